From an optimization exercise on the open Yosys and OpenROAD flow, aimed at small area and a short achievable clock period; shortcuts taken in it are not production practice.
At most, simulation tests tie the RTL to the original design; equivalence was not proved.
Runs are listed by start time; runs that overlapped did not see each other's results, and the first one shown may already differ from the original design.
Not every run is shown, and edits may drop behaviour that the tests do not exercise.
For runs 2 to 4, only the layout was checked, not whether the RTL still works.
Power figures rest on the tool's default switching activity, not on a simulated workload.

File: flow/design.v
module apb_if (
    input clk,
    input rst_n,
    input psel,
    input pwrite,
    input penable,
    input [11:0] paddr,
    input [31:0] pwdata,
    input [3:0] pstrb,
    input error,
    input [31:0] rdata,
    output reg pready,
    output reg pslverr,
    output reg [31:0] prdata,
    output reg_ren,
    output reg_wen,
    output [11:0] addr,
    output [31:0] wdata,
    output [3:0] byte_en
);
    reg wait_cnt;
    reg [1:0] state;
    reg [1:0] next_state;
    parameter IDLE = 0;
    parameter SETUP = 1;
    parameter WAIT = 2;
    parameter ACCESS = 3;
    assign addr = paddr;
    assign wdata = pwdata;
    assign byte_en = pstrb;
    assign reg_wen = (state == ACCESS && pwrite);
    assign reg_ren = (state == ACCESS && !pwrite);
    always @(*) begin
        next_state = state;
        case (state)
            IDLE:
                begin
                    if (psel && !penable)
                        next_state = SETUP;
                    else
                        next_state = IDLE;
                end
            SETUP:
                if (psel && penable)
                    next_state = WAIT;
            WAIT:
                if (wait_cnt == 1)
                    next_state = ACCESS;
            ACCESS:
                begin
                    if (psel && !penable)
                        next_state = SETUP;
                    else
                        next_state = IDLE;
                end
        endcase
    end
    always @(posedge clk or negedge rst_n) begin
        if (!rst_n)
            state <= IDLE;
        else
            state <= next_state;
    end
    always @(posedge clk or negedge rst_n) begin
        if (!rst_n)
            begin
                wait_cnt <= 0;
                prdata <= 0;
                pready <= 0;
                pslverr <= 0;
            end
        else
            begin
                pslverr <= (state == ACCESS) && error;
                case (state)
                    IDLE:
                        begin
                            wait_cnt <= 0;
                            pready <= 0;
                        end
                    WAIT:
                        begin
                            wait_cnt <= 1;
                            pready <= 0;
                        end
                    ACCESS:
                        begin
                            prdata <= rdata;
                            pready <= 1;
                            wait_cnt <= 0;
                        end
                    default:
                        pready <= 0;
                endcase
            end
    end
endmodule
module register_file (
    input clk,
    input rst_n,
    input r_en,
    input w_en,
    input [11:0] addr,
    input [31:0] wdata,
    input [3:0] byte_en,
    input [63:0] counter,
    input int_st,
    input halt_ack,
    output error,
    output reg [31:0] rdata,
    output timer_en,
    output div_en,
    output [3:0] div_val,
    output halt_req,
    output int_en,
    output int_clr,
    output compare,
    output reg tdr0_wr_select,
    output reg tdr1_wr_select,
    output [31:0] tdr0_value,
    output [31:0] tdr1_value
);
    localparam A_TCR   = 12'h000;
    localparam A_TDR0  = 12'h004;
    localparam A_TDR1  = 12'h008;
    localparam A_TCMP0 = 12'h00C;
    localparam A_TCMP1 = 12'h010;
    localparam A_TIER  = 12'h014;
    localparam A_TISR  = 12'h018;
    localparam A_THCSR = 12'h01C;
    reg [31:0] TCR;
    reg [31:0] TCMP0;
    reg [31:0] TCMP1;
    reg [31:0] TIER;
    reg [31:0] TISR;
    reg [31:0] THCSR;
    reg [31:0] TDR0;
    reg [31:0] TDR1;
    wire [31:0] TCR_wm = 32'h00000F03;
    wire [31:0] TIER_wm = 32'h00000001;
    wire [31:0] THCSR_wm = 32'h00000001;
    wire div_val_er;
    wire timer_en_div_val_er;
    wire timer_en_div_en_er;
    function [31:0] apply_byte_en;
        input [31:0] old_data;
        input [31:0] new_data;
        input [3:0] byte_en;
        begin
            apply_byte_en = old_data;
            if (byte_en[0])
                apply_byte_en[7:0] = new_data[7:0];
            if (byte_en[1])
                apply_byte_en[15:8] = new_data[15:8];
            if (byte_en[2])
                apply_byte_en[23:16] = new_data[23:16];
            if (byte_en[3])
                apply_byte_en[31:24] = new_data[31:24];
        end
    endfunction
    assign timer_en = TCR[0];
    assign div_en = TCR[1];
    assign div_val = TCR[11:8];
    assign int_en = TIER[0];
    assign halt_req = THCSR[0];
    assign compare = (TCMP0 == counter[31:0]) && (TCMP1 == counter[63:32]);
    assign int_clr = (w_en && addr == A_TISR && byte_en[0] && wdata[0] == 1);
    assign div_val_er = w_en && addr == A_TCR && (wdata[11:8] > 4'd8);
    assign timer_en_div_val_er = w_en && addr == A_TCR && TCR[0] && byte_en[1] && (TCR[11:8] !== wdata[15:8]);
    assign timer_en_div_en_er = w_en && addr == A_TCR && TCR[0] && byte_en[0] && (TCR[1] !== wdata[1]);
    assign error = div_val_er || timer_en_div_val_er || timer_en_div_en_er;
    assign tdr0_value = TDR0;
    assign tdr1_value = TDR1;
    always @(posedge clk or negedge rst_n) begin
        if (!rst_n)
            begin
                TCR <= 32'h0000_0100; 
                TCMP0 <= 32'hFFFF_FFFF; 
                TCMP1 <= 32'hFFFF_FFFF;
                TIER <= 0;
                TISR <= 0;
                THCSR <= 0;
                TDR0 <= 0;
                TDR1 <= 0;
                tdr0_wr_select <= 0;
                tdr1_wr_select <= 0;
            end 
        else
            begin
                tdr0_wr_select <= w_en && addr == A_TDR0;
                tdr1_wr_select <= w_en && addr == A_TDR1;
                if (w_en && addr == A_TISR && byte_en[0] && wdata[0])
                    begin
                        TISR[0] <= 0;
                    end
                else if (int_st)
                    begin
                        TISR[0] <= 1;
                    end
                if (halt_ack)
                    THCSR[1] <= 1;
                else
                    THCSR[1] <= 0;
                if (w_en)
                    begin
                        case (addr)
                            A_TCR:
                                begin
                                    if (byte_en[0])
                                        TCR[0] <= wdata[0];
                                    if (!error)
                                        begin
                                            if (byte_en[0])
                                                TCR[1] <= wdata[1];
                                            if (byte_en[1])
                                                TCR[11:8] <= wdata[11:8];
                                        end
                                end
                            A_TDR0:
                                TDR0 <= apply_byte_en(TDR0, wdata, byte_en);
                            A_TDR1:
                                TDR1 <= apply_byte_en(TDR1, wdata, byte_en);
                            A_TCMP0:
                                TCMP0 <= apply_byte_en(TCMP0, wdata, byte_en);
                            A_TCMP1:
                                TCMP1 <= apply_byte_en(TCMP1, wdata, byte_en);
                            A_TIER:
                                TIER <= (apply_byte_en(TIER, wdata, byte_en) & TIER_wm) | (TIER & ~TIER_wm);
                            A_THCSR:
                                THCSR <= (apply_byte_en(THCSR, wdata, byte_en) & THCSR_wm) | (THCSR & ~THCSR_wm);
                            default: ;
                        endcase
                    end
            end
    end
    always @(*) begin
        if (r_en)
            begin
                case (addr)
                    A_TCR:
                        rdata = {20'h0, TCR[11:8], 6'h0, TCR[1:0]};
                    A_TDR0:
                        rdata = counter[31:0];   
                    A_TDR1:
                        rdata = counter[63:32];  
                    A_TCMP0:
                        rdata = TCMP0;
                    A_TCMP1:
                        rdata = TCMP1;
                    A_TIER:
                        rdata = {31'h0, TIER[0]};
                    A_TISR:
                        rdata = {31'h0, TISR[0]};
                    A_THCSR:
                        rdata = {30'h0, THCSR[1:0]};
                    default:
                        rdata = 32'h0;
                endcase
            end
        else
            rdata = 32'h0;
    end
endmodule
module counter (
    input clk,
    input rst_n,
    input timer_en,
    input div_en,
    input [3:0] div_val,
    input halt,
    input tdr0_wr_select,
    input tdr1_wr_select,
    input [31:0] tdr0_init,
    input [31:0] tdr1_init,
    output reg [63:0] counter
);
    reg [7:0] div_cnt;
    reg [31:0] tdr0_reg;
    reg [31:0] tdr1_reg;
    wire cnt_en;
    wire [8:0] div_sel;
    always @(posedge clk or negedge rst_n) begin
        if (!rst_n)
            begin
                tdr0_reg <= 32'h0;
                tdr1_reg <= 32'h0;
            end
        else
            begin
                if (tdr0_wr_select)
                    tdr0_reg <= tdr0_init;
                if (tdr1_wr_select)
                    tdr1_reg <= tdr1_init;
            end
    end
    assign div_sel = div_en ? 1 << div_val : 4'h0;
    always @(posedge clk or negedge rst_n) begin
        if (!rst_n)
            div_cnt <= 0;
        else
            begin
                if (timer_en && !halt)
                    begin
                        if (div_cnt == (div_en ? div_sel - 1 : 0))
                            div_cnt <= 0;
                        else
                            div_cnt <= div_cnt + 1;
                    end
                else
                    div_cnt <= 0;
            end
    end
    assign cnt_en = (timer_en && !halt && div_cnt == (div_en ? div_sel - 1 : 0));
    always @(posedge clk or negedge rst_n) begin
        if (!rst_n)
            begin
                counter <= 0;
            end
        else
            begin
                if (!timer_en)
                    begin
                        counter <= {tdr1_reg, tdr0_reg};
                    end
                else if (cnt_en && !halt)
                    begin
                        counter <= counter + 1;
                    end
            end
    end
endmodule
module interrupt_ctrl (
    input clk,
    input rst_n,
    input int_en,
    input compare,
    input int_clr,
    output tim_int,
    output reg int_st
);
    always @(posedge clk or negedge rst_n) begin
        if (!rst_n)
            begin
                int_st <= 0;
            end
        else
            begin
                if (int_clr)
                    begin
                        int_st <= 0;
                    end
                else if (compare)
                    begin
                        int_st <= 1;
                    end
            end
    end
    assign tim_int = int_en && int_st;
endmodule
module halt_ctrl (
    input clk,
    input rst_n,
    input halt_req,
    input dbg_mode,
    output reg halt_ack,
    output halt_en
);
    always @(posedge clk or negedge rst_n) begin
        if (!rst_n)
            halt_ack <= 1'b0;
        else
            halt_ack <= halt_req && dbg_mode;
    end
    assign halt_en = halt_req && dbg_mode;
endmodule
module timer_top (
    input sys_clk,
    input sys_rst_n,
    input tim_psel,
    input tim_pwrite,
    input tim_penable,
    input [11:0] tim_paddr,
    input [31:0] tim_pwdata,
    input [3:0] tim_pstrb,
    input dbg_mode,
    output tim_int,
    output tim_pready,
    output tim_pslverr,
    output [31:0] tim_prdata
);
    wire [11:0] addr;
    wire [31:0] wdata;
    wire [31:0] rdata;
    wire [3:0] byte_en;
    wire reg_ren;
    wire reg_wen;
    wire error_response;
    wire timer_en;
    wire div_en;
    wire halt_req;
    wire int_en;
    wire int_clr;
    wire compare;
    wire int_st;
    wire halt_ack;
    wire [3:0] div_val;
    wire halt_en;
    wire [63:0] counter_out;
    wire tdr0_wr_select;
    wire tdr1_wr_select;
    wire [31:0] tdr0_value;
    wire [31:0] tdr1_value;
    apb_if APB (
        .clk(sys_clk),
        .rst_n(sys_rst_n),
        .psel(tim_psel),
        .pwrite(tim_pwrite),
        .penable(tim_penable),
        .paddr(tim_paddr),
        .pwdata(tim_pwdata),
        .pstrb(tim_pstrb),
        .error(error_response),
        .rdata(rdata),
        .pready(tim_pready),
        .pslverr(tim_pslverr),
        .prdata(tim_prdata),
        .reg_ren(reg_ren),
        .reg_wen(reg_wen),
        .addr(addr),
        .wdata(wdata),
        .byte_en(byte_en)
    );
    register_file REG (
        .clk(sys_clk),
        .rst_n(sys_rst_n),
        .r_en(reg_ren),
        .w_en(reg_wen),
        .addr(addr),
        .wdata(wdata),
        .byte_en(byte_en),
        .counter(counter_out),
        .int_st(int_st),
        .halt_ack(halt_ack),
        .error(error_response),
        .rdata(rdata),
        .timer_en(timer_en),
        .div_en(div_en),
        .div_val(div_val),
        .halt_req(halt_req),
        .int_en(int_en),
        .int_clr(int_clr),
        .compare(compare),
        .tdr0_wr_select(tdr0_wr_select),
        .tdr1_wr_select(tdr1_wr_select),
        .tdr0_value(tdr0_value),
        .tdr1_value(tdr1_value)
    );
    counter CNT (
        .clk(sys_clk),
        .rst_n(sys_rst_n),
        .timer_en(timer_en),
        .div_en(div_en),
        .div_val(div_val),
        .halt(halt_en),
        .tdr0_wr_select(tdr0_wr_select),
        .tdr1_wr_select(tdr1_wr_select),
        .tdr0_init(tdr0_value),
        .tdr1_init(tdr1_value),
        .counter(counter_out)
    );
    interrupt_ctrl INTR (
        .clk(sys_clk),
        .rst_n(sys_rst_n),
        .int_en(int_en),
        .compare(compare),
        .int_clr(int_clr),
        .tim_int(tim_int),
        .int_st(int_st)
    );
    halt_ctrl HALT (
        .clk(sys_clk),
        .rst_n(sys_rst_n),
        .halt_req(halt_req),
        .dbg_mode(dbg_mode),
        .halt_ack(halt_ack),
        .halt_en(halt_en)
    );
endmodule
File: flow/config.mk
export PLATFORM = sky130hd
export DESIGN_NAME = timer_top
export DESIGN_NICKNAME = timer_top
export VERILOG_FILES = /design/flow/design.v
export SDC_FILE = /design/flow/constraint.sdc
export NUM_CORES = 4
export LEC_CHECK = 0
export CAP_MARGIN = 20
export CORE_MARGIN = 2
export CORE_UTILIZATION = 40
export SLEW_MARGIN = 20
File: flow/constraint.sdc
create_clock -name core_clock -period 4.0 [get_ports {sys_clk}]
set_input_delay 0.8000 -clock core_clock [delete_from_list [all_inputs] [get_ports {sys_clk}]]
set_output_delay 0.8000 -clock core_clock [all_outputs]
set_load 0.01 [all_outputs]
File: flow/run.sh
#!/bin/bash
# synth_recipe.tcl (not shown) runs the flow's synth.tcl, then flattens the netlist and writes it again
# the make line also repeats each setting of config.mk as NAME=value (left out here)
make -C /OpenROAD-flow-scripts/flow DESIGN_CONFIG=/design/flow/config.mk WORK_HOME=/design/flow/orfs CLKGATE_MAP_FILE= SYNTH_SCRIPT=/design/flow/synth_recipe.tcl finish
==> metrics.cfg, run 1 <==
[cts]
h-tree-depth = 2
insertion_delay_ns = 0.53
clock-sinks = 315
postCtsResizedCells = 0
cts_buffers = 36
cts_setup_buffers = 0
clockBufferDepth = 3
cts_tree = yes
cts_root_buf = clkbuf_16
cts.clk_slew.worst_paths_ns = 0.07
cts_hold_buf = 0

[grt]
grt_max_degree = 121
gr-total-overflow = 0
antenna_found_initial = 0
grt_pass1_wl_um = 72700
grt_pass1_vias = 11844
track_usage_pct = 23.0

[routing]
drc_errors = 0
drtAntennaViolNets = 0
routed_wl_um = 47300
drt_iter0_drc = 1217
vias_per_cell = 5.88
first_pass_iters = 6
wl_per_cell_um = 22.9
via_count = 12157

[sta]
tns_ns = 0
finalSetupViolCount = 0
clock_skew_ns = 0.0156
slew_headroom_pct = 36.5
post-route-period-util_pct = 92.2
worstMarginPinSlew_ns = 0.952
final_hold_viol_count = 0
rsz0062_at_grt = false
finalCriticalPeriod_ns = 3.69
clock.fmax_mhz = 271
slew_violations = 0

[floorplan]
start_util_pct = 40.3
fp.dieW_um = 203
chipHeight_um = 203
rows = 73
fp.dieArea_mm2 = 0.0414
num_io_pins = 89
fp.coreArea_mm2 = 0.0395

[power_and_ir_drop]
pwr_density_cell_mw_per_mm2 = 368
leakage_nw = 8.36
ir_drop_v = 0.000201

[yosys]
synthTopCellsByCount = 250 x dfrtp_1, 200 x mux2_2, 85 x nor2_1
yosysSeqAreaShare_pct = 50.1
synth_seq_cells = 315
synth_cell_types = 77
yosysWarnings = 5
yosysTopAreaCellShare_pct = 39.3
yosysMostFrequentCell = dfrtp_1
syn_area_mm2 = 0.0159
synth_edf_count = 0
synth_area_leaders = dfrtp_1 39%, mux2_2 14%, dfstp_2 11%
synth_nets = 1484
syn_area_per_cell_um2 = 11.2
synthArstFlopShare_pct = 100
ys.flop_type = dfrtp_1
yosys.area.top_type = dfrtp_1
synthCells = 1423

[place]
dp_cells = 2004
finalWeightedCongestion = 0.878
dp_hpwl_um = 33000
dpl_cell_area_mm2 = 0.0175
portBuffers = 88

[worst_setup_path]
critical_path_arrival_ns = 4.08
critPathKind = reg -> reg
start_kind = flop
regToRegEndpoint = CNT.counter[58]
cp_cell_sequence = nand4_1, ha_1, and2_4, o211ai_4, o2111ai_1, a211oi_2, o311a_1, nor2_1, or3_1
worst-path-max-fanout = 12
slowest_stage = dfstp_2
cpPeakStageDelay_ns = 0.69
endpoint_kind = flop
r2r_slack_ns = 0.31
worstPathRequired_ns = 4.39
timing.rr.start = REG.TCR[8]
r2r_cells = 9

[finish]
final_layout_size_suffix_gt1_share_pct = 26.2
syn_to_final_growth_pct = 17.5
final_nets = 1578
finalInstanceArea_mm2 = 0.0187
seqCellArea_mm2 = 0.00797
n_fill_cell = 3690
largest_register_ffs = 64
finalNonFillerCells = 2068
multiInputGateArea_mm2 = 0.00734
post-route-util_pct = 47.4
n_antenna_cell = 0
max_flop_register = CNT.counter

[worst_hold_path]
hold_class = in -> async

[flow_run]
maxCapViolCount = 0

[outcome]
status = finished clean

==> worst max path at each step <==
stage | from | end | slack (ns) | depth (start not counted)
finish | REG.TCR[8] | CNT.counter[58] | 0.31 | 9
global route | REG.TCR[8] | CNT.counter[50] | 0.09 | 10
CTS | REG.TCR[8] | CNT.counter[58] | 0.35 | 9
detailed placement | REG.TCR[8] | CNT.counter[58] | 0.38 | 9
global placement | tim_paddr[8] | REG.TCR[10] | 0.44 | 7
floorplan | REG.TCR[1] | CNT.counter[63] | 0.58 | 13
==> power breakdown <==
part           total, mW  internal [mW]  switching [mW]
clock network       3.26           1.96            1.30
logic              0.381          0.121           0.260
registers           3.23           3.21          0.0167
==> cells by family after synthesis <==
| group | count (synthesis) | synth area share, % |
|---|---|---|
| AOI/OAI and AO/OA | 250 | 12.1 |
| xor gates and xnor gates | 84 | 4.63 |
| adders and majority gates | 7 | 0.551 |
| buffers and inverters | 148 | 3.79 |
| DFF | 315 | 50.1 |
| muxes | 218 | 15.3 |
| and+or+nand+nor | 401 | 13.5 |
==> worst max-delay path, delay by kind of cell (launching register included) <==
kind	cells	cell delay, ns
AO/OA/AOI/OAI	4	1.70
AND/OR/NAND/NOR	4	0.82
flip-flops	1	0.69
adder cells (fa/ha/maj)	1	0.33
==> cells in the final DEF (no fill, tap or decap), types with 28 or more instances in the layout <==
cell type | Yosys | routed
xor2_1 | 72 | 72
a222oi_1 | 30 | 30
clkbuf_16 | 0 | 37
o22ai_1 | 32 | 32
dfstp_2 | 65 | 65
dfrtp_1 | 250 | 248
nor2_1 | 85 | 83
buf_4 | 1 | 58
nand3_1 | 55 | 55
o21ai_0 | 29 | 29
clkdlybuf4s50_1 | 0 | 87
inv_1 | 57 | 56
nand2_1 | 74 | 74
mux2_2 | 200 | 200
a21boi_0 | 28 | 28
==> cell type report <==
cell class | instances | share of cell area, %
flip-flops and latches | 315 | 42.6
clock buffers | 53 | 5.65
clock inverters | 11 | 0.569
inverters | 57 | 1.15
multi-input cells | 960 | 39.3
repair buffers | 147 | 7.18
well taps | 525 | 3.52
==> routing by layer <==
layer / track usage (%) / part of all wire, % / vias up
met4: 6.62 / 2.3 / 0
met3: 3.04 / 5.5 / 71
met1: 33.3 / 46 / 6248
li1: - / - / 5449
met5: 0 / 0 / -
met2: 36.2 / 46 / 389
==> metrics by stage <==
step	worst slack, ns	power, mW	hold WS (ns)
2_1_floorplan	0.581	3.42	0.448
3_3_place_gp	0.438	3.66	0.461
3_5_place_dp	0.378	3.67	0.465
4_1_cts	0.353	6.94	0.425
5_1_grt	0.0912	7.11	0.455
6_report	0.313	6.87	0.388
==> inputs of run 2 (changes only) <==
==> flow/design.v (replaced) <==
module timer_top (
    input sys_clk,
    input sys_rst_n,
    input tim_psel,
    input tim_pwrite,
    input tim_penable,
    input [11:0] tim_paddr,
    input [31:0] tim_pwdata,
    input [3:0] tim_pstrb,
    input dbg_mode,
    output tim_int,
    output tim_pready,
    output tim_pslverr,
    output [31:0] tim_prdata
);
    reg [1:0] ph;
    reg       acc;
    reg       pready_q;
    reg [7:0] sel;           
    wire ph3 = (ph == 2'd3);
    always @(posedge sys_clk or negedge sys_rst_n) begin
        if (!sys_rst_n) begin
            ph       <= 2'd0;
            acc      <= 1'b0;
            pready_q <= 1'b0;
            sel      <= 8'd0;
        end else begin
            if (ph == 2'd0)
                ph <= (tim_psel && !tim_penable) ? 2'd1 : 2'd0;
            else
                ph <= ph + 2'd1;
            acc      <= ph3;
            pready_q <= acc;
            sel      <= (ph3 && tim_paddr[11:5] == 7'd0 && tim_paddr[1:0] == 2'd0)
                        ? (8'd1 << tim_paddr[4:2]) : 8'd0;
        end
    end
    wire s_tcr   = sel[0];
    wire s_tdr0  = sel[1];
    wire s_tdr1  = sel[2];
    wire s_tcmp0 = sel[3];
    wire s_tcmp1 = sel[4];
    wire s_tier  = sel[5];
    wire s_tisr  = sel[6];
    wire s_thcsr = sel[7];
    wire wr = tim_pwrite;
    reg       timer_en;
    reg       div_en;
    reg [3:0] div_val;
    wire err = (tim_pwdata[11:8] > 4'd8)
             || (timer_en && tim_pstrb[1] && (tim_pwdata[15:8] != {4'd0, div_val}))
             || (timer_en && tim_pstrb[0] && (tim_pwdata[1] != div_en));
    wire tcr_we = s_tcr && wr;
    reg pslverr_q;
    always @(posedge sys_clk or negedge sys_rst_n) begin
        if (!sys_rst_n) begin
            timer_en  <= 1'b0;
            div_en    <= 1'b0;
            div_val   <= 4'd1;
            pslverr_q <= 1'b0;
        end else begin
            pslverr_q <= tcr_we && err;
            if (tcr_we && tim_pstrb[0])
                timer_en <= tim_pwdata[0];
            if (tcr_we && !err && tim_pstrb[0])
                div_en <= tim_pwdata[1];
            if (tcr_we && !err && tim_pstrb[1])
                div_val <= tim_pwdata[11:8];
        end
    end
    reg [31:0] tdr0, tdr1, tcmp0, tcmp1;
    integer b;
    always @(posedge sys_clk or negedge sys_rst_n) begin
        if (!sys_rst_n) begin
            tdr0  <= 32'h0;
            tdr1  <= 32'h0;
            tcmp0 <= 32'hFFFF_FFFF;
            tcmp1 <= 32'hFFFF_FFFF;
        end else begin
            for (b = 0; b < 4; b = b + 1) begin
                if (s_tdr0 && wr && tim_pstrb[b])  tdr0[8*b +: 8]  <= tim_pwdata[8*b +: 8];
                if (s_tdr1 && wr && tim_pstrb[b])  tdr1[8*b +: 8]  <= tim_pwdata[8*b +: 8];
                if (s_tcmp0 && wr && tim_pstrb[b]) tcmp0[8*b +: 8] <= tim_pwdata[8*b +: 8];
                if (s_tcmp1 && wr && tim_pstrb[b]) tcmp1[8*b +: 8] <= tim_pwdata[8*b +: 8];
            end
        end
    end
    reg        ld_hold;
    reg [7:0]  div_cnt;
    reg [63:0] counter;
    wire halt = halt_req && dbg_mode;
    wire [7:0] div_mask = (8'd1 << div_val) - 8'd1;
    wire div_hit = !div_en || (&(div_cnt | ~div_mask));
    wire cnt_inc = !halt && div_hit;
    always @(posedge sys_clk or negedge sys_rst_n) begin
        if (!sys_rst_n) begin
            ld_hold <= 1'b0;
            div_cnt <= 8'd0;
            counter <= 64'd0;
        end else begin
            ld_hold <= wr && (s_tdr0 || s_tdr1);
            if (!timer_en || halt || div_hit)
                div_cnt <= 8'd0;
            else
                div_cnt <= div_cnt + 8'd1;
            if (!timer_en) begin
                if (!ld_hold)
                    counter <= {tdr1, tdr0};
            end else if (cnt_inc) begin
                counter <= counter + 64'd1;
            end
        end
    end
    reg int_en, pending, status, tim_int_q;
    wire compare = (counter == {tcmp1, tcmp0});
    wire int_clr = s_tisr && wr && tim_pstrb[0] && tim_pwdata[0];
    wire int_en_n  = (s_tier && wr && tim_pstrb[0]) ? tim_pwdata[0] : int_en;
    wire pending_n = !int_clr && (pending || compare);
    always @(posedge sys_clk or negedge sys_rst_n) begin
        if (!sys_rst_n) begin
            int_en    <= 1'b0;
            pending   <= 1'b0;
            status    <= 1'b0;
            tim_int_q <= 1'b0;
        end else begin
            int_en    <= int_en_n;
            pending   <= pending_n;
            status    <= !int_clr && (status || pending);
            tim_int_q <= int_en_n && pending_n;
        end
    end
    reg halt_req;
    reg dbg_d1, dbg_d2;      
    always @(posedge sys_clk or negedge sys_rst_n) begin
        if (!sys_rst_n)
            halt_req <= 1'b0;
        else if (s_thcsr && wr && tim_pstrb[0])
            halt_req <= tim_pwdata[0];
    end
    always @(posedge sys_clk) begin
        dbg_d1 <= dbg_mode;
        dbg_d2 <= dbg_d1;
    end
    reg [31:0] prdata_q;
    wire [31:0] rdata =
          ({32{s_tcr}}   & {20'h0, div_val, 6'h0, div_en, timer_en})
        | ({32{s_tdr0}}  & counter[31:0])
        | ({32{s_tdr1}}  & counter[63:32])
        | ({32{s_tcmp0}} & tcmp0)
        | ({32{s_tcmp1}} & tcmp1)
        | ({32{s_tier}}  & {31'h0, int_en})
        | ({32{s_tisr}}  & {31'h0, status})
        | ({32{s_thcsr}} & {30'h0, halt_req && dbg_d2, halt_req});
    always @(posedge sys_clk or negedge sys_rst_n) begin
        if (!sys_rst_n)
            prdata_q <= 32'h0;
        else
            prdata_q <= rdata;
    end
    assign tim_int     = tim_int_q;
    assign tim_pready  = pready_q;
    assign tim_pslverr = pslverr_q;
    assign tim_prdata  = prdata_q;
endmodule
==> metrics.cfg, run 2 <==
[outcome]
status = finished clean

[yosys]
yosys.area_share.simple_pct = 12.2
syn_area_per_cell_um2 = 10.9
synth_cell_types = 67
ys.flop_type = dfrtp_1
synth_nets = 1254
synthTopCellsByCount = 192 x dfrtp_1, 138 x mux2_2, 98 x nand2_1
syn_area_mm2 = 0.0130
synth_compound_area_share_pct = 16.4
synth-adder-area-share_pct = 0.481
synthArstFlopShare_pct = 99.2
yosys.area.top_type = dfrtp_1
synth_top_family_by_area = compound AO/OA/AOI/OAI gates
synth_xor_area_share_pct = 5.05
yosysMostFrequentCell = dfrtp_1
synth.area.mux_share_pct = 12.1
synth_edf_count = 0
yosysTopAreaCellShare_pct = 37.0
synthCells = 1195
synth_area_leaders = dfrtp_1 37%, dfstp_2 13%, mux2_2 12%
synth_seq_cells = 259
yosysWarnings = 1
yosysSeqAreaShare_pct = 50.4

[floorplan]
rows = 66
start_util_pct = 40.3
chipHeight_um = 184
num_io_pins = 89
fp.coreArea_mm2 = 0.0323
fp.dieW_um = 184
fp.dieArea_mm2 = 0.0340

[finish]
final_layout_size_suffix_gt1_share_pct = 22.9
post-route-util_pct = 47.8
finalNonFillerCells = 1729
largest_register_ffs = 64
syn_to_final_growth_pct = 18.7
final_nets = 1322
final_common_cell = dfrtp_1
n_fill_cell = 2967
finalInstanceArea_mm2 = 0.0154
final_cell_mix = 191 x dfrtp_1, 138 x mux2_2, 98 x nand2_1
max_flop_register = counter

[grt]
gr-total-overflow = 0
antenna_found_initial = 2
track_usage_pct = 24.1
grt_pass1_wl_um = 62400
grt_pass1_vias = 10077
grt_max_degree = 105

[worst_setup_path]
worst-path-max-fanout = 40
endpoint_kind = flop
critPathKind = reg -> reg
start_kind = flop
worstPathRequired_ns = 4.44
critical_path_arrival_ns = 3.40

[routing]
met3_length_um = 3180
via_count = 10416
first_pass_iters = 8
route.met2.wl_um = 18100
vias_per_cell = 6.02
drt_iter0_drc = 1131
wl_per_cell_um = 23.6
routed_wl_um = 40900
topRoutingLayerUsed = met5
wl_met1_um = 17700
drc_errors = 0
drtAntennaViolNets = 0

[cts]
cts_tree = yes
h-tree-depth = 1
clockBufferDepth = 3
cts.clk_slew.worst_paths_ns = 0.06
cts_buffers = 29
postCtsResizedCells = 0
cts_root_buf = clkbuf_16
cts_hold_buf = 0
cts_setup_buffers = 0
clock-sinks = 259
insertion_delay_ns = 0.56

[sta]
worstMarginPinSlew_ns = 1.08
finalWorstSetupSlack_ns = 1.04
final_hold_viol_count = 0
tns_ns = 0
slew_violations = 0
finalCriticalPeriod_ns = 2.96
clock.fmax_mhz = 338
finalSetupViolCount = 0
clock_skew_ns = 0.0147
post-route-period-util_pct = 74.0
hold-worst-slack_ns = 0.295
rsz0062_at_grt = false
slew_headroom_pct = 27.8

[place]
place_ws_ns = 0.707
dpl_cell_area_mm2 = 0.0144
dp_hpwl_um = 28200
portBuffers = 88
dp_cells = 1674
finalWeightedCongestion = 0.904

[power_and_ir_drop]
pwr_density_cell_mw_per_mm2 = 379
leakage_nw = 7.06
finalPower_mw = 5.84
ir_drop_v = 0.000345

[worst_hold_path]
hold_class = in -> async

[flow_run]
maxCapViolCount = 0

run 2: changes by cell type after synthesis, sizes merged, moves of 26 or more:
cell    change
a21boi     -26
a22oi      +90
dfrtp      -58
inv        -30
mux2       -62
nor2       -33
run 2: power breakdown:
group | leakage, nW | switching (mW) | internal [mW] | total (mW)
sequential | 3.35 | 0.0153 | 2.65 | 2.66
clock | 0.521 | 1.12 | 1.86 | 2.97
combinational | 3.19 | 0.118 | 0.0845 | 0.202
run 2: path summary, 6_finish.rpt:
kind | cells after the start | slack [ns] | to | start
setup reg to reg | 10 | 1.04 | counter[63] | div_val[1]
max in group asynchronous | 2 | 2.67 | tcmp0[16] | sys_rst_n
setup / recovery | 10 | 1.04 | counter[63] | div_val[1]
hold / removal | 1 | 0.30 | prdata_q[16] | sys_rst_n
min in group core_clock | 0 | 0.35 | dbg_d2 | dbg_d1
hold reg to reg | 0 | 0.35 | dbg_d2 | dbg_d1
run 2: per-layer routing:
metal	vias up	GRT usage, %
li1	4614	-
met1	5226	34.3
met2	473	36.2
met3	101	4.11
met4	2	10.3
met5	-	0
run 2: cell type report:
cell class / instances / area (µm²) / share of cell area [%]
Sequential cell: 259 / 6560 / 42.5
Timing Repair Buffer: 117 / 1130 / 7.32
Tap cell: 442 / 553 / 3.58
Clock buffer: 39 / 803 / 5.21
Multi-Input combinational cell: 828 / 6020 / 39.0
Inverter: 28 / 105 / 0.681
Clock inverter: 15 / 260 / 1.69
Antenna cell: 1 / 2.50 / 0.0162
run 2: cells by family after synthesis:
kind of cell    after synthesis
simple gates                313
buf+inv                     108
compound gates              295
mux                         140
flops                       259
xor+xnor                     75
fa+ha+maj                     5
run 2: critical path: stages (launching register included):
cell and delay [ns]:
dfrtp_1 0.47, nor2_1 0.24, nand3_1 0.11, ha_1 0.23, nor2b_1 0.14, o31ai_1 0.23, nand3_1 0.16, nand4_1 0.18
buf_4 0.49, a2111oi_0 0.19, or3_1 0.39
==> inputs of run 3 (changes only) <==
--- a/flow/config.mk
+++ b/flow/config.mk
@@ -6,6 +6,8 @@
 export NUM_CORES = 4
 export LEC_CHECK = 0
+export ABC_CLOCK_PERIOD_IN_PS = 1700
 export CAP_MARGIN = 20
 export CORE_MARGIN = 2
-export CORE_UTILIZATION = 40
+export CORE_UTILIZATION = 60
+export SETUP_SLACK_MARGIN = 2.3
 export SLEW_MARGIN = 20
==> metrics.cfg, run 3 <==
[outcome]
status = finished clean

[worst_setup_path]
crit_family = simple AND/OR/NAND/NOR gates
startpoint = div_val[2]
endpoint_kind = flop
r2r_cells = 12
cp_cell_sequence = nor2_4, nand3_2, ha_4, nor2b_4, o31ai_1, nand3_1, buf_4, and4_4, nor2_4, buf_12, buf_12, a2bb2oi_2
r2r_slack_ns = 1.55
timing.rr.start = div_val[2]
critical_path_arrival_ns = 2.93
path_depth = 12
start_kind = flop
worstPathRequired_ns = 4.48
regToRegEndpoint = counter[44]
cpPeakStageDelay_ns = 0.44
cp_num_buf_inv = 3
slowest_stage = dfrtp_2
crit_path_end = counter[44]
worst-path-max-fanout = 8
critPathKind = reg -> reg

[yosys]
synth_nets = 1254
syn_area_mm2 = 0.0130
yosys.area.top_type = dfrtp_1
synth_cell_types = 67
synth_seq_cells = 259
yosysWarnings = 1
synthArstFlopShare_pct = 99.2
synth_area_leaders = dfrtp_1 37%, dfstp_2 13%, mux2_2 12%
yosysTopAreaCellShare_pct = 37.0
synthTopCellsByCount = 192 x dfrtp_1, 138 x mux2_2, 98 x nand2_1
synth_edf_count = 0
synthCells = 1195
syn_area_per_cell_um2 = 10.9
yosysSeqAreaShare_pct = 50.4
ys.flop_type = dfrtp_1
yosysMostFrequentCell = dfrtp_1

[power_and_ir_drop]
pwr_density_cell_mw_per_mm2 = 335
p_int_mw = 4.42
ir_drop_v = 0.000356
p_sw_share_pct = 22.3
leakage_nw = 7.82
p_clk_share_pct = 49.3
switching_power_mw = 1.26
combPwrFrac_pct = 3.8
p_seq_share_pct = 46.9

[routing]
drc_errors = 0
vias_per_cell = 7.13
first_pass_iters = 7
wl_per_cell_um = 27.4
via_count = 11462
routed_wl_um = 44000
drtAntennaViolNets = 0
drt_iter0_drc = 1780

[finish]
final_common_cell = dfrtp_1
final_cell_mix = 164 x dfrtp_1, 101 x mux2_2, 87 x nand2_1
post-route-util_pct = 80.1
final_nets = 1368
max_flop_register = counter
syn_to_final_growth_pct = 30.4
final_layout_size_suffix_gt1_share_pct = 40.9
largest_register_ffs = 64

[floorplan]
fp.coreArea_mm2 = 0.0212
fp.dieW_um = 151
rows = 53
num_io_pins = 89
fp.dieArea_mm2 = 0.0229
chipHeight_um = 151
start_util_pct = 61.4

[sta]
tns_ns = 0
slew_headroom_pct = 47.5
post-route-period-util_pct = 61.3
final_hold_viol_count = 0
worstMarginPinSlew_ns = 0.787
rsz0062_at_grt = true
finalSetupViolCount = 0
clock.fmax_mhz = 408
hold-worst-slack_ns = 0.244
clock_skew_ns = 0.0135
slew_violations = 0
finalCriticalPeriod_ns = 2.45

[cts]
insertion_delay_ns = 0.56
cts.clk_slew.worst_paths_ns = 0.06
cts_hold_buf = 0
cts_buffers = 29
h-tree-depth = 1
clockBufferDepth = 3
cts_tree = yes
cts_root_buf = clkbuf_16
clock-sinks = 259

[grt]
antenna_found_initial = 2
gr-total-overflow = 0
track_usage_pct = 37.3
grt_pass1_vias = 10871
grt_max_degree = 94
grt_pass1_wl_um = 64800

[place]
dp_hpwl_um = 27000
portBuffers = 88
finalWeightedCongestion = 0.973

[flow_run]
maxCapViolCount = 0

[worst_hold_path]
hold_class = in -> async

[run 3: per-layer routing]
metal | routed length, µm | track usage, %
met5 | 49 | 0
met4 | 3090 | 18.4
met3 | 4830 | 8.80
met2 | 19000 | 54.5
met1 | 17100 | 52.5
[run 3: per-stage QoR]
step                instance area [µm²]  std cells  total power [mW]  worst slack [ns]
floorplan                         13500       1195              2.77              1.82
global placement                  14500       1501              2.92              1.10
detailed placement                14500       1501              2.92              1.07
CTS                               16200       1591              5.69              1.67
global route                      17000       1607              5.85              1.52
finish                            17000       1608              5.68              1.55
[run 3: worst min path at each step]
stage / depth (start not counted) / end / from / slack (ns)
2_1_floorplan: 0 / dbg_d2 / dbg_d1 / 0.31
3_3_place_gp: 0 / dbg_d2 / dbg_d1 / 0.33
3_5_place_dp: 0 / dbg_d2 / dbg_d1 / 0.31
4_1_cts: 1 / prdata_q[10] / sys_rst_n / 0.30
5_1_grt: 1 / prdata_q[10] / sys_rst_n / 0.30
6_report: 1 / prdata_q[10] / sys_rst_n / 0.24
[run 3: cells by family after synthesis]
logic type | synth area share (%)
adder cells (fa/ha/maj) | 0.481
multiplexers | 12.1
AND/OR/NAND/NOR | 12.2
buffers and inverters | 3.35
flip-flops | 50.4
AO/OA/AOI/OAI | 16.4
XOR/XNOR | 5.05
[run 3: final cells by class]
type | count | area [µm²]
Clock buffer | 43 | 858
Multi-Input combinational cell | 829 | 7170
Fill cell | 1289 | 4200
Clock inverter | 11 | 153
Inverter | 28 | 105
Sequential cell | 259 | 6590
Antenna cell | 1 | 2.50
Tap cell | 275 | 344
Timing Repair Buffer | 162 | 1730
[run 3: timing repair]
item / in CTS / in global routing
cloned: 7 / 6
buffers inserted: 29 / 10
pin swaps: 37 / 54
endpoints found under the hold margin: 0 / 0
resized for setup: 270 / 102
endpoints found under the setup margin: 239 / 160
[run 3: power groups by stage]
stage	Clock, mW	Combinational (mW)	Sequential, mW
floorplan	0	0.0579	2.71
global placement	0	0.211	2.71
detailed placement	0	0.215	2.71
CTS	2.81	0.217	2.66
global route	2.94	0.240	2.67
finish	2.80	0.218	2.66
==> inputs of run 4 (changes only) <==
--- a/flow/design.v
+++ b/flow/design.v
@@ -48,9 +48,13 @@
     reg       div_en;
     reg [3:0] div_val;
-    wire err = (tim_pwdata[11:8] > 4'd8)
-             || (timer_en && tim_pstrb[1] && (tim_pwdata[15:8] != {4'd0, div_val}))
-             || (timer_en && tim_pstrb[0] && (tim_pwdata[1] != div_en));
+    wire err_n = (tim_pwdata[11:8] > 4'd8)
+               || (timer_en && tim_pstrb[1] && (tim_pwdata[15:8] != {4'd0, div_val}))
+               || (timer_en && tim_pstrb[0] && (tim_pwdata[1] != div_en));
     wire tcr_we = s_tcr && wr;
-    reg pslverr_q;
+    reg err, pslverr_q;
+    always @(posedge sys_clk)
+        err <= err_n;
+    wire div_en_n = (tcr_we && !err && tim_pstrb[0]) ? tim_pwdata[1] : div_en;
+    wire [3:0] div_val_n = (tcr_we && !err && tim_pstrb[1]) ? tim_pwdata[11:8] : div_val;
     always @(posedge sys_clk or negedge sys_rst_n) begin
         if (!sys_rst_n) begin
@@ -63,11 +67,9 @@
             if (tcr_we && tim_pstrb[0])
                 timer_en <= tim_pwdata[0];
-            if (tcr_we && !err && tim_pstrb[0])
-                div_en <= tim_pwdata[1];
-            if (tcr_we && !err && tim_pstrb[1])
-                div_val <= tim_pwdata[11:8];
+            div_en   <= div_en_n;
+            div_val  <= div_val_n;
         end
     end
-    reg [31:0] tdr0, tdr1, tcmp0, tcmp1;
+    reg [31:0] tdr0, tdr1, tcmp0n, tcmp1n;    
     integer b;
     always @(posedge sys_clk or negedge sys_rst_n) begin
@@ -75,43 +77,45 @@
             tdr0  <= 32'h0;
             tdr1  <= 32'h0;
-            tcmp0 <= 32'hFFFF_FFFF;
-            tcmp1 <= 32'hFFFF_FFFF;
+            tcmp0n <= 32'h0;
+            tcmp1n <= 32'h0;
         end else begin
             for (b = 0; b < 4; b = b + 1) begin
                 if (s_tdr0 && wr && tim_pstrb[b])  tdr0[8*b +: 8]  <= tim_pwdata[8*b +: 8];
                 if (s_tdr1 && wr && tim_pstrb[b])  tdr1[8*b +: 8]  <= tim_pwdata[8*b +: 8];
-                if (s_tcmp0 && wr && tim_pstrb[b]) tcmp0[8*b +: 8] <= tim_pwdata[8*b +: 8];
-                if (s_tcmp1 && wr && tim_pstrb[b]) tcmp1[8*b +: 8] <= tim_pwdata[8*b +: 8];
+                if (s_tcmp0 && wr && tim_pstrb[b]) tcmp0n[8*b +: 8] <= ~tim_pwdata[8*b +: 8];
+                if (s_tcmp1 && wr && tim_pstrb[b]) tcmp1n[8*b +: 8] <= ~tim_pwdata[8*b +: 8];
             end
         end
     end
     reg        ld_hold;
-    reg [7:0]  div_cnt;
+    reg [7:0]  div_cnt;      
+    reg        div_hit;      
     reg [63:0] counter;
     wire halt = halt_req && dbg_mode;
-    wire [7:0] div_mask = (8'd1 << div_val) - 8'd1;
-    wire div_hit = !div_en || (&(div_cnt | ~div_mask));
+    wire run  = timer_en && !halt;
+    wire [7:0] div_mask  = (8'd1 << div_val) - 8'd1;
+    wire [7:0] div_inc   = div_cnt + 8'd1;
+    wire div_hit_n = run ? (!div_en || (&(div_inc | ~div_mask))) : (!div_en_n || (div_val_n == 4'd0));
     wire cnt_inc = !halt && div_hit;
     always @(posedge sys_clk or negedge sys_rst_n) begin
         if (!sys_rst_n) begin
             ld_hold <= 1'b0;
-            div_cnt <= 8'd0;
-            counter <= 64'd0;
+            div_hit <= 1'b1;
         end else begin
             ld_hold <= wr && (s_tdr0 || s_tdr1);
-            if (!timer_en || halt || div_hit)
-                div_cnt <= 8'd0;
-            else
-                div_cnt <= div_cnt + 8'd1;
-            if (!timer_en) begin
-                if (!ld_hold)
-                    counter <= {tdr1, tdr0};
-            end else if (cnt_inc) begin
-                counter <= counter + 64'd1;
-            end
+            div_hit <= div_hit_n;
+        end
+    end
+    always @(posedge sys_clk) begin
+        div_cnt <= run ? div_inc : 8'd0;
+        if (!timer_en) begin
+            if (!ld_hold)
+                counter <= {tdr1, tdr0};
+        end else if (cnt_inc) begin
+            counter <= counter + 64'd1;
         end
     end
     reg int_en, pending, status, tim_int_q;
-    wire compare = (counter == {tcmp1, tcmp0});
+    wire compare = &(counter ^ {tcmp1n, tcmp0n});
     wire int_clr = s_tisr && wr && tim_pstrb[0] && tim_pwdata[0];
     wire int_en_n  = (s_tier && wr && tim_pstrb[0]) ? tim_pwdata[0] : int_en;
@@ -147,6 +151,6 @@
         | ({32{s_tdr0}}  & counter[31:0])
         | ({32{s_tdr1}}  & counter[63:32])
-        | ({32{s_tcmp0}} & tcmp0)
-        | ({32{s_tcmp1}} & tcmp1)
+        | ({32{s_tcmp0}} & ~tcmp0n)
+        | ({32{s_tcmp1}} & ~tcmp1n)
         | ({32{s_tier}}  & {31'h0, int_en})
         | ({32{s_tisr}}  & {31'h0, status})
==> flow/flow/run.sh (new file) <==
#!/bin/bash
# Standard ORFS layout, with plain buffers on the ports (instead of the
# delay-cell buffers buffer_ports picks by default) and repair allowed to
# resize across cell footprints.
set -euo pipefail
bash standard.sh MATCH_CELL_FOOTPRINT=0 "BUFFER_PORTS_ARGS=-buffer_cell sky130_fd_sc_hd__buf_2" finish > flow_make.log 2>&1
==> flow/standard.sh (new file) <==
#!/bin/bash
# synth_recipe.tcl (not shown) runs the flow's synth.tcl, then flattens the netlist and writes it again
# the make line also repeats each setting of config.mk as NAME=value (left out here)
make -C /OpenROAD-flow-scripts/flow DESIGN_CONFIG=/design/flow/config.mk WORK_HOME=/design/flow/orfs CLKGATE_MAP_FILE= SYNTH_SCRIPT=/design/flow/synth_recipe.tcl "${@:-finish}"
removed: flow/run.sh
==> metrics.cfg, run 4 <==
[grt]
antenna_found_initial = 0
grt_use_met1_pct = 51.5
track_usage_pct = 34.2
grtUsageMet3_pct = 5.86
grt_pass1_wl_um = 58100
grt.busiest_layer = met2
grt_max_degree = 101
gr-total-overflow = 0
use_met2_pct = 52.2
grt_pass1_vias = 10018

[worst_setup_path]
startpoint = counter[26]
worst-path-max-fanout = 7
critPathKind = reg -> reg
critical_path_arrival_ns = 2.73
start_kind = flop
timing.rr.start = counter[26]
worstPathRequired_ns = 4.36
endpoint_kind = flop

[cts]
clockBufferDepth = 3
h-tree-depth = 1
cts_tree = yes
cts.clk_slew.worst_paths_ns = 0.07
clock-sinks = 261
cts_root_buf = clkbuf_16
insertion_delay_ns = 0.54
cts_buffers = 27

[power_and_ir_drop]
leakage_nw = 7.66
ir_drop_v = 0.000290
switching_power_mw = 1.18
p_int_mw = 4.34
combPwrFrac_pct = 2.8
p_seq_share_pct = 49.9
p_sw_share_pct = 21.4
p_clk_share_pct = 47.3
pwr_density_cell_mw_per_mm2 = 341

[place]
portBuffers = 88
finalWeightedCongestion = 0.911
place_ws_ns = 1.33
dp_hpwl_um = 23600
dpl_cell_area_mm2 = 0.0133

[yosys]
synthCells = 1164
ys.flop_type = dfrtp_1
yosysSeqAreaShare_pct = 54.8
yosysTopAreaCellShare_pct = 37.1
yosysWarnings = 1
synthArstFlopShare_pct = 71.3
synth_area_leaders = dfrtp_1 37%, edfxtp_1 15%, mux2_2 6.6%
synth_seq_cells = 261
yosysMostFrequentCell = dfrtp_1
synth_edf_count = 64
synth_cell_types = 49
syn_area_mm2 = 0.0124
synth_nets = 1223
syn_area_per_cell_um2 = 10.7
synthTopCellsByCount = 184 x dfrtp_1, 107 x nand2_1, 91 x nor2_1, 91 x o21ai_0, 85 x xor2_1
yosys.area.top_type = dfrtp_1

[sta]
finalCriticalPeriod_ns = 2.37
worstMarginPinSlew_ns = 0.834
slew_violations = 0
rsz0062_at_grt = true
finalWorstSetupSlack_ns = 1.63
clock.fmax_mhz = 422
final_hold_viol_count = 0
post-route-period-util_pct = 59.3
tns_ns = 0
clock_skew_ns = 0.0245
finalSetupViolCount = 0
slew_headroom_pct = 44.4

[floorplan]
chipHeight_um = 148
fp.dieW_um = 148
rows = 52
start_util_pct = 61.3
num_io_pins = 89
fp.coreArea_mm2 = 0.0202
fp.dieArea_mm2 = 0.0218

[routing]
vias_per_cell = 6.53
via_count = 10801
drt_iter0_drc = 1437
routed_wl_um = 38800
drc_errors = 0
first_pass_iters = 6
wl_per_cell_um = 23.5
drtAntennaViolNets = 0

[finish]
n_antenna_cell = 0
syn_to_final_growth_pct = 30.7
final_nets = 1424
finalInstanceArea_mm2 = 0.0162
final_layout_size_suffix_gt1_share_pct = 35.0
n_fill_cell = 1211
final_cell_mix = 177 x dfrtp_1, 113 x buf_4, 100 x nand2_1
final_common_cell = dfrtp_1
largest_register_ffs = 64
max_flop_register = counter

[flow_run]
maxCapViolCount = 0

[worst_hold_path]
hold_class = in -> async

[outcome]
status = finished clean

## run 4: cell count changes after synthesis, moves of 14 or more
| cell | delta |
|---|---|
| dfstp_2 | -63 |
| xnor2_1 | +26 |
| or3_1 | +15 |
| o22a_1 | -19 |
| a21oi_1 | +20 |
| nor2_1 | +40 |
| o221ai_1 | +26 |
| o2bb2a_1 | -15 |
| xor2_1 | +14 |
| a22oi_1 | -67 |
| o22ai_1 | -30 |
| o21ai_0 | +61 |
| edfxtp_1 | +64 |
| mux2_2 | -65 |
## run 4: timing repair
item / 4_1_cts / 5_1_grt
endpoints found under the setup margin: 275 / 190
setup buffers: 93 / 49
hold buffers: 0 / 0
gates resized for setup: 103 / 65
pin swaps: 74 / 58
gates cloned: 2 / 1
## run 4: cell families after synthesis
kind of cell | after synthesis | synth area share [%]
AND/OR/NAND/NOR | 375 | 14.9
flip-flops | 261 | 54.8
adder cells (fa/ha/maj) | 5 | 0.504
AO/OA/AOI/OAI | 245 | 12.2
XOR/XNOR | 115 | 8.12
buffers and inverters | 90 | 2.88
multiplexers | 73 | 6.63
## run 4: power groups by stage
stage	logic, mW	registers, mW	clock network (mW)
finish	0.155	2.76	2.61
global route	0.179	2.76	2.73
global placement	0.146	2.81	0
floorplan	0.0501	2.81	0
CTS	0.154	2.76	2.63
detailed placement	0.148	2.81	0
## run 4: area by class of cell
| cell class | instances | area (µm²) | area share (%) |
|---|---|---|---|
| Inverter | 16 | 70.1 | 0.432 |
| Multi-Input combinational cell | 816 | 6220 | 38.4 |
| Sequential cell | 261 | 6820 | 42.0 |
| Tap cell | 270 | 338 | 2.08 |
| Clock inverter | 16 | 183 | 1.13 |
| Clock buffer | 33 | 728 | 4.49 |
| Timing Repair Buffer | 243 | 1860 | 11.5 |
## run 4: final timing paths
check / endpoint / slack, ns / cells after the start
max reg2reg: counter[50] / 1.63 / 8
min in group core_clock: pready_q / 0.35 / 0
min: prdata_q[8] / 0.33 / 1
max in group asynchronous: tcmp1n[26] / 2.82 / 2
min reg2reg: pready_q / 0.35 / 0
max: counter[50] / 1.63 / 8
## run 4: per-layer routing
| metal | vias to the layer above | share of wire [%] |
|---|---|---|
| li1 | 4652 | - |
| met1 | 5308 | 40 |
| met2 | 709 | 45 |
| met3 | 132 | 11 |
| met4 | 0 | 3.6 |
| met5 | - | 0 |
## run 4: critical path, cell delays in order, from the launching register on
cell	delay, ns
edfxtp_1	0.39
buf_6	0.12
nand4_1	0.23
nor4_4	0.41
buf_6	0.18
nand3_4	0.14
buf_6	0.15
or3_1	0.33
a31oi_1	0.23
## run 4: through the flow
stage | cells | power (mW) | utilization (%) | hold slack [ns]
2_1_floorplan | 1164 | 2.86 | - | 0.310
3_3_place_gp | 1461 | 2.96 | 66.0 | 0.329
3_5_place_dp | 1461 | 2.96 | 66.0 | 0.318
4_1_cts | 1605 | 5.54 | 76.8 | 0.348
5_1_grt | 1655 | 5.67 | 80.1 | 0.353
6_report | 1655 | 5.52 | 80.1 | 0.333
==> inputs of run 5 (changes only) <==
--- a/flow/design.v
+++ b/flow/design.v
@@ -107,11 +107,43 @@
         end
     end
+    reg  [7:1] lo_ones;
+    wire [7:0] byte_ones;        
+    wire [7:0] tdr_byte_ones;
+    wire [63:0] tdr = {tdr1, tdr0};
+    wire [63:0] carry;           
+    wire [7:1] lo_ones_inc;      
+    wire [7:1] lo_ones_ld;       
+    genvar gi;
+    generate
+        for (gi = 0; gi < 8; gi = gi + 1) begin : g_byte
+            assign byte_ones[gi]     = &counter[8*gi +: 8];
+            assign tdr_byte_ones[gi] = &tdr[8*gi +: 8];
+        end
+        for (gi = 0; gi < 64; gi = gi + 1) begin : g_carry
+            if (gi % 8 == 0)
+                assign carry[gi] = (gi == 0) ? 1'b1 : lo_ones[gi / 8];
+            else if (gi < 8)
+                assign carry[gi] = &counter[gi - 1:0];
+            else
+                assign carry[gi] = lo_ones[gi / 8] & (&counter[gi - 1:(gi / 8) * 8]);
+        end
+        for (gi = 1; gi < 8; gi = gi + 1) begin : g_lo
+            if (gi == 1)
+                assign lo_ones_inc[gi] = (counter[7:0] == 8'hFE);
+            else
+                assign lo_ones_inc[gi] = (counter[7:0] == 8'hFE) && (&byte_ones[gi - 1:1]);
+            assign lo_ones_ld[gi]  = &tdr_byte_ones[gi - 1:0];
+        end
+    endgenerate
     always @(posedge sys_clk) begin
         div_cnt <= run ? div_inc : 8'd0;
         if (!timer_en) begin
-            if (!ld_hold)
-                counter <= {tdr1, tdr0};
+            if (!ld_hold) begin
+                counter <= tdr;
+                lo_ones <= lo_ones_ld;
+            end
         end else if (cnt_inc) begin
-            counter <= counter + 64'd1;
+            counter <= counter ^ carry;
+            lo_ones <= lo_ones_inc;
         end
     end
==> flow/flow/run.sh (replaced) <==
#!/bin/bash
# Standard ORFS layout (standard.sh, standard synthesis unchanged) with:
#  - plain buf_2 port buffers instead of the delay-cell buffers buffer_ports picks by default,
#  - timing repair allowed to resize across cell footprints,
#  - larger clock-tree sink clusters without dummy loads.
# make's full output goes to flow_make.log; ORFS keeps each step's log under orfs/logs.
set -euo pipefail
bash standard.sh MATCH_CELL_FOOTPRINT=0 \
  "BUFFER_PORTS_ARGS=-buffer_cell sky130_fd_sc_hd__buf_2" \
  "CTS_ARGS=-sink_clustering_enable -repair_clock_nets -dont_use_dummy_load -sink_clustering_size 30 -sink_clustering_max_diameter 60" \
  finish > flow_make.log 2>&1
--- a/flow/config.mk
+++ b/flow/config.mk
@@ -6,8 +6,7 @@
 export NUM_CORES = 4
 export LEC_CHECK = 0
-export ABC_CLOCK_PERIOD_IN_PS = 1700
 export CAP_MARGIN = 20
 export CORE_MARGIN = 2
 export CORE_UTILIZATION = 60
-export SETUP_SLACK_MARGIN = 2.3
+export SETUP_SLACK_MARGIN = 2.1
 export SLEW_MARGIN = 20
==> metrics.cfg, run 5 <==
[outcome]
status = finished clean

[grt]
gr-total-overflow = 0
grt_max_degree = 83
track_usage_pct = 30.8
antenna_found_initial = 0
grt_pass1_vias = 8713
grt_pass1_wl_um = 51600

[sta]
finalCriticalPeriod_ns = 2.29
tns_ns = 0
worstMarginPinSlew_ns = 1.03
slew_violations = 0
slew_headroom_pct = 31.1
clock.fmax_mhz = 437
post-route-period-util_pct = 57.2
clock_skew_ns = 0.0307
final_hold_viol_count = 0
finalWorstSetupSlack_ns = 1.71
rsz0062_at_grt = true
finalSetupViolCount = 0

[worst_setup_path]
cpPeakStageDelay_ns = 0.56
r2r_cells = 7
endpoint_kind = flop
crit_path_end = div_hit
timing.rr.start = div_val[1]
worstPathRequired_ns = 4.42
startpoint = div_val[1]
regToRegEndpoint = div_hit
r2r_slack_ns = 1.71
slowest_stage = or4_4
critPathKind = reg -> reg
critical_path_arrival_ns = 2.71
cp_cell_sequence = or4_4, ha_4, or3_1, or3b_1, a31o_2, nand4_1, a2bb2oi_1
start_kind = flop
worst-path-max-fanout = 2

[yosys]
synth_compound_area_share_pct = 10.8
yosysTopAreaCellShare_pct = 37.1
ys.flop_type = dfrtp_1
synth_seq_cells = 268
synth_nets = 1179
synth.area.mux_share_pct = 7.53
yosysSeqAreaShare_pct = 56.4
synth_xor_area_share_pct = 8.96
synth_cell_types = 50
synth_top_family_by_area = simple AND/OR/NAND/NOR gates
yosysMostFrequentCell = dfrtp_1
syn_area_per_cell_um2 = 11.2
syn_area_mm2 = 0.0124
synthCells = 1110
yosysWarnings = 1
yosys.area.top_type = dfrtp_1
synthArstFlopShare_pct = 69.4
synth_area_leaders = dfrtp_1 37%, edfxtp_1 17%, mux2_2 7.5%
synthTopCellsByCount = 184 x dfrtp_1, 112 x nand2_1, 93 x xor2_1
synth_edf_count = 71
yosys.area_share.simple_pct = 12.6
synth-adder-area-share_pct = 1.51

[power_and_ir_drop]
leakage_nw = 6.63
pwr_density_cell_mw_per_mm2 = 338
ir_drop_v = 0.000370

[floorplan]
rows = 52
fp.dieArea_mm2 = 0.0219
chipHeight_um = 148
start_util_pct = 61.2
fp.dieW_um = 148
fp.coreArea_mm2 = 0.0203
num_io_pins = 89

[routing]
first_pass_iters = 5
vias_per_cell = 6.16
wl_per_cell_um = 22.5
drc_errors = 0
routed_wl_um = 33100
via_count = 9068
drt_iter0_drc = 831
drtAntennaViolNets = 0

[finish]
n_fill_cell = 1552
final_layout_size_suffix_gt1_share_pct = 22.7
syn_to_final_growth_pct = 13.2
seqCellArea_mm2 = 0.00702
n_antenna_cell = 0
max_flop_register = counter
final_cell_mix = 178 x dfrtp_1, 112 x nand2_1, 87 x buf_2
final_common_cell = dfrtp_1
largest_register_ffs = 64
final_nets = 1273
post-route-util_pct = 69.3
finalInstanceArea_mm2 = 0.0141
multiInputGateArea_mm2 = 0.00533

[worst_hold_path]
hold_class = in -> async

[cts]
cts_tree = yes
cts.clk_slew.worst_paths_ns = 0.08
cts_buffers = 20
clockBufferDepth = 3
clock-sinks = 268
cts_root_buf = clkbuf_16
h-tree-depth = 1
insertion_delay_ns = 0.51
cts_hold_buf = 0

[place]
place_ws_ns = 1.53
portBuffers = 88
finalWeightedCongestion = 0.887
dp_hpwl_um = 22800
dpl_cell_area_mm2 = 0.0131

[flow_run]
maxCapViolCount = 0

[run 5: critical path: cells and delay by family (launching register included)]
family	cells	cell delay, ns
AND/OR/NAND/NOR	4	1.32
AO/OA/AOI/OAI	2	0.32
flip-flops	1	0.41
adder cells (fa/ha/maj)	1	0.18
[run 5: cell type report]
type	count	share of cell area, %
clock buffers	20	3.56
flip-flops and latches	268	49.9
multi-input cells	775	37.9
repair buffers	128	5.85
inverters	11	0.347
well taps	270	2.40
[run 5: power by group]
part	total (mW)	switching, mW	internal, mW
logic	0.147	0.0972	0.0494
clock network	1.77	0.884	0.886
registers	2.84	0.0155	2.82
total	4.75	0.997	3.76
[run 5: routing by layer]
layer	global-route usage, %	up-vias	part of all wire [%]
li1	-	4169	-
met1	46.2	4458	44
met2	49.7	388	47
met3	3.09	53	7.4
met4	6.19	0	2.2
met5	0	-	0
[run 5: cell families (layout without fill, tap and decap cells)]
group	count (synthesis)	count (layout)
adder cells (fa/ha/maj)	15	15
AO/OA/AOI/OAI	215	216
XOR/XNOR	127	127
multiplexers	83	83
flip-flops	268	268
buffers and inverters	68	159
AND/OR/NAND/NOR	334	334
[run 5: stage by stage]
step / power (mW) / hold slack (ns) / instances
final: 4.75 / 0.314 / 1472
after global routing: 4.91 / 0.352 / 1472
after CTS: 4.79 / 0.338 / 1460
after detailed placement: 3.04 / 0.322 / 1424
after global placement: 3.04 / 0.318 / 1424
after floorplan: 2.93 / 0.310 / 1110
[run 5: worst min path at each step]
stage,to,startpoint,slack (ns),cells past startpoint
finish,tdr0[17],sys_rst_n,0.31,1
global route,dbg_d2,dbg_d1,0.35,0
CTS,tdr0[17],sys_rst_n,0.34,1
detailed placement,dbg_d2,dbg_d1,0.32,0
global placement,dbg_d2,dbg_d1,0.32,0
floorplan,dbg_d2,dbg_d1,0.31,0
[run 5: timing repair]
item                       in CTS  in global routing
setup buffers                  14                 12
pin swaps                       3                  3
setup endpoints to repair     173                  6
cloned                          2                  0
gates resized for setup        24                 14
==> inputs of run 6 (changes only) <==
==> flow/run.sh (new file) <==
#!/bin/bash
# synth_recipe.tcl (not shown) runs the flow's synth.tcl, then flattens the netlist and writes it again
# the make line also repeats each setting of config.mk as NAME=value (left out here)
make -C /OpenROAD-flow-scripts/flow DESIGN_CONFIG=/design/flow/config.mk WORK_HOME=/design/flow/orfs CLKGATE_MAP_FILE= SYNTH_SCRIPT=/design/flow/synth_recipe.tcl finish
--- a/flow/config.mk
+++ b/flow/config.mk
@@ -9,4 +9,6 @@
 export CORE_MARGIN = 2
 export CORE_UTILIZATION = 60
+export CTS_CLUSTER_DIAMETER = 60
+export CTS_CLUSTER_SIZE = 30
 export SETUP_SLACK_MARGIN = 2.1
 export SLEW_MARGIN = 20
removed: flow/flow/run.sh
removed: flow/standard.sh
==> metrics.cfg, run 6 <==
[cts]
clock-sinks = 268
cts.clk_slew.worst_paths_ns = 0.10
cts_tree = yes
cts_buffers = 20
insertion_delay_ns = 0.53
clockBufferDepth = 3
cts_hold_buf = 0
cts_root_buf = clkbuf_16
h-tree-depth = 1

[yosys]
yosysSeqAreaShare_pct = 56.4
synth_edf_count = 71
yosys.area.top_type = dfrtp_1
yosysWarnings = 1
syn_area_per_cell_um2 = 11.2
synth_nets = 1179
yosysMostFrequentCell = dfrtp_1
synth_area_leaders = dfrtp_1 37%, edfxtp_1 17%, mux2_2 7.5%
synthTopCellsByCount = 184 x dfrtp_1, 112 x nand2_1, 93 x xor2_1
synth_seq_cells = 268
synth_cell_types = 50
yosysTopAreaCellShare_pct = 37.1
syn_area_mm2 = 0.0124
synthArstFlopShare_pct = 69.4
synthCells = 1110
ys.flop_type = dfrtp_1

[worst_setup_path]
worst-path-max-fanout = 2
slowest_stage = or4_4
worstPathRequired_ns = 4.45
critPathKind = reg -> reg
critical_path_arrival_ns = 2.77
cpPeakStageDelay_ns = 0.56
endpoint_kind = flop
cp_cell_sequence = or4_4, ha_4, or3_4, or3b_1, a31o_2, nand4_1, a2bb2oi_1
start_kind = flop

[sta]
finalCriticalPeriod_ns = 2.33
post-route-period-util_pct = 58.1
slew_violations = 0
rsz0062_at_grt = true
slew_headroom_pct = 49.8
hold-worst-slack_ns = 0.288
clock_skew_ns = 0.0285
clock.fmax_mhz = 430
finalSetupViolCount = 0
worstMarginPinSlew_ns = 0.754
final_hold_viol_count = 0
tns_ns = 0

[routing]
wl_met1_um = 13600
via_count = 9147
drc_errors = 0
drt_iter0_drc = 777
met3_length_um = 2690
wl_per_cell_um = 21.9
routed_wl_um = 32700
route.met2.wl_um = 15200
first_pass_iters = 5
drtAntennaViolNets = 0
topRoutingLayerUsed = met5
vias_per_cell = 6.13

[finish]
final_nets = 1276
n_antenna_cell = 0
seqCellArea_mm2 = 0.00702
syn_to_final_growth_pct = 18.5
max_flop_register = counter
final_cell_mix = 178 x dfrtp_1, 111 x nand2_1, 83 x nor2_1, 83 x mux2_2, 78 x xor2_1
final_layout_size_suffix_gt1_share_pct = 21.4
largest_register_ffs = 64
n_fill_cell = 1489
multiInputGateArea_mm2 = 0.00548
final_common_cell = dfrtp_1

[floorplan]
start_util_pct = 61.2
rows = 52
fp.dieArea_mm2 = 0.0219
num_io_pins = 89
chipHeight_um = 148
fp.dieW_um = 148
fp.coreArea_mm2 = 0.0203

[power_and_ir_drop]
pwr_density_cell_mw_per_mm2 = 358
ir_drop_v = 0.000297
leakage_nw = 6.79

[worst_hold_path]
hold_class = in -> async

[outcome]
status = finished clean

[place]
finalWeightedCongestion = 0.868
dp_hpwl_um = 22000
portBuffers = 88

[grt]
grt_max_degree = 91
antenna_found_initial = 1
grt_pass1_wl_um = 51100
track_usage_pct = 30.4
gr-total-overflow = 0
grt_pass1_vias = 8992

[flow_run]
maxCapViolCount = 0

## run 6: cell counts after synthesis
No cell type changed its count.
## run 6: critical path, delay by kind of cell (launching register included)
family / cells / cell delay, ns
AO/OA/AOI/OAI: 2 / 0.32
flip-flops: 1 / 0.42
adder cells (fa/ha/maj): 1 / 0.18
AND/OR/NAND/NOR: 4 / 1.34
## run 6: through the flow
stage	worst slack (ns)	instance area [µm²]	cells	total power, mW	utilization [%]
2_1_floorplan	1.63	12500	1110	2.93	-
3_3_place_gp	1.04	13500	1419	3.07	66.7
3_5_place_dp	0.965	13500	1419	3.08	66.7
4_1_cts	1.69	14400	1472	5.31	70.8
5_1_grt	1.62	14700	1491	5.44	72.5
6_report	1.67	14700	1491	5.27	72.5
## run 6: cell families after synthesis
family	synth area share [%]
buffers and inverters	2.22
adder cells (fa/ha/maj)	1.51
flip-flops	56.4
XOR/XNOR	8.96
AND/OR/NAND/NOR	12.6
multiplexers	7.53
AO/OA/AOI/OAI	10.8
## run 6: path summary, 6_finish.rpt
kind	from	endpoint	slack, ns	cells past startpoint
worst max-delay path	div_val[2]	div_hit	1.67	7
worst min-delay path	sys_rst_n	tcmp0n[19]	0.29	1
worst max register to register	div_val[2]	div_hit	1.67	7
worst min register to register	dbg_d1	dbg_d2	0.36	0
max in group asynchronous	sys_rst_n	tcmp1n[28]	2.79	2
min in group core_clock	dbg_d1	dbg_d2	0.36	0
## run 6: repair_timing
item / in CTS / in global routing
cloned: 2 / 0
resized for setup: 166 / 37
pin swaps: 6 / 12
buffers inserted: 15 / 19
setup endpoints to repair: 301 / 109
## run 6: report_power, final
group	internal, mW	switching, mW	leakage (nW)	total [mW]
clock network	1.08	1.18	0.362	2.26
logic	0.0745	0.103	2.90	0.178
registers	2.82	0.0161	3.53	2.84
total	3.97	1.30	6.79	5.27
## run 6: layer usage
metal / global-route usage [%] / up-vias
met1: 42.5 / 4531
li1: - / 4199
met4: 10.7 / 2
met2: 48.1 / 346
met3: 5.80 / 69
met5: 0 / -
## run 6: area by class of cell
class                   count  area share [%]
clock buffers              21            3.57
clock inverters            15            1.50
inverters                  11           0.332
multi-input cells         775            37.3
flip-flops and latches    268            47.7
well taps                 270            2.30
repair buffers            131            7.34
==> inputs of run 7 (changes only) <==
--- a/flow/design.v
+++ b/flow/design.v
@@ -108,4 +108,5 @@
     end
     reg  [7:1] lo_ones;
+    reg  [6:0] tdr_ones_q;
     wire [7:0] byte_ones;        
     wire [7:0] tdr_byte_ones;
@@ -133,18 +134,35 @@
             else
                 assign lo_ones_inc[gi] = (counter[7:0] == 8'hFE) && (&byte_ones[gi - 1:1]);
-            assign lo_ones_ld[gi]  = &tdr_byte_ones[gi - 1:0];
+            assign lo_ones_ld[gi]  = &tdr_ones_q[gi - 1:0];
+        end
+    endgenerate
+    wire cnt_load = !timer_en && !ld_hold;
+    wire cnt_step = timer_en && cnt_inc;
+    wire [7:0] byte_step;        
+    generate
+        for (gi = 0; gi < 8; gi = gi + 1) begin : g_step
+            if (gi == 0)
+                assign byte_step[gi] = cnt_step;
+            else
+                assign byte_step[gi] = cnt_step && lo_ones[gi];
+        end
+    endgenerate
+    wire [63:0] toggle;
+    generate
+        for (gi = 0; gi < 64; gi = gi + 1) begin : g_tog
+            if (gi % 8 == 0)
+                assign toggle[gi] = byte_step[gi / 8];
+            else
+                assign toggle[gi] = byte_step[gi / 8] && (&counter[gi - 1:(gi / 8) * 8]);
         end
     endgenerate
     always @(posedge sys_clk) begin
+        tdr_ones_q <= tdr_byte_ones[6:0];
         div_cnt <= run ? div_inc : 8'd0;
-        if (!timer_en) begin
-            if (!ld_hold) begin
-                counter <= tdr;
-                lo_ones <= lo_ones_ld;
-            end
-        end else if (cnt_inc) begin
-            counter <= counter ^ carry;
+        counter <= cnt_load ? tdr : (counter ^ toggle);
+        if (cnt_load)
+            lo_ones <= lo_ones_ld;
+        else if (cnt_step)
             lo_ones <= lo_ones_inc;
-        end
     end
     reg int_en, pending, status, tim_int_q;
==> flow/flow/run.sh (new file) <==
#!/bin/bash
# Standard ORFS layout (standard.sh, standard synthesis unchanged) with:
#  - plain buf_2 port buffers instead of the delay-cell buffers buffer_ports picks by default,
#  - timing repair allowed to resize across cell footprints,
#  - larger clock-tree sink clusters without dummy loads.
# make's full output goes to flow_make.log; ORFS keeps each step's log under orfs/logs.
set -euo pipefail
bash standard.sh MATCH_CELL_FOOTPRINT=0 \
  "BUFFER_PORTS_ARGS=-buffer_cell sky130_fd_sc_hd__buf_2" \
  "CTS_ARGS=-sink_clustering_enable -repair_clock_nets -dont_use_dummy_load -sink_clustering_size 30 -sink_clustering_max_diameter 60" \
  finish > flow_make.log 2>&1
==> flow/standard.sh (new file) <==
#!/bin/bash
# synth_recipe.tcl (not shown) runs the flow's synth.tcl, then flattens the netlist and writes it again
# the make line also repeats each setting of config.mk as NAME=value (left out here)
make -C /OpenROAD-flow-scripts/flow DESIGN_CONFIG=/design/flow/config.mk WORK_HOME=/design/flow/orfs CLKGATE_MAP_FILE= SYNTH_SCRIPT=/design/flow/synth_recipe.tcl "${@:-finish}"
--- a/flow/config.mk
+++ b/flow/config.mk
@@ -9,6 +9,4 @@
 export CORE_MARGIN = 2
 export CORE_UTILIZATION = 60
-export CTS_CLUSTER_DIAMETER = 60
-export CTS_CLUSTER_SIZE = 30
 export SETUP_SLACK_MARGIN = 2.1
 export SLEW_MARGIN = 20
removed: flow/run.sh
==> metrics.cfg, run 7 <==
[outcome]
status = finished clean

[grt]
gr-total-overflow = 0
track_usage_pct = 30.3
antenna_found_initial = 0
grt_max_degree = 90
grt_pass1_vias = 8779
grt_pass1_wl_um = 50100

[place]
dp_cells = 1469
dp_hpwl_um = 22300
finalWeightedCongestion = 0.889
portBuffers = 88

[yosys]
synthArstFlopShare_pct = 67.6
synthCells = 1164
yosysMostFrequentCell = dfrtp_1
yosysSeqAreaShare_pct = 53.7
synth_seq_cells = 275
synthTopCellsByCount = 184 x dfrtp_1, 178 x nand2_1, 123 x o21ai_0
synth_area_leaders = dfrtp_1 38%, dfxtp_1 14%, xor2_1 6.7%
synth_nets = 1230
yosys.area.top_type = dfrtp_1
syn_area_mm2 = 0.0121
yosysTopAreaCellShare_pct = 38.0
syn_area_per_cell_um2 = 10.4
synth_cell_types = 61
synth_edf_count = 7
yosysWarnings = 1
ys.flop_type = dfrtp_1

[floorplan]
fp.dieArea_mm2 = 0.0213
chipHeight_um = 146
rows = 51
start_util_pct = 61.6
fp.coreArea_mm2 = 0.0197
num_io_pins = 89
fp.dieW_um = 146

[finish]
finalNonFillerCells = 1511
final_cell_mix = 178 x dfrtp_1, 176 x nand2_1, 122 x o21ai_0
n_antenna_cell = 0
final_layout_size_suffix_gt1_share_pct = 21.8
largest_register_ffs = 64
final_nets = 1314
final_common_cell = dfrtp_1
syn_to_final_growth_pct = 12.3
max_flop_register = counter

[sta]
slew_violations = 0
finalCriticalPeriod_ns = 2.33
rsz0062_at_grt = true
clock_skew_ns = 0.0331
post-route-period-util_pct = 58.2
hold-worst-slack_ns = 0.291
tns_ns = 0
clock.fmax_mhz = 429
finalSetupViolCount = 0
final_hold_viol_count = 0
slew_headroom_pct = 50.1
worstMarginPinSlew_ns = 0.748

[routing]
via_count = 9117
routed_wl_um = 32400
wl_per_cell_um = 21.4
drc_errors = 0
vias_per_cell = 6.03
first_pass_iters = 5
drtAntennaViolNets = 0
drt_iter0_drc = 712

[worst_setup_path]
slowest_stage = or4_4
endpoint_kind = flop
critical_path_arrival_ns = 2.78
worst-path-max-fanout = 3
cp_cell_sequence = or4_4, ha_4, or3_1, or3b_1, a31o_1, a31oi_1, nor3_1
start_kind = flop
worstPathRequired_ns = 4.45
cpPeakStageDelay_ns = 0.56
critPathKind = reg -> reg

[cts]
cts.clk_slew.worst_paths_ns = 0.08
cts_hold_buf = 0
cts_tree = yes
h-tree-depth = 1
cts_buffers = 21
clock-sinks = 275
cts_root_buf = clkbuf_16
clockBufferDepth = 3
insertion_delay_ns = 0.52

[power_and_ir_drop]
pwr_density_cell_mw_per_mm2 = 353
leakage_nw = 6.37
ir_drop_v = 0.000341

[worst_hold_path]
hold_class = in -> async

[flow_run]
maxCapViolCount = 0

-- run 7: cell types whose count changed in the layout (fill, tap and decap cells not counted), sizes merged, moves of 4 or more --
cell           delta
clkinv            -4
o21ai            +55
buf              +34
mux2             -11
nor2             -43
nand2            +68
dfxtp            +71
a21oi            -53
clkdlybuf4s50    -51
edfxtp           -64
-- run 7: logic make-up after synthesis --
logic type | Yosys count | share of synthesized area [%]
AOI/OAI and AO/OA | 222 | 11.5
adders and majority gates | 12 | 1.24
xor gates and xnor gates | 129 | 9.33
DFF | 275 | 53.7
and+or+nand+nor | 375 | 14.9
buffers and inverters | 79 | 2.65
muxes | 72 | 6.69
-- run 7: metrics by stage --
step | power [mW] | utilization, % | worst slack (ns) | instance area, µm²
detailed placement | 3.02 | 65.0 | 1.48 | 12800
global placement | 3.02 | 65.0 | 1.49 | 12800
global route | 4.96 | 69.2 | 1.61 | 13600
finish | 4.80 | 69.2 | 1.67 | 13600
CTS | 4.83 | 68.6 | 1.70 | 13500
floorplan | 2.90 | - | 1.64 | 12100
-- run 7: timing repair --
action                                  4_1_cts  5_1_grt
gates resized for setup                      21       20
setup buffers                                12        6
endpoints found under the setup margin       71       58
cloned                                        2        1
pin swaps                                     5        6
hold endpoints to repair                      0        0
-- run 7: final cells by class --
class	instances	area, µm²
Tap cell	265	332
Fill cell	1575	6050
Multi-Input combinational cell	811	5420
Inverter	23	93.8
Clock buffer	21	526
Sequential cell	275	6540
Timing Repair Buffer	114	682
Timing Repair inverter	2	15.0
-- run 7: where the power goes --
part / switching (mW) / total [mW] / internal (mW)
clock: 0.917 / 1.84 / 0.928
combinational: 0.102 / 0.147 / 0.0456
sequential: 0.0118 / 2.81 / 2.80
total: 1.03 / 4.80 / 3.77
-- run 7: per-layer routing --
| metal | track usage, % | part of all wire (%) | wire length, µm | up-vias |
|---|---|---|---|---|
| li1 | - | - | - | 4253 |
| met1 | 43.4 | 44 | 14300 | 4500 |
| met2 | 47.6 | 46 | 15000 | 302 |
| met3 | 4.59 | 6.6 | 2130 | 62 |
| met4 | 10.2 | 3.0 | 973 | 0 |
| met5 | 0 | 0 | 0 | - |
-- run 7: critical path, delay by kind of cell (launching register included) --
kind	cells	cell delay [ns]
fa+ha+maj	1	0.18
simple gates	4	1.32
flops	1	0.42
compound gates	2	0.36
-- run 7: worst paths after layout --
kind	from	to	slack [ns]	cells after the start
max	div_val[2]	div_hit	1.67	7
min	sys_rst_n	sel[1]	0.29	1
max reg2reg	div_val[2]	div_hit	1.67	7
min reg2reg	dbg_d1	dbg_d2	0.35	0
max in group asynchronous	sys_rst_n	tcmp0n[20]	2.80	2
min in group core_clock	dbg_d1	dbg_d2	0.35	0
==> inputs of run 8 (changes only) <==
--- a/flow/design.v
+++ b/flow/design.v
@@ -94,7 +94,18 @@
     wire halt = halt_req && dbg_mode;
     wire run  = timer_en && !halt;
-    wire [7:0] div_mask  = (8'd1 << div_val) - 8'd1;
     wire [7:0] div_inc   = div_cnt + 8'd1;
-    wire div_hit_n = run ? (!div_en || (&(div_inc | ~div_mask))) : (!div_en_n || (div_val_n == 4'd0));
+    wire [8:0] next_ones;
+    assign next_ones[0] = 1'b1;
+    assign next_ones[1] = !div_cnt[0];
+    genvar gk;
+    generate
+        for (gk = 2; gk <= 8; gk = gk + 1) begin : g_next_ones
+            assign next_ones[gk] = !div_cnt[0] && (&div_cnt[gk - 1:1]);
+        end
+    endgenerate
+    wire tcr_wok = tcr_we && !err;
+    wire val0_n  = (tcr_wok && tim_pstrb[1]) ? (tim_pwdata[11:8] == 4'd0) : (div_val == 4'd0);
+    wire den_n   = (tcr_wok && tim_pstrb[0]) ? tim_pwdata[1] : div_en;
+    wire div_hit_n = run ? (!div_en || next_ones[div_val]) : (!den_n || val0_n);
     wire cnt_inc = !halt && div_hit;
     always @(posedge sys_clk or negedge sys_rst_n) begin
@@ -109,4 +120,5 @@
     reg  [7:1] lo_ones;
     reg  [6:0] tdr_ones_q;
+    reg  [7:2] mid_ones;
     wire [7:0] byte_ones;        
     wire [7:0] tdr_byte_ones;
@@ -133,5 +145,5 @@
                 assign lo_ones_inc[gi] = (counter[7:0] == 8'hFE);
             else
-                assign lo_ones_inc[gi] = (counter[7:0] == 8'hFE) && (&byte_ones[gi - 1:1]);
+                assign lo_ones_inc[gi] = (counter[7:0] == 8'hFE) && mid_ones[gi];
             assign lo_ones_ld[gi]  = &tdr_ones_q[gi - 1:0];
         end
@@ -159,4 +171,9 @@
     always @(posedge sys_clk) begin
         tdr_ones_q <= tdr_byte_ones[6:0];
+        mid_ones   <= cnt_load
+                      ? {&tdr_ones_q[6:1], &tdr_ones_q[5:1], &tdr_ones_q[4:1],
+                         &tdr_ones_q[3:1], &tdr_ones_q[2:1], tdr_ones_q[1]}
+                      : {&byte_ones[6:1], &byte_ones[5:1], &byte_ones[4:1],
+                         &byte_ones[3:1], &byte_ones[2:1], byte_ones[1]};
         div_cnt <= run ? div_inc : 8'd0;
         counter <= cnt_load ? tdr : (counter ^ toggle);
==> flow/flow/run.sh (replaced) <==
#!/bin/bash
# Standard ORFS layout (standard.sh, standard synthesis unchanged) with:
#  - plain buf_1 port buffers instead of the delay-cell buffers buffer_ports
#    picks by default (timing repair upsizes them where needed),
#  - timing repair allowed to resize across cell footprints,
#  - larger clock-tree sink clusters without dummy loads.
# make's full output goes to flow_make.log; ORFS keeps each step's log under orfs/logs.
set -euo pipefail
bash standard.sh MATCH_CELL_FOOTPRINT=0 \
  "BUFFER_PORTS_ARGS=-buffer_cell sky130_fd_sc_hd__buf_1" \
  "CTS_ARGS=-sink_clustering_enable -repair_clock_nets -dont_use_dummy_load -sink_clustering_size 30 -sink_clustering_max_diameter 60" \
  finish > flow_make.log 2>&1
--- a/flow/config.mk
+++ b/flow/config.mk
@@ -8,5 +8,5 @@
 export CAP_MARGIN = 20
 export CORE_MARGIN = 2
-export CORE_UTILIZATION = 60
+export CORE_UTILIZATION = 70
 export SETUP_SLACK_MARGIN = 2.1
 export SLEW_MARGIN = 20
==> metrics.cfg, run 8 <==
[outcome]
status = finished clean

[grt]
gr-total-overflow = 0
grt_max_degree = 111
antenna_found_initial = 0
grt_pass1_wl_um = 49400
track_usage_pct = 35.1
grt_pass1_vias = 9025

[worst_setup_path]
timing.rr.start = sel[4]
r2r_slack_ns = 2.06
critical_path_arrival_ns = 2.38
r2r_cells = 4
critPathKind = reg -> reg
endpoint_kind = flop
regToRegEndpoint = prdata_q[29]
worst-path-max-fanout = 17
worstPathRequired_ns = 4.43
start_kind = flop

[yosys]
synth-adder-area-share_pct = 1.24
synthCells = 1146
syn_area_per_cell_um2 = 10.5
yosysSeqAreaShare_pct = 54.9
synthTopCellsByCount = 184 x dfrtp_1, 176 x nand2_1, 106 x o21ai_0
synth_cell_types = 49
synth.area.mux_share_pct = 6.71
synth_nets = 1212
yosysMostFrequentCell = dfrtp_1
synth_edf_count = 7
yosysTopAreaCellShare_pct = 38.1
yosysWarnings = 1
synth_top_family_by_area = simple AND/OR/NAND/NOR gates
synthArstFlopShare_pct = 66.2
ys.flop_type = dfrtp_1
synth_seq_cells = 281
synth_compound_area_share_pct = 11.5
yosys.area.top_type = dfrtp_1
synth_area_leaders = dfrtp_1 38%, dfxtp_1 15%, xor2_1 6.7%
yosys.area_share.simple_pct = 14.4
synth_xor_area_share_pct = 9.35
syn_area_mm2 = 0.0121

[sta]
worstMarginPinSlew_ns = 0.747
final_hold_viol_count = 0
tns_ns = 0
clock_skew_ns = 0.0437
post-route-period-util_pct = 48.6
slew_headroom_pct = 50.1
finalCriticalPeriod_ns = 1.94
finalSetupViolCount = 0
rsz0062_at_grt = true
clock.fmax_mhz = 514
slew_violations = 0

[power_and_ir_drop]
finalPower_mw = 4.65
ir_drop_v = 0.000398
pwr_density_cell_mw_per_mm2 = 351
leakage_nw = 5.99

[finish]
final_cell_mix = 181 x dfrtp_1, 176 x nand2_1, 105 x o21ai_0
max_flop_register = counter
final_common_cell = dfrtp_1
largest_register_ffs = 64
n_antenna_cell = 0
final_layout_size_suffix_gt1_share_pct = 11.3
final_nets = 1293
syn_to_final_growth_pct = 9.55

[place]
portBuffers = 88
finalWeightedCongestion = 0.898
dp_hpwl_um = 21700

[floorplan]
num_io_pins = 89
fp.coreArea_mm2 = 0.0171
chipHeight_um = 135
fp.dieW_um = 135
fp.dieArea_mm2 = 0.0183
rows = 48
start_util_pct = 70.9

[cts]
insertion_delay_ns = 0.51
cts_root_buf = clkbuf_16
h-tree-depth = 1
cts_buffers = 17
cts_hold_buf = 0
cts.clk_slew.worst_paths_ns = 0.10
clock-sinks = 281
clockBufferDepth = 3
cts_tree = yes

[routing]
routed_wl_um = 31500
drc_errors = 0
via_count = 9264
drt_iter0_drc = 947
wl_per_cell_um = 21.7
vias_per_cell = 6.39
drtAntennaViolNets = 0
first_pass_iters = 6

[worst_hold_path]
hold_class = in -> async

[flow_run]
maxCapViolCount = 0

run 8: through the flow:
step | instance area, µm² | util (%) | hold WS (ns) | worst slack [ns] | cells
floorplan | 12100 | - | 0.310 | 2.03 | 1146
global placement | 12600 | 74.1 | 0.331 | 1.39 | 1423
detailed placement | 12600 | 74.1 | 0.323 | 1.37 | 1423
CTS | 13200 | 77.2 | 0.271 | 2.10 | 1446
global route | 13200 | 77.6 | 0.296 | 2.07 | 1450
finish | 13200 | 77.6 | 0.262 | 2.06 | 1450
run 8: cell type report:
| class | instances | area [µm²] |
|---|---|---|
| Sequential cell | 281 | 6640 |
| Timing Repair Buffer | 108 | 509 |
| Clock buffer | 17 | 425 |
| Fill cell | 1188 | 3820 |
| Inverter | 16 | 63.8 |
| Multi-Input combinational cell | 803 | 5320 |
| Tap cell | 225 | 282 |
run 8: critical path, stage by stage (launching register included):
cell and delay [ns]:
dfrtp_1 0.63, clkinvlp_4 0.48, buf_4 0.36, o21ai_0 0.21, a221o_1 0.16
run 8: what timing repair did:
action,in CTS,in global routing
endpoints found under the hold margin,0,0
gates cloned,1,0
setup buffers,5,4
pin swaps,1,1
resized for setup,12,10
setup endpoints to repair,124,12
run 8: kinds of logic after synthesis:
family / Yosys count
adder cells (fa/ha/maj): 12
buffers and inverters: 63
flip-flops: 281
AO/OA/AOI/OAI: 223
multiplexers: 72
AND/OR/NAND/NOR: 366
XOR/XNOR: 129
run 8: worst max path at each step:
stage	startpoint	to	slack [ns]
final	sel[4]	prdata_q[29]	2.06
after global routing	sel[3]	prdata_q[0]	2.07
after CTS	timer_en	lo_ones[7]	2.10
after detailed placement	dbg_mode	counter[55]	1.37
after global placement	dbg_mode	counter[55]	1.39
after floorplan	dbg_mode	counter[63]	2.03
run 8: report_power, final:
group / internal (mW) / switching, mW / leakage, nW
logic: 0.0356 / 0.0973 / 2.42
registers: 2.86 / 0.0121 / 3.37
clock network: 0.760 / 0.887 / 0.209
total: 3.65 / 0.997 / 5.99
run 8: layer usage:
| layer | wire length (µm) | share of wire [%] | track usage, % |
|---|---|---|---|
| met1 | 13100 | 42 | 48.1 |
| met2 | 15000 | 47 | 57.5 |
| met3 | 2450 | 7.8 | 6.55 |
| met4 | 941 | 3.0 | 10.6 |
| met5 | 0 | 0 | 0 |
==> inputs of run 9 (changes only) <==
==> flow/run.sh (new file) <==
#!/bin/bash
# synth_recipe.tcl (not shown) runs the flow's synth.tcl, then flattens the netlist and writes it again
# the make line also repeats each setting of config.mk as NAME=value (left out here)
make -C /OpenROAD-flow-scripts/flow DESIGN_CONFIG=/design/flow/config.mk WORK_HOME=/design/flow/orfs CLKGATE_MAP_FILE= SYNTH_SCRIPT=/design/flow/synth_recipe.tcl finish
--- a/flow/config.mk
+++ b/flow/config.mk
@@ -9,4 +9,6 @@
 export CORE_MARGIN = 2
 export CORE_UTILIZATION = 70
+export CTS_CLUSTER_DIAMETER = 60
+export CTS_CLUSTER_SIZE = 30
 export SETUP_SLACK_MARGIN = 2.1
 export SLEW_MARGIN = 20
removed: flow/flow/run.sh
removed: flow/standard.sh
==> metrics.cfg, run 9 <==
[yosys]
synth_cell_types = 49
syn_area_mm2 = 0.0121
synth_seq_cells = 281
yosysSeqAreaShare_pct = 54.9
ys.flop_type = dfrtp_1
synthTopCellsByCount = 184 x dfrtp_1, 176 x nand2_1, 106 x o21ai_0
synthCells = 1146
synth_nets = 1212
synthArstFlopShare_pct = 66.2
yosysWarnings = 1
synth_edf_count = 7
yosys.area.top_type = dfrtp_1
synth_area_leaders = dfrtp_1 38%, dfxtp_1 15%, xor2_1 6.7%
yosysMostFrequentCell = dfrtp_1
syn_area_per_cell_um2 = 10.5
yosysTopAreaCellShare_pct = 38.1

[floorplan]
start_util_pct = 70.9
fp.dieArea_mm2 = 0.0183
chipHeight_um = 135
fp.dieW_um = 135
rows = 48
num_io_pins = 89
fp.coreArea_mm2 = 0.0171

[routing]
drt_iter0_drc = 1171
wl_per_cell_um = 21.9
drc_errors = 0
vias_per_cell = 6.43
first_pass_iters = 6
drtAntennaViolNets = 0
via_count = 9462
routed_wl_um = 32200

[grt]
grt_pass1_vias = 9219
track_usage_pct = 36.1
antenna_found_initial = 0
gr-total-overflow = 0
grt_max_degree = 92
grt_pass1_wl_um = 50700

[power_and_ir_drop]
p_clk_share_pct = 37.5
switching_power_mw = 1.12
leakage_nw = 6.37
combPwrFrac_pct = 3.5
p_seq_share_pct = 58.9
ir_drop_v = 0.000372
pwr_density_cell_mw_per_mm2 = 352
p_int_mw = 3.75
p_sw_share_pct = 23.0

[worst_setup_path]
r2r_slack_ns = 2.11
r2r_cells = 6
worstPathRequired_ns = 4.43
endpoint_kind = flop
critPathKind = reg -> reg
start_kind = flop
regToRegEndpoint = mid_ones[7]
worst-path-max-fanout = 10
timing.rr.start = timer_en
critical_path_arrival_ns = 2.32

[finish]
final_layout_size_suffix_gt1_share_pct = 16.6
final_nets = 1302
n_antenna_cell = 0
largest_register_ffs = 64
final_cell_mix = 182 x dfrtp_1, 176 x nand2_1, 106 x o21ai_0
syn_to_final_growth_pct = 14.5
final_common_cell = dfrtp_1
max_flop_register = counter
n_fill_cell = 1111

[cts]
cts_root_buf = clkbuf_16
clockBufferDepth = 3
cts_tree = yes
insertion_delay_ns = 0.51
cts_buffers = 17
clock-sinks = 281
cts_hold_buf = 0
cts.clk_slew.worst_paths_ns = 0.09
h-tree-depth = 1

[place]
finalWeightedCongestion = 0.900
place_ws_ns = 0.980
dp_hpwl_um = 21800
portBuffers = 88

[sta]
hold-worst-slack_ns = 0.320
slew_headroom_pct = 31.5
slew_violations = 0
finalWorstSetupSlack_ns = 2.11
tns_ns = 0
post-route-period-util_pct = 47.2
rsz0062_at_grt = true
worstMarginPinSlew_ns = 1.03
finalSetupViolCount = 0
clock.fmax_mhz = 529
finalCriticalPeriod_ns = 1.89
clock_skew_ns = 0.0175
final_hold_viol_count = 0

[outcome]
status = finished clean

[worst_hold_path]
hold_class = in -> async

[flow_run]
maxCapViolCount = 0

==> run 9: cell counts after synthesis <==
Identical to the previous run, type by type.
==> run 9: worst max path at each step <==
stage          startpoint           to  slack, ns  cells past startpoint
5_1_grt        counter[1]      pending       2.07                      5
6_report         timer_en  mid_ones[7]       2.11                      6
3_3_place_gp     dbg_mode  counter[55]       1.05                      6
2_1_floorplan    dbg_mode  counter[63]       2.03                      5
3_5_place_dp     dbg_mode  counter[55]       0.98                      6
4_1_cts          timer_en  counter[63]       2.09                      5
==> run 9: layout make-up <==
cell class	instances	area, µm²	area share, %
flip-flops and latches	281	6640	48.0
multi-input cells	804	5380	38.8
repair buffers	116	950	6.86
clock buffers	18	429	3.10
well taps	225	282	2.03
clock inverters	12	100	0.723
inverters	16	67.6	0.488
==> run 9: cell families (layout without fill, tap and decap cells) <==
group	count (synthesis)	in the layout	synth area share [%]
XOR/XNOR	129	129	9.35
multiplexers	72	72	6.71
flip-flops	281	281	54.9
buffers and inverters	63	162	1.97
AND/OR/NAND/NOR	366	368	14.4
adder cells (fa/ha/maj)	12	12	1.24
AO/OA/AOI/OAI	223	223	11.5
==> run 9: layer usage <==
| metal | track usage (%) | wire, µm | vias up |
|---|---|---|---|
| li1 | - | - | 4232 |
| met1 | 50.3 | 13000 | 4616 |
| met2 | 58.2 | 15200 | 513 |
| met3 | 5.65 | 2740 | 101 |
| met4 | 13.2 | 1240 | 0 |
| met5 | 0 | 0 | - |
==> run 9: power by group through the flow <==
| stage | Combinational [mW] | Clock, mW | Sequential [mW] |
|---|---|---|---|
| CTS | 0.174 | 1.85 | 2.87 |
| finish | 0.172 | 1.83 | 2.87 |
| floorplan | 0.0346 | 0 | 2.93 |
| detailed placement | 0.177 | 0 | 2.93 |
| global route | 0.194 | 1.95 | 2.87 |
| global placement | 0.173 | 0 | 2.93 |
==> run 9: per-stage QoR <==
stage / total power, mW / instance area [µm²] / cells / utilization [%]
floorplan: 2.96 / 12100 / 1146 / -
global placement: 3.10 / 13200 / 1428 / 77.5
detailed placement: 3.11 / 13200 / 1428 / 77.5
CTS: 4.89 / 13800 / 1470 / 81.1
global route: 5.02 / 13800 / 1472 / 81.2
finish: 4.87 / 13800 / 1472 / 81.2
==> run 9: timing repair <==
action	CTS	global route
gates resized for setup	150	27
buffers inserted	10	2
setup endpoints to repair	260	50
pin swaps	7	3
gates cloned	2	0
==> run 9: critical path, cell delays in order (launching register included) <==
cell and delay, ns:
dfrtp_2 0.49, buf_4 0.16, or2_4 0.27, nand4_1 0.19, nor4_1 0.33, nand4_1 0.17
o21ai_0 0.19
==> inputs of run 10 (changes only) <==
==> flow/flow/run.sh (new file) <==
#!/bin/bash
# Standard ORFS layout (standard.sh, standard synthesis unchanged) with:
#  - plain buf_1 port buffers instead of the delay-cell buffers buffer_ports
#    picks by default (timing repair upsizes them where needed),
#  - timing repair allowed to resize across cell footprints,
#  - larger clock-tree sink clusters without dummy loads.
# make's full output goes to flow_make.log; ORFS keeps each step's log under orfs/logs.
set -euo pipefail
bash standard.sh MATCH_CELL_FOOTPRINT=0 \
  "BUFFER_PORTS_ARGS=-buffer_cell sky130_fd_sc_hd__buf_1" \
  "CTS_ARGS=-sink_clustering_enable -repair_clock_nets -dont_use_dummy_load -sink_clustering_size 30 -sink_clustering_max_diameter 60" \
  finish > flow_make.log 2>&1
==> flow/standard.sh (new file) <==
#!/bin/bash
# synth_recipe.tcl (not shown) runs the flow's synth.tcl, then flattens the netlist and writes it again
# the make line also repeats each setting of config.mk as NAME=value (left out here)
make -C /OpenROAD-flow-scripts/flow DESIGN_CONFIG=/design/flow/config.mk WORK_HOME=/design/flow/orfs CLKGATE_MAP_FILE= SYNTH_SCRIPT=/design/flow/synth_recipe.tcl "${@:-finish}"
--- a/flow/config.mk
+++ b/flow/config.mk
@@ -8,7 +8,5 @@
 export CAP_MARGIN = 20
 export CORE_MARGIN = 2
-export CORE_UTILIZATION = 70
-export CTS_CLUSTER_DIAMETER = 60
-export CTS_CLUSTER_SIZE = 30
+export CORE_UTILIZATION = 75
 export SETUP_SLACK_MARGIN = 2.1
 export SLEW_MARGIN = 20
removed: flow/run.sh
==> metrics.cfg, run 10 <==
[outcome]
status = finished clean

[routing]
wl_met1_um = 12500
vias_per_cell = 6.62
first_pass_iters = 5
drtAntennaViolNets = 0
wl_per_cell_um = 22.0
topRoutingLayerUsed = met4
drc_errors = 0
drt_iter0_drc = 1128
via_count = 9549
met3_length_um = 2980
route.met2.wl_um = 14700
routed_wl_um = 31700

[power_and_ir_drop]
ir_drop_v = 0.000366
leakage_nw = 5.96
pwr_density_cell_mw_per_mm2 = 344

[worst_setup_path]
r2r_cells = 5
worstPathRequired_ns = 4.39
start_kind = flop
r2r_slack_ns = 2.02
regToRegEndpoint = pending
endpoint_kind = flop
critPathKind = reg -> reg
critical_path_arrival_ns = 2.38
worst-path-max-fanout = 3
timing.rr.start = tcmp1n[26]

[worst_hold_path]
worstHoldStart = dbg_d1
hold_path_depth = 0
hold_class = reg -> reg
min_delay_worst_endpoint = dbg_d2

[yosys]
yosysMostFrequentCell = dfrtp_1
synth-adder-area-share_pct = 1.24
synthCells = 1146
yosysTopAreaCellShare_pct = 38.1
syn_area_per_cell_um2 = 10.5
synthArstFlopShare_pct = 66.2
synth_nets = 1212
synth_cell_types = 49
yosys.area_share.simple_pct = 14.4
synth.area.mux_share_pct = 6.71
synthTopCellsByCount = 184 x dfrtp_1, 176 x nand2_1, 106 x o21ai_0
yosys.area.top_type = dfrtp_1
synth_area_leaders = dfrtp_1 38%, dfxtp_1 15%, xor2_1 6.7%
ys.flop_type = dfrtp_1
syn_area_mm2 = 0.0121
synth_xor_area_share_pct = 9.35
synth_seq_cells = 281
synth_edf_count = 7
synth_top_family_by_area = simple AND/OR/NAND/NOR gates
yosysSeqAreaShare_pct = 54.9
synth_compound_area_share_pct = 11.5
yosysWarnings = 1

[grt]
gr-total-overflow = 0
grt_pass1_wl_um = 48800
antenna_found_initial = 0
grt_max_degree = 65
grt_pass1_vias = 8938
track_usage_pct = 37.5

[place]
dp_cells = 1418
portBuffers = 88
dp_hpwl_um = 21900
finalWeightedCongestion = 0.942

[floorplan]
num_io_pins = 89
fp.coreArea_mm2 = 0.0158
chipHeight_um = 131
fp.dieArea_mm2 = 0.0171
rows = 46
fp.dieW_um = 131
start_util_pct = 76.4

[finish]
n_fill_cell = 917
final_cell_mix = 182 x dfrtp_1, 176 x nand2_1, 105 x o21ai_0
seqCellArea_mm2 = 0.00664
multiInputGateArea_mm2 = 0.00530
n_antenna_cell = 0
largest_register_ffs = 64
final_common_cell = dfrtp_1
final_layout_size_suffix_gt1_share_pct = 11.5
final_nets = 1295
finalNonFillerCells = 1443
max_flop_register = counter
post-route-util_pct = 83.5
syn_to_final_growth_pct = 9.33

[sta]
post-route-period-util_pct = 49.6
worstMarginPinSlew_ns = 0.770
final_hold_viol_count = 0
hold-worst-slack_ns = 0.354
clock.fmax_mhz = 504
rsz0062_at_grt = true
clock_skew_ns = 0.0393
finalSetupViolCount = 0
slew_headroom_pct = 48.6
tns_ns = 0
slew_violations = 0
finalCriticalPeriod_ns = 1.98

[cts]
cts_tree = yes
clock-sinks = 281
insertion_delay_ns = 0.51
h-tree-depth = 1
clockBufferDepth = 3
cts.clk_slew.worst_paths_ns = 0.09
cts_root_buf = clkbuf_16
cts_buffers = 15

[flow_run]
maxCapViolCount = 0

-- run 10: what timing repair did --
item                       in CTS  in global routing
buffers inserted                5                  5
gates cloned                    0                  0
hold buffers                    0                  0
pin swaps                       0                  1
resized for setup               9                 12
setup endpoints to repair      89                 19
-- run 10: final cells by class --
cell class	instances	area share [%]
inverters	16	0.511
repair buffers	113	4.26
clock buffers	15	2.84
multi-input cells	802	40.1
well taps	216	2.05
flip-flops and latches	281	50.2
-- run 10: kinds of logic (layout without fill, tap and decap cells) --
| family | after synthesis | after routing |
|---|---|---|
| multiplexers | 72 | 72 |
| flip-flops | 281 | 281 |
| XOR/XNOR | 129 | 129 |
| buffers and inverters | 63 | 144 |
| AO/OA/AOI/OAI | 223 | 223 |
| AND/OR/NAND/NOR | 366 | 366 |
| adder cells (fa/ha/maj) | 12 | 12 |
-- run 10: worst max-delay path, cell delays in order, from the launching register on --
cell and delay, ns:
dfrtp_1 0.43, xor2_1 0.34, nand4_1 0.18, nor4_1 0.35
nand4_1 0.29, a21boi_0 0.30
-- run 10: how the worst max path moves through the flow --
stage                startpoint     endpoint  slack (ns)  depth (start not counted)
floorplan              dbg_mode  counter[63]        2.03                          5
global placement       dbg_mode  counter[55]        1.47                          6
detailed placement     dbg_mode  counter[55]        1.44                          6
CTS                 counter[33]      pending        2.11                          5
global route         tcmp0n[27]      pending        2.05                          5
finish               tcmp1n[26]      pending        2.02                          5
-- run 10: through the flow --
stage / area, µm² / setup slack, ns / total power [mW]
floorplan: 12100 / 2.03 / 2.96
global placement: 12700 / 1.47 / 3.06
detailed placement: 12700 / 1.44 / 3.07
CTS: 13100 / 2.11 / 4.54
global route: 13200 / 2.05 / 4.66
finish: 13200 / 2.02 / 4.54
-- run 10: where the power goes --
group | total, mW | internal [mW] | leakage (nW) | switching, mW
logic | 0.138 | 0.0376 | 2.41 | 0.100
clock network | 1.53 | 0.675 | 0.185 | 0.859
registers | 2.87 | 2.86 | 3.37 | 0.0135
-- run 10: metal layers --
layer	up-vias	track usage, %
li1	4220	-
met1	4618	51.3
met2	586	60.9
met3	125	6.56
met4	0	14.0
met5	-	0
==> inputs of run 11 (changes only) <==
--- a/flow/design.v
+++ b/flow/design.v
@@ -18,4 +18,5 @@
     reg       pready_q;
     reg [7:0] sel;           
+    reg [4:1] wsel;          
     wire ph3 = (ph == 2'd3);
     always @(posedge sys_clk or negedge sys_rst_n) begin
@@ -25,4 +26,5 @@
             pready_q <= 1'b0;
             sel      <= 8'd0;
+            wsel     <= 4'd0;
         end else begin
             if (ph == 2'd0)
@@ -34,4 +36,6 @@
             sel      <= (ph3 && tim_paddr[11:5] == 7'd0 && tim_paddr[1:0] == 2'd0)
                         ? (8'd1 << tim_paddr[4:2]) : 8'd0;
+            wsel     <= (ph3 && tim_pwrite && tim_paddr[11:5] == 7'd0 && tim_paddr[1:0] == 2'd0)
+                        ? ((8'd1 << tim_paddr[4:2]) >> 1) : 4'd0;
         end
     end
@@ -81,8 +85,8 @@
         end else begin
             for (b = 0; b < 4; b = b + 1) begin
-                if (s_tdr0 && wr && tim_pstrb[b])  tdr0[8*b +: 8]  <= tim_pwdata[8*b +: 8];
-                if (s_tdr1 && wr && tim_pstrb[b])  tdr1[8*b +: 8]  <= tim_pwdata[8*b +: 8];
-                if (s_tcmp0 && wr && tim_pstrb[b]) tcmp0n[8*b +: 8] <= ~tim_pwdata[8*b +: 8];
-                if (s_tcmp1 && wr && tim_pstrb[b]) tcmp1n[8*b +: 8] <= ~tim_pwdata[8*b +: 8];
+                if (wsel[1] && tim_pstrb[b])  tdr0[8*b +: 8]  <= tim_pwdata[8*b +: 8];
+                if (wsel[2] && tim_pstrb[b])  tdr1[8*b +: 8]  <= tim_pwdata[8*b +: 8];
+                if (wsel[3] && tim_pstrb[b]) tcmp0n[8*b +: 8] <= ~tim_pwdata[8*b +: 8];
+                if (wsel[4] && tim_pstrb[b]) tcmp1n[8*b +: 8] <= ~tim_pwdata[8*b +: 8];
             end
         end
@@ -114,5 +118,5 @@
             div_hit <= 1'b1;
         end else begin
-            ld_hold <= wr && (s_tdr0 || s_tdr1);
+            ld_hold <= wsel[1] || wsel[2];
             div_hit <= div_hit_n;
         end
--- a/flow/config.mk
+++ b/flow/config.mk
@@ -8,5 +8,5 @@
 export CAP_MARGIN = 20
 export CORE_MARGIN = 2
-export CORE_UTILIZATION = 75
+export CORE_UTILIZATION = 70
 export SETUP_SLACK_MARGIN = 2.1
 export SLEW_MARGIN = 20
==> metrics.cfg, run 11 <==
[outcome]
status = finished clean

[power_and_ir_drop]
pwr_density_cell_mw_per_mm2 = 356
finalPower_mw = 4.76
leakage_nw = 6.10
ir_drop_v = 0.000367

[worst_setup_path]
critPathKind = reg -> reg
start_kind = flop
critical_path_arrival_ns = 2.39
worst-path-max-fanout = 10
endpoint_kind = flop
worstPathRequired_ns = 4.43

[yosys]
synthCells = 1157
synth_area_leaders = dfrtp_1 38%, dfxtp_1 14%, xor2_1 6.7%
ys.flop_type = dfrtp_1
yosysSeqAreaShare_pct = 55.1
synth_nets = 1223
yosysMostFrequentCell = dfrtp_1
synthTopCellsByCount = 188 x dfrtp_1, 144 x nand2_1, 93 x xor2_1
yosys.area.top_type = dfrtp_1
syn_area_mm2 = 0.0122
synth_seq_cells = 285
synthArstFlopShare_pct = 66.7
syn_area_per_cell_um2 = 10.6
yosysWarnings = 1
synth_cell_types = 51
yosysTopAreaCellShare_pct = 38.5
synth_edf_count = 7

[routing]
first_pass_iters = 5
drc_errors = 0
wl_per_cell_um = 21.5
drt_iter0_drc = 1024
vias_per_cell = 6.39
routed_wl_um = 31400
drtAntennaViolNets = 0
via_count = 9305

[grt]
grt_pass1_wl_um = 49500
grt_pass1_vias = 8950
grt_use_met1_pct = 49.4
antenna_found_initial = 1
gr-total-overflow = 0
grt.busiest_layer = met2
track_usage_pct = 34.8
use_met2_pct = 55.4
grt_max_degree = 61
grtUsageMet3_pct = 5.78

[sta]
post-route-period-util_pct = 49.1
clock_skew_ns = 0.0364
rsz0062_at_grt = true
final_hold_viol_count = 0
finalSetupViolCount = 0
clock.fmax_mhz = 509
slew_headroom_pct = 39.6
tns_ns = 0
finalCriticalPeriod_ns = 1.96
worstMarginPinSlew_ns = 0.905
slew_violations = 0
hold-worst-slack_ns = 0.354
finalWorstSetupSlack_ns = 2.04

[cts]
cts_root_buf = clkbuf_16
cts_tree = yes
cts.clk_slew.worst_paths_ns = 0.10
insertion_delay_ns = 0.51
h-tree-depth = 1
clockBufferDepth = 3
cts_hold_buf = 0
cts_buffers = 18
clock-sinks = 285

[finish]
finalNonFillerCells = 1457
final_cell_mix = 186 x dfrtp_1, 144 x nand2_1, 90 x xor2_1
final_common_cell = dfrtp_1
largest_register_ffs = 64
final_nets = 1299
multiInputGateArea_mm2 = 0.00532
syn_to_final_growth_pct = 9.40
n_fill_cell = 1170
max_flop_register = counter
seqCellArea_mm2 = 0.00674
final_layout_size_suffix_gt1_share_pct = 10.9

[floorplan]
num_io_pins = 89
chipHeight_um = 136
start_util_pct = 71.2
fp.dieArea_mm2 = 0.0185
fp.dieW_um = 136
fp.coreArea_mm2 = 0.0172
rows = 48

[place]
dp_cells = 1429
finalWeightedCongestion = 0.896
dp_hpwl_um = 21600
portBuffers = 88
place_ws_ns = 1.43

[worst_hold_path]
hold_class = reg -> reg

[flow_run]
maxCapViolCount = 0

-- run 11: cell types whose count changed after synthesis, sizes merged, moves of 3 or more --
cell,previous run,this run
a21oi,6,48
and2,0,6
buf,6,3
clkbuf,41,47
dfrtp,184,188
nand2,176,144
nand3,43,25
nor2,36,79
o21ai,133,90
-- run 11: power breakdown --
group | leakage, nW | switching (mW) | total [mW] | internal (mW)
Clock | 0.222 | 0.913 | 1.72 | 0.803
Sequential | 3.42 | 0.0126 | 2.91 | 2.90
Combinational | 2.45 | 0.0979 | 0.137 | 0.0393
Total | 6.10 | 1.02 | 4.76 | 3.74
-- run 11: final cells by class --
type	count	share of cell area [%]
flip-flops and latches	285	50.4
multi-input cells	806	39.8
repair buffers	105	3.86
clock buffers	18	3.37
well taps	225	2.11
inverters	17	0.477
diodes	1	0.0187
-- run 11: layer usage --
metal | part of all wire (%) | up-vias
met2 | 47 | 404
met3 | 7.8 | 60
met4 | 2.8 | 2
met1 | 42 | 4613
met5 | 0.032 | -
li1 | - | 4226
-- run 11: worst max-delay path, stage by stage (launching register included) --
cell and delay, ns:
dfrtp_1 0.49, or2_4 0.28, nand4_1 0.32, nor4_2 0.39
nand4_1 0.22, o21ai_1 0.17
-- run 11: final timing paths --
| check | startpoint | end | slack [ns] | depth (start not counted) |
|---|---|---|---|---|
| min in group asynchronous | sys_rst_n | prdata_q[22] | 0.44 | 1 |
| min | dbg_d1 | dbg_d2 | 0.35 | 0 |
| max in group asynchronous | sys_rst_n | div_hit | 2.73 | 2 |
| min reg2reg | dbg_d1 | dbg_d2 | 0.35 | 0 |
| max reg2reg | ld_hold | mid_ones[7] | 2.04 | 5 |
| max | ld_hold | mid_ones[7] | 2.04 | 5 |
-- run 11: per-stage QoR --
step	instance area (µm²)	util (%)
global placement	12800	74.3
global route	13400	77.8
CTS	13300	77.3
floorplan	12200	-
detailed placement	12800	74.3
finish	13400	77.8
-- run 11: timing repair --
action,CTS,global route
endpoints found under the setup margin,81,31
buffers inserted,2,6
pin swaps,1,1
gates cloned,1,0
resized for setup,8,7
-- run 11: kinds of logic after synthesis --
| logic type | count (synthesis) | synth area share (%) |
|---|---|---|
| buffers and inverters | 67 | 2.08 |
| adders and majority gates | 12 | 1.23 |
| muxes | 72 | 6.63 |
| xor gates and xnor gates | 129 | 9.24 |
| and+or+nand+nor | 369 | 14.4 |
| AOI/OAI and AO/OA | 223 | 11.4 |
| DFF | 285 | 55.1 |
==> inputs of run 12 (changes only) <==
--- a/flow/design.v
+++ b/flow/design.v
@@ -18,5 +18,4 @@
     reg       pready_q;
     reg [7:0] sel;           
-    reg [4:1] wsel;          
     wire ph3 = (ph == 2'd3);
     always @(posedge sys_clk or negedge sys_rst_n) begin
@@ -26,5 +25,4 @@
             pready_q <= 1'b0;
             sel      <= 8'd0;
-            wsel     <= 4'd0;
         end else begin
             if (ph == 2'd0)
@@ -36,6 +34,4 @@
             sel      <= (ph3 && tim_paddr[11:5] == 7'd0 && tim_paddr[1:0] == 2'd0)
                         ? (8'd1 << tim_paddr[4:2]) : 8'd0;
-            wsel     <= (ph3 && tim_pwrite && tim_paddr[11:5] == 7'd0 && tim_paddr[1:0] == 2'd0)
-                        ? ((8'd1 << tim_paddr[4:2]) >> 1) : 4'd0;
         end
     end
@@ -85,8 +81,8 @@
         end else begin
             for (b = 0; b < 4; b = b + 1) begin
-                if (wsel[1] && tim_pstrb[b])  tdr0[8*b +: 8]  <= tim_pwdata[8*b +: 8];
-                if (wsel[2] && tim_pstrb[b])  tdr1[8*b +: 8]  <= tim_pwdata[8*b +: 8];
-                if (wsel[3] && tim_pstrb[b]) tcmp0n[8*b +: 8] <= ~tim_pwdata[8*b +: 8];
-                if (wsel[4] && tim_pstrb[b]) tcmp1n[8*b +: 8] <= ~tim_pwdata[8*b +: 8];
+                if (s_tdr0 && wr && tim_pstrb[b])  tdr0[8*b +: 8]  <= tim_pwdata[8*b +: 8];
+                if (s_tdr1 && wr && tim_pstrb[b])  tdr1[8*b +: 8]  <= tim_pwdata[8*b +: 8];
+                if (s_tcmp0 && wr && tim_pstrb[b]) tcmp0n[8*b +: 8] <= ~tim_pwdata[8*b +: 8];
+                if (s_tcmp1 && wr && tim_pstrb[b]) tcmp1n[8*b +: 8] <= ~tim_pwdata[8*b +: 8];
             end
         end
@@ -118,5 +114,5 @@
             div_hit <= 1'b1;
         end else begin
-            ld_hold <= wsel[1] || wsel[2];
+            ld_hold <= wr && (s_tdr0 || s_tdr1);
             div_hit <= div_hit_n;
         end
--- a/flow/config.mk
+++ b/flow/config.mk
@@ -8,5 +8,5 @@
 export CAP_MARGIN = 20
 export CORE_MARGIN = 2
-export CORE_UTILIZATION = 70
-export SETUP_SLACK_MARGIN = 2.1
+export CORE_UTILIZATION = 75
+export SETUP_SLACK_MARGIN = 2.2
 export SLEW_MARGIN = 20
==> metrics.cfg, run 12 <==
[floorplan]
fp.dieArea_mm2 = 0.0171
fp.dieW_um = 131
rows = 46
start_util_pct = 76.4
chipHeight_um = 131
num_io_pins = 89
fp.coreArea_mm2 = 0.0158

[grt]
grt_max_degree = 69
track_usage_pct = 38.2
grt_pass1_wl_um = 49900
grt_pass1_vias = 9164
gr-total-overflow = 0
antenna_found_initial = 0

[power_and_ir_drop]
leakage_nw = 6.07
ir_drop_v = 0.000376
pwr_density_cell_mw_per_mm2 = 338

[routing]
wl_per_cell_um = 22.4
routed_wl_um = 32400
drc_errors = 0
first_pass_iters = 6
vias_per_cell = 6.60
drt_iter0_drc = 1138
via_count = 9519
drtAntennaViolNets = 0

[worst_setup_path]
timing.rr.start = counter[33]
endpoint_kind = flop
critical_path_arrival_ns = 2.30
worstPathRequired_ns = 4.43
regToRegEndpoint = pending
r2r_slack_ns = 2.13
cpPeakStageDelay_ns = 0.42
slowest_stage = dfxtp_2
worst-path-max-fanout = 6
r2r_cells = 5
crit_path_end = pending
start_kind = flop
cp_cell_sequence = xor2_2, nand4_1, nor4_2, nand4_1, a21boi_1
startpoint = counter[33]
critPathKind = reg -> reg
crit_top_cell = nand4_1

[yosys]
synth_nets = 1212
yosysTopAreaCellShare_pct = 38.1
yosysSeqAreaShare_pct = 54.9
synthTopCellsByCount = 184 x dfrtp_1, 176 x nand2_1, 106 x o21ai_0
yosysMostFrequentCell = dfrtp_1
synth_cell_types = 49
synth_top_family_by_area = simple AND/OR/NAND/NOR gates
synth.area.mux_share_pct = 6.71
yosysWarnings = 1
yosys.area_share.simple_pct = 14.4
synth-adder-area-share_pct = 1.24
synth_seq_cells = 281
synth_edf_count = 7
ys.flop_type = dfrtp_1
yosys.area.top_type = dfrtp_1
syn_area_per_cell_um2 = 10.5
synth_xor_area_share_pct = 9.35
synth_area_leaders = dfrtp_1 38%, dfxtp_1 15%, xor2_1 6.7%
synth_compound_area_share_pct = 11.5
synthCells = 1146
synthArstFlopShare_pct = 66.2
syn_area_mm2 = 0.0121

[finish]
max_flop_register = counter
final_nets = 1295
n_fill_cell = 894
final_layout_size_suffix_gt1_share_pct = 16.1
n_antenna_cell = 0
syn_to_final_growth_pct = 11.2
final_cell_mix = 181 x dfrtp_1, 175 x nand2_1, 105 x o21ai_0
finalNonFillerCells = 1443
final_common_cell = dfrtp_1
largest_register_ffs = 64

[place]
dp_cells = 1413
dp_hpwl_um = 22000
portBuffers = 88
finalWeightedCongestion = 0.921

[sta]
slew_headroom_pct = 39.9
rsz0062_at_grt = true
finalSetupViolCount = 0
tns_ns = 0
clock.fmax_mhz = 534
clock_skew_ns = 0.0592
slew_violations = 0
post-route-period-util_pct = 46.8
worstMarginPinSlew_ns = 0.902
finalCriticalPeriod_ns = 1.87
final_hold_viol_count = 0

[cts]
h-tree-depth = 1
cts_buffers = 15
cts_root_buf = clkbuf_16
cts_tree = yes
cts.clk_slew.worst_paths_ns = 0.10
clock-sinks = 281
clockBufferDepth = 3
insertion_delay_ns = 0.51

[worst_hold_path]
hold_class = reg -> reg

[flow_run]
maxCapViolCount = 0

[outcome]
status = finished clean

-- run 12: cell types whose count changed after synthesis, moves of 4 or more --
cell	delta
nand2_1	+32
dfrtp_1	-4
a21oi_1	-42
nor2_1	-43
o21ai_0	+44
buf_1	+4
and2_1	-6
clkbuf_1	-6
nand3_1	+18
-- run 12: cell type report --
class	instances	area, µm²	area share [%]
clock buffers	15	375	2.79
inverters	16	67.6	0.503
multi-input cells	803	5450	40.5
flip-flops and latches	281	6650	49.5
well taps	216	270	2.01
repair buffers	112	632	4.70
-- run 12: repair_timing --
| item | in CTS | in global routing |
|---|---|---|
| endpoints found under the setup margin | 189 | 107 |
| gates cloned | 1 | 0 |
| buffers inserted | 9 | 5 |
| hold buffers | 0 | 0 |
| pin swaps | 5 | 11 |
| gates resized for setup | 22 | 64 |
-- run 12: where the power goes --
part / leakage [nW] / switching [mW] / internal, mW / total (mW)
sequential: 3.37 / 0.0138 / 2.86 / 2.87
combinational: 2.51 / 0.101 / 0.0380 / 0.139
clock: 0.185 / 0.857 / 0.675 / 1.53
total: 6.07 / 0.972 / 3.57 / 4.54
-- run 12: worst min path at each step --
stage | startpoint | end | cells past startpoint | slack [ns]
finish | acc | pready_q | 0 | 0.35
global route | acc | pready_q | 0 | 0.36
CTS | acc | pready_q | 0 | 0.35
detailed placement | dbg_d1 | dbg_d2 | 0 | 0.34
global placement | dbg_d1 | dbg_d2 | 0 | 0.33
floorplan | dbg_d1 | dbg_d2 | 0 | 0.31
-- run 12: logic make-up (layout without fill, tap and decap cells) --
kind of cell	count (synthesis)	after routing
compound gates	223	223
xor+xnor	129	129
fa+ha+maj	12	12
buf+inv	63	143
flops	281	281
mux	72	72
simple gates	366	367
-- run 12: worst max-delay path, delay by kind of cell (launching register included) --
family,cells,cell delay (ns)
xor gates and xnor gates,1,0.28
AOI/OAI and AO/OA,1,0.25
and+or+nand+nor,3,0.84
DFF,1,0.42
-- run 12: through the flow --
step | utilization, % | cell area (µm²) | hold slack [ns] | power [mW] | setup WS [ns]
floorplan | - | 12100 | 0.310 | 2.96 | 2.03
global placement | 79.8 | 12600 | 0.327 | 3.06 | 1.48
detailed placement | 79.8 | 12600 | 0.336 | 3.07 | 1.43
CTS | 83.4 | 13200 | 0.350 | 4.55 | 2.18
global route | 84.9 | 13400 | 0.358 | 4.67 | 2.11
finish | 84.9 | 13400 | 0.345 | 4.54 | 2.13
-- run 12: layer usage --
| metal | share of wire [%] | vias up | wire length (µm) | global-route usage, % |
|---|---|---|---|---|
| met4 | 3.9 | 0 | 1270 | 12.5 |
| met2 | 48 | 538 | 15500 | 61.7 |
| met3 | 9.4 | 97 | 3040 | 8.18 |
| met5 | 0 | - | 0 | 0 |
| li1 | - | 4211 | - | - |
| met1 | 39 | 4673 | 12500 | 52.1 |
==> inputs of run 13 (changes only) <==
--- a/flow/config.mk
+++ b/flow/config.mk
@@ -8,5 +8,5 @@
 export CAP_MARGIN = 20
 export CORE_MARGIN = 2
-export CORE_UTILIZATION = 75
-export SETUP_SLACK_MARGIN = 2.2
+export CORE_UTILIZATION = 70
+export SETUP_SLACK_MARGIN = 2.25
 export SLEW_MARGIN = 20
==> metrics.cfg, run 13 <==
[outcome]
status = finished clean

[yosys]
yosysWarnings = 1
synthTopCellsByCount = 184 x dfrtp_1, 176 x nand2_1, 106 x o21ai_0
synth_area_leaders = dfrtp_1 38%, dfxtp_1 15%, xor2_1 6.7%
yosysSeqAreaShare_pct = 54.9
yosysTopAreaCellShare_pct = 38.1
synthArstFlopShare_pct = 66.2
synth_seq_cells = 281
ys.flop_type = dfrtp_1
syn_area_mm2 = 0.0121
synthCells = 1146
yosys.area.top_type = dfrtp_1
synth_nets = 1212
synth_cell_types = 49
synth_edf_count = 7
yosysMostFrequentCell = dfrtp_1
syn_area_per_cell_um2 = 10.5

[grt]
gr-total-overflow = 0
track_usage_pct = 35.3
grtUsageMet3_pct = 6.43
grt_use_met1_pct = 50.1
grt.busiest_layer = met2
grt_pass1_vias = 9036
grt_max_degree = 89
antenna_found_initial = 0
grt_pass1_wl_um = 49800
use_met2_pct = 55.2

[cts]
clock-sinks = 281
clockBufferDepth = 3
cts_hold_buf = 0
cts_tree = yes
cts_root_buf = clkbuf_16
cts_buffers = 17
cts.clk_slew.worst_paths_ns = 0.09
h-tree-depth = 1
insertion_delay_ns = 0.50

[worst_setup_path]
worstPathRequired_ns = 4.43
endpoint_kind = flop
r2r_cells = 5
critPathKind = reg -> reg
start_kind = flop
worst-path-max-fanout = 3
critical_path_arrival_ns = 2.24

[sta]
clock.fmax_mhz = 551
finalSetupViolCount = 0
finalWorstSetupSlack_ns = 2.18
tns_ns = 0
finalCriticalPeriod_ns = 1.82
slew_violations = 0
worstMarginPinSlew_ns = 0.648
clock_skew_ns = 0.0396
post-route-period-util_pct = 45.4
rsz0062_at_grt = true
slew_headroom_pct = 56.7
hold-worst-slack_ns = 0.289
final_hold_viol_count = 0

[routing]
drtAntennaViolNets = 0
vias_per_cell = 6.39
wl_per_cell_um = 21.6
routed_wl_um = 31600
drc_errors = 0
drt_iter0_drc = 1084
first_pass_iters = 6
via_count = 9330

[finish]
final_common_cell = dfrtp_1
n_antenna_cell = 0
n_fill_cell = 1081
syn_to_final_growth_pct = 12.7
final_cell_mix = 179 x dfrtp_1, 175 x nand2_1, 102 x o21ai_0
largest_register_ffs = 64
final_layout_size_suffix_gt1_share_pct = 19.0
max_flop_register = counter
post-route-util_pct = 79.9
final_nets = 1304

[floorplan]
fp.dieW_um = 135
chipHeight_um = 135
fp.coreArea_mm2 = 0.0171
num_io_pins = 89
rows = 48
start_util_pct = 70.9
fp.dieArea_mm2 = 0.0183

[power_and_ir_drop]
leakage_nw = 6.16
ir_drop_v = 0.000432
pwr_density_cell_mw_per_mm2 = 342

[place]
dp_hpwl_um = 21500
place_ws_ns = 1.22
portBuffers = 88
finalWeightedCongestion = 0.960

[flow_run]
maxCapViolCount = 0

[worst_hold_path]
hold_class = in -> async

## run 13: where the power goes
| group | internal, mW | switching, mW | leakage, nW | total (mW) |
|---|---|---|---|---|
| Combinational | 0.0385 | 0.0980 | 2.58 | 0.137 |
| Clock | 0.760 | 0.889 | 0.209 | 1.65 |
| Sequential | 2.86 | 0.0119 | 3.37 | 2.87 |
| Total | 3.66 | 0.999 | 6.16 | 4.66 |
## run 13: path summary, 6_finish.rpt
kind / start / to / slack, ns
setup / recovery: tcmp1n[1] / pending / 2.18
hold / removal: sys_rst_n / tdr1[13] / 0.29
max in group asynchronous: sys_rst_n / sel[3] / 2.83
min in group core_clock: acc / pready_q / 0.36
hold reg to reg: acc / pready_q / 0.36
setup reg to reg: tcmp1n[1] / pending / 2.18
## run 13: area by class of cell
cell class / count / area [µm²] / area share [%]
Clock buffer: 17 / 425 / 3.12
Inverter: 16 / 70.1 / 0.514
Multi-Input combinational cell: 803 / 5510 / 40.4
Sequential cell: 281 / 6660 / 48.9
Tap cell: 225 / 282 / 2.07
Timing Repair Buffer: 118 / 672 / 4.93
Timing Repair inverter: 1 / 7.51 / 0.0551
## run 13: kinds of logic after synthesis
group | Yosys count | synth area share [%]
AO/OA/AOI/OAI | 223 | 11.5
adder cells (fa/ha/maj) | 12 | 1.24
buffers and inverters | 63 | 1.97
XOR/XNOR | 129 | 9.35
multiplexers | 72 | 6.71
flip-flops | 281 | 54.9
AND/OR/NAND/NOR | 366 | 14.4
## run 13: stage by stage
step | power [mW] | cell area (µm²) | instances
after CTS | 4.67 | 13400 | 1454
after floorplan | 2.97 | 12100 | 1146
after detailed placement | 3.06 | 12700 | 1422
after global routing | 4.77 | 13600 | 1461
after global placement | 3.06 | 12700 | 1422
final | 4.66 | 13600 | 1461
## run 13: what timing repair did
action                     CTS  global route
gates resized for setup     54            65
pin swaps                    6            15
cloned                       2             0
hold endpoints to repair     0             0
buffers inserted            13             7
setup endpoints to repair  273           125
## run 13: critical path, cell delays in order (launching register included)
cell      delay, ns
dfrtp_1        0.46
xor2_2         0.23
nand4_1        0.17
nor4_2         0.38
nand4_1        0.29
a21boi_1       0.21
## run 13: per-layer routing
metal,up-vias,share of wire (%),routed length (µm)
li1,4228,-,-
met1,4507,41,13000
met2,512,46,14500
met3,83,9.2,2930
met4,0,3.8,1200
met5,-,0,0
==> inputs of run 14 (changes only) <==
--- a/flow/config.mk
+++ b/flow/config.mk
@@ -9,4 +9,4 @@
 export CORE_MARGIN = 2
 export CORE_UTILIZATION = 70
-export SETUP_SLACK_MARGIN = 2.25
+export SETUP_SLACK_MARGIN = 2.35
 export SLEW_MARGIN = 20
==> metrics.cfg, run 14 <==
[yosys]
syn_area_per_cell_um2 = 10.5
synth_area_leaders = dfrtp_1 38%, dfxtp_1 15%, xor2_1 6.7%
synthCells = 1146
yosysTopAreaCellShare_pct = 38.1
synthTopCellsByCount = 184 x dfrtp_1, 176 x nand2_1, 106 x o21ai_0
synth_nets = 1212
yosysSeqAreaShare_pct = 54.9
synthArstFlopShare_pct = 66.2
syn_area_mm2 = 0.0121
yosys.area.top_type = dfrtp_1
synth_seq_cells = 281
ys.flop_type = dfrtp_1
synth_cell_types = 49
yosysWarnings = 1
synth_edf_count = 7
yosysMostFrequentCell = dfrtp_1

[routing]
drt_iter0_drc = 1021
vias_per_cell = 6.54
topRoutingLayerUsed = met4
wl_met1_um = 13200
drtAntennaViolNets = 0
route.met2.wl_um = 15500
routed_wl_um = 33000
met3_length_um = 2790
via_count = 9632
drc_errors = 0
wl_per_cell_um = 22.4
first_pass_iters = 7

[finish]
final_nets = 1315
syn_to_final_growth_pct = 16.9
final_layout_size_suffix_gt1_share_pct = 25.0
largest_register_ffs = 64
final_common_cell = dfrtp_1
seqCellArea_mm2 = 0.00670
max_flop_register = counter
n_fill_cell = 985
final_cell_mix = 176 x dfrtp_1, 174 x nand2_1, 104 x o21ai_0
multiInputGateArea_mm2 = 0.00575

[worst_hold_path]
hold_class = reg -> reg

[cts]
insertion_delay_ns = 0.52
cts.clk_slew.worst_paths_ns = 0.09
cts_buffers = 19
cts_root_buf = clkbuf_16
cts_tree = yes
clock-sinks = 281
h-tree-depth = 1
clockBufferDepth = 3

[floorplan]
fp.dieArea_mm2 = 0.0183
num_io_pins = 89
start_util_pct = 70.9
chipHeight_um = 135
rows = 48
fp.dieW_um = 135
fp.coreArea_mm2 = 0.0171

[worst_setup_path]
critPathKind = reg -> reg
cp_num_buf_inv = 1
critical_path_arrival_ns = 2.25
endpoint_kind = flop
cpPeakStageDelay_ns = 0.60
worst-path-max-fanout = 4
slowest_stage = or4_4
cp_cell_sequence = a21bo_4, or4_4, buf_4, nor2_4, xnor2_2, o21ai_1
start_kind = flop
crit_family = simple AND/OR/NAND/NOR gates
worstPathRequired_ns = 4.39

[sta]
finalCriticalPeriod_ns = 1.86
finalSetupViolCount = 0
slew_violations = 0
finalWorstSetupSlack_ns = 2.14
rsz0062_at_grt = true
worstMarginPinSlew_ns = 1.05
tns_ns = 0
post-route-period-util_pct = 46.5
slew_headroom_pct = 30.2
clock_skew_ns = 0.0421
final_hold_viol_count = 0
clock.fmax_mhz = 538
hold-worst-slack_ns = 0.337

[place]
portBuffers = 88
place_ws_ns = 1.40
finalWeightedCongestion = 0.883
dp_hpwl_um = 21000

[grt]
gr-total-overflow = 0
antenna_found_initial = 1
grt_pass1_vias = 9171
track_usage_pct = 35.2
grt_max_degree = 187
grt_pass1_wl_um = 49400

[power_and_ir_drop]
leakage_nw = 6.31
pwr_density_cell_mw_per_mm2 = 337
ir_drop_v = 0.000408

[outcome]
status = finished clean

[flow_run]
maxCapViolCount = 0

==> run 14: cell counts after synthesis <==
No cell type changed its count.
==> run 14: path summary, 6_finish.rpt <==
check / start / end / slack [ns] / depth (start not counted)
worst max-delay path: halt_req / counter[62] / 2.14 / 6
worst min-delay path: dbg_d1 / dbg_d2 / 0.34 / 0
worst max register to register: halt_req / counter[62] / 2.14 / 6
worst min register to register: dbg_d1 / dbg_d2 / 0.34 / 0
max in group asynchronous: sys_rst_n / timer_en / 2.68 / 2
min in group asynchronous: sys_rst_n / tcmp1n[19] / 0.42 / 2
==> run 14: what timing repair did <==
item | in CTS | in global routing
gates cloned | 1 | 3
hold buffers | 0 | 0
gates resized for setup | 82 | 111
buffers inserted | 13 | 16
pin swaps | 16 | 19
setup endpoints to repair | 171 | 166
==> run 14: kinds of logic (layout without fill, tap and decap cells) <==
| family | Yosys count | after routing | synth area share (%) |
|---|---|---|---|
| compound gates | 223 | 223 | 11.5 |
| xor+xnor | 129 | 129 | 9.35 |
| fa+ha+maj | 12 | 12 | 1.24 |
| simple gates | 366 | 366 | 14.4 |
| flops | 281 | 281 | 54.9 |
| buf+inv | 63 | 164 | 1.97 |
| other cells | 0 | 1 | 0 |
| mux | 72 | 72 | 6.71 |
==> run 14: routing by layer <==
layer,GRT usage (%),vias to the layer above
met5,0,-
met1,46.5,4733
met3,7.63,120
met2,55.6,523
li1,-,4256
met4,17.4,0
==> run 14: stage by stage <==
stage / std cells / instance area, µm² / util (%) / total power, mW
finish: 1473 / 14100 / 82.8 / 4.76
global route: 1472 / 14100 / 82.8 / 4.89
CTS: 1453 / 13600 / 79.4 / 4.77
detailed placement: 1420 / 12700 / 74.4 / 3.06
global placement: 1420 / 12700 / 74.4 / 3.06
floorplan: 1146 / 12200 / - / 2.97
==> run 14: report_power, final <==
group | switching [mW] | internal (mW) | total [mW]
registers | 0.0134 | 2.85 | 2.87
clock network | 0.907 | 0.845 | 1.75
logic | 0.101 | 0.0408 | 0.142
total | 1.02 | 3.74 | 4.76
==> run 14: layout make-up <==
| type | count | area share, % |
|---|---|---|
| tap | 225 | 1.99 |
| sequential | 281 | 47.5 |
| timing repair inverter | 1 | 0.0532 |
| clock buffer | 19 | 3.37 |
| antenna | 1 | 0.0177 |
| inverter | 16 | 0.496 |
| timing repair buffer | 128 | 5.87 |
| multi-input combinational | 802 | 40.7 |
==> inputs of run 15 (changes only) <==
--- a/flow/config.mk
+++ b/flow/config.mk
@@ -9,4 +9,4 @@
 export CORE_MARGIN = 2
 export CORE_UTILIZATION = 70
-export SETUP_SLACK_MARGIN = 2.35
+export SETUP_SLACK_MARGIN = 2.45
 export SLEW_MARGIN = 20
==> metrics.cfg, run 15 <==
[outcome]
status = finished clean

[finish]
final_common_cell = dfrtp_1
n_antenna_cell = 0
n_fill_cell = 901
largest_register_ffs = 64
syn_to_final_growth_pct = 19.9
final_layout_size_suffix_gt1_share_pct = 26.8
final_nets = 1327
multiInputGateArea_mm2 = 0.00602
final_cell_mix = 174 x dfrtp_1, 168 x nand2_1, 86 x xor2_1
seqCellArea_mm2 = 0.00669
max_flop_register = counter
finalInstanceArea_mm2 = 0.0145

[grt]
gr-total-overflow = 0
grt_pass1_vias = 9404
grt_pass1_wl_um = 52000
antenna_found_initial = 0
track_usage_pct = 37.2
grt_max_degree = 187

[cts]
clock-sinks = 281
cts_buffers = 18
cts_tree = yes
cts.clk_slew.worst_paths_ns = 0.11
clockBufferDepth = 3
insertion_delay_ns = 0.53
cts_hold_buf = 0
h-tree-depth = 1
cts_root_buf = clkbuf_16

[worst_setup_path]
timing.rr.start = halt_req
path_depth = 1
critical_path_arrival_ns = 1.04
cpPeakStageDelay_ns = 0.39
slowest_stage = dfrtp_1
endpoint_kind = primary output
critPathKind = reg -> out
r2r_slack_ns = 2.18
startpoint = tim_int_q
start_kind = flop
worstPathRequired_ns = 3.20
r2r_cells = 7
cp_num_buf_inv = 1
cp_cell_sequence = clkbuf_2
worst-path-max-fanout = 1
regToRegEndpoint = counter[39]
crit_family = flip-flops

[routing]
vias_per_cell = 6.60
via_count = 9798
wl_per_cell_um = 23.6
drc_errors = 0
routed_wl_um = 35100
drt_iter0_drc = 1331
first_pass_iters = 5
drtAntennaViolNets = 0

[yosys]
synth_nets = 1212
synthTopCellsByCount = 184 x dfrtp_1, 176 x nand2_1, 106 x o21ai_0
synth_area_leaders = dfrtp_1 38%, dfxtp_1 15%, xor2_1 6.7%
syn_area_mm2 = 0.0121
yosys.area.top_type = dfrtp_1
yosysMostFrequentCell = dfrtp_1
synth_cell_types = 49
ys.flop_type = dfrtp_1
synthCells = 1146
syn_area_per_cell_um2 = 10.5
synth_edf_count = 7
yosysTopAreaCellShare_pct = 38.1
yosysSeqAreaShare_pct = 54.9
synthArstFlopShare_pct = 66.2
synth_seq_cells = 281
yosysWarnings = 1

[sta]
slew_violations = 0
worstMarginPinSlew_ns = 0.700
clock.fmax_mhz = 544
final_hold_viol_count = 0
hold-worst-slack_ns = 0.275
finalWorstSetupSlack_ns = 2.16
finalSetupViolCount = 0
post-route-period-util_pct = 45.9
rsz0062_at_grt = true
tns_ns = 0
finalCriticalPeriod_ns = 1.84
clock_skew_ns = 0.0482
slew_headroom_pct = 53.3

[place]
place_ws_ns = 1.32
portBuffers = 88
dpl_cell_area_mm2 = 0.0128
dp_hpwl_um = 21100
finalWeightedCongestion = 0.904

[power_and_ir_drop]
ir_drop_v = 0.000382
p_int_mw = 3.70
finalPower_mw = 4.72
pwr_density_cell_mw_per_mm2 = 326
leakage_nw = 6.37
combPwrFrac_pct = 3.3
p_sw_share_pct = 21.5
switching_power_mw = 1.02
p_seq_share_pct = 60.8
p_clk_share_pct = 35.9

[floorplan]
fp.coreArea_mm2 = 0.0171
start_util_pct = 70.9
num_io_pins = 89
rows = 48
chipHeight_um = 135
fp.dieW_um = 135
fp.dieArea_mm2 = 0.0183

[flow_run]
maxCapViolCount = 0

[worst_hold_path]
hold_class = in -> async

-- run 15: cell count changes in the layout (fill, tap and decap cells not counted), sizes merged --
cell	change
buf	+7
clkbuf	+3
nor2	+3
clkinvlp	-1
diode	-1
-- run 15: cell families after synthesis --
kind of cell               share of synthesized area (%)
xor gates and xnor gates                            9.35
adders and majority gates                           1.24
buffers and inverters                               1.97
AOI/OAI and AO/OA                                   11.5
and+or+nand+nor                                     14.4
muxes                                               6.71
DFF                                                 54.9
-- run 15: worst max path at each step --
| stage | endpoint | slack (ns) |
|---|---|---|
| floorplan | counter[63] | 2.03 |
| global placement | counter[55] | 1.42 |
| detailed placement | counter[55] | 1.32 |
| CTS | tim_prdata[1] | 2.17 |
| global route | counter[39] | 2.10 |
| finish | tim_int | 2.16 |
-- run 15: area by class of cell --
class                           count  area share [%]
Tap cell                          225            1.94
Clock buffer                       18            3.11
Inverter                           16           0.483
Multi-Input combinational cell    805            41.5
Timing Repair Buffer              139            6.77
Sequential cell                   281            46.2
-- run 15: timing repair --
action / CTS / global route
buffers inserted: 29 / 12
pin swaps: 42 / 30
gates resized for setup: 179 / 81
setup endpoints to repair: 290 / 129
cloned: 3 / 3
-- run 15: routing by layer --
metal  part of all wire, %  vias to the layer above  GRT usage, %
met5                     0                        -             0
met4                   5.1                        0          16.4
met3                   7.8                      130          6.36
met2                    47                      523          59.3
met1                    40                     4842          50.7
li1                      -                     4303             -
-- run 15: per-stage QoR --
stage	util, %	instances
finish	85.0	1484
global route	85.0	1484
CTS	82.5	1468
global placement	74.8	1418
floorplan	-	1146
detailed placement	74.8	1418
-- run 15: power groups by stage --
stage	sequential [mW]	combinational [mW]	clock, mW
after floorplan	2.93	0.0434	0
after global placement	2.93	0.134	0
after detailed placement	2.93	0.138	0
after CTS	2.87	0.146	1.70
after global routing	2.87	0.173	1.80
final	2.87	0.155	1.69
==> inputs of run 16 (changes only) <==
--- a/flow/config.mk
+++ b/flow/config.mk
@@ -8,5 +8,5 @@
 export CAP_MARGIN = 20
 export CORE_MARGIN = 2
-export CORE_UTILIZATION = 70
-export SETUP_SLACK_MARGIN = 2.45
+export CORE_UTILIZATION = 75
+export SETUP_SLACK_MARGIN = 2.25
 export SLEW_MARGIN = 20
==> metrics.cfg, run 16 <==
[yosys]
syn_area_mm2 = 0.0121
ys.flop_type = dfrtp_1
synth_seq_cells = 281
synth_edf_count = 7
synth_area_leaders = dfrtp_1 38%, dfxtp_1 15%, xor2_1 6.7%
syn_area_per_cell_um2 = 10.5
synthTopCellsByCount = 184 x dfrtp_1, 176 x nand2_1, 106 x o21ai_0
synth_cell_types = 49
yosysTopAreaCellShare_pct = 38.1
yosysSeqAreaShare_pct = 54.9
yosys.area.top_type = dfrtp_1
synth_nets = 1212
synthCells = 1146
yosysWarnings = 1
yosysMostFrequentCell = dfrtp_1
synthArstFlopShare_pct = 66.2

[sta]
worstMarginPinSlew_ns = 0.649
clock.fmax_mhz = 498
final_hold_viol_count = 0
finalSetupViolCount = 0
finalCriticalPeriod_ns = 2.01
post-route-period-util_pct = 50.2
slew_violations = 0
rsz0062_at_grt = true
clock_skew_ns = 0.0464
tns_ns = 0
slew_headroom_pct = 56.7

[routing]
drt_iter0_drc = 1273
via_count = 9896
routed_wl_um = 34400
drtAntennaViolNets = 0
first_pass_iters = 6
vias_per_cell = 6.83
drc_errors = 0
wl_per_cell_um = 23.7

[cts]
cts.clk_slew.worst_paths_ns = 0.11
cts_buffers = 16
clock-sinks = 281
clockBufferDepth = 3
insertion_delay_ns = 0.52
cts_hold_buf = 0
h-tree-depth = 1
cts_root_buf = clkbuf_16
cts_tree = yes

[floorplan]
rows = 46
fp.dieW_um = 131
chipHeight_um = 131
fp.dieArea_mm2 = 0.0171
fp.coreArea_mm2 = 0.0158
num_io_pins = 89
start_util_pct = 76.4

[finish]
final_cell_mix = 181 x dfrtp_1, 174 x nand2_1, 99 x o21ai_0
final_common_cell = dfrtp_1
largest_register_ffs = 64
final_layout_size_suffix_gt1_share_pct = 20.6
final_nets = 1301
n_antenna_cell = 0
syn_to_final_growth_pct = 13.9
max_flop_register = counter

[worst_setup_path]
worstPathRequired_ns = 4.42
r2r_slack_ns = 1.99
critical_path_arrival_ns = 2.42
worst-path-max-fanout = 3
critPathKind = reg -> reg
start_kind = flop
endpoint_kind = flop

[outcome]
status = finished clean

[place]
portBuffers = 88
finalWeightedCongestion = 0.956
dp_hpwl_um = 21700

[power_and_ir_drop]
pwr_density_cell_mw_per_mm2 = 336
leakage_nw = 6.17
finalPower_mw = 4.62
ir_drop_v = 0.000396

[grt]
antenna_found_initial = 0
gr-total-overflow = 0
grt_max_degree = 81
grt_pass1_vias = 9269
grt_pass1_wl_um = 50600
track_usage_pct = 39.1

[flow_run]
maxCapViolCount = 0

[worst_hold_path]
hold_class = in -> async

[run 16: cell counts after synthesis]
No cell type changed its count.
[run 16: logic make-up (layout without fill, tap and decap cells)]
logic type | Yosys count | count (layout) | share of synthesized area, %
AOI/OAI and AO/OA | 223 | 223 | 11.5
xor gates and xnor gates | 129 | 129 | 9.35
adders and majority gates | 12 | 12 | 1.24
buffers and inverters | 63 | 150 | 1.97
DFF | 281 | 281 | 54.9
muxes | 72 | 72 | 6.71
and+or+nand+nor | 366 | 366 | 14.4
[run 16: final timing paths]
kind	startpoint	endpoint	cells past startpoint
worst max-delay path	tcmp0n[1]	pending	5
worst min-delay path	sys_rst_n	tdr1[13]	1
worst max register to register	tcmp0n[1]	pending	5
worst min register to register	dbg_d1	dbg_d2	0
max in group asynchronous	sys_rst_n	sel[1]	2
min in group core_clock	dbg_d1	dbg_d2	0
[run 16: area by class of cell]
cell class                      instances  area, µm²
Sequential cell                       281       6670
Multi-Input combinational cell        802       5630
Fill cell                             798       2060
Timing Repair Buffer                  118        728
Clock buffer                           16        400
Tap cell                              216        270
Inverter                               16       70.1
[run 16: routing by layer]
| metal | global-route usage [%] | share of wire [%] |
|---|---|---|
| met5 | 0 | 0 |
| met4 | 17.8 | 5.8 |
| met3 | 7.90 | 11 |
| met2 | 61.6 | 46 |
| met1 | 53.1 | 37 |
[run 16: what timing repair did]
action                     4_1_cts  5_1_grt
setup buffers                   13        7
pin swaps                        8       27
setup endpoints to repair      283      141
gates resized for setup         68       85
gates cloned                     1        0
[run 16: power by group]
part / total (mW) / internal, mW / leakage, nW / switching, mW
Sequential: 2.87 / 2.86 / 3.38 / 0.0142
Combinational: 0.139 / 0.0382 / 2.59 / 0.101
Clock: 1.61 / 0.718 / 0.197 / 0.891
Total: 4.62 / 3.61 / 6.17 / 1.01
[run 16: stage by stage]
step / cell area [µm²] / hold slack, ns / setup slack [ns] / utilization, % / instances
after floorplan: 12100 / 0.310 / 2.03 / - / 1146
after global placement: 12700 / 0.336 / 1.52 / 80.0 / 1411
after detailed placement: 12700 / 0.329 / 1.41 / 80.1 / 1412
after CTS: 13400 / 0.327 / 2.18 / 84.8 / 1442
after global routing: 13800 / 0.361 / 2.02 / 87.0 / 1449
final: 13800 / 0.309 / 1.99 / 87.0 / 1449
[run 16: critical path, cell delays in order, from the launching register on]
cell and delay [ns]:
dfrtp_1 0.44, xor2_1 0.30, nand4_1 0.26, nor4_2 0.38, nand4_1 0.29, a21boi_1 0.24
==> inputs of run 17 (changes only) <==
--- a/flow/config.mk
+++ b/flow/config.mk
@@ -8,5 +8,5 @@
 export CAP_MARGIN = 20
 export CORE_MARGIN = 2
-export CORE_UTILIZATION = 75
-export SETUP_SLACK_MARGIN = 2.25
+export CORE_UTILIZATION = 65
+export SETUP_SLACK_MARGIN = 2.2
 export SLEW_MARGIN = 20
==> metrics.cfg, run 17 <==
[worst_setup_path]
slowest_stage = dfrtp_1
critical_path_arrival_ns = 1.04
cpPeakStageDelay_ns = 0.41
critPathKind = reg -> out
cp_num_buf_inv = 1
cp_cell_sequence = clkbuf_2
endpoint_kind = primary output
worstPathRequired_ns = 3.20
start_kind = flop
crit_family = flip-flops
worst-path-max-fanout = 1

[yosys]
yosysTopAreaCellShare_pct = 38.1
synthCells = 1146
synth_edf_count = 7
ys.flop_type = dfrtp_1
synth_area_leaders = dfrtp_1 38%, dfxtp_1 15%, xor2_1 6.7%
yosys.area.top_type = dfrtp_1
yosysSeqAreaShare_pct = 54.9
synth_nets = 1212
yosysMostFrequentCell = dfrtp_1
syn_area_per_cell_um2 = 10.5
synthTopCellsByCount = 184 x dfrtp_1, 176 x nand2_1, 106 x o21ai_0
syn_area_mm2 = 0.0121
synthArstFlopShare_pct = 66.2
yosysWarnings = 1
synth_cell_types = 49
synth_seq_cells = 281

[routing]
drtAntennaViolNets = 0
drc_errors = 0
vias_per_cell = 6.31
wl_per_cell_um = 22.0
first_pass_iters = 5
routed_wl_um = 32300
via_count = 9251
drt_iter0_drc = 751

[grt]
grt_pass1_vias = 9200
antenna_found_initial = 0
grt_pass1_wl_um = 51900
track_usage_pct = 33.8
gr-total-overflow = 0
grt_max_degree = 96

[outcome]
status = finished clean

[worst_hold_path]
hold_class = in -> async

[place]
dp_cells = 1429
portBuffers = 88
finalWeightedCongestion = 0.938
dp_hpwl_um = 22500

[cts]
clock-sinks = 281
cts_tree = yes
h-tree-depth = 1
cts_hold_buf = 0
clockBufferDepth = 3
cts_buffers = 20
insertion_delay_ns = 0.52
cts.clk_slew.worst_paths_ns = 0.07
cts_root_buf = clkbuf_16

[sta]
slew_violations = 0
clock_skew_ns = 0.0385
hold-worst-slack_ns = 0.255
slew_headroom_pct = 55.7
post-route-period-util_pct = 46.1
final_hold_viol_count = 0
finalSetupViolCount = 0
clock.fmax_mhz = 542
worstMarginPinSlew_ns = 0.663
rsz0062_at_grt = true
finalCriticalPeriod_ns = 1.84
tns_ns = 0

[finish]
finalNonFillerCells = 1465
syn_to_final_growth_pct = 11.6
final_common_cell = dfrtp_1
final_nets = 1304
n_antenna_cell = 0
final_cell_mix = 181 x dfrtp_1, 176 x nand2_1, 105 x o21ai_0
max_flop_register = counter
largest_register_ffs = 64
final_layout_size_suffix_gt1_share_pct = 16.0

[power_and_ir_drop]
p_int_mw = 3.78
leakage_nw = 6.18
p_sw_share_pct = 21.3
switching_power_mw = 1.02
finalPower_mw = 4.81
pwr_density_cell_mw_per_mm2 = 356
p_seq_share_pct = 59.7
combPwrFrac_pct = 2.9
p_clk_share_pct = 37.4
ir_drop_v = 0.000446

[floorplan]
num_io_pins = 89
start_util_pct = 66.8
chipHeight_um = 140
rows = 49
fp.dieW_um = 140
fp.coreArea_mm2 = 0.0181
fp.dieArea_mm2 = 0.0197

[flow_run]
maxCapViolCount = 0

-- run 17: metal layers --
metal	vias up	share of wire [%]	routed length [µm]	GRT usage [%]
met2	414	46	15000	53.6
met3	68	7.6	2460	5.20
met5	-	0	0	0
li1	4220	-	-	-
met4	0	3.4	1100	10.9
met1	4549	43	13700	48.4
-- run 17: cell type report --
| class | count | area (µm²) |
|---|---|---|
| clock buffers | 20 | 500 |
| fillers | 1289 | 4600 |
| inverters | 16 | 67.6 |
| multi-input cells | 803 | 5360 |
| flip-flops and latches | 281 | 6650 |
| well taps | 229 | 287 |
| repair buffers | 116 | 627 |
-- run 17: what timing repair did --
item | CTS | global route
endpoints found under the setup margin | 239 | 89
cloned | 1 | 0
resized for setup | 39 | 34
setup buffers | 11 | 4
pin swaps | 7 | 4
-- run 17: cell families after synthesis --
kind of cell	Yosys count	synth area share, %
AO/OA/AOI/OAI	223	11.5
XOR/XNOR	129	9.35
AND/OR/NAND/NOR	366	14.4
buffers and inverters	63	1.97
flip-flops	281	54.9
multiplexers	72	6.71
adder cells (fa/ha/maj)	12	1.24
-- run 17: power by group through the flow --
stage / logic [mW] / clock network (mW) / registers, mW
2_1_floorplan: 0.0347 / 0 / 2.93
3_3_place_gp: 0.134 / 0 / 2.93
3_5_place_dp: 0.138 / 0 / 2.93
4_1_cts: 0.139 / 1.83 / 2.87
5_1_grt: 0.160 / 1.93 / 2.88
6_report: 0.139 / 1.80 / 2.87
-- run 17: worst paths after layout --
kind / startpoint / to / slack [ns] / cells after the start
worst max-delay path: prdata_q[6] / tim_prdata[6] / 2.16 / 1
worst min-delay path: sys_rst_n / tdr1[18] / 0.26 / 1
worst max register to register: tcmp1n[8] / pending / 2.16 / 6
worst min register to register: acc / pready_q / 0.36 / 0
max in group asynchronous: sys_rst_n / status / 2.85 / 2
min in group core_clock: acc / pready_q / 0.36 / 0
-- run 17: per-stage QoR --
| stage | instance area (µm²) | utilization [%] | setup WS (ns) |
|---|---|---|---|
| after floorplan | 12100 | - | 2.03 |
| after global placement | 12700 | 70.1 | 1.45 |
| after detailed placement | 12700 | 70.1 | 1.37 |
| after CTS | 13400 | 74.0 | 2.15 |
| after global routing | 13500 | 74.6 | 2.13 |
| final | 13500 | 74.6 | 2.16 |
==> inputs of run 18 (changes only) <==
--- a/flow/config.mk
+++ b/flow/config.mk
@@ -9,4 +9,4 @@
 export CORE_MARGIN = 2
 export CORE_UTILIZATION = 65
-export SETUP_SLACK_MARGIN = 2.2
+export SETUP_SLACK_MARGIN = 2.25
 export SLEW_MARGIN = 20
==> metrics.cfg, run 18 <==
[outcome]
status = finished clean

[worst_setup_path]
worstPathRequired_ns = 3.20
cpPeakStageDelay_ns = 0.42
crit_family = flip-flops
critical_path_arrival_ns = 1.08
cp_num_buf_inv = 1
critPathKind = reg -> out
r2r_cells = 5
endpoint_kind = primary output
worst-path-max-fanout = 1
start_kind = flop
path_depth = 1
cp_cell_sequence = clkbuf_2
slowest_stage = dfrtp_1

[floorplan]
fp.coreArea_mm2 = 0.0181
start_util_pct = 66.8
fp.dieArea_mm2 = 0.0197
chipHeight_um = 140
fp.dieW_um = 140
num_io_pins = 89
rows = 49

[sta]
clock_skew_ns = 0.0386
finalSetupViolCount = 0
finalCriticalPeriod_ns = 1.88
post-route-period-util_pct = 47.1
hold-worst-slack_ns = 0.327
slew_violations = 0
clock.fmax_mhz = 531
rsz0062_at_grt = true
worstMarginPinSlew_ns = 0.744
tns_ns = 0
final_hold_viol_count = 0
slew_headroom_pct = 50.4
finalWorstSetupSlack_ns = 2.12

[routing]
via_count = 9305
first_pass_iters = 5
drc_errors = 0
drt_iter0_drc = 828
drtAntennaViolNets = 0
wl_per_cell_um = 22.2
routed_wl_um = 32500
vias_per_cell = 6.34

[place]
dp_hpwl_um = 22100
finalWeightedCongestion = 0.883
place_ws_ns = 1.39
portBuffers = 88
dp_cells = 1427

[worst_hold_path]
hold_class = reg -> reg
hold_path_depth = 0

[grt]
grt_max_degree = 130
antenna_found_initial = 0
grt_pass1_wl_um = 51000
grt_pass1_vias = 9051
track_usage_pct = 33.4
gr-total-overflow = 0

[cts]
clock-sinks = 281
insertion_delay_ns = 0.52
cts_root_buf = clkbuf_16
clockBufferDepth = 3
cts_hold_buf = 0
cts_buffers = 20
h-tree-depth = 1
cts_tree = yes
cts.clk_slew.worst_paths_ns = 0.10

[yosys]
synth_edf_count = 7
synthArstFlopShare_pct = 66.2
synthCells = 1146
yosys.area.top_type = dfrtp_1
synth_cell_types = 49
synth_area_leaders = dfrtp_1 38%, dfxtp_1 15%, xor2_1 6.7%
synth_nets = 1212
syn_area_mm2 = 0.0121
synthTopCellsByCount = 184 x dfrtp_1, 176 x nand2_1, 106 x o21ai_0
synth_seq_cells = 281
syn_area_per_cell_um2 = 10.5
yosysMostFrequentCell = dfrtp_1
ys.flop_type = dfrtp_1
yosysSeqAreaShare_pct = 54.9
yosysTopAreaCellShare_pct = 38.1
yosysWarnings = 1

[flow_run]
maxCapViolCount = 0

[finish]
n_antenna_cell = 0
final_layout_size_suffix_gt1_share_pct = 19.4
final_common_cell = dfrtp_1
largest_register_ffs = 64
final_nets = 1306
finalNonFillerCells = 1467
final_cell_mix = 180 x dfrtp_1, 175 x nand2_1, 102 x o21ai_0
syn_to_final_growth_pct = 13.1
max_flop_register = counter

[power_and_ir_drop]
leakage_nw = 6.21
pwr_density_cell_mw_per_mm2 = 352
ir_drop_v = 0.000379

## run 18: kinds of logic (layout without fill, tap and decap cells)
| kind of cell | after synthesis | in the layout | share of synthesized area [%] |
|---|---|---|---|
| AOI/OAI and AO/OA | 223 | 223 | 11.5 |
| muxes | 72 | 72 | 6.71 |
| adders and majority gates | 12 | 12 | 1.24 |
| DFF | 281 | 281 | 54.9 |
| buffers and inverters | 63 | 154 | 1.97 |
| xor gates and xnor gates | 129 | 129 | 9.35 |
| and+or+nand+nor | 366 | 367 | 14.4 |
## run 18: layout make-up
class / count / area, µm²
clock buffers: 20 / 500
fillers: 1301 / 4420
inverters: 16 / 70.1
multi-input cells: 803 / 5500
flip-flops and latches: 281 / 6670
well taps: 229 / 287
repair buffers: 118 / 647
## run 18: where the power goes
part | internal [mW] | leakage (nW) | switching (mW) | total, mW
combinational | 0.0372 | 2.59 | 0.100 | 0.137
clock | 0.887 | 0.246 | 0.923 | 1.81
sequential | 2.86 | 3.38 | 0.0118 | 2.87
total | 3.78 | 6.21 | 1.04 | 4.82
## run 18: metrics by stage
step | power, mW | cell area [µm²] | utilization [%]
after CTS | 4.85 | 13500 | 74.4
after detailed placement | 3.07 | 12700 | 70.1
after global routing | 4.96 | 13700 | 75.6
after floorplan | 2.97 | 12100 | -
final | 4.82 | 13700 | 75.6
after global placement | 3.06 | 12700 | 70.1
## run 18: final timing paths
kind | from | end | slack [ns]
setup / recovery | prdata_q[6] | tim_prdata[6] | 2.12
hold / removal | dbg_d1 | dbg_d2 | 0.33
min in group asynchronous | sys_rst_n | prdata_q[6] | 0.39
hold reg to reg | dbg_d1 | dbg_d2 | 0.33
setup reg to reg | div_hit | counter[5] | 2.22
max in group asynchronous | sys_rst_n | sel[0] | 2.94
## run 18: layer usage
layer  wire length, µm  part of all wire [%]  global-route usage, %  up-vias
met5                 0                     0                      0        -
li1                  -                     -                      -     4240
met4               964                   3.0                   10.9        0
met1             13600                    42                   47.1     4562
met2             15300                    47                   53.3      419
met3              2710                   8.3                   5.85       84
## run 18: what timing repair did
item	CTS	global route
cloned	1	0
setup endpoints to repair	274	95
resized for setup	53	65
pin swaps	5	11
setup buffers	12	7
==> inputs of run 19 (changes only) <==
--- a/flow/config.mk
+++ b/flow/config.mk
@@ -8,5 +8,5 @@
 export CAP_MARGIN = 20
 export CORE_MARGIN = 2
-export CORE_UTILIZATION = 65
-export SETUP_SLACK_MARGIN = 2.25
+export CORE_UTILIZATION = 70
+export SETUP_SLACK_MARGIN = 2.3
 export SLEW_MARGIN = 20
==> metrics.cfg, run 19 <==
[place]
portBuffers = 88
place_ws_ns = 1.28
dpl_cell_area_mm2 = 0.0127
dp_cells = 1421
finalWeightedCongestion = 0.945
dp_hpwl_um = 21400

[power_and_ir_drop]
p_seq_share_pct = 61.0
combPwrFrac_pct = 3.0
ir_drop_v = 0.000383
p_clk_share_pct = 36.0
p_sw_share_pct = 21.3
switching_power_mw = 1.00
leakage_nw = 6.26
finalPower_mw = 4.70
p_int_mw = 3.70
pwr_density_cell_mw_per_mm2 = 339

[sta]
clock.fmax_mhz = 546
finalSetupViolCount = 0
finalWorstSetupSlack_ns = 2.17
finalCriticalPeriod_ns = 1.83
slew_headroom_pct = 51.0
hold-worst-slack_ns = 0.339
clock_skew_ns = 0.0638
final_hold_viol_count = 0
rsz0062_at_grt = true
slew_violations = 0
tns_ns = 0
worstMarginPinSlew_ns = 0.735
post-route-period-util_pct = 45.8

[routing]
via_count = 9587
drc_errors = 0
wl_per_cell_um = 22.5
routed_wl_um = 33200
vias_per_cell = 6.50
drt_iter0_drc = 1145
drtAntennaViolNets = 0
first_pass_iters = 5

[worst_setup_path]
worst-path-max-fanout = 1
endpoint_kind = primary output
critical_path_arrival_ns = 1.03
cp_num_buf_inv = 1
slowest_stage = dfrtp_1
cp_cell_sequence = clkbuf_2
start_kind = flop
cpPeakStageDelay_ns = 0.38
worstPathRequired_ns = 3.20
crit_family = flip-flops
critPathKind = reg -> out

[finish]
post-route-util_pct = 81.3
largest_register_ffs = 64
final_common_cell = dfrtp_1
final_cell_mix = 177 x dfrtp_1, 174 x nand2_1, 96 x o21ai_0
final_nets = 1317
finalNonFillerCells = 1475
final_layout_size_suffix_gt1_share_pct = 21.0
max_flop_register = counter
finalInstanceArea_mm2 = 0.0139
syn_to_final_growth_pct = 14.8

[floorplan]
rows = 48
fp.dieW_um = 135
num_io_pins = 89
chipHeight_um = 135
start_util_pct = 70.9
fp.coreArea_mm2 = 0.0171
fp.dieArea_mm2 = 0.0183

[grt]
track_usage_pct = 36.5
grt_pass1_vias = 9105
gr-total-overflow = 0
antenna_found_initial = 1
grt_pass1_wl_um = 50900
grt_max_degree = 79

[yosys]
yosysTopAreaCellShare_pct = 38.1
synthCells = 1146
ys.flop_type = dfrtp_1
synthTopCellsByCount = 184 x dfrtp_1, 176 x nand2_1, 106 x o21ai_0
syn_area_mm2 = 0.0121
synth_nets = 1212
yosys.area.top_type = dfrtp_1
yosysMostFrequentCell = dfrtp_1
yosysSeqAreaShare_pct = 54.9
synthArstFlopShare_pct = 66.2
synth_seq_cells = 281
synth_cell_types = 49
syn_area_per_cell_um2 = 10.5
synth_area_leaders = dfrtp_1 38%, dfxtp_1 15%, xor2_1 6.7%
synth_edf_count = 7
yosysWarnings = 1

[flow_run]
maxCapViolCount = 0

[cts]
h-tree-depth = 1
insertion_delay_ns = 0.53
cts.clk_slew.worst_paths_ns = 0.10
cts_hold_buf = 0
clock-sinks = 281
cts_root_buf = clkbuf_16
clockBufferDepth = 3
cts_tree = yes
cts_buffers = 18

[outcome]
status = finished clean

[worst_hold_path]
hold_class = in -> async

[run 19: cell counts after synthesis]
No cell type changed its count.
[run 19: kinds of logic after synthesis]
family                   Yosys count  share of synthesized area (%)
AND/OR/NAND/NOR                  366                           14.4
flip-flops                       281                           54.9
AO/OA/AOI/OAI                    223                           11.5
XOR/XNOR                         129                           9.35
multiplexers                      72                           6.71
buffers and inverters             63                           1.97
adder cells (fa/ha/maj)           12                           1.24
[run 19: cell type report]
type / instances / area [µm²]
Sequential cell: 281 / 6670
Antenna cell: 1 / 2.50
Inverter: 16 / 70.1
Clock buffer: 18 / 450
Fill cell: 1052 / 3180
Timing Repair Buffer: 131 / 827
Tap cell: 225 / 282
Multi-Input combinational cell: 803 / 5580
[run 19: repair_timing]
item                                    in CTS  in global routing
resized for setup                           80                 58
endpoints found under the setup margin     269                130
cloned                                       4                  0
buffers inserted                            19                 12
pin swaps                                   16                 15
[run 19: worst paths after layout]
path,from,to,slack [ns],cells past startpoint
worst max register to register,div_hit,counter[63],2.21,5
worst min register to register,dbg_d1,dbg_d2,0.35,0
min in group core_clock,dbg_d1,dbg_d2,0.35,0
worst max-delay path,prdata_q[4],tim_prdata[4],2.17,1
worst min-delay path,sys_rst_n,tcmp0n[14],0.34,1
max in group asynchronous,sys_rst_n,tdr0[30],2.91,2
[run 19: power groups by stage]
stage | registers, mW | logic [mW] | clock network [mW]
final | 2.87 | 0.140 | 1.69
after global routing | 2.87 | 0.160 | 1.81
after CTS | 2.87 | 0.139 | 1.71
after detailed placement | 2.93 | 0.137 | 0
after global placement | 2.93 | 0.134 | 0
after floorplan | 2.93 | 0.0369 | 0
[run 19: metal layers]
layer	global-route usage (%)	part of all wire (%)	up-vias
li1	-	-	4255
met1	51.0	40	4658
met3	7.41	10	119
met2	56.8	45	555
met4	14.4	4.5	0
met5	0	0	-

[afterwards: timing with drivers on the ports]
How much do the figures lean on ideal ports? The routed layouts below were timed once more, with nothing changed but the port constraints. Step 1 (the two cells are an assumption about what drives the block):
set clk [get_ports {sys_clk}]
set_driving_cell -lib_cell sky130_fd_sc_hd__clkbuf_16 $clk
set_driving_cell -lib_cell sky130_fd_sc_hd__buf_2 [delete_from_list [all_inputs] $clk]
Step 2, shift: input delay + t, output delay - t, t = (earliest + latest rising clock arrival at the registers) / 2. This alone moves slack from input paths to output paths. Slacks: no drivers / after step 1 / after step 2; pairs: no drivers / after step 1.
run | t, ns | setup WS [ns] | hold slack, ns | worst data-port slew with drivers (ns) | pins driven straight from the clock port
run 1 | 0.572 | 0.313 / 0.313 / 0.272 | 0.388 / 0.385 / 0.480 | 0.05 | 1
run 2 | 0.609 | 1.041 / 1.041 / 0.747 | 0.295 / 0.291 / 0.351 | 0.05 | 1
run 3 | 0.603 | 1.549 / 1.549 / 1.004 | 0.244 / 0.242 / 0.344 | 0.05 | 1
run 4 | 0.582 | 1.629 / 1.629 / 1.629 | 0.333 / 0.324 / 0.348 | 0.04 | 1
run 5 | 0.540 | 1.712 / 1.712 / 1.620 | 0.314 / 0.300 / 0.339 | 0.05 | 1
run 6 | 0.567 | 1.674 / 1.674 / 1.295 | 0.288 / 0.274 / 0.361 | 0.04 | 1
run 7 | 0.555 | 1.670 / 1.670 / 1.636 | 0.291 / 0.280 / 0.349 | 0.04 | 1
run 8 | 0.538 | 2.056 / 2.056 / 1.609 | 0.262 / 0.241 / 0.352 | 0.03 | 1
run 9 | 0.552 | 2.111 / 2.111 / 1.588 | 0.320 / 0.309 / 0.365 | 0.04 | 1
run 10 | 0.534 | 2.018 / 2.018 / 1.659 | 0.354 / 0.354 / 0.354 | 0.04 | 1
run 11 | 0.542 | 2.037 / 2.037 / 1.665 | 0.354 / 0.354 / 0.354 | 0.03 | 1
run 12 | 0.532 | 2.129 / 2.122 / 1.652 | 0.345 / 0.345 / 0.345 | 0.04 | 1
run 13 | 0.530 | 2.185 / 2.145 / 1.737 | 0.289 / 0.265 / 0.359 | 0.03 | 1
run 14 | 0.546 | 2.140 / 2.118 / 1.622 | 0.337 / 0.337 / 0.337 | 0.05 | 1
run 15 | 0.549 | 2.163 / 2.115 / 1.712 | 0.275 / 0.252 / 0.340 | 0.06 | 1
run 16 | 0.551 | 1.992 / 1.992 / 1.739 | 0.309 / 0.293 / 0.359 | 0.04 | 1
run 17 | 0.554 | 2.155 / 2.106 / 1.741 | 0.255 / 0.232 / 0.365 | 0.04 | 1
run 18 | 0.549 | 2.116 / 2.069 / 1.696 | 0.327 / 0.327 / 0.327 | 0.04 | 1
run 19 | 0.541 | 2.168 / 2.122 / 1.735 | 0.339 / 0.333 / 0.354 | 0.07 | 1
After both steps every run listed still meets setup and hold. For run 3, which loses most, drivers alone change the setup slack by 0.000 ns; drivers and shift together by -0.545 ns.
